Source: an optimization exercise on an open RTL-to-GDS flow (aim: small area). Production flows keep margins and buffers that such runs may drop.
Where RTL was checked, it was by simulation tests only, not by an equivalence proof against the original.
Runs are listed by start time; runs that overlapped did not see each other's results, and the first one shown may already differ from the original design.
The series may have gaps, and a smaller design here may also do less where the tests do not look.
No functional check of the RTL was part of runs 1, 5, 6 and 9.
Power figures rest on the tool's default switching activity, not on a simulated workload.

==> design.v <==
`timescale 1ns / 1ps
module complete_alu(input clock,reset,enable_arith,enable_shift,input signed [15:0] aluin1,aluin2,input [2:0] operation,opselect,input [4:0] shift_number,output  reg [15:0] aluoutfinal);
reg [15:0] aluoutarith,aluoutshift;
parameter MEM_READ = 3'b101;
parameter MEM_WRITE=3'b100;
parameter ARITH_LOGIC = 3'b001;
parameter SHIFT_REG=3'b000;
parameter ADD=3'b000;
parameter HADD=3'b001;
parameter SUB=3'b010;
parameter NOT=3'b011;
parameter AND=3'b100;
parameter OR=3'b101;
parameter XOR=3'b110;
parameter LHG=3'b111;
parameter SHLEFTLOG = 3'b000;
parameter SHLEFTART = 3'b001;
parameter SHRGHTLOG = 3'b010;
parameter SHRGHTART = 3'b011;
parameter LOADBYTE = 3'b000;
parameter LOADBYTEU =3'b100;
parameter LOADHALF = 3'b001;
parameter LOADHALFU = 3'b101;
parameter LOADWORD=3'b011;
always@(posedge clock)
begin
if(!reset)
begin
aluoutfinal <= 0;
aluoutarith<=0;
aluoutshift<=0;
end
else
begin
if(enable_arith)
     begin
     aluoutfinal<=aluoutarith;
      if(opselect == ARITH_LOGIC)
       begin
            if(operation == ADD)
            aluoutarith<=aluin1+aluin2;
            else if(operation == HADD)
            {aluoutarith[15],aluoutarith[6:0]}<=aluin1[6:0]+aluin2[6:0];
            else if(operation == SUB)
            aluoutarith<=aluin1-aluin2;
            else if(operation == NOT)
            aluoutarith<={1'b0,~aluin2[14:0]};
            else if(operation == AND)
            aluoutarith<=aluin1 & aluin2;
            else if(operation == OR)
            aluoutarith<=aluin1 | aluin2;
            else if(operation == XOR)
            aluoutarith<=aluin1 ^ aluin2;
            else if(operation == LHG)
            begin
            aluoutarith[14:6]<= aluin2[6:0];
            aluoutarith[6:0]<= 0;
            end
      end
else
if(opselect == MEM_READ)
    begin
            if (operation == LOADBYTE)
            aluoutarith<={{7{aluin2[7]}},{aluin2[7:0]}};
            else if (operation == LOADBYTEU)
            aluoutarith<={{7{aluoutarith[15]}},{aluin2[7:0]}};
            else if (operation == LOADHALF)
            aluoutarith<={{8{aluin2[6]}},{aluin2[6:0]}};
            else if (operation == LOADHALFU)
            aluoutarith<={{8{aluoutarith[15]}},{aluin2[6:0]}};
            else if (operation == LOADWORD)
            aluoutarith<={{1{aluoutarith[15]}},{aluin2}};
    end
    end
 else
  if(enable_shift)
      begin
      aluoutshift[15]<=0;
      if(operation==SHLEFTLOG)
      aluoutshift[14:0] <= aluin1<<shift_number;
      else if(operation==SHLEFTART)
      begin
      aluoutshift[15]<=aluin1[14];
      aluoutshift[14:0] <= aluin1<<<shift_number;
      end
      else if(operation==SHRGHTLOG)
      aluoutshift[14:0] <= aluin1>>shift_number;
      else if(operation==SHRGHTART)
      aluoutshift[14:0]<=aluin1>>>shift_number;
      aluoutfinal<=aluoutshift;
      end
end
end
endmodule
`timescale 1ns / 1ps
module new_process(input clock,reset,enable_ex,input [15:0]imm,mem_data_read_in1,mem_data_read_in2,input [6:0]control_in,output  reg enable_arith,enable_shift,output reg [4:0]  shift_number,output reg [2:0] operation,opselect,output reg [15:0]aluin1,aluin2,output  [15:0] aluoutfinal);
complete_alu b3(.clock(clock),.reset(reset),.enable_arith(enable_arith),.enable_shift(enable_shift),.aluin1(aluin1),.aluin2(aluin2),.operation(operation),.opselect(opselect),.shift_number(shift_number),.aluoutfinal(aluoutfinal));
parameter MEM_READ = 3'b101;
parameter ARITH_LOGIC = 3'b001;
parameter SHIFT_REG=3'b000;
always@(posedge clock)
begin
if(!reset)
    begin
    enable_arith<=0;
    enable_shift<=0;
    shift_number<=0;
    aluin1<=0;
    aluin2<=0;
    opselect<=0;
    operation<=0;
    end
else
    begin
    opselect<={control_in[2:0]};
    operation<={control_in[6:4]};
    if(enable_ex) 
        begin
        aluin1<=mem_data_read_in1;
        if(opselect== ARITH_LOGIC && control_in[3]==1)
            begin
            aluin2<=imm;
            enable_arith<=1;
            enable_shift<=0;
            end
        else if(opselect== ARITH_LOGIC && control_in[3]==0)
            begin
            aluin2<=mem_data_read_in2;
            enable_arith<=1;
            enable_shift<=0;
            end
        else if(opselect== MEM_READ && control_in[3]==0)
            begin
            aluin2<=aluin2;
            enable_arith<=0;
            enable_shift<=0;
            end
        else if(opselect== MEM_READ && control_in[3]==1)
            begin
            aluin2<=mem_data_read_in2;
            enable_arith<=1;
            enable_shift<=0;
            end
        else if(opselect== SHIFT_REG  && imm[2]==0)
            begin
            shift_number<=imm[10:6];
            enable_shift<=1;
            enable_arith<=0;
            end
        else if(opselect== SHIFT_REG  && imm[2]==1)
            begin
            shift_number<=mem_data_read_in2[4:0];
            enable_shift<=1;
            enable_arith<=0;
            end
       end
    end
end
endmodule
`timescale 1ns / 1ps
module fetch_controller(foutput,operation,opselect,enable_arith,enable_shift,shift_number,aluin1,aluin2,wr_a, mem_data_read_in1,mem_data_read_in2,reset,control_in,datain_a,addr_a,dataout_a, clock, src1, src2,imm);
parameter n = 16;
input  [n-1:0] dataout_a; 
output reg [12:0] addr_a; 
input  wr_a,reset;
output reg [n-1:0]datain_a,mem_data_read_in1,mem_data_read_in2;
output  [n-1:0] aluin1,aluin2;
output  [4:0] shift_number;
input clock;
output reg [6:0]control_in;
output reg [n-1:0]src1;
output reg [n-1:0]src2;
output reg [n-1:0]imm;
reg enable_ex;
reg [n-1:0] control_in2; 
reg [n-1:0] src12;
reg [n-1:0] src22;
reg [n-1:0] imm2;
reg [n-1:0] mem_data_read_in12;
output  [n-1:0] foutput;
integer i;
integer j;
output   enable_arith,enable_shift;
output [2:0] operation,opselect;
new_process np(.enable_arith(enable_arith),.enable_shift(enable_shift),.operation(operation),.opselect(opselect),.shift_number(shift_number),.aluin1(aluin1),.aluin2(aluin2),.clock(clock),.reset(reset),.enable_ex(enable_ex),.imm(imm),.mem_data_read_in1(mem_data_read_in1),.mem_data_read_in2(mem_data_read_in2),.control_in(control_in),.aluoutfinal(foutput));
always@(posedge clock)
    begin
    if(!reset)
        begin
        i<=-1;
        datain_a<=0;
        end
    else
        begin
        datain_a <= 0;
        if(!wr_a)
            begin
            if(i<8195)
                i<=i+1;
            else
                i<=0;
            end
        end
    end
always@(posedge clock)
begin
    if(!reset)
        j<=0;
    else if(!wr_a&i>2)
        begin
            if(j<5)
                j<=j+1;
            else
                j<=0;
        end
end
always@(posedge clock)
begin
if(!reset)
    begin
    addr_a<=0;
    enable_ex<=0;
    control_in2<=0;
    src12<=0;
    src22<=0;
    imm2<=0;
    mem_data_read_in12<=0;
    mem_data_read_in1<=0;
    mem_data_read_in2<=0;
    control_in<=0;
    src1<=0;
    src2<=0;
    imm<=0;
    end
else if(!wr_a)
    begin
case(j)
2: begin     addr_a<=i;  src12<=dataout_a;  end
3: begin     addr_a<=i;  src22<= dataout_a;end
4: begin addr_a<= src12; imm2<=dataout_a;end
5: begin   addr_a<= src22;mem_data_read_in12<=dataout_a; end
0: begin    addr_a<=i;   enable_ex<=1; mem_data_read_in2<=dataout_a;mem_data_read_in1<=mem_data_read_in12;  control_in<=control_in2[6:0]; src1 <= src12; src2 <= src22; imm<=imm2; end
1: begin     addr_a<=i;   control_in2<=dataout_a;end
default:begin addr_a <= 89; end
endcase
    end
end
endmodule
==> run.sh <==
#!/bin/bash
# synth_recipe.tcl (not shown) runs the flow's synth.tcl, then flattens the netlist and writes it again
# the make line also repeats each setting of config.mk as NAME=value (left out here)
make -C /OpenROAD-flow-scripts/flow DESIGN_CONFIG=/design/flow/config.mk WORK_HOME=/design/flow/orfs CLKGATE_MAP_FILE= SYNTH_SCRIPT=/design/flow/synth_recipe.tcl finish
==> config.mk <==
export PLATFORM = sky130hd
export DESIGN_NAME = fetch_controller
export DESIGN_NICKNAME = fetch_controller
export VERILOG_FILES = /design/flow/design.v
export SDC_FILE = /design/flow/constraint.sdc
export NUM_CORES = 4
export LEC_CHECK = 0
export CAP_MARGIN = 20
export CORE_MARGIN = 2
export CORE_UTILIZATION = 40
export SLEW_MARGIN = 20
==> constraint.sdc <==
create_clock -name core_clock -period 5.0 [get_ports {clock}]
set_input_delay 1.0000 -clock core_clock [delete_from_list [all_inputs] [get_ports {clock}]]
set_output_delay 1.0000 -clock core_clock [all_outputs]
set_load 0.01 [all_outputs]
==> out/summary.txt, run 1 <==
Outcome - timing/DRC/antenna clean
Routed len/inst - 20.7 um
FMAX - 0.289 GHz
Clock sinks - 329
Final WL - 59.4 mm
FP Rows - 75
Core area - 42,100 sq um
Synth async-reset ratio - 0%
FF/Latch Area - 6590 sq um
Final setup viols - 0
CP arrival - 3.84 ns
First-pass GRT wire length - 91.5 mm
RSZ-0062 raised after global routing - false
Flop and latch count out of synthesis - 329
Post-CTS Resized - 0
Mapped Area - 17,100 sq um
Worst-margin pin slew - 1.12 ns
RD Place Congestion - 0.932
Initial antenna violation count - 0
CP Class - register to register
Vias - 16.2k
Clock skew - 0.0384 ns
CTS tree - built
Worst R2R Setup Slack - 1.54 ns
Vias in the first global route - 15.3k
VDD IR-drop max - 263 uV
Ys flop type - dfxtp_1
Final slew viol count - 0
Clock transition at path regs - 0.06 ns
Dpl ws - 1.15 ns
TNS Setup - 0 ns
First-pass DRT Iterations - 7
Die X - 211 um
Post-Syn Instances - 2,198
Capture point of the worst reg-to-reg path - np.b3.aluoutarith[6]$_SDFFE_PN0P_
Ant diodes - 0
Residual DRC count - 0
Leakage - 7.29 nW
Num ports - 196
Area of the multi-input gates - 9600 sq um
Seq/Total Area, Yosys - 38.5%
GR Util All Layers - 26.4%
Mapped Avg Cell Area - 7.79 sq um
Critical Path Source Type - register
YS warnings - 3
Slew margin rel. - 25.1%
RR Startpoint - np.aluin1[2]$_SDFFE_PN0P_
Antenna-violating nets left - 0
Hpwl dp - 42.9 mm
Cts hold-fix bufs - 0
Nets - 2,374
Initial Util - 40.6%
H-Tree Depth - 2
Layout Cells excl Fill - 2,870
Critical Path Sink Type - register
Synth top area cells - dfxtp_1 (38%), nand2_1 (9.5%), a21oi_1 (8.6%)
Util after Layout - 48.8%
Pwr Total - 6.95 mW
Max clock buf depth - 3
Max_cap viols - 0
P&R area growth vs syn - 20.2%
Cell taking the most area after synthesis - dfxtp_1
Final setup margin - 1.54 ns
Fill cells - 4,160
Pwr Density - 338 nW/um^2
Post-synth EDFFs - 0
Library cells used by synthesis - 77
CP Max Fanout - 8
R2R depth - 10
Setup Buffers After CTS - 0
Placed insts - 2,797
Critical Path RT - 5.38 ns
Crit path from - np.aluin1[2]$_SDFFE_PN0P_
Largest net degree at the start of global routing - 127
Clk Latency, worst-skew pair - 0.58 ns
End of the critical path - np.b3.aluoutarith[6]$_SDFFE_PN0P_
First DRT Iteration DRCs - 1,405
Grt ovf - 0
Most frequent cell after synthesis - nand2_1
Num CTS Buffers - 39
Hold Path Class - register to register
Crit share post-route - 69.2%
Root Buffer - clkbuf_16
Crit path time final - 3.46 ns
Yosys top cell area share - 38.5%
Die ar. - 44,500 sq um
IO buf count - 179
Share of cells above drive strength 1 - 6.35%
Die H - 211 um
Vias per cell - 5.66
Synth cell count leaders - nand2_1 (433), dfxtp_1 (329), a21oi_1 (294), nor2_1 (175), o21ai_0 (124)
Final hold vios - 0
==> per-layer routing <==
metal | part of all wire (%) | vias up | track usage (%) | routed length [um]
met5 | 0 | - | 0 | 0
met4 | 3.9 | 0 | 11.1 | 2290
met3 | 5.9 | 107 | 3.57 | 3530
met2 | 48 | 546 | 44.4 | 28300
met1 | 42 | 7762 | 34.1 | 25200
li1 | - | 7821 | - | -
==> area by class of cell <==
class | instances | share of cell area [%]
Clock inverter | 20 | 1.35
Multi-Input combinational cell | 1649 | 46.7
Clock buffer | 52 | 5.42
Tap cell | 539 | 3.28
Sequential cell | 329 | 32.0
Timing Repair Buffer | 213 | 10.0
Inverter | 68 | 1.26
==> power by group <==
group          internal [mW]  leakage, nW  switching, mW
Sequential              2.79         2.66          0.180
Clock                   1.84        0.689           1.20
Combinational          0.389         3.94          0.544
Total                   5.02         7.29           1.93
==> logic make-up (layout without fill, tap and decap cells) <==
| kind of cell | Yosys count | count (layout) | synth area share (%) |
|---|---|---|---|
| fa+ha+maj | 55 | 55 | 4.11 |
| compound gates | 595 | 595 | 20.8 |
| flops | 329 | 329 | 38.5 |
| other cells | 1 | 16 | 0.0219 |
| simple gates | 823 | 823 | 21.3 |
| buf+inv | 235 | 353 | 5.93 |
| mux | 100 | 100 | 6.34 |
| xor+xnor | 60 | 60 | 3.07 |
==> layout by cell type, fill, tap and decap left out, types with 16 or more instances in the layout <==
master	count
inv_1	65
or3_1	25
clkdlybuf4s50_1	178
xor2_1	31
nor2_1	175
clkbuf_16	39
dfxtp_1	327
nor4_1	18
buf_4	32
and2_1	19
a21oi_1	293
nand2_1	432
nand3_1	42
a211oi_1	32
and3_1	19
xnor2_1	29
o21ai_0	124
mux2i_1	86
conb_1	16
ha_1	53
nor3_1	20
==> per-stage QoR <==
stage	area (sq um)	hold WS (ns)
2_1_floorplan	17200	0.432
3_3_place_gp	19200	0.436
3_5_place_dp	19200	0.443
4_1_cts	20600	0.443
5_1_grt	20600	0.466
6_report	20600	0.437
==> registers in the layout (all words and copies together) (netlist names), 13 cells and up <==
register / cells
i: 32
j: 32
imm2: 16
imm: 16
mem_data_read_in12: 16
mem_data_read_in1: 16
mem_data_read_in2: 16
np.aluin1: 16
np.aluin2: 16
np.b3.aluoutarith: 16
np.b3.aluoutfinal: 16
np.b3.aluoutshift: 16
src12: 16
src1: 16
src22: 16
src2: 16
addr_a: 13
==> critical path: stages, from the launching register on <==
cell and delay (ns):
dfxtp_1 0.59, inv_1 0.16, ha_1 0.43, nand2b_1 0.23, a221o_1 0.38, a21oi_1 0.19, nor2_1 0.08, a221o_1 0.35
a222oi_1 0.33, a2bb2oi_1 0.41, a21oi_1 0.12
==> worst min path at each step <==
stage                                                    from                                 end  slack [ns]  depth (start not counted)
after global placement                  imm2[15]$_SDFFE_PN0P_                imm[15]$_SDFFE_PN0P_        0.44                          2
after floorplan            np.b3.aluoutshift[15]$_SDFFE_PN0P_  np.b3.aluoutshift[15]$_SDFFE_PN0P_        0.43                          2
final                                  src22[14]$_SDFFE_PN0P_               src2[14]$_SDFFE_PN0P_        0.44                          2
after global routing      mem_data_read_in12[13]$_SDFFE_PN0P_  mem_data_read_in1[13]$_SDFFE_PN0P_        0.47                          2
after CTS                              src22[14]$_SDFFE_PN0P_               src2[14]$_SDFFE_PN0P_        0.44                          2
after detailed placement                imm2[15]$_SDFFE_PN0P_                imm[15]$_SDFFE_PN0P_        0.44                          2
==> run 2: changes to the inputs <==
==> design.v (replaced) <==
`timescale 1ns / 1ps
module complete_alu(input clock,reset,enable_arith,enable_shift,input [15:0] aluin1,aluin2,input [2:0] operation,opselect,input [4:0] shift_number,output reg [15:0] aluoutfinal);
reg [15:0] aluoutarith, aluoutshift;
wire [15:0] a = aluin1, b = aluin2;
wire [15:0] ar = aluoutarith;
wire os_al = (opselect == 3'b001);
wire os_mr = (opselect == 3'b101);
wire op0 = (operation == 3'b000), op1 = (operation == 3'b001), op2 = (operation == 3'b010);
wire op3 = (operation == 3'b011), op4 = (operation == 3'b100), op5 = (operation == 3'b101);
wire op6 = (operation == 3'b110), op7 = (operation == 3'b111);
wire addop = os_al & (op0 | op1 | op2);
wire t0 = os_al & (op2 | op3);                          
wire t1 = os_al & (op0 | op1 | op5 | op6) | os_mr;      
wire t2 = os_al & (op0 | op1 | op3 | op5 | op6);        
wire t3 = os_al & (op2 | op4 | op5) | os_mr;            
wire sub = operation[1];
wire [16:0] c;
assign c[0] = sub;
wire [15:0] lin;
genvar k;
generate for (k = 0; k < 16; k = k + 1) begin : g_bit
    wire bb = b[k] ^ sub;
    assign c[k+1] = (a[k] & bb) | (c[k] & (a[k] ^ bb));
    wire f = a[k] ? (b[k] ? t3 : t2) : (b[k] ? t1 : t0);
    assign lin[k] = f ^ (addop & c[k]);
end endgenerate
wire ld_b = os_mr & (op0 | op4);           
wire ld_h = os_mr & (op1 | op5);           
wire extv = operation[2] ? ar[15] : (operation[0] ? b[6] : b[7]);
wire lhg = os_al & op7;
reg [15:0] an;
integer m;
always @* begin
    an[6:0] = lin[6:0];
    an[7] = lhg ? b[1] : ld_h ? extv : lin[7];
    for (m = 8; m < 13; m = m + 1)
        an[m] = lhg ? b[m-6] : (ld_b | ld_h) ? extv : lin[m];
    for (m = 13; m < 15; m = m + 1)
        an[m] = (ld_b | ld_h) ? extv : lin[m];
    an[15] = (os_al & op1) ? c[7] : ((os_al & op3) | (os_mr & ~op3)) ? 1'b0 : lin[15];
end
wire en_all = enable_arith & (os_al | (os_mr & (op0 | op4 | op1 | op5 | op3)));
wire en_mid = en_all & ~(os_al & op1);
wire en_15  = en_all & ~lhg;
wire left = ~operation[1];
wire fill = operation[1] & operation[0] & aluin1[15];
wire [15:0] x;
generate for (k = 0; k < 16; k = k + 1) begin : g_x
    assign x[k] = left ? aluin1[15-k] : aluin1[k];
end endgenerate
wire [31:0] xe = {{16{fill}}, x};
wire [31:0] xs = xe >> shift_number[3:0];
wire [15:0] t = shift_number[4] ? {16{fill}} : xs[15:0];
wire [14:0] sh;
generate for (k = 0; k < 15; k = k + 1) begin : g_sh
    assign sh[k] = left ? t[15-k] : t[k];
end endgenerate
wire es_only = enable_shift & ~enable_arith;
wire s_lo = reset & es_only & ~operation[2];
wire s_15 = reset & es_only;
wire a_lo = reset & en_all, a_mid = reset & en_mid, a_15 = reset & en_15;
wire f_a = reset & enable_arith, f_s = reset & es_only;
wire f_h = reset & ~enable_arith & ~enable_shift;
always @(posedge clock) begin
    aluoutfinal <= ({16{f_a}} & ar) | ({16{f_s}} & aluoutshift) | ({16{f_h}} & aluoutfinal);
    aluoutarith[6:0]  <= ({7{a_lo}} & an[6:0]) | ({7{reset & ~a_lo}} & ar[6:0]);
    aluoutarith[14:7] <= ({8{a_mid}} & an[14:7]) | ({8{reset & ~a_mid}} & ar[14:7]);
    aluoutarith[15]   <= (a_15 & an[15]) | (reset & ~a_15 & ar[15]);
    aluoutshift[14:0] <= ({15{s_lo}} & sh) | ({15{reset & ~s_lo}} & aluoutshift[14:0]);
    aluoutshift[15]   <= (s_15 & (operation == 3'b001) & aluin1[14]) | (reset & ~s_15 & aluoutshift[15]);
end
endmodule
`timescale 1ns / 1ps
`timescale 1ns / 1ps
module fetch_controller(foutput,operation,opselect,enable_arith,enable_shift,shift_number,aluin1,aluin2,wr_a, mem_data_read_in1,mem_data_read_in2,reset,control_in,datain_a,addr_a,dataout_a, clock, src1, src2,imm);
parameter n = 16;
input  [n-1:0] dataout_a;
output [12:0] addr_a;
input  wr_a,reset;
output [n-1:0] datain_a;
output reg [n-1:0] mem_data_read_in2;
output [n-1:0] mem_data_read_in1;
output [n-1:0] aluin1;
output reg [n-1:0] aluin2;
output reg [4:0] shift_number;
input clock;
output [6:0] control_in;
output reg [n-1:0] src1;
output reg [n-1:0] src2;
output reg [n-1:0] imm;
output [n-1:0] foutput;
output reg enable_arith,enable_shift;
output [2:0] operation,opselect;
assign datain_a = 16'd0;
reg [13:0] pi;       
reg        first;    
reg [2:0]  j;        
reg [15:0] src12, src22, imm2;
reg [6:0]  c0, c1;   
reg [15:0] r0, r1;   
reg        p;        
reg        q;        
wire exec = !wr_a;
wire pi_3fff = pi[13] & pi[12];
wire pi_8195 = pi[13] & ~pi[12] & pi[1] & pi[0];
wire pi_hi   = |pi[12:2] | pi[13];
wire pi_gt2  = (pi_hi | (pi[1] & pi[0])) & ~pi_3fff;              
wire i_gt2   = ~first & (pi_hi | pi[1]) & ~pi_3fff & ~pi_8195;    
wire [13:0] i_now = first ? 14'h3fff : (pi_8195 ? 14'd0 : pi + 14'd1);
wire j0 = (j == 3'd0), j1 = (j == 3'd1), j2 = (j == 3'd2);
wire j3 = (j == 3'd3), j4 = (j == 3'd4), j5 = (j == 3'd5);
wire last4 = pi_gt2 ? j5 : j4;
wire last5 = pi_gt2 ? j0 : j5;
wire copy  = exec & j0 & last5;
assign addr_a = last4 ? src12[12:0] : last5 ? src22[12:0] : pi[12:0];
assign control_in = p ? c1 : c0;
assign mem_data_read_in1 = p ? r1 : r0;
wire [6:0] cq = q ? c1 : c0;
assign opselect  = cq[2:0];
assign operation = cq[6:4];
assign aluin1 = q ? r1 : r0;
wire ld_pi = reset & exec;             
wire hd_pi = reset & ~exec;
wire ld_j  = reset & exec & i_gt2;
wire hd_j  = reset & ~(exec & i_gt2);
wire ld_c0 = reset & exec & j1 & p,  hd_c0 = reset & ~(exec & j1 & p);
wire ld_r0 = reset & exec & j5 & p,  hd_r0 = reset & ~(exec & j5 & p);
wire ld_m2 = reset & exec & j0,      hd_m2 = reset & ~(exec & j0);
wire ld_cp = reset & copy,           hd_cp = reset & ~copy;
wire ld_c1 = exec & j1 & ~p, ld_r1 = exec & j5 & ~p;
wire ld_s1 = exec & j2, ld_s2 = exec & j3, ld_im = exec & j4;
always @(posedge clock) begin
    pi    <= ({14{ld_pi}} & i_now) | ({14{hd_pi}} & pi);
    first <= ~reset | (hd_pi & first);
    j     <= ({3{ld_j}} & (j5 ? 3'd0 : j + 3'd1)) | ({3{hd_j}} & j);
    p     <= (ld_cp & ~p) | (hd_cp & p);
    q     <= reset & p;
    c0    <= ({7{ld_c0}} & dataout_a[6:0]) | ({7{hd_c0}} & c0);
    r0    <= ({16{ld_r0}} & dataout_a) | ({16{hd_r0}} & r0);
    mem_data_read_in2 <= ({16{ld_m2}} & dataout_a) | ({16{hd_m2}} & mem_data_read_in2);
    src1  <= ({16{ld_cp}} & src12) | ({16{hd_cp}} & src1);
    src2  <= ({16{ld_cp}} & src22) | ({16{hd_cp}} & src2);
    imm   <= ({16{ld_cp}} & imm2)  | ({16{hd_cp}} & imm);
    c1    <= ({7{ld_c1}} & dataout_a[6:0]) | ({7{~ld_c1}} & c1);
    r1    <= ({16{ld_r1}} & dataout_a) | ({16{~ld_r1}} & r1);
    src12 <= ({16{ld_s1}} & dataout_a) | ({16{~ld_s1}} & src12);
    src22 <= ({16{ld_s2}} & dataout_a) | ({16{~ld_s2}} & src22);
    imm2  <= ({16{ld_im}} & dataout_a) | ({16{~ld_im}} & imm2);
end
wire act   = reset & ~first;
wire os_al = (opselect == 3'b001);
wire os_mr = (opselect == 3'b101);
wire os_sh = (opselect == 3'b000);
wire a2_imm = act & os_al & control_in[3];
wire a2_m2  = act & (os_al & ~control_in[3] | os_mr & control_in[3]);
wire a2_hd  = reset & ~(a2_imm | a2_m2);
wire ld_e   = act & (os_al | os_mr | os_sh), hd_e = reset & ~ld_e;
wire sn_m2  = act & os_sh & imm[2];
wire sn_im  = act & os_sh & ~imm[2];
wire sn_hd  = reset & ~(act & os_sh);
always @(posedge clock) begin
    aluin2 <= ({16{a2_imm}} & imm) | ({16{a2_m2}} & mem_data_read_in2) | ({16{a2_hd}} & aluin2);
    shift_number <= ({5{sn_m2}} & mem_data_read_in2[4:0]) | ({5{sn_im}} & imm[10:6]) | ({5{sn_hd}} & shift_number);
    enable_arith <= (ld_e & (os_al | os_mr & control_in[3])) | (hd_e & enable_arith);
    enable_shift <= (ld_e & os_sh) | (hd_e & enable_shift);
end
complete_alu b3(.clock(clock),.reset(reset),.enable_arith(enable_arith),.enable_shift(enable_shift),.aluin1(aluin1),.aluin2(aluin2),.operation(operation),.opselect(opselect),.shift_number(shift_number),.aluoutfinal(foutput));
endmodule
--- a/config.mk
+++ b/config.mk
@@ -5,7 +5,9 @@
 export SDC_FILE = /design/flow/constraint.sdc
 export NUM_CORES = 4
 export LEC_CHECK = 0
+export ABC_AREA = 1
 export CAP_MARGIN = 20
 export CORE_MARGIN = 2
 export CORE_UTILIZATION = 40
+export CTS_BUF_LIST = sky130_fd_sc_hd__clkbuf_4
 export SLEW_MARGIN = 20
==> out/summary.txt, run 2 <==
Flop and latch count out of synthesis - 249 (-24%)
Slew margin rel. - 26.0% (+0.95 points)
Critical Path Most Common Cell - nand2_1
Post-synth EDFFs - 71 (+71)
Cell taking the most area after synthesis - dfxtp_1
Crit share post-route - 89.8% (+21 points)
Leading cell types in the layout, fill and taps excluded - nand2_1 (267), inv_1 (222), o21ai_0 (219)
Hpwl dp - 31.8 mm (-26%)
Clock skew - 0.0497 ns (+0.0113 ns)
Clock transition at path regs - 0.06 ns (about the same)
Xor-xnor portion of the synthesized cell area - 1.83% (-1.2 points)
FP Rows - 63 (-16%)
Post-Syn Instances - 1,499 (-32%)
RD Place Congestion - 0.969 (+4.0%)
CP arrival - 3.49 ns (-0.35 ns)
Final setup margin - 0.508 ns (-1.03 ns)
Final setup viols - 0 (unchanged)
Max clock buf depth - 3 (unchanged)
Largest family of logic cells by synthesized area - compound AO/OA/AOI/OAI gates
CP Max Fanout - 42 (+34)
Mapped Area - 12,000 sq um (-30%)
Num ports - 196 (unchanged)
Most frequent cell after synthesis - nand2_1
Initial Util - 40.5% (-0.13 points)
Compound-Gate Fraction of Synth Area - 21.0% (+0.19 points)
CP Class - register to primary output
FMAX - 0.223 GHz (-23%)
Critical Path Sink Type - primary output
Mux contribution to synthesized area - 0.0836% (-6.3 points)
Nets - 1,736 (-27%)
P&R area growth vs syn - 25.5%
Grt ovf - 0 (unchanged)
Dpl ws - 1.18 ns (+0.0275 ns)
Synth cell count leaders - nand2_1 (267), inv_1 (222), o21ai_0 (219), dfxtp_1 (178), nor2_1 (87)
Share of cells above drive strength 1 - 11.3% (+4.9 points)
Post-synthesis simple-gate area fraction - 17.3% (-4.0 points)
Hold Worst Slack - 0.450 ns (+0.0131 ns)
Post-CTS Resized - 0 (unchanged)
Vias in the first global route - 10.8k (-30%)
Die H - 177 um (-16%)
First-pass DRT Iterations - 5 (-2)
YS warnings - 2 (-1)
CTS tree - built
H-Tree Depth - 3 (+1)
GR Util All Layers - 26.5% (+0.081 points)
IO buf count - 179 (unchanged)
Pwr Density - 343 nW/um^2 (+1.4%)
Largest net degree at the start of global routing - 56 (-56%)
CP max-delay cell - clkdlybuf4s50_1
Synth top area cells - dfxtp_1 (30%), edfxtp_1 (18%), o21ai_0 (9.2%)
Post-Synth Adder-Cell Area - 1.67% (-2.4 points)
CP bufs+invs - 3 (+2)
Vias - 11.5k (-29%)
First-pass GRT wire length - 63.0 mm (-31%)
Final slew viol count - 0 (unchanged)
Die ar. - 31,300 sq um (-30%)
Final WL - 42.2 mm (-29%)
Initial antenna violation count - 1 (+1)
Worst-margin pin slew - 1.11 ns (-0.00906 ns)
First DRT Iteration DRCs - 1,079 (-23%)
RSZ-0062 raised after global routing - false
Critical Path Source Type - register
Library cells used by synthesis - 47 (-39%)
Root Buffer - clkbuf_4
Crit path time final - 4.49 ns (+1.03 ns)
Clk Latency, worst-skew pair - 0.69 ns (+0.11 ns)
Synth async-reset ratio - 0% (unchanged)
Critical Path RT - 4.00 ns (-1.38 ns)
Max_cap viols - 0 (unchanged)
Worst path cell trace - inv_1, nand4_1, nor3_1, nand2_1, nand2_1, nand2_1, o21ai_4, buf_4, nor2_1, o22ai_1, clkdlybuf4s50_1
Final hold vios - 0 (unchanged)
Top Family by Delay on Critical Path - buffers and inverters
Routed len/inst - 19.7 um (-5.0%)
Vias per cell - 5.38 (-4.9%)
Yosys top cell area share - 29.8% (-8.7 points)
Setup Buffers After CTS - 0 (unchanged)
VDD IR-drop max - 185 uV (-30%)
Seq/Total Area, Yosys - 47.6% (+9.1 points)
Clock sinks - 249 (-24%)
Ys flop type - dfxtp_1
Leakage - 5.82 nW (-20%)
Outcome - timing/DRC/antenna clean
Residual DRC count - 0 (unchanged)
Pwr Total - 5.15 mW (-26%)
Commonest non-fill, non-tap cell in the layout - nand2_1
Antenna-violating nets left - 0 (unchanged)
Mapped Avg Cell Area - 7.99 sq um (+2.5%)
Num CTS Buffers - 68 (+74%)
Core area - 29,600 sq um (-30%)
TNS Setup - 0 ns (unchanged)
Largest stage delay on the critical path - 0.58 ns (about the same)
Hold Path Class - register to register
Die X - 177 um (-16%)
Cts hold-fix bufs - 0 (unchanged)
==> run 2: changes by cell type after synthesis, sizes merged, moves of 108 or more <==
cell / delta
dfxtp: -151
a21oi: -279
nand2: -147
o21ai: +108
inv: +163
==> run 2: kinds of logic (layout without fill, tap and decap cells) <==
group / Yosys count / count (layout)
AOI/OAI and AO/OA: 417 / 417
xor gates and xnor gates: 25 / 25
adders and majority gates: 16 / 16
buffers and inverters: 314 / 554
DFF: 249 / 249
muxes: 1 / 1
other: 1 / 17
and+or+nand+nor: 476 / 476
==> run 2: where the power goes <==
group | internal (mW) | total [mW] | switching (mW)
sequential | 2.16 | 2.23 | 0.0712
clock | 1.00 | 1.88 | 0.881
combinational | 0.397 | 1.03 | 0.636
==> run 2: layout make-up <==
cell class                 count  area [sq um]
inverter                     230           863
tap                          390           488
sequential                   249          5700
clock buffer                 109           818
fill                        2935         14500
clock inverter                14          86.3
antenna                        1          2.50
multi-input combinational    951          5100
timing repair buffer         201          1960
==> run 2: through the flow <==
| stage | cells | cell area [sq um] | util, % |
|---|---|---|---|
| after CTS | 2144 | 15000 | 50.8 |
| final | 2145 | 15000 | 50.8 |
| after floorplan | 1514 | 12000 | - |
| after detailed placement | 2021 | 14100 | 47.8 |
| after global placement | 2020 | 14100 | 47.7 |
| after global routing | 2145 | 15000 | 50.8 |
==> run 2: worst paths after layout <==
kind / from / to / slack (ns) / cells after the start
max: pi[9]$_DFF_P_ / addr_a[12] / 0.51 / 11
min: b3.aluoutfinal[15]$_DFF_P_ / b3.aluoutfinal[15]$_DFF_P_ / 0.45 / 2
max reg2reg: q$_DFF_P_ / b3.aluoutarith[14]$_DFF_P_ / 1.22 / 32
min reg2reg: b3.aluoutfinal[15]$_DFF_P_ / b3.aluoutfinal[15]$_DFF_P_ / 0.45 / 2
==> run 2: per-layer routing <==
metal,part of all wire [%],GRT usage [%],vias to the layer above
met3,7.8,4.49,91
met4,3.6,10.9,0
met5,0,0,-
met1,46,38.4,5403
li1,-,-,5502
met2,43,39.0,546
==> run 2: worst reg2reg max path, delay by kind of cell, from the launching register on <==
kind | cells | cell delay (ns)
xor+xnor | 1 | 0.18
simple gates | 27 | 2.25
fa+ha+maj | 1 | 0.25
compound gates | 1 | 0.06
flops | 1 | 0.37
buf+inv | 2 | 0.60
==> run 3: changes to the inputs <==
--- a/config.mk
+++ b/config.mk
@@ -9,5 +9,4 @@
 export CAP_MARGIN = 20
 export CORE_MARGIN = 2
 export CORE_UTILIZATION = 40
-export CTS_BUF_LIST = sky130_fd_sc_hd__clkbuf_4
 export SLEW_MARGIN = 20
==> out/summary.txt, run 3 <==
Hpwl dp - 31.8 mm (unchanged)
Clock skew - 0.00746 ns (-0.0422 ns)
Clock sinks - 249 (unchanged)
Pwr Density - 350 nW/um^2 (+2.2%)
Library cells used by synthesis - 47 (unchanged)
Leakage - 5.72 nW (-1.8%)
First-pass DRT Iterations - 6 (+1)
Leading cell types in the layout, fill and taps excluded - nand2_1 (267), inv_1 (222), o21ai_0 (219)
Crit share post-route - 87.5% (-2.3 points)
Ant diodes - 0 (-1)
Final slew viol count - 0 (unchanged)
Max_cap viols - 0 (unchanged)
Num ports - 196 (unchanged)
Clock transition at path regs - 0.06 ns (about the same)
Critical Path Sink Type - primary output
Cell taking the most area after synthesis - dfxtp_1
Commonest non-fill, non-tap cell in the layout - nand2_1
Worst-margin pin slew - 1.12 ns (+0.00956 ns)
Hold Path Class - register to register
Post-CTS Resized - 0 (unchanged)
Grt ovf - 0 (unchanged)
H-Tree Depth - 1 (-2)
Core area - 29,600 sq um (unchanged)
Antenna-violating nets left - 0 (unchanged)
Outcome - timing/DRC/antenna clean
Residual DRC count - 0 (unchanged)
Vias per cell - 5.45 (+1.2%)
RSZ-0062 raised after global routing - false
Pwr Total - 5.25 mW (+2.0%)
Post-Syn Instances - 1,499 (unchanged)
Root Buffer - clkbuf_16
Crit path from - pi[9]$_DFF_P_
YS warnings - 2 (unchanged)
IO buf count - 179 (unchanged)
Final setup viols - 0 (unchanged)
Cts hold-fix bufs - 0 (unchanged)
Dpl ws - 1.18 ns (unchanged)
Post-synth EDFFs - 71 (unchanged)
CP Max Fanout - 42 (unchanged)
Final setup margin - 0.623 ns (+0.115 ns)
Clk Latency, worst-skew pair - 0.54 ns (-0.15 ns)
Layout Cells excl Fill - 2,071 (-3.4%)
Crit path time final - 4.38 ns (-0.115 ns)
Setup Buffers After CTS - 0 (unchanged)
Vias - 11.3k (-2.2%)
Seq/Total Area, Yosys - 47.6% (unchanged)
First-pass GRT wire length - 62.5 mm (-0.88%)
Largest net degree at the start of global routing - 56 (unchanged)
CTS tree - built
Flop and latch count out of synthesis - 249 (unchanged)
Hold Worst Slack - 0.453 ns (+0.00249 ns)
GR Util All Layers - 26.2% (-0.35 points)
Routed len/inst - 20.2 um (+2.9%)
Nets - 1,695 (-2.4%)
Die ar. - 31,300 sq um (unchanged)
FMAX - 0.228 GHz (+2.6%)
Die X - 177 um (unchanged)
Synth async-reset ratio - 0% (unchanged)
Critical Path Source Type - register
Final hold vios - 0 (unchanged)
Yosys top cell area share - 29.8% (unchanged)
Die H - 177 um (unchanged)
RR Startpoint - q$_DFF_P_
First DRT Iteration DRCs - 1,103 (+2.2%)
Mapped Area - 12,000 sq um (unchanged)
Initial antenna violation count - 0 (-1)
Most frequent cell after synthesis - nand2_1
CP Class - register to primary output
Max clock buf depth - 3 (unchanged)
Synth top area cells - dfxtp_1 (30%), edfxtp_1 (18%), o21ai_0 (9.2%)
Placed insts - 2,021 (unchanged)
CP arrival - 3.38 ns (-0.11 ns)
P&R area growth vs syn - 25.2%
Share of cells above drive strength 1 - 7.32% (-4.0 points)
Hold_sp - b3.aluoutfinal[15]$_DFF_P_
Num CTS Buffers - 27 (-60%)
Synth cell count leaders - nand2_1 (267), inv_1 (222), o21ai_0 (219), dfxtp_1 (178), nor2_1 (87)
Critical Path RT - 4.00 ns (about the same)
VDD IR-drop max - 237 uV (+28%)
RD Place Congestion - 0.969 (unchanged)
Ys flop type - dfxtp_1
Mapped Avg Cell Area - 7.99 sq um (unchanged)
Vias in the first global route - 10.4k (-3.3%)
TNS Setup - 0 ns (unchanged)
Slew margin rel. - 25.4% (-0.64 points)
Initial Util - 40.5% (unchanged)
FP Rows - 63 (unchanged)
Final WL - 41.9 mm (-0.69%)
-- run 3: changes by cell type in the layout (fill, tap and decap cells not counted) --
cell | before | now
clkinvlp_4 | 1 | 0
clkbuf_1 | 0 | 8
bufinv_16 | 0 | 2
inv_6 | 3 | 1
clkinv_4 | 3 | 1
clkinv_2 | 0 | 7
clkinv_1 | 9 | 3
clkbuf_16 | 0 | 28
clkbuf_4 | 109 | 0
clkbuf_8 | 0 | 2
diode_2 | 1 | 0
-- run 3: metrics by stage --
stage / area [sq um] / utilization [%]
2_1_floorplan: 12000 / -
3_3_place_gp: 14100 / 47.7
3_5_place_dp: 14100 / 47.8
4_1_cts: 15000 / 50.7
5_1_grt: 15000 / 50.7
6_report: 15000 / 50.7
-- run 3: cell type report --
type                       instances  area (sq um)
clock buffer                      38           758
clock inverter                    12           116
fill                            2881         14600
inverter                         230           863
multi-input combinational        951          5100
sequential                       249          5700
tap                              390           488
timing repair buffer             201          1960
-- run 3: kinds of logic (layout without fill, tap and decap cells) --
kind of cell / count (synthesis) / in the layout / share of synthesized area [%]
multiplexers: 1 / 1 / 0.0836
flip-flops: 249 / 249 / 47.6
AO/OA/AOI/OAI: 417 / 417 / 21.0
AND/OR/NAND/NOR: 476 / 476 / 17.3
XOR/XNOR: 25 / 25 / 1.83
other: 1 / 16 / 0.0313
buffers and inverters: 314 / 481 / 10.6
adder cells (fa/ha/maj): 16 / 16 / 1.67
-- run 3: metal layers --
metal / global-route usage (%) / vias to the layer above / part of all wire [%]
li1: - / 5368 / -
met1: 38.6 / 5298 / 46
met4: 10.1 / 0 / 4.2
met2: 38.7 / 516 / 43
met5: 0 / - / 0
met3: 3.46 / 101 / 6.9
-- run 3: critical path, stage by stage, from the launching register on --
cell	delay (ns)
dfxtp_1	0.33
inv_1	0.15
nand4_1	0.13
nor3_1	0.30
nand2_1	0.08
nand2_1	0.17
nand2_1	0.12
o21ai_4	0.16
buf_4	0.48
nor2_1	0.12
o22ai_1	0.22
clkdlybuf4s50_1	0.58
-- run 3: power breakdown --
group          total, mW  internal [mW]  switching [mW]
Sequential          2.23           2.16          0.0718
Clock               1.98           1.16           0.821
Combinational       1.03          0.397           0.636
Total               5.25           3.72            1.53
-- run 3: final timing paths --
check | cells past startpoint | slack [ns] | end
hold / removal | 2 | 0.45 | b3.aluoutfinal[15]$_DFF_P_
setup / recovery | 11 | 0.62 | addr_a[12]
hold reg to reg | 2 | 0.45 | b3.aluoutfinal[15]$_DFF_P_
setup reg to reg | 35 | 1.21 | b3.aluoutarith[14]$_DFF_P_
==> run 4: changes to the inputs <==
==> flow/run.sh (new file) <==
#!/bin/bash
# The standard layout (standard.sh) with three changes:
#  * synthesis uses synth_recipe.tcl unchanged, but ABC maps with the
#    area-oriented script flow/abc_area.script (registers are untouched);
#  * the port buffers are the smallest buffer cell (buf_1);
#  * clock tree: clkbuf_8 cells, smaller sink clusters, no dummy loads.
# Each tool's output goes to the ORFS logs under orfs/logs; the make output
# goes to standard.log.
set -euo pipefail
HERE=$(pwd)
rm -rf "$HERE/myscripts"
cp -r "$FLOW_HOME/scripts" "$HERE/myscripts"
cp "$HERE/flow/abc_area.script" "$HERE/myscripts/abc_area.script"
{ echo "set ::env(SCRIPTS_DIR) $HERE/myscripts"; cat "$HERE/synth_recipe.tcl"; } > "$HERE/my_synth.tcl"
sed "s|SYNTH_SCRIPT=[^ ]*|SYNTH_SCRIPT=$HERE/my_synth.tcl|" "$HERE/standard.sh" > "$HERE/my_standard.sh"
grep -q "SYNTH_SCRIPT=$HERE/my_synth.tcl" "$HERE/my_standard.sh"
export BUFFER_PORTS_ARGS="-buffer_cell sky130_fd_sc_hd__buf_1"
CTS_OPTS=""
if [[ -f "$HERE/flow/cts_args.txt" ]]; then CTS_OPTS=$(cat "$HERE/flow/cts_args.txt"); fi
if [[ -n "$CTS_OPTS" ]]; then export CTS_ARGS="$CTS_OPTS"; fi
bash "$HERE/my_standard.sh" > "$HERE/standard.log" 2>&1
==> flow/abc_area.script (new file) <==
strash
dc2
balance
rewrite
refactor
balance
rewrite
rewrite -z
balance
refactor -z
rewrite -z
balance
dc2
balance
rewrite
refactor
balance
rewrite
rewrite -z
balance
refactor -z
rewrite -z
balance
dc2
&get -n
&st
&dch -f
&nf -a -R 2000
&put
topo
==> flow/cts_args.txt (new file) <==
-sink_clustering_enable -repair_clock_nets -dont_use_dummy_load -buf_list sky130_fd_sc_hd__clkbuf_8 -sink_clustering_size 20 -sink_clustering_max_diameter 60
==> standard.sh (new file) <==
#!/bin/bash
# synth_recipe.tcl (not shown) runs the flow's synth.tcl, then flattens the netlist and writes it again
# the make line also repeats each setting of config.mk as NAME=value (left out here)
make -C /OpenROAD-flow-scripts/flow DESIGN_CONFIG=/design/flow/config.mk WORK_HOME=/design/flow/orfs CLKGATE_MAP_FILE= SYNTH_SCRIPT=/design/flow/synth_recipe.tcl "${@:-finish}"
removed: run.sh
==> out/summary.txt, run 4 <==
RD Place Congestion - 0.933 (-3.7%)
Ant diodes - 0 (unchanged)
RSZ-0062 raised after global routing - false
Comb power frac - 16.4% (-3.3 points)
Post-synth EDFFs - 71 (unchanged)
Yosys top cell area share - 32.3% (+2.5 points)
Commonest non-fill, non-tap cell in the layout - nand2_1
Post-DP Area - 12,300 sq um (-13%)
Fin area - 12,600 sq um (-16%)
Clock power share - 25.7% (-12 points)
GR Util met2 - 36.4% (-2.3 points)
Largest net degree at the start of global routing - 50 (-11%)
Final setup viols - 0 (unchanged)
Core area - 27,000 sq um (-8.6%)
Util after Layout - 46.7% (-4.0 points)
Max_cap viols - 0 (unchanged)
Ys flop type - dfxtp_1
Crit path time final - 4.52 ns (+0.142 ns)
Pwr Total - 3.86 mW (-26%)
Clock transition at path regs - 0.11 ns (+0.05 ns)
Switching part of the total - 29.4% (+0.23 points)
CP arrival - 5.00 ns (+1.62 ns)
Xor-xnor portion of the synthesized cell area - 2.46% (+0.63 points)
YS warnings - 2 (unchanged)
Synth top area cells - dfxtp_1 (32%), edfxtp_1 (19%), a22o_1 (6.9%)
First DRT Iteration DRCs - 890 (-19%)
Largest stage delay on the critical path - 0.51 ns (-0.07 ns)
Final slew viol count - 0 (unchanged)
Leading cell types in the layout, fill and taps excluded - nand2_1 (183), buf_1 (179), dfxtp_1 (177)
Clock sinks - 249 (unchanged)
Post-synthesis simple-gate area fraction - 12.1% (-5.2 points)
Post-Syn Instances - 1,071 (-29%)
GR Util All Layers - 23.6% (-2.6 points)
Seq/Total Area, Yosys - 51.6% (+4.0 points)
Outcome - timing/DRC/antenna clean
Flop and latch count out of synthesis - 249 (unchanged)
Leakage - 4.75 nW (-17%)
Post-Synth Adder-Cell Area - 1.81% (+0.14 points)
Final WL - 34.9 mm (-17%)
P&R area growth vs syn - 14.3%
Vias - 9,397 (-17%)
Largest family of logic cells by synthesized area - compound AO/OA/AOI/OAI gates
Mapped Area - 11,000 sq um (-7.8%)
IO buf count - 179 (unchanged)
Critical Path RT - 5.48 ns (+1.48 ns)
Initial antenna violation count - 0 (unchanged)
Synth async-reset ratio - 0% (unchanged)
Synth cell count leaders - nand2_1 (183), dfxtp_1 (178), a22o_1 (87), nor2_1 (78), edfxtp_1 (71)
Vias per cell - 5.74 (+5.3%)
Switching power - 1.13 mW (-26%)
Mux contribution to synthesized area - 8.47% (+8.4 points)
Cell taking the most area after synthesis - dfxtp_1
Final setup margin - 0.482 ns (-0.142 ns)
Die ar. - 28,900 sq um (-7.6%)
CP Max Fanout - 14 (-67%)
Initial Util - 40.8% (+0.35 points)
Hpwl dp - 25.6 mm (-19%)
Num ports - 196 (unchanged)
TNS Setup - 0 ns (unchanged)
Crit share post-route - 90.4% (+2.8 points)
FP Rows - 60 (-4.8%)
VDD IR-drop max - 245 uV (+3.4%)
Clock skew - 0.0459 ns (+0.0384 ns)
GRT met1 Usage - 34.5% (-4.0 points)
Num CTS Buffers - 20 (-26%)
Hold Worst Slack - 0.430 ns (-0.0232 ns)
Critical Path Source Type - register
Share of power burned in registers - 57.9% (+15 points)
Grt ovf - 0 (unchanged)
CP max-delay cell - dfxtp_2
Placed insts - 1,618 (-20%)
Compound-Gate Fraction of Synth Area - 21.0% (+0.048 points)
Antenna-violating nets left - 0 (unchanged)
Final hold vios - 0 (unchanged)
Cts hold-fix bufs - 0 (unchanged)
Mapped Avg Cell Area - 10.3 sq um (+29%)
Nets - 1,334 (-21%)
H-Tree Depth - 1 (unchanged)
Residual DRC count - 0 (unchanged)
Critical Path Most Common Cell - a21o_1
FMAX - 0.221 GHz (-3.1%)
Dpl ws - 0.447 ns (-0.730 ns)
CP Class - register to register
Most frequent cell after synthesis - nand2_1
Worst path cell trace - buf_4, mux2_1, ha_1, a21o_1, a21o_1, a21oi_1, o21bai_1, a21o_1, a21o_1, a21o_1, a21o_1, a21o_1, a21o_1, a21o_1, a21oi_1, nor2_1, a22oi_1, xor2_1, nand3_1, a31oi_1
Top Usage Layer GRT - met2
Share of cells above drive strength 1 - 5.63% (-1.7 points)
Worst-margin pin slew - 1.16 ns (+0.0396 ns)
Die H - 170 um (-3.9%)
First-pass DRT Iterations - 6 (unchanged)
Slew margin rel. - 22.7% (-2.7 points)
Die X - 170 um (-3.9%)
GRT met3 Usage - 4.12% (+0.66 points)
Clk Latency, worst-skew pair - 0.55 ns (about the same)
Hold Path Class - register to register
Layout Cells excl Fill - 1,638 (-21%)
Max clock buf depth - 3 (unchanged)
Routed len/inst - 21.3 um (+5.5%)
CTS tree - built
First-pass GRT wire length - 52.3 mm (-16%)
Post-CTS Resized - 0 (unchanged)
Root Buffer - clkbuf_8
Critical Path Sink Type - register
Vias in the first global route - 8,605 (-17%)
Pwr Density - 306 nW/um^2 (-13%)
Library cells used by synthesis - 46 (-2.1%)
Setup Buffers After CTS - 0 (unchanged)
Int Power - 2.73 mW (-27%)
run 4: changes by cell type after synthesis, sizes merged, moves of 18 or more:
cell    previous run  this run
a21oi             15        55
a22o               0        87
a22oi              1        21
clkbuf            54         0
clkinv             2        41
inv              228         0
mux2               0        37
nand2            286       183
nand3             58        12
o211ai            22         4
o21ai            233        63
o221ai            30         0
o22ai             84         3
xnor2              9        27
run 4: layout make-up:
class / instances / area [sq um]
Fill cell: 2606 / 14400
Sequential cell: 249 / 5700
Clock buffer: 20 / 275
Timing Repair Buffer: 208 / 890
Inverter: 41 / 154
Tap cell: 341 / 427
Multi-Input combinational cell: 779 / 5180
run 4: power groups by stage:
stage | Combinational (mW) | Sequential [mW] | Clock [mW]
2_1_floorplan | 0.354 | 2.30 | 0
3_3_place_gp | 0.625 | 2.28 | 0
3_5_place_dp | 0.627 | 2.28 | 0
4_1_cts | 0.630 | 2.23 | 1.02
5_1_grt | 0.692 | 2.25 | 1.07
6_report | 0.633 | 2.24 | 0.990
run 4: critical path, delay by kind of cell, from the launching register on:
kind	cells	cell delay [ns]
adder cells (fa/ha/maj)	1	0.32
multiplexers	1	0.45
buffers and inverters	1	0.32
flip-flops	1	0.51
AND/OR/NAND/NOR	2	0.18
AO/OA/AOI/OAI	14	2.53
XOR/XNOR	1	0.16
run 4: final timing paths:
check,from,end,slack (ns),cells past startpoint
max,q$_DFF_P_,b3.aluoutarith[15]$_DFF_P_,0.48,20
min,b3.aluoutarith[11]$_DFF_P_,b3.aluoutfinal[11]$_DFF_P_,0.43,2
max reg2reg,q$_DFF_P_,b3.aluoutarith[15]$_DFF_P_,0.48,20
min reg2reg,b3.aluoutarith[11]$_DFF_P_,b3.aluoutfinal[11]$_DFF_P_,0.43,2
run 4: cells by family after synthesis:
| logic type | after synthesis |
|---|---|
| compound gates | 324 |
| other cells | 1 |
| mux | 70 |
| fa+ha+maj | 16 |
| simple gates | 322 |
| flops | 249 |
| xor+xnor | 31 |
| buf+inv | 58 |
run 4: routing by layer:
metal	share of wire [%]	vias to the layer above	wire [um]
met5	0	-	0
met1	47	4537	16500
met3	7.0	37	2440
li1	-	4452	-
met2	43	371	15200
met4	2.2	0	780
==> run 5: changes to the inputs <==
--- a/design.v
+++ b/design.v
@@ -95,11 +95,11 @@
 reg [13:0] pi;       
 reg        first;    
 reg [2:0]  j;        
-reg [15:0] src12, src22, imm2;
-reg [6:0]  c0, c1;   
-reg [15:0] r0, r1;   
-reg        p;        
-reg        q;        
+reg [15:0] src12, src22, imm2, mdr12;
+reg [6:0]  ctl2;
+reg [6:0]  ctl;
+reg [15:0] mdr1, a1;
+reg [5:0]  opr;      
 wire exec = !wr_a;
 wire pi_3fff = pi[13] & pi[12];
 wire pi_8195 = pi[13] & ~pi[12] & pi[1] & pi[0];
@@ -113,36 +113,33 @@
 wire last5 = pi_gt2 ? j0 : j5;
 wire copy  = exec & j0 & last5;
 assign addr_a = last4 ? src12[12:0] : last5 ? src22[12:0] : pi[12:0];
-assign control_in = p ? c1 : c0;
-assign mem_data_read_in1 = p ? r1 : r0;
-wire [6:0] cq = q ? c1 : c0;
-assign opselect  = cq[2:0];
-assign operation = cq[6:4];
-assign aluin1 = q ? r1 : r0;
+assign control_in = ctl;
+assign mem_data_read_in1 = mdr1;
+assign opselect  = opr[2:0];
+assign operation = opr[5:3];
+assign aluin1 = a1;
 wire ld_pi = reset & exec;             
 wire hd_pi = reset & ~exec;
 wire ld_j  = reset & exec & i_gt2;
 wire hd_j  = reset & ~(exec & i_gt2);
-wire ld_c0 = reset & exec & j1 & p,  hd_c0 = reset & ~(exec & j1 & p);
-wire ld_r0 = reset & exec & j5 & p,  hd_r0 = reset & ~(exec & j5 & p);
 wire ld_m2 = reset & exec & j0,      hd_m2 = reset & ~(exec & j0);
 wire ld_cp = reset & copy,           hd_cp = reset & ~copy;
-wire ld_c1 = exec & j1 & ~p, ld_r1 = exec & j5 & ~p;
+wire ld_c2 = exec & j1, ld_m12 = exec & j5;
 wire ld_s1 = exec & j2, ld_s2 = exec & j3, ld_im = exec & j4;
 always @(posedge clock) begin
     pi    <= ({14{ld_pi}} & i_now) | ({14{hd_pi}} & pi);
     first <= ~reset | (hd_pi & first);
     j     <= ({3{ld_j}} & (j5 ? 3'd0 : j + 3'd1)) | ({3{hd_j}} & j);
-    p     <= (ld_cp & ~p) | (hd_cp & p);
-    q     <= reset & p;
-    c0    <= ({7{ld_c0}} & dataout_a[6:0]) | ({7{hd_c0}} & c0);
-    r0    <= ({16{ld_r0}} & dataout_a) | ({16{hd_r0}} & r0);
     mem_data_read_in2 <= ({16{ld_m2}} & dataout_a) | ({16{hd_m2}} & mem_data_read_in2);
     src1  <= ({16{ld_cp}} & src12) | ({16{hd_cp}} & src1);
     src2  <= ({16{ld_cp}} & src22) | ({16{hd_cp}} & src2);
     imm   <= ({16{ld_cp}} & imm2)  | ({16{hd_cp}} & imm);
-    c1    <= ({7{ld_c1}} & dataout_a[6:0]) | ({7{~ld_c1}} & c1);
-    r1    <= ({16{ld_r1}} & dataout_a) | ({16{~ld_r1}} & r1);
+    ctl   <= ({7{ld_cp}} & ctl2)   | ({7{hd_cp}} & ctl);
+    mdr1  <= ({16{ld_cp}} & mdr12) | ({16{hd_cp}} & mdr1);
+    opr   <= {6{reset}} & {ctl[6:4], ctl[2:0]};
+    a1    <= {16{reset}} & mdr1;
+    ctl2  <= ({7{ld_c2}} & dataout_a[6:0]) | ({7{~ld_c2}} & ctl2);
+    mdr12 <= ({16{ld_m12}} & dataout_a) | ({16{~ld_m12}} & mdr12);
     src12 <= ({16{ld_s1}} & dataout_a) | ({16{~ld_s1}} & src12);
     src22 <= ({16{ld_s2}} & dataout_a) | ({16{~ld_s2}} & src22);
     imm2  <= ({16{ld_im}} & dataout_a) | ({16{~ld_im}} & imm2);
==> flow/cts_args.txt (replaced) <==
-sink_clustering_enable -repair_clock_nets -dont_use_dummy_load -buf_list sky130_fd_sc_hd__clkbuf_8 -sink_clustering_size 15 -sink_clustering_max_diameter 50
==> out/summary.txt, run 5 <==
GR Util All Layers - 22.4% (-1.1 points)
RSZ-0062 raised after global routing - false
YS warnings - 2 (unchanged)
Die X - 170 um (+0.16%)
H-Tree Depth - 1 (unchanged)
Initial antenna violation count - 0 (unchanged)
Synth cell count leaders - dfxtp_1 (198), nand2_1 (112), a22o_1 (88), nor2_1 (74), edfxtp_1 (71)
Mapped Avg Cell Area - 10.9 sq um (+5.9%)
Vias per cell - 5.49 (-4.3%)
Setup Buffers After CTS - 0 (unchanged)
CP arrival - 4.70 ns (-0.30 ns)
CP Class - register to register
Root Buffer - clkbuf_8
Flop and latch count out of synthesis - 269 (+8.0%)
Vias - 8,872 (-5.6%)
Final hold vios - 0 (unchanged)
Largest net degree at the start of global routing - 45 (-10%)
FMAX - 0.234 GHz (+5.9%)
Fill cells - 2,600 (-0.23%)
Ant diodes - 0 (unchanged)
Vias in the first global route - 8,594 (-0.13%)
P&R area growth vs syn - 15.3%
Core area - 27,100 sq um (+0.28%)
Hpwl dp - 24.0 mm (-6.1%)
Ys flop type - dfxtp_1
Cell taking the most area after synthesis - dfxtp_1
Critical Path RT - 5.43 ns (-0.05 ns)
Worst R2R Setup Slack - 0.73 ns (+0.25 ns)
Mapped Area - 11,100 sq um (+0.33%)
Synth async-reset ratio - 0% (unchanged)
Commonest non-fill, non-tap cell in the layout - dfxtp_1
Outcome - timing/DRC/antenna clean
Crit path time final - 4.27 ns (-0.251 ns)
Critical Path Source Type - register
Antenna-violating nets left - 0 (unchanged)
Hold Path Class - register to register
TNS Setup - 0 ns (unchanged)
Most frequent cell after synthesis - dfxtp_1
Critical Path Sink Type - register
VDD IR-drop max - 214 uV (-13%)
Yosys top cell area share - 35.8% (+3.5 points)
R2R depth - 19 (-5.0%)
Max_cap viols - 0 (unchanged)
RD Place Congestion - 0.855 (-8.3%)
First-pass DRT Iterations - 6 (unchanged)
First-pass GRT wire length - 50.7 mm (-3.1%)
First DRT Iteration DRCs - 725 (-19%)
IO buf count - 179 (unchanged)
Slew margin rel. - 26.7% (+4.0 points)
Max clock buf depth - 3 (unchanged)
FP Rows - 60 (unchanged)
Residual DRC count - 0 (unchanged)
Leakage - 4.80 nW (+1.2%)
Final slew viol count - 0 (unchanged)
Num ports - 196 (unchanged)
Die ar. - 29,000 sq um (+0.32%)
Final WL - 33.1 mm (-5.4%)
End of the critical path - b3.aluoutarith[15]$_DFF_P_
Crit path from - opr[4]$_DFF_P_
Die H - 170 um (+0.16%)
Grt ovf - 0 (unchanged)
Leading cell types in the layout, fill and taps excluded - dfxtp_1 (196), buf_1 (179), nand2_1 (112)
Capture point of the worst reg-to-reg path - b3.aluoutarith[15]$_DFF_P_
Num CTS Buffers - 28 (+40%)
Crit share post-route - 85.4% (-5.0 points)
Util after Layout - 47.1% (+0.43 points)
Clock transition at path regs - 0.09 ns (-0.02 ns)
Library cells used by synthesis - 52 (+13%)
Post-synth EDFFs - 71 (unchanged)
Initial Util - 40.9% (about the same)
Pwr Density - 337 nW/um^2 (+10%)
Clock sinks - 269 (+8.0%)
Nets - 1,281 (-4.0%)
Final setup viols - 0 (unchanged)
CTS tree - built
Synth top area cells - dfxtp_1 (36%), edfxtp_1 (19%), a22o_1 (7.0%)
Post-CTS Resized - 0 (unchanged)
Share of cells above drive strength 1 - 6.35% (+0.72 points)
Cts hold-fix bufs - 0 (unchanged)
Clock skew - 0.140 ns (+0.0944 ns)
Seq/Total Area, Yosys - 55.0% (+3.4 points)
Post-Syn Instances - 1,015 (-5.2%)
CP Max Fanout - 27 (+13)
Worst-margin pin slew - 1.10 ns (-0.0637 ns)
RR Startpoint - opr[4]$_DFF_P_
Clk Latency, worst-skew pair - 0.63 ns (+0.08 ns)
Routed len/inst - 20.5 um (-4.1%)
[run 5: cell count changes after synthesis, moves of 16 or more]
cell,before,now
mux2_1,37,10
dfxtp_1,178,198
xor2_1,4,20
xnor2_1,27,8
nand2_1,183,112
and2_0,6,28
[run 5: cells by family after synthesis]
logic type	share of synthesized area, %
muxes	5.72
xor gates and xnor gates	2.21
other	0.0339
DFF	55.0
adders and majority gates	1.81
AOI/OAI and AO/OA	21.2
buffers and inverters	2.34
and+or+nand+nor	11.6
[run 5: cell type report]
cell class	count	area (sq um)	share of cell area, %
sequential	269	6100	47.8
inverter	35	131	1.03
multi-input combinational	709	4820	37.8
timing repair buffer	203	865	6.77
clock buffer	28	385	3.02
tap	372	465	3.64
[run 5: worst min-delay path by stage]
stage	startpoint	to	slack (ns)	cells after the start
after floorplan	b3.aluoutarith[8]$_DFF_P_	b3.aluoutarith[8]$_DFF_P_	0.41	2
after global placement	b3.aluoutshift[15]$_DFF_P_	b3.aluoutfinal[15]$_DFF_P_	0.44	2
after detailed placement	b3.aluoutarith[8]$_DFF_P_	b3.aluoutarith[8]$_DFF_P_	0.44	2
after CTS	b3.aluoutshift[15]$_DFF_P_	b3.aluoutfinal[15]$_DFF_P_	0.40	2
after global routing	b3.aluoutshift[3]$_DFF_P_	b3.aluoutfinal[3]$_DFF_P_	0.45	2
final	b3.aluoutshift[15]$_DFF_P_	b3.aluoutfinal[15]$_DFF_P_	0.40	2
[run 5: through the flow]
stage                     cells  setup slack (ns)  instance area [sq um]  total power [mW]  hold slack [ns]
final                      1616             0.732                  12800              4.30            0.404
after global routing       1616             0.405                  12800              4.49            0.449
after CTS                  1616             0.723                  12800              4.34            0.404
after detailed placement   1588             0.810                  12400              3.15            0.438
after global placement     1588             0.899                  12400              3.15            0.436
after floorplan            1030             0.545                  11100              2.88            0.414
[run 5: worst max-delay path, stage by stage (launching register included)]
cell and delay [ns]:
dfxtp_2 0.51, buf_4 0.44, xor2_1 0.19, ha_1 0.24
a21o_1 0.16, a21o_1 0.19, a21o_1 0.18, a21o_1 0.20
a21o_1 0.20, a21o_1 0.19, a21o_1 0.19, a21o_1 0.20
a21o_1 0.19, a21o_1 0.21, a21oi_1 0.16, nor3_1 0.08
a22oi_1 0.19, xor2_1 0.17, o211ai_1 0.11, a31oi_1 0.13
[run 5: power by group]
part           switching [mW]  internal (mW)
sequential              0.136           2.35
clock                   0.703          0.494
combinational           0.397          0.227
total                    1.24           3.07
[run 5: layer usage]
layer,vias to the layer above,wire length [um],GRT usage (%)
met5,-,0,0
met4,0,889,5.98
met3,53,1980,4.47
met2,257,15500,37.2
met1,4268,14700,30.0
li1,4294,-,-
==> run 6: changes to the inputs <==
--- a/design.v
+++ b/design.v
@@ -15,14 +15,15 @@
 wire t3 = os_al & (op2 | op4 | op5) | os_mr;            
 wire sub = operation[1];
 wire [16:0] c;
-assign c[0] = sub;
+assign c[0] = sub & addop;
+wire x1 = addop & ~sub, x0 = addop & sub;
 wire [15:0] lin;
 genvar k;
 generate for (k = 0; k < 16; k = k + 1) begin : g_bit
-    wire bb = b[k] ^ sub;
-    assign c[k+1] = (a[k] & bb) | (c[k] & (a[k] ^ bb));
+    wire bb = b[k] ? x1 : x0;
+    assign c[k+1] = (a[k] & bb) | (c[k] & (a[k] | bb));
     wire f = a[k] ? (b[k] ? t3 : t2) : (b[k] ? t1 : t0);
-    assign lin[k] = f ^ (addop & c[k]);
+    assign lin[k] = f ^ c[k];
 end endgenerate
 wire ld_b = os_mr & (op0 | op4);           
 wire ld_h = os_mr & (op1 | op5);           
@@ -95,11 +96,11 @@
 reg [13:0] pi;       
 reg        first;    
 reg [2:0]  j;        
-reg [15:0] src12, src22, imm2, mdr12;
-reg [6:0]  ctl2;
-reg [6:0]  ctl;
-reg [15:0] mdr1, a1;
-reg [5:0]  opr;      
+reg [15:0] src12, src22, imm2;
+reg [6:0]  c0, c1;   
+reg [15:0] r0, r1;   
+reg        p;        
+reg        q;        
 wire exec = !wr_a;
 wire pi_3fff = pi[13] & pi[12];
 wire pi_8195 = pi[13] & ~pi[12] & pi[1] & pi[0];
@@ -113,33 +114,36 @@
 wire last5 = pi_gt2 ? j0 : j5;
 wire copy  = exec & j0 & last5;
 assign addr_a = last4 ? src12[12:0] : last5 ? src22[12:0] : pi[12:0];
-assign control_in = ctl;
-assign mem_data_read_in1 = mdr1;
-assign opselect  = opr[2:0];
-assign operation = opr[5:3];
-assign aluin1 = a1;
+assign control_in = p ? c1 : c0;
+assign mem_data_read_in1 = p ? r1 : r0;
+wire [6:0] cq = q ? c1 : c0;
+assign opselect  = cq[2:0];
+assign operation = cq[6:4];
+assign aluin1 = q ? r1 : r0;
 wire ld_pi = reset & exec;             
 wire hd_pi = reset & ~exec;
 wire ld_j  = reset & exec & i_gt2;
 wire hd_j  = reset & ~(exec & i_gt2);
+wire ld_c0 = reset & exec & j1 & p,  hd_c0 = reset & ~(exec & j1 & p);
+wire ld_r0 = reset & exec & j5 & p,  hd_r0 = reset & ~(exec & j5 & p);
 wire ld_m2 = reset & exec & j0,      hd_m2 = reset & ~(exec & j0);
 wire ld_cp = reset & copy,           hd_cp = reset & ~copy;
-wire ld_c2 = exec & j1, ld_m12 = exec & j5;
+wire ld_c1 = exec & j1 & ~p, ld_r1 = exec & j5 & ~p;
 wire ld_s1 = exec & j2, ld_s2 = exec & j3, ld_im = exec & j4;
 always @(posedge clock) begin
     pi    <= ({14{ld_pi}} & i_now) | ({14{hd_pi}} & pi);
     first <= ~reset | (hd_pi & first);
     j     <= ({3{ld_j}} & (j5 ? 3'd0 : j + 3'd1)) | ({3{hd_j}} & j);
+    p     <= (ld_cp & ~p) | (hd_cp & p);
+    q     <= reset & p;
+    c0    <= ({7{ld_c0}} & dataout_a[6:0]) | ({7{hd_c0}} & c0);
+    r0    <= ({16{ld_r0}} & dataout_a) | ({16{hd_r0}} & r0);
     mem_data_read_in2 <= ({16{ld_m2}} & dataout_a) | ({16{hd_m2}} & mem_data_read_in2);
     src1  <= ({16{ld_cp}} & src12) | ({16{hd_cp}} & src1);
     src2  <= ({16{ld_cp}} & src22) | ({16{hd_cp}} & src2);
     imm   <= ({16{ld_cp}} & imm2)  | ({16{hd_cp}} & imm);
-    ctl   <= ({7{ld_cp}} & ctl2)   | ({7{hd_cp}} & ctl);
-    mdr1  <= ({16{ld_cp}} & mdr12) | ({16{hd_cp}} & mdr1);
-    opr   <= {6{reset}} & {ctl[6:4], ctl[2:0]};
-    a1    <= {16{reset}} & mdr1;
-    ctl2  <= ({7{ld_c2}} & dataout_a[6:0]) | ({7{~ld_c2}} & ctl2);
-    mdr12 <= ({16{ld_m12}} & dataout_a) | ({16{~ld_m12}} & mdr12);
+    c1    <= ({7{ld_c1}} & dataout_a[6:0]) | ({7{~ld_c1}} & c1);
+    r1    <= ({16{ld_r1}} & dataout_a) | ({16{~ld_r1}} & r1);
     src12 <= ({16{ld_s1}} & dataout_a) | ({16{~ld_s1}} & src12);
     src22 <= ({16{ld_s2}} & dataout_a) | ({16{~ld_s2}} & src22);
     imm2  <= ({16{ld_im}} & dataout_a) | ({16{~ld_im}} & imm2);
==> flow/run.sh (replaced) <==
#!/bin/bash
# The standard layout (standard.sh) with these changes:
#  * synthesis uses synth_recipe.tcl unchanged, but ABC maps with the
#    area-oriented script flow/abc_area.script (registers are untouched);
#  * the port buffers are the smallest buffer cell (buf_1);
#  * one tie cell drives all constant outputs (no tie fanout repair);
#  * clock tree: options from flow/cts_args.txt (clkbuf_8, smaller sink
#    clusters, no dummy loads).
# Each tool's output goes to its ORFS log under orfs/logs; the make output
# goes to standard.log.
set -euo pipefail
HERE=$(pwd)
rm -rf "$HERE/myscripts"
cp -r "$FLOW_HOME/scripts" "$HERE/myscripts"
cp "$HERE/flow/abc_area.script" "$HERE/myscripts/abc_area.script"
{ echo "set ::env(SCRIPTS_DIR) $HERE/myscripts"; cat "$HERE/synth_recipe.tcl"; } > "$HERE/my_synth.tcl"
sed "s|SYNTH_SCRIPT=[^ ]*|SYNTH_SCRIPT=$HERE/my_synth.tcl|" "$HERE/standard.sh" > "$HERE/my_standard.sh"
grep -q "SYNTH_SCRIPT=$HERE/my_synth.tcl" "$HERE/my_standard.sh"
export BUFFER_PORTS_ARGS="-buffer_cell sky130_fd_sc_hd__buf_1"
export SKIP_REPAIR_TIE_FANOUT=1
export CTS_ARGS="$(cat "$HERE/flow/cts_args.txt")"
bash "$HERE/my_standard.sh" > "$HERE/standard.log" 2>&1
--- a/config.mk
+++ b/config.mk
@@ -9,4 +9,5 @@
 export CAP_MARGIN = 20
 export CORE_MARGIN = 2
 export CORE_UTILIZATION = 40
+export GPL_TIMING_DRIVEN = 0
 export SLEW_MARGIN = 20
==> out/summary.txt, run 6 <==
Seq/Total Area, Yosys - 52.2% (-2.9 points)
Critical Path Source Type - register
CP max-delay cell - dfxtp_4
Vias - 9,958 (+12%)
Max clock buf depth - 3 (unchanged)
Slew margin rel. - 26.7% (about the same)
Critical Path RT - 5.41 ns (-0.02 ns)
Flop and latch count out of synthesis - 249 (-7.4%)
Fin area - 13,400 sq um (+4.8%)
Residual DRC count - 0 (unchanged)
FP Rows - 60 (unchanged)
Final setup margin - -0.977 ns (-1.71 ns)
Largest stage delay on the critical path - 0.43 ns (-0.08 ns)
Synth top area cells - dfxtp_1 (33%), edfxtp_1 (20%), a22o_1 (7.1%)
Crit share post-route - 120% (+34 points)
Pwr Total - 4.04 mW (-6.0%)
Dpl ws - -2.05 ns (-2.86 ns)
VDD IR-drop max - 183 uV (-15%)
Synth async-reset ratio - 0% (unchanged)
Critical Path Sink Type - register
Die ar. - 28,600 sq um (-1.4%)
CTS tree - built
Post-synth EDFFs - 71 (unchanged)
Final setup viols - 4 (+4)
Fill cells - 2,577 (-0.88%)
Grt ovf - 0 (unchanged)
Final WL - 36.2 mm (+9.4%)
Ant diodes - 0 (unchanged)
Final hold vios - 0 (unchanged)
Clock sinks - 249 (-7.4%)
Worst R2R Setup Slack - -0.98 ns (-1.71 ns)
Capture point of the worst reg-to-reg path - b3.aluoutarith[15]$_DFF_P_
RR Startpoint - q$_DFF_P_
Clock skew - 0.118 ns (-0.0223 ns)
Leading cell types in the layout, fill and taps excluded - buf_1 (179), dfxtp_1 (176), nand2_1 (164)
YS warnings - 2 (unchanged)
Post-Syn Instances - 1,094 (+7.8%)
Clk Latency, worst-skew pair - 0.60 ns (-0.03 ns)
Crit path time final - 5.98 ns (+1.71 ns)
Nets - 1,384 (+8.0%)
Num CTS Buffers - 26 (-7.1%)
Initial antenna violation count - 0 (unchanged)
Die H - 169 um (-0.70%)
Synth cell count leaders - dfxtp_1 (178), nand2_1 (168), nor2_1 (106), a22o_1 (88), o21ai_0 (76)
Critical Path Most Common Cell - maj3_2
Hold Path Class - register to register
Share of cells above drive strength 1 - 12.9% (+6.6 points)
Commonest non-fill, non-tap cell in the layout - buf_1
First DRT Iteration DRCs - 1,070 (+48%)
Yosys top cell area share - 32.6% (-3.2 points)
Cell taking the most area after synthesis - dfxtp_1
Post-DP Area - 12,400 sq um (about the same)
Routed len/inst - 21.3 um (+3.9%)
RSZ-0062 raised after global routing - true
Leakage - 4.94 nW (+2.9%)
Crit path from - q$_DFF_P_
Die X - 169 um (-0.70%)
Pwr Density - 302 nW/um^2 (-10%)
CP Max Fanout - 6 (-78%)
FMAX - 0.167 GHz (-29%)
Fail Reasons - setup timing
FF/Latch Area - 5700 sq um (-6.5%)
Hpwl dp - 25.7 mm (+6.7%)
GR Util All Layers - 24.4% (+2.0 points)
Mapped Avg Cell Area - 9.98 sq um (-8.5%)
Library cells used by synthesis - 46 (-12%)
Max_cap viols - 0 (unchanged)
First-pass DRT Iterations - 6 (unchanged)
Vias in the first global route - 9,120 (+6.1%)
R2R depth - 29 (+10)
Outcome - finished with violations
CP arrival - 6.39 ns (+1.69 ns)
IO buf count - 179 (unchanged)
Final slew viol count - 0 (unchanged)
Num ports - 196 (unchanged)
Area of the multi-input gates - 5210 sq um (+8.0%)
Util after Layout - 49.8% (+2.7 points)
H-Tree Depth - 1 (unchanged)
First-pass GRT wire length - 54.2 mm (+6.9%)
Initial Util - 40.6% (-0.24 points)
RD Place Congestion - 0.918 (+7.3%)
Antenna-violating nets left - 0 (unchanged)
Core area - 26,900 sq um (-0.83%)
Clock transition at path regs - 0.07 ns (-0.02 ns)
Most frequent cell after synthesis - dfxtp_1
End of the critical path - b3.aluoutarith[15]$_DFF_P_
Ys flop type - dfxtp_1
P&R area growth vs syn - 22.6%
Worst-margin pin slew - 1.09 ns (-0.000853 ns)
Largest net degree at the start of global routing - 31 (-31%)
Mapped Area - 10,900 sq um (-1.4%)
Vias per cell - 5.85 (+6.6%)
CP Class - register to register
Root Buffer - clkbuf_8
[run 6: how the worst min path moves through the flow]
stage                               startpoint                    endpoint  slack (ns)  depth (start not counted)
finish              b3.aluoutfinal[15]$_DFF_P_  b3.aluoutfinal[15]$_DFF_P_        0.44                          2
CTS                 b3.aluoutfinal[15]$_DFF_P_  b3.aluoutfinal[15]$_DFF_P_        0.44                          2
global route        b3.aluoutfinal[15]$_DFF_P_  b3.aluoutfinal[15]$_DFF_P_        0.46                          2
floorplan           b3.aluoutarith[10]$_DFF_P_  b3.aluoutarith[10]$_DFF_P_        0.42                          2
detailed placement  b3.aluoutfinal[15]$_DFF_P_  b3.aluoutfinal[15]$_DFF_P_        0.43                          2
global placement    b3.aluoutfinal[15]$_DFF_P_  b3.aluoutfinal[15]$_DFF_P_        0.43                          2
[run 6: repair_timing]
action / CTS / global route
setup buffers: 26 / 17
pin swaps: 21 / 23
hold buffers: 0 / 0
cloned: 3 / 0
gates resized for setup: 36 / 15
setup endpoints to repair: 8 / 5
[run 6: final cells by class]
type	count	area share, %
Multi-Input combinational cell	779	38.9
Inverter	49	1.61
Buffer	17	0.953
Clock buffer	26	2.67
Sequential cell	249	42.6
Timing Repair inverter	1	0.122
Tap cell	341	3.19
Timing Repair Buffer	240	9.94
[run 6: stage by stage]
step	cells	hold slack, ns	TNS, ns
2_1_floorplan	1094	0.424	-2.85
3_3_place_gp	1614	0.431	-57.29
3_5_place_dp	1629	0.432	-8.31
4_1_cts	1684	0.442	-2.16
5_1_grt	1702	0.459	-3.22
6_report	1702	0.443	-2.36
[run 6: logic make-up (layout without fill, tap and decap cells)]
family | Yosys count | after routing | synth area share (%)
xor gates and xnor gates | 10 | 10 | 0.802
DFF | 249 | 249 | 52.2
buffers and inverters | 66 | 333 | 2.85
AOI/OAI and AO/OA | 354 | 354 | 22.5
and+or+nand+nor | 335 | 335 | 12.7
muxes | 67 | 67 | 7.82
adders and majority gates | 12 | 12 | 1.15
other | 1 | 1 | 0.0343
[run 6: layer usage]
layer	track usage, %	wire length [um]
met2	37.2	15800
met5	0	0
met3	6.27	3390
met4	6.39	792
met1	34.6	16200
[run 6: power by group]
part	total, mW	switching, mW	internal (mW)	leakage, nW
Sequential	2.26	0.105	2.15	2.09
Clock	1.12	0.655	0.461	0.187
Combinational	0.673	0.418	0.255	2.67
[run 6: worst max-delay path: cells and delay by family (launching register included)]
family	cells	cell delay (ns)
adder cells (fa/ha/maj)	10	3.09
AO/OA/AOI/OAI	9	1.09
buffers and inverters	5	0.55
flip-flops	1	0.43
multiplexers	2	0.32
AND/OR/NAND/NOR	3	0.32
==> run 7: changes to the inputs <==
--- a/design.v
+++ b/design.v
@@ -128,8 +128,11 @@
 wire ld_r0 = reset & exec & j5 & p,  hd_r0 = reset & ~(exec & j5 & p);
 wire ld_m2 = reset & exec & j0,      hd_m2 = reset & ~(exec & j0);
 wire ld_cp = reset & copy,           hd_cp = reset & ~copy;
-wire ld_c1 = exec & j1 & ~p, ld_r1 = exec & j5 & ~p;
-wire ld_s1 = exec & j2, ld_s2 = exec & j3, ld_im = exec & j4;
+wire ld_c1 = reset & exec & j1 & ~p, hd_c1 = reset & ~(exec & j1 & ~p);
+wire ld_r1 = reset & exec & j5 & ~p, hd_r1 = reset & ~(exec & j5 & ~p);
+wire ld_s1 = reset & exec & j2,      hd_s1 = reset & ~(exec & j2);
+wire ld_s2 = reset & exec & j3,      hd_s2 = reset & ~(exec & j3);
+wire ld_im = reset & exec & j4,      hd_im = reset & ~(exec & j4);
 always @(posedge clock) begin
     pi    <= ({14{ld_pi}} & i_now) | ({14{hd_pi}} & pi);
     first <= ~reset | (hd_pi & first);
@@ -142,11 +145,11 @@
     src1  <= ({16{ld_cp}} & src12) | ({16{hd_cp}} & src1);
     src2  <= ({16{ld_cp}} & src22) | ({16{hd_cp}} & src2);
     imm   <= ({16{ld_cp}} & imm2)  | ({16{hd_cp}} & imm);
-    c1    <= ({7{ld_c1}} & dataout_a[6:0]) | ({7{~ld_c1}} & c1);
-    r1    <= ({16{ld_r1}} & dataout_a) | ({16{~ld_r1}} & r1);
-    src12 <= ({16{ld_s1}} & dataout_a) | ({16{~ld_s1}} & src12);
-    src22 <= ({16{ld_s2}} & dataout_a) | ({16{~ld_s2}} & src22);
-    imm2  <= ({16{ld_im}} & dataout_a) | ({16{~ld_im}} & imm2);
+    c1    <= ({7{ld_c1}} & dataout_a[6:0]) | ({7{hd_c1}} & c1);
+    r1    <= ({16{ld_r1}} & dataout_a) | ({16{hd_r1}} & r1);
+    src12 <= ({16{ld_s1}} & dataout_a) | ({16{hd_s1}} & src12);
+    src22 <= ({16{ld_s2}} & dataout_a) | ({16{hd_s2}} & src22);
+    imm2  <= ({16{ld_im}} & dataout_a) | ({16{hd_im}} & imm2);
 end
 wire act   = reset & ~first;
 wire os_al = (opselect == 3'b001);
--- a/config.mk
+++ b/config.mk
@@ -9,5 +9,4 @@
 export CAP_MARGIN = 20
 export CORE_MARGIN = 2
 export CORE_UTILIZATION = 40
-export GPL_TIMING_DRIVEN = 0
 export SLEW_MARGIN = 20
==> out/summary.txt, run 7 <==
Outcome - finished with violations
Fail Reasons - setup timing
VDD IR-drop max - 189 uV (+3.6%)
Dpl ws - -0.438 ns (+1.62 ns)
Post-synth EDFFs - 0 (-100%)
Clk Latency, worst-skew pair - 0.61 ns (about the same)
Slew margin rel. - 29.1% (+2.4 points)
Vias - 10.3k (+3.0%)
Most frequent cell after synthesis - dfxtp_1
Antenna-violating nets left - 0 (unchanged)
Mapped Avg Cell Area - 9.44 sq um (-5.4%)
Max clock buf depth - 3 (unchanged)
Cts hold-fix bufs - 0 (unchanged)
Clock skew - 0.122 ns (+0.00390 ns)
Crit path from - q$_DFF_P_
Clock transition at path regs - 0.10 ns (+0.03 ns)
Max_cap viols - 0 (unchanged)
Top Family by Delay on Critical Path - adder cells
Seq/Total Area, Yosys - 46.0% (-6.2 points)
Num CTS Buffers - 26 (unchanged)
Leading cell types in the layout, fill and taps excluded - dfxtp_1 (248), buf_1 (179), a22o_1 (161)
FMAX - 0.182 GHz (+8.9%)
Mapped Area - 10,800 sq um (-0.72%)
Initial antenna violation count - 0 (unchanged)
Ys flop type - dfxtp_1
Library cells used by synthesis - 46 (unchanged)
Die X - 169 um (-0.35%)
Initial Util - 40.4% (-0.18 points)
Synth async-reset ratio - 0% (unchanged)
Final hold vios - 0 (unchanged)
Synth cell count leaders - dfxtp_1 (249), a22o_1 (161), nand2_1 (161), nor2_1 (94), o21ai_0 (81)
Post-Syn Instances - 1,148 (+4.9%)
Clock sinks - 249 (unchanged)
CP arrival - 5.95 ns (-0.44 ns)
First DRT Iteration DRCs - 826 (-23%)
Critical Path Source Type - register
Final slew viol count - 0 (unchanged)
FP Rows - 60 (unchanged)
Yosys top cell area share - 46.0% (+13 points)
YS warnings - 2 (unchanged)
Num ports - 196 (unchanged)
First-pass DRT Iterations - 9 (+3)
Vias in the first global route - 9,589 (+5.1%)
P&R area growth vs syn - 21.4%
Hpwl dp - 26.8 mm (+4.5%)
Hold Worst Slack - 0.431 ns (-0.0122 ns)
IO buf count - 179 (unchanged)
Area of the multi-input gates - 5710 sq um (+9.5%)
Crit path time final - 5.49 ns (-0.488 ns)
Worst path cell trace - buf_6, mux2i_4, nor2_1, o211a_1, maj3_2, maj3_2, maj3_2, maj3_2, maj3_2, maj3_2, maj3_2, maj3_2, clkinv_2, maj3_2, maj3_2, maj3_2, a21o_1, o21ai_2, inv_2, maj3_2, maj3_2, xnor2_2, nand2_1, a31oi_1
Root Buffer - clkbuf_8
First-pass GRT wire length - 56.2 mm (+3.8%)
Nets - 1,461 (+5.6%)
Die ar. - 28,400 sq um (-0.70%)
Largest net degree at the start of global routing - 44 (+42%)
Synth top area cells - dfxtp_1 (46%), a22o_1 (13%), nand2_1 (5.6%)
Worst-margin pin slew - 1.06 ns (-0.0355 ns)
Commonest non-fill, non-tap cell in the layout - dfxtp_1
Final setup viols - 5 (+1)
Final WL - 36.7 mm (+1.4%)
Cell taking the most area after synthesis - dfxtp_1
CP bufs+invs - 3 (-2)
Pwr Total - 3.63 mW (-10%)
Share of cells above drive strength 1 - 12.7% (-0.28 points)
Routed len/inst - 20.6 um (-3.0%)
H-Tree Depth - 1 (unchanged)
RD Place Congestion - 0.915 (-0.30%)
Flop and latch count out of synthesis - 249 (unchanged)
Residual DRC count - 0 (unchanged)
Hold Path Class - register to register
Critical Path Sink Type - register
CTS tree - built
GR Util All Layers - 25.0% (+0.64 points)
CP Class - register to register
RSZ-0062 raised after global routing - true
Core area - 26,800 sq um (-0.28%)
RR Startpoint - q$_DFF_P_
Crit share post-route - 110% (-9.8 points)
FF/Latch Area - 4990 sq um (-12%)
CP Max Fanout - 5 (-1)
Final setup margin - -0.489 ns (+0.488 ns)
Ant diodes - 0 (unchanged)
Util after Layout - 49.1% (-0.70 points)
Largest stage delay on the critical path - 0.42 ns (about the same)
Vias per cell - 5.76 (-1.5%)
CP max-delay cell - dfxtp_4
Die H - 169 um (-0.35%)
Grt ovf - 0 (unchanged)
Critical Path RT - 5.46 ns (+0.05 ns)
Pwr Density - 276 nW/um^2 (-8.7%)
Hold_sp - b3.aluoutshift[7]$_DFF_P_
Critical Path Most Common Cell - maj3_2
Fill cells - 2,660 (+3.2%)
Leakage - 5.11 nW (+3.4%)
[run 7: cell types whose count changed in the layout (fill, tap and decap cells not counted), moves of 5 or more]
cell / change
a22o_1: +73
buf_4: +37
clkinv_1: +7
dfxtp_1: +72
edfxtp_1: -71
nand2_1: -5
nor2_1: -5
nor3_1: -5
or2_0: +6
[run 7: what timing repair did]
action	CTS	global route
buffers inserted	12	10
pin swaps	12	12
cloned	0	0
endpoints found under the setup margin	4	6
gates resized for setup	11	4
[run 7: where the power goes]
part	internal [mW]	switching (mW)
clock network	0.459	0.665
registers	2.02	0.0476
logic	0.135	0.303
[run 7: tightest hold or removal path, cell delays in order, from the launching register on]
cell	delay (ns)
dfxtp_1	0.31
nand2_1	0.06
nand2_1	0.04
[run 7: final timing paths]
| check | end | slack, ns | cells after the start |
|---|---|---|---|
| setup / recovery | b3.aluoutarith[15]$_DFF_P_ | -0.49 | 24 |
| hold / removal | b3.aluoutfinal[7]$_DFF_P_ | 0.43 | 2 |
| setup reg to reg | b3.aluoutarith[15]$_DFF_P_ | -0.49 | 24 |
| hold reg to reg | b3.aluoutfinal[7]$_DFF_P_ | 0.43 | 2 |
[run 7: metal layers]
layer  global-route usage [%]  share of wire [%]
met1                     32.8                 43
met2                     42.8                 48
met3                     4.35                6.0
met4                     6.67                2.6
met5                        0                  0
[run 7: layout make-up]
| type | instances | share of cell area [%] |
|---|---|---|
| multi-input cells | 827 | 43.4 |
| inverters | 55 | 1.63 |
| flip-flops and latches | 249 | 37.9 |
| well taps | 341 | 3.24 |
| repair buffers | 281 | 11.2 |
| clock buffers | 26 | 2.72 |
[run 7: kinds of logic (layout without fill, tap and decap cells)]
group           count (synthesis)  in the layout  synth area share (%)
flops                         249            249                  46.0
other cells                     1              1                0.0346
compound gates                416            416                  28.0
buf+inv                        72            362                  3.08
simple gates                  314            314                  12.0
mux                            69             69                  8.53
fa+ha+maj                      15             15                  1.43
xor+xnor                       12             12                 0.970
[run 7: stage by stage]
stage / area (sq um) / std cells / TNS (ns)
5_1_grt: 13200 / 1779 / -2.63
2_1_floorplan: 10900 / 1148 / -3.00
3_5_place_dp: 12600 / 1731 / -0.727
3_3_place_gp: 12600 / 1731 / -0.363
6_report: 13200 / 1779 / -1.36
4_1_cts: 13100 / 1769 / -1.09
==> run 8: changes to the inputs <==
--- a/design.v
+++ b/design.v
@@ -15,15 +15,14 @@
 wire t3 = os_al & (op2 | op4 | op5) | os_mr;            
 wire sub = operation[1];
 wire [16:0] c;
-assign c[0] = sub & addop;
-wire x1 = addop & ~sub, x0 = addop & sub;
+assign c[0] = sub;
 wire [15:0] lin;
 genvar k;
 generate for (k = 0; k < 16; k = k + 1) begin : g_bit
-    wire bb = b[k] ? x1 : x0;
-    assign c[k+1] = (a[k] & bb) | (c[k] & (a[k] | bb));
+    wire bb = b[k] ^ sub;
+    assign c[k+1] = (a[k] & bb) | (c[k] & (a[k] ^ bb));
     wire f = a[k] ? (b[k] ? t3 : t2) : (b[k] ? t1 : t0);
-    assign lin[k] = f ^ c[k];
+    assign lin[k] = f ^ (addop & c[k]);
 end endgenerate
 wire ld_b = os_mr & (op0 | op4);           
 wire ld_h = os_mr & (op1 | op5);           
==> flow/abc_area.script (replaced) <==
strash
dc2
balance
rewrite
refactor
balance
rewrite
rewrite -z
balance
refactor -z
rewrite -z
balance
dc2
&get -n
&st
&deepsyn -T 60
&dch -f
&nf -a -R 2000
&put
topo
==> out/summary.txt, run 8 <==
Final setup margin - 0.476 ns (+0.965 ns)
First-pass DRT Iterations - 7 (-2)
Crit share post-route - 90.5% (-19 points)
Critical Path Source Type - register
Die H - 169 um (+0.31%)
Residual DRC count - 0 (unchanged)
Hold Worst Slack - 0.418 ns (-0.0134 ns)
Leakage - 5.00 nW (-2.1%)
Clock sinks - 249 (unchanged)
Post-DP Area - 12,300 sq um (-2.6%)
Post-CTS Resized - 0 (-11)
Final setup viols - 0 (-5)
Share of cells above drive strength 1 - 5.90% (-6.8 points)
CP Depth - 22 (-8.3%)
Mapped Area - 10,900 sq um (+0.65%)
VDD IR-drop max - 201 uV (+6.3%)
P&R area growth vs syn - 15.8%
Met2 wire length - 17.6 mm (-0.96%)
Metal1 wirelength - 16.6 mm (+5.4%)
Critical Path Most Common Cell - a21o_1
Seq/Total Area, Yosys - 45.7% (-0.30 points)
Critical Path Sink Type - register
YS warnings - 2 (unchanged)
R2R depth - 22 (-8.3%)
Leading cell types in the layout, fill and taps excluded - dfxtp_1 (248), buf_1 (179), a22o_1 (165)
Top sig layer - met4
Core area - 26,900 sq um (+0.28%)
Num CTS Buffers - 28 (+7.7%)
Pwr Total - 3.60 mW (-0.75%)
Cts hold-fix bufs - 0 (unchanged)
RD Place Congestion - 0.992 (+8.4%)
Ys flop type - dfxtp_1
Dpl ws - 0.534 ns (+0.972 ns)
Post-Syn Instances - 1,159 (+0.96%)
H-Tree Depth - 1 (unchanged)
Clock skew - 0.130 ns (+0.00850 ns)
Initial antenna violation count - 0 (unchanged)
First DRT Iteration DRCs - 839 (+1.6%)
Post-synthesis simple-gate area fraction - 13.0% (+1.0 points)
CP arrival - 4.95 ns (-1.00 ns)
End of the critical path - b3.aluoutarith[15]$_DFF_P_
Flop and latch count out of synthesis - 249 (unchanged)
Hpwl dp - 28.6 mm (+6.6%)
Largest net degree at the start of global routing - 51 (+16%)
CP bufs+invs - 1 (-2)
First-pass GRT wire length - 59.3 mm (+5.4%)
Crit path time final - 4.52 ns (-0.965 ns)
Xor-xnor portion of the synthesized cell area - 1.85% (+0.88 points)
GR Util All Layers - 26.3% (+1.2 points)
Root Buffer - clkbuf_8
Ant diodes - 0 (unchanged)
Mapped Avg Cell Area - 9.41 sq um (-0.31%)
Hold Path Class - register to register
IO buf count - 179 (unchanged)
Crit path from - q$_DFF_P_
Worst path cell trace - mux2i_1, clkinv_1, nand2_1, o21ai_0, a21o_1, a21o_1, a21o_1, a21o_1, a21o_1, a21o_1, a21o_1, a21o_1, a21oi_1, o21bai_1, a21o_1, a21oi_1, nor2_1, a22o_1, a22oi_1, xnor2_1, o221ai_1, a31oi_1
Mux contribution to synthesized area - 5.08% (-3.4 points)
Max clock buf depth - 3 (unchanged)
Area of the multi-input gates - 5700 sq um (-0.11%)
Largest family of logic cells by synthesized area - compound AO/OA/AOI/OAI gates
CP Max Fanout - 7 (+2)
Num ports - 196 (unchanged)
Worst-margin pin slew - 1.04 ns (-0.0167 ns)
Capture point of the worst reg-to-reg path - b3.aluoutarith[15]$_DFF_P_
Clock transition at path regs - 0.08 ns (-0.02 ns)
Most frequent cell after synthesis - dfxtp_1
Vias per cell - 5.93 (+2.9%)
FMAX - 0.221 GHz (+21%)
FP Rows - 60 (unchanged)
CP Class - register to register
CP max-delay cell - dfxtp_2
Vias - 10.3k (+0.20%)
Routed wl met3 - 3.04 mm (+39%)
Pwr Density - 285 nW/um^2 (+3.4%)
RR Startpoint - q$_DFF_P_
Initial Util - 40.6% (+0.15 points)
Die X - 169 um (+0.31%)
RSZ-0062 raised after global routing - false
FF/Latch Area - 4990 sq um (about the same)
Slew margin rel. - 30.5% (+1.3 points)
Fill cells - 2,667 (+0.26%)
Outcome - timing/DRC/antenna clean
Max_cap viols - 0 (unchanged)
Compound-Gate Fraction of Synth Area - 29.9% (+2.0 points)
Yosys top cell area share - 45.7% (-0.30 points)
Library cells used by synthesis - 51 (+11%)
Synth cell count leaders - dfxtp_1 (249), a22o_1 (165), nand2_1 (156), nor2_1 (68), o21ai_0 (56)
Synth top area cells - dfxtp_1 (46%), a22o_1 (13%), nand2_1 (5.4%)
Largest stage delay on the critical path - 0.47 ns (+0.05 ns)
Synth async-reset ratio - 0% (unchanged)
Post-Synth Adder-Cell Area - 1.84% (+0.40 points)
Top Family by Delay on Critical Path - compound AO/OA/AOI/OAI gates
Nets - 1,428 (-2.3%)
Routed len/inst - 22.2 um (+7.7%)
Setup Buffers After CTS - 0 (-12)
CTS tree - built
Worst R2R Setup Slack - 0.48 ns (+0.97 ns)
Critical Path RT - 5.42 ns (-0.04 ns)
Grt ovf - 0 (unchanged)
Final WL - 38.5 mm (+4.9%)
Vias in the first global route - 9,954 (+3.8%)
Die ar. - 28,600 sq um (+0.63%)
Clk Latency, worst-skew pair - 0.61 ns (about the same)
Post-synth EDFFs - 0 (unchanged)
Antenna-violating nets left - 0 (unchanged)
Final slew viol count - 0 (unchanged)
Commonest non-fill, non-tap cell in the layout - dfxtp_1
TNS Setup - 0 ns (+1.36 ns)
Cell taking the most area after synthesis - dfxtp_1
Final hold vios - 0 (unchanged)
Fin area - 12,600 sq um (-4.0%)
==> run 8: changes by cell type in the layout (fill, tap and decap cells not counted), sizes merged, moves of 15 or more <==
cell | before | now
nor2 | 94 | 68
o22ai | 2 | 20
a22oi | 10 | 45
a21oi | 70 | 55
o21ai | 81 | 56
nor3 | 10 | 25
buf | 281 | 221
==> run 8: worst min-delay path by stage <==
| stage | start | endpoint | cells past startpoint |
|---|---|---|---|
| after floorplan | b3.aluoutarith[10]$_DFF_P_ | b3.aluoutarith[10]$_DFF_P_ | 2 |
| after global placement | b3.aluoutarith[8]$_DFF_P_ | b3.aluoutfinal[8]$_DFF_P_ | 2 |
| after detailed placement | b3.aluoutarith[10]$_DFF_P_ | b3.aluoutarith[10]$_DFF_P_ | 2 |
| after CTS | b3.aluoutarith[11]$_DFF_P_ | b3.aluoutfinal[11]$_DFF_P_ | 2 |
| after global routing | b3.aluoutarith[11]$_DFF_P_ | b3.aluoutfinal[11]$_DFF_P_ | 2 |
| final | b3.aluoutarith[11]$_DFF_P_ | b3.aluoutfinal[11]$_DFF_P_ | 2 |
==> run 8: where the power goes <==
| group | switching, mW | internal [mW] |
|---|---|---|
| registers | 0.0509 | 2.03 |
| logic | 0.257 | 0.111 |
| clock network | 0.665 | 0.494 |
| total | 0.973 | 2.63 |
==> run 8: per-layer routing <==
metal | global-route usage (%) | vias up
met2 | 42.5 | 428
li1 | - | 4884
met4 | 7.92 | 0
met3 | 5.76 | 69
met1 | 35.2 | 4892
met5 | 0 | -
==> run 8: stage by stage <==
step           std cells  util (%)
3_3_place_gp        1704      45.6
2_1_floorplan       1159         -
5_1_grt             1732      47.0
3_5_place_dp        1704      45.6
4_1_cts             1732      47.0
6_report            1732      47.0
==> run 8: logic make-up after synthesis <==
logic type / Yosys count
AND/OR/NAND/NOR: 324
other: 1
AO/OA/AOI/OAI: 440
XOR/XNOR: 23
multiplexers: 49
flip-flops: 249
adder cells (fa/ha/maj): 16
buffers and inverters: 57
==> run 8: cell type report <==
type,instances,share of cell area [%]
Clock buffer,28,3.05
Inverter,40,1.19
Multi-Input combinational cell,853,45.1
Sequential cell,249,39.5
Tap cell,341,3.38
Timing Repair Buffer,221,7.81
==> run 8: worst register-to-register path, delay by kind of cell (launching register included) <==
family          cells  cell delay [ns]
simple gates        2             0.16
compound gates     17             3.15
buf+inv             1             0.15
xor+xnor            1             0.15
mux                 1             0.37
flops               1             0.47
==> run 9: changes to the inputs <==
--- a/design.v
+++ b/design.v
@@ -1,5 +1,5 @@
 `timescale 1ns / 1ps
-module complete_alu(input clock,reset,enable_arith,enable_shift,input [15:0] aluin1,aluin2,input [2:0] operation,opselect,input [4:0] shift_number,output reg [15:0] aluoutfinal);
+module complete_alu(input clock,reset,enable_arith,enable_shift,input [15:0] aluin1,aluin2,input [2:0] operation,opselect,input [4:0] shift_number,input [6:0] next_ctl,output reg [15:0] aluoutfinal);
 reg [15:0] aluoutarith, aluoutshift;
 wire [15:0] a = aluin1, b = aluin2;
 wire [15:0] ar = aluoutarith;
@@ -15,14 +15,20 @@
 wire t3 = os_al & (op2 | op4 | op5) | os_mr;            
 wire sub = operation[1];
 wire [16:0] c;
-assign c[0] = sub;
+wire n_add = (next_ctl[2:0] == 3'b001) & ~next_ctl[6] & ~(next_ctl[5] & next_ctl[4]);
+reg x1, x0;
+always @(posedge clock) begin
+    x1 <= reset & n_add & ~next_ctl[5];
+    x0 <= reset & n_add & next_ctl[5];
+end
+assign c[0] = x0;
 wire [15:0] lin;
 genvar k;
 generate for (k = 0; k < 16; k = k + 1) begin : g_bit
-    wire bb = b[k] ^ sub;
-    assign c[k+1] = (a[k] & bb) | (c[k] & (a[k] ^ bb));
+    wire bb = b[k] ? x1 : x0;
+    assign c[k+1] = (a[k] & bb) | (c[k] & (a[k] | bb));
     wire f = a[k] ? (b[k] ? t3 : t2) : (b[k] ? t1 : t0);
-    assign lin[k] = f ^ (addop & c[k]);
+    assign lin[k] = f ^ c[k];
 end endgenerate
 wire ld_b = os_mr & (op0 | op4);           
 wire ld_h = os_mr & (op1 | op5);           
@@ -167,5 +173,5 @@
     enable_arith <= (ld_e & (os_al | os_mr & control_in[3])) | (hd_e & enable_arith);
     enable_shift <= (ld_e & os_sh) | (hd_e & enable_shift);
 end
-complete_alu b3(.clock(clock),.reset(reset),.enable_arith(enable_arith),.enable_shift(enable_shift),.aluin1(aluin1),.aluin2(aluin2),.operation(operation),.opselect(opselect),.shift_number(shift_number),.aluoutfinal(foutput));
+complete_alu b3(.clock(clock),.reset(reset),.enable_arith(enable_arith),.enable_shift(enable_shift),.aluin1(aluin1),.aluin2(aluin2),.operation(operation),.opselect(opselect),.shift_number(shift_number),.next_ctl(control_in),.aluoutfinal(foutput));
 endmodule
==> out/summary.txt, run 9 <==
Pwr Density - 288 nW/um^2 (+0.82%)
First-pass GRT wire length - 57.6 mm (-2.8%)
First DRT Iteration DRCs - 1,042 (+24%)
Flop and latch count out of synthesis - 251 (+0.80%)
Fill cells - 2,608 (-2.2%)
Critical Path Source Type - register
FP Rows - 60 (unchanged)
Xor-xnor portion of the synthesized cell area - 0.732% (-1.1 points)
P&R area growth vs syn - 17.4%
CTS tree - built
GR Util All Layers - 25.8% (-0.43 points)
YS warnings - 2 (unchanged)
Num CTS Buffers - 28 (unchanged)
First-pass DRT Iterations - 10 (+3)
Slew margin rel. - 31.2% (+0.75 points)
Initial antenna violation count - 0 (unchanged)
Leading cell types in the layout, fill and taps excluded - dfxtp_1 (250), buf_1 (179), a22o_1 (160)
Die ar. - 28,300 sq um (-1.2%)
Die H - 168 um (-0.62%)
Final WL - 37.8 mm (-1.9%)
Cts hold-fix bufs - 0 (unchanged)
Root Buffer - clkbuf_8
Ant diodes - 0 (unchanged)
Synth cell count leaders - dfxtp_1 (251), a22o_1 (160), nor2_1 (108), nand2_1 (73), o21ai_0 (67)
Mapped Area - 10,800 sq um (-1.3%)
Yosys top cell area share - 46.7% (+0.96 points)
Critical Path Sink Type - register
Core area - 26,700 sq um (-0.56%)
Residual DRC count - 0 (unchanged)
Ys flop type - dfxtp_1
Share of cells above drive strength 1 - 9.06% (+3.2 points)
Post-DP Area - 12,200 sq um (-0.48%)
CP Class - register to register
Final hold vios - 0 (unchanged)
Hpwl dp - 27.1 mm (-5.1%)
Largest family of logic cells by synthesized area - compound AO/OA/AOI/OAI gates
Post-synth EDFFs - 0 (unchanged)
CP Max Fanout - 4 (-3)
RD Place Congestion - 0.911 (-8.2%)
Cell taking the most area after synthesis - dfxtp_1
Die X - 168 um (-0.62%)
Synth async-reset ratio - 0% (unchanged)
Max clock buf depth - 3 (unchanged)
IO buf count - 179 (unchanged)
Vias per cell - 6.13 (+3.4%)
Crit share post-route - 95.9% (+5.4 points)
Mapped Avg Cell Area - 9.84 sq um (+4.5%)
Library cells used by synthesis - 48 (-5.9%)
Routed len/inst - 22.5 um (+1.4%)
Worst-margin pin slew - 1.02 ns (-0.0201 ns)
Clock skew - 0.119 ns (-0.0116 ns)
Mux contribution to synthesized area - 8.60% (+3.5 points)
Seq/Total Area, Yosys - 46.7% (+0.96 points)
Crit path time final - 4.79 ns (+0.269 ns)
VDD IR-drop max - 182 uV (-9.4%)
Clock transition at path regs - 0.10 ns (+0.02 ns)
Num ports - 196 (unchanged)
Final slew viol count - 0 (unchanged)
Nets - 1,358 (-4.9%)
Antenna-violating nets left - 0 (unchanged)
Fin area - 12,600 sq um (about the same)
Leakage - 4.76 nW (-4.9%)
Largest net degree at the start of global routing - 51 (unchanged)
FMAX - 0.209 GHz (-5.6%)
Critical Path RT - 5.39 ns (-0.03 ns)
Vias in the first global route - 9,596 (-3.6%)
Clock sinks - 251 (+0.80%)
Max_cap viols - 0 (unchanged)
Hold Path Class - register to register
Post-Synth Adder-Cell Area - 0.976% (-0.86 points)
Most frequent cell after synthesis - dfxtp_1
Synth top area cells - dfxtp_1 (47%), a22o_1 (13%), nor2_1 (3.8%)
Hold Worst Slack - 0.447 ns (+0.0290 ns)
Vias - 10.3k (+0.068%)
Commonest non-fill, non-tap cell in the layout - dfxtp_1
Compound-Gate Fraction of Synth Area - 28.8% (-1.1 points)
Initial Util - 40.3% (-0.29 points)
Post-Syn Instances - 1,095 (-5.5%)
Outcome - timing/DRC/antenna clean
H-Tree Depth - 1 (unchanged)
Grt ovf - 0 (unchanged)
Final setup viols - 0 (unchanged)
Clk Latency, worst-skew pair - 0.62 ns (about the same)
CP arrival - 5.19 ns (+0.24 ns)
Post-synthesis simple-gate area fraction - 10.9% (-2.1 points)
==> run 9: cell count changes after synthesis, moves of 10 or more <==
| cell | delta |
|---|---|
| nand2_1 | -83 |
| nor2_1 | +40 |
| a222oi_1 | +20 |
| a22oi_1 | -20 |
| clkinv_1 | +20 |
| ha_1 | -14 |
| nor3_1 | -13 |
| a21oi_1 | -12 |
| xnor2_1 | -12 |
| mux4_2 | +11 |
| o21ai_0 | +11 |
| nor2b_1 | -10 |
| o31ai_1 | -10 |
==> run 9: layer usage <==
| metal | wire length [um] | vias up | GRT usage (%) | share of wire (%) |
|---|---|---|---|---|
| met5 | 0 | - | 0 | 0 |
| met4 | 1560 | 0 | 9.97 | 4.1 |
| met3 | 2880 | 83 | 4.89 | 7.6 |
| met2 | 17000 | 486 | 41.1 | 45 |
| met1 | 16300 | 4989 | 34.9 | 43 |
| li1 | - | 4722 | - | - |
==> run 9: critical path: stages (launching register included) <==
cell,delay [ns]
dfxtp_4,0.39
mux2i_4,0.26
clkinv_2,0.10
nand2_2,0.09
nor2_1,0.04
o21ai_1,0.17
a22oi_2,0.12
maj3_2,0.34
maj3_2,0.32
maj3_2,0.31
maj3_2,0.35
o21ai_2,0.18
maj3_2,0.23
a21o_1,0.15
maj3_2,0.20
maj3_2,0.19
a21oi_1,0.04
o21bai_4,0.19
o21ai_2,0.17
a21oi_2,0.08
maj3_2,0.31
o21ai_2,0.11
a21oi_1,0.05
o221a_1,0.19
==> run 9: final timing paths <==
kind / from / slack [ns] / endpoint / depth (start not counted)
setup / recovery: q$_DFF_P_ / 0.21 / b3.aluoutarith[15]$_DFF_P_ / 23
hold / removal: imm2[15]$_DFF_P_ / 0.45 / imm[15]$_DFF_P_ / 1
setup reg to reg: q$_DFF_P_ / 0.21 / b3.aluoutarith[15]$_DFF_P_ / 23
hold reg to reg: imm2[15]$_DFF_P_ / 0.45 / imm[15]$_DFF_P_ / 1
==> run 9: repair_timing <==
action / in CTS / in global routing
gates resized for setup: 3 / 4
setup buffers: 0 / 6
hold endpoints to repair: 0 / 0
endpoints found under the setup margin: 1 / 1
pin swaps: 1 / 13
==> run 9: layout make-up <==
type                    count  area [sq um]  share of cell area (%)
inverters                  60           226                    1.79
clock buffers              28           385                    3.05
well taps                 341           427                    3.37
multi-input cells         767          5520                    43.6
repair buffers            229          1060                    8.38
flip-flops and latches    251          5030                    39.8
==> run 9: power by group <==
group | total, mW | switching [mW] | internal [mW]
Sequential | 2.10 | 0.0608 | 2.04
Clock | 1.17 | 0.677 | 0.494
Combinational | 0.367 | 0.252 | 0.115
==> run 9: cells by family after synthesis <==
logic type                 Yosys count
and+or+nand+nor                    267
DFF                                251
xor gates and xnor gates             9
other                                1
buffers and inverters               77
AOI/OAI and AO/OA                  408
muxes                               72
adders and majority gates           10
==> run 9: through the flow <==
step                total power, mW  worst slack (ns)  instances  TNS (ns)  utilization (%)
finish                         3.63             0.207       1676         0             47.3
global route                   3.78           -0.0698       1676   -0.0698             47.3
CTS                            3.66           0.00163       1670         0             47.1
detailed placement             2.50            0.0893       1642         0             45.6
global placement               2.50             0.163       1641         0             45.5
floorplan                      2.34           -0.0555       1095   -0.0555                -
==> run 10: changes to the inputs <==
--- a/design.v
+++ b/design.v
@@ -1,5 +1,5 @@
 `timescale 1ns / 1ps
-module complete_alu(input clock,reset,enable_arith,enable_shift,input [15:0] aluin1,aluin2,input [2:0] operation,opselect,input [4:0] shift_number,input [6:0] next_ctl,output reg [15:0] aluoutfinal);
+module complete_alu(input clock,reset,enable_arith,enable_shift,input [15:0] aluin1,aluin2,input [2:0] operation,opselect,input [4:0] shift_number,output reg [15:0] aluoutfinal);
 reg [15:0] aluoutarith, aluoutshift;
 wire [15:0] a = aluin1, b = aluin2;
 wire [15:0] ar = aluoutarith;
@@ -15,20 +15,14 @@
 wire t3 = os_al & (op2 | op4 | op5) | os_mr;            
 wire sub = operation[1];
 wire [16:0] c;
-wire n_add = (next_ctl[2:0] == 3'b001) & ~next_ctl[6] & ~(next_ctl[5] & next_ctl[4]);
-reg x1, x0;
-always @(posedge clock) begin
-    x1 <= reset & n_add & ~next_ctl[5];
-    x0 <= reset & n_add & next_ctl[5];
-end
-assign c[0] = x0;
+assign c[0] = sub;
 wire [15:0] lin;
 genvar k;
 generate for (k = 0; k < 16; k = k + 1) begin : g_bit
-    wire bb = b[k] ? x1 : x0;
-    assign c[k+1] = (a[k] & bb) | (c[k] & (a[k] | bb));
+    wire bb = b[k] ^ sub;
+    assign c[k+1] = (a[k] & bb) | (c[k] & (a[k] ^ bb));
     wire f = a[k] ? (b[k] ? t3 : t2) : (b[k] ? t1 : t0);
-    assign lin[k] = f ^ c[k];
+    assign lin[k] = f ^ (addop & c[k]);
 end endgenerate
 wire ld_b = os_mr & (op0 | op4);           
 wire ld_h = os_mr & (op1 | op5);           
@@ -173,5 +167,5 @@
     enable_arith <= (ld_e & (os_al | os_mr & control_in[3])) | (hd_e & enable_arith);
     enable_shift <= (ld_e & os_sh) | (hd_e & enable_shift);
 end
-complete_alu b3(.clock(clock),.reset(reset),.enable_arith(enable_arith),.enable_shift(enable_shift),.aluin1(aluin1),.aluin2(aluin2),.operation(operation),.opselect(opselect),.shift_number(shift_number),.next_ctl(control_in),.aluoutfinal(foutput));
+complete_alu b3(.clock(clock),.reset(reset),.enable_arith(enable_arith),.enable_shift(enable_shift),.aluin1(aluin1),.aluin2(aluin2),.operation(operation),.opselect(opselect),.shift_number(shift_number),.aluoutfinal(foutput));
 endmodule
--- a/config.mk
+++ b/config.mk
@@ -8,5 +8,5 @@
 export ABC_AREA = 1
 export CAP_MARGIN = 20
 export CORE_MARGIN = 2
-export CORE_UTILIZATION = 40
+export CORE_UTILIZATION = 50
 export SLEW_MARGIN = 20
==> out/summary.txt, run 10 <==
Synth cell count leaders - dfxtp_1 (249), a22o_1 (165), nand2_1 (156), nor2_1 (68), o21ai_0 (56)
Synth async-reset ratio - 0% (unchanged)
Fill cells - 2,034 (-22%)
Worst R2R Setup Slack - 0.48 ns (+0.27 ns)
First-pass GRT wire length - 55.7 mm (-3.4%)
Placed insts - 1,636 (-0.37%)
Max clock buf depth - 3 (unchanged)
Hold Path Class - register to register
Comb power frac - 10.2% (about the same)
Cell taking the most area after synthesis - dfxtp_1
Ys flop type - dfxtp_1
Hold_sp - b3.aluoutarith[7]$_DFF_P_
IO buf count - 179 (unchanged)
Mapped Avg Cell Area - 9.41 sq um (-4.3%)
Seq/Total Area, Yosys - 45.7% (-0.96 points)
Max_cap viols - 0 (unchanged)
TNS Setup - 0 ns (unchanged)
Capture point of the worst reg-to-reg path - b3.aluoutarith[15]$_DFF_P_
H-Tree Depth - 1 (unchanged)
Leakage - 4.96 nW (+4.3%)
Int Power - 2.60 mW (-1.8%)
Critical Path Source Type - register
Clock power share - 31.4% (-0.8 points)
Clock skew - 0.0631 ns (-0.0557 ns)
Ant diodes - 0 (unchanged)
Grt ovf - 0 (unchanged)
FP Rows - 54 (-10%)
Most frequent cell after synthesis - dfxtp_1
Hpwl dp - 27.5 mm (+1.6%)
Slew margin rel. - 30.6% (-0.63 points)
Share of cells above drive strength 1 - 5.42% (-3.6 points)
Commonest non-fill, non-tap cell in the layout - dfxtp_1
Initial Util - 50.5% (+10 points)
CP Class - register to register
Final WL - 37.1 mm (-1.8%)
Area of the multi-input gates - 5700 sq um (+3.4%)
Vias per cell - 6.23 (+1.6%)
P&R area growth vs syn - 14.7%
First DRT Iteration DRCs - 784 (-25%)
Routed len/inst - 22.3 um (-1.1%)
Final setup viols - 0 (unchanged)
RD Place Congestion - 1.02 (+12%)
Final hold vios - 0 (unchanged)
Post-synth EDFFs - 0 (unchanged)
Clock transition at path regs - 0.09 ns (about the same)
Largest net degree at the start of global routing - 51 (unchanged)
Library cells used by synthesis - 51 (+6.3%)
Crit share post-route - 90.5% (-5.4 points)
RSZ-0062 raised after global routing - false
Post-Syn Instances - 1,159 (+5.8%)
CP arrival - 4.98 ns (-0.21 ns)
Crit path time final - 4.52 ns (-0.270 ns)
Share of power burned in registers - 58.4% (+0.7 points)
VDD IR-drop max - 225 uV (+23%)
Switching power - 0.959 mW (-3.1%)
Vias - 10.4k (+0.84%)
Clk Latency, worst-skew pair - 0.59 ns (-0.03 ns)
Antenna-violating nets left - 0 (unchanged)
Leading cell types in the layout, fill and taps excluded - dfxtp_1 (248), buf_1 (179), a22o_1 (165)
Switching part of the total - 27.0% (-0.26 points)
Outcome - timing/DRC/antenna clean
Num CTS Buffers - 26 (-7.1%)
FF/Latch Area - 4990 sq um (-0.80%)
CP Max Fanout - 11 (+7)
Critical Path Sink Type - register
CTS tree - built
Layout Cells excl Fill - 1,663 (-0.78%)
Initial antenna violation count - 0 (unchanged)
Die H - 152 um (-9.7%)
Root Buffer - clkbuf_8
GR Util All Layers - 31.3% (+5.5 points)
YS warnings - 2 (unchanged)
Flop and latch count out of synthesis - 249 (-0.80%)
Nets - 1,420 (+4.6%)
WHS Path Cells - 2 (+1)
Die X - 152 um (-9.7%)
Clock sinks - 249 (-0.80%)
Final slew viol count - 0 (unchanged)
Num ports - 196 (unchanged)
Critical Path RT - 5.45 ns (+0.06 ns)
Yosys top cell area share - 45.7% (-0.96 points)
RR Startpoint - q$_DFF_P_
FMAX - 0.221 GHz (+6.0%)
R2R depth - 22 (-4.3%)
Worst-margin pin slew - 1.04 ns (+0.0182 ns)
Die ar. - 23,000 sq um (-19%)
Vias in the first global route - 9,576 (-0.21%)
Mapped Area - 10,900 sq um (+1.3%)
Hold worst-path end - b3.aluoutfinal[7]$_DFF_P_
Synth top area cells - dfxtp_1 (46%), a22o_1 (13%), nand2_1 (5.4%)
Core area - 21,600 sq um (-19%)
First-pass DRT Iterations - 7 (-3)
Cts hold-fix bufs - 0 (unchanged)
Residual DRC count - 0 (unchanged)
Pwr Density - 284 nW/um^2 (-1.1%)
## run 10: changes by cell type after synthesis, sizes merged, moves of 12 or more
cell / previous run / this run
a222oi: 36 / 16
nand2: 73 / 156
a21oi: 43 / 55
nor2: 108 / 68
clkinv: 60 / 40
nor3: 12 / 25
xnor2: 7 / 19
ha: 2 / 16
a22oi: 25 / 45
## run 10: timing repair
| action | 4_1_cts | 5_1_grt |
|---|---|---|
| gates resized for setup | 0 | 1 |
| setup buffers | 0 | 0 |
| endpoints found under the setup margin | 0 | 1 |
## run 10: through the flow
stage	power [mW]	cell area, sq um	setup slack, ns	hold WS [ns]	utilization (%)
3_5_place_dp	2.48	12100	0.481	0.432	56.0
2_1_floorplan	2.33	10900	0.149	0.415	-
4_1_cts	3.57	12500	0.355	0.438	57.7
6_report	3.56	12500	0.477	0.431	57.9
3_3_place_gp	2.48	12100	0.552	0.427	56.0
5_1_grt	3.68	12500	0.102	0.458	57.9
## run 10: worst max-delay path, stage by stage, from the launching register on
cell	delay, ns
dfxtp_4	0.48
mux2i_1	0.34
clkinv_1	0.13
nand2_1	0.08
o21ai_0	0.10
a21o_1	0.22
a21o_1	0.19
a21o_1	0.21
a21o_1	0.20
a21o_1	0.20
a21o_1	0.21
a21o_1	0.20
a21o_1	0.20
a21oi_1	0.22
o21bai_1	0.13
a21o_1	0.21
a21oi_1	0.14
nor2_1	0.07
a22o_1	0.20
a22oi_1	0.17
xnor2_1	0.16
o221ai_1	0.14
a31oi_1	0.17
## run 10: final cells by class
| type | count | share of cell area, % |
|---|---|---|
| inverter | 40 | 1.20 |
| multi-input combinational | 853 | 45.6 |
| sequential | 249 | 39.9 |
| tap | 280 | 2.80 |
| timing repair buffer | 215 | 7.69 |
| clock buffer | 26 | 2.86 |
## run 10: how the worst max path moves through the flow
stage	from	endpoint	slack (ns)	depth (start not counted)
after global routing	q$_DFF_P_	b3.aluoutarith[15]$_DFF_P_	0.10	22
after floorplan	q$_DFF_P_	b3.aluoutarith[15]$_DFF_P_	0.15	21
final	q$_DFF_P_	b3.aluoutarith[15]$_DFF_P_	0.48	22
after global placement	q$_DFF_P_	b3.aluoutarith[15]$_DFF_P_	0.55	21
after detailed placement	q$_DFF_P_	b3.aluoutarith[15]$_DFF_P_	0.48	22
after CTS	q$_DFF_P_	b3.aluoutarith[15]$_DFF_P_	0.36	22
## run 10: power groups by stage
stage	clock [mW]	combinational [mW]	sequential, mW
5_1_grt	1.21	0.394	2.08
3_5_place_dp	0	0.355	2.12
6_report	1.12	0.364	2.08
4_1_cts	1.14	0.356	2.08
2_1_floorplan	0	0.201	2.13
3_3_place_gp	0	0.355	2.12
## run 10: logic make-up after synthesis
group / synth area share (%)
AOI/OAI and AO/OA: 29.9
xor gates and xnor gates: 1.85
adders and majority gates: 1.84
buffers and inverters: 2.55
DFF: 45.7
muxes: 5.08
other: 0.0344
and+or+nand+nor: 13.0
## run 10: layer usage
layer / vias to the layer above / routed length [um] / global-route usage [%]
li1: 4875 / - / -
met1: 4935 / 15200 / 39.7
met2: 453 / 16800 / 49.5
met3: 103 / 2870 / 6.77
met4: 0 / 2200 / 17.6
met5: - / 0 / 0
==> run 11: changes to the inputs <==
--- a/config.mk
+++ b/config.mk
@@ -8,5 +8,5 @@
 export ABC_AREA = 1
 export CAP_MARGIN = 20
 export CORE_MARGIN = 2
-export CORE_UTILIZATION = 50
+export CORE_UTILIZATION = 58
 export SLEW_MARGIN = 20
==> out/summary.txt, run 11 <==
YS warnings - 2 (unchanged)
CP max-delay cell - dfxtp_4
Clock sinks - 249 (unchanged)
GR Util All Layers - 35.4% (+4.0 points)
Residual DRC count - 0 (unchanged)
Clock skew - 0.0561 ns (-0.00699 ns)
Core area - 18,600 sq um (-14%)
Layout Cells excl Fill - 1,611 (-3.1%)
Max_cap viols - 0 (unchanged)
VDD IR-drop max - 256 uV (+14%)
Ys flop type - dfxtp_1
IO buf count - 179 (unchanged)
Final slew viol count - 0 (unchanged)
Top Family by Delay on Critical Path - compound AO/OA/AOI/OAI gates
Critical Path Source Type - register
RR Startpoint - q$_DFF_P_
Grt ovf - 0 (unchanged)
CP bufs+invs - 2 (+1)
Largest stage delay on the critical path - 0.44 ns (-0.04 ns)
Post-DP Area - 12,000 sq um (-0.67%)
WHS Path Cells - 2 (unchanged)
Seq/Total Area, Yosys - 45.7% (unchanged)
Setup Buffers After CTS - 0 (unchanged)
Antenna-violating nets left - 0 (unchanged)
Flop and latch count out of synthesis - 249 (unchanged)
First-pass GRT wire length - 55.8 mm (about the same)
Hold Path Class - register to register
FMAX - 0.218 GHz (-1.5%)
Num CTS Buffers - 25 (-3.8%)
H-Tree Depth - 1 (unchanged)
Mapped Avg Cell Area - 9.41 sq um (unchanged)
Final setup margin - 0.406 ns (-0.0708 ns)
Routed len/inst - 22.6 um (+1.6%)
Die ar. - 19,900 sq um (-13%)
Max clock buf depth - 3 (unchanged)
Hold_sp - b3.aluoutarith[5]$_DFF_P_
CP Max Fanout - 12 (+1)
Largest net degree at the start of global routing - 51 (unchanged)
Placed insts - 1,585 (-3.1%)
Slew margin rel. - 28.7% (-1.9 points)
Critical Path Sink Type - register
Initial Util - 58.7% (+8.3 points)
CP Class - register to register
Pwr Density - 283 nW/um^2 (-0.37%)
Final hold vios - 0 (unchanged)
Cts hold-fix bufs - 0 (unchanged)
Final setup viols - 0 (unchanged)
Leakage - 4.94 nW (-0.48%)
CTS tree - built
Hold worst-path end - b3.aluoutfinal[5]$_DFF_P_
TNS Setup - 0 ns (unchanged)
Nets - 1,414 (-0.42%)
Worst-margin pin slew - 1.07 ns (+0.0279 ns)
First DRT Iteration DRCs - 1,018 (+30%)
Fin area - 12,400 sq um (-0.60%)
Outcome - timing/DRC/antenna clean
Vias per cell - 6.55 (+5.1%)
Worst path cell trace - buf_4, mux2i_2, clkinv_1, ha_1, a21o_1, a21o_1, a21o_1, a21o_1, a21o_1, a21o_1, a21oi_1, o21bai_1, a21o_1, a21oi_1, nor2_1, a22o_1, a22oi_1, xnor2_1, o221ai_1, a31oi_1
Worst R2R Setup Slack - 0.41 ns (-0.07 ns)
Most frequent cell after synthesis - dfxtp_1
Vias in the first global route - 9,838 (+2.7%)
Commonest non-fill, non-tap cell in the layout - dfxtp_1
Critical Path RT - 5.46 ns (about the same)
Yosys top cell area share - 45.7% (unchanged)
Util after Layout - 66.9% (+9.1 points)
Die H - 141 um (-7.0%)
Critical Path Most Common Cell - a21o_1
Synth top area cells - dfxtp_1 (46%), a22o_1 (13%), nand2_1 (5.4%)
Vias - 10.6k (+1.8%)
Root Buffer - clkbuf_8
CP arrival - 5.05 ns (+0.07 ns)
Post-Syn Instances - 1,159 (unchanged)
Die X - 141 um (-7.0%)
Final WL - 36.5 mm (-1.6%)
Synth cell count leaders - dfxtp_1 (249), a22o_1 (165), nand2_1 (156), nor2_1 (68), o21ai_0 (56)
Hpwl dp - 26.7 mm (-3.0%)
Capture point of the worst reg-to-reg path - b3.aluoutarith[15]$_DFF_P_
Initial antenna violation count - 0 (unchanged)
Leading cell types in the layout, fill and taps excluded - dfxtp_1 (248), buf_1 (179), a22o_1 (165)
Clock transition at path regs - 0.09 ns (about the same)
Mapped Area - 10,900 sq um (unchanged)
Post-synth EDFFs - 0 (unchanged)
RSZ-0062 raised after global routing - false
R2R depth - 20 (-9.1%)
Crit share post-route - 91.9% (+1.4 points)
P&R area growth vs syn - 14.0%
Clk Latency, worst-skew pair - 0.55 ns (-0.04 ns)
Dpl ws - 0.296 ns (-0.185 ns)
Library cells used by synthesis - 51 (unchanged)
Crit path time final - 4.59 ns (+0.0708 ns)
Synth async-reset ratio - 0% (unchanged)
First-pass DRT Iterations - 6 (-1)
FP Rows - 50 (-7.4%)
Share of cells above drive strength 1 - 5.23% (-0.19 points)
Ant diodes - 0 (unchanged)
Num ports - 196 (unchanged)
Cell taking the most area after synthesis - dfxtp_1
RD Place Congestion - 0.990 (-2.6%)
[run 11: changes by cell type in the layout (fill, tap and decap cells not counted), sizes merged]
cell	before	now
buf	215	210
clkbuf	26	25
[run 11: layout make-up]
class / instances / area [sq um]
clock buffers: 25 / 344
fillers: 1595 / 6140
inverters: 40 / 150
multi-input cells: 853 / 5740
flip-flops and latches: 249 / 4990
well taps: 234 / 293
repair buffers: 210 / 925
[run 11: cell families (layout without fill, tap and decap cells)]
logic type / after synthesis / in the layout / synth area share [%]
fa+ha+maj: 16 / 16 / 1.84
other cells: 1 / 1 / 0.0344
xor+xnor: 23 / 23 / 1.85
flops: 249 / 249 / 45.7
mux: 49 / 49 / 5.08
buf+inv: 57 / 275 / 2.55
compound gates: 440 / 440 / 29.9
simple gates: 324 / 324 / 13.0
[run 11: worst max path at each step]
stage / startpoint / slack (ns) / to / cells past startpoint
6_report: q$_DFF_P_ / 0.41 / b3.aluoutarith[15]$_DFF_P_ / 20
5_1_grt: q$_DFF_P_ / 0.009 / b3.aluoutarith[15]$_DFF_P_ / 23
4_1_cts: q$_DFF_P_ / 0.25 / b3.aluoutarith[15]$_DFF_P_ / 20
3_5_place_dp: q$_DFF_P_ / 0.30 / b3.aluoutarith[15]$_DFF_P_ / 20
3_3_place_gp: q$_DFF_P_ / 0.50 / b3.aluoutarith[15]$_DFF_P_ / 20
2_1_floorplan: q$_DFF_P_ / 0.15 / b3.aluoutarith[15]$_DFF_P_ / 21
[run 11: timing repair]
| item | in CTS | in global routing |
|---|---|---|
| setup endpoints to repair | 0 | 1 |
| gates resized for setup | 0 | 4 |
| endpoints found under the hold margin | 0 | 0 |
[run 11: stage by stage]
step / power, mW / hold slack [ns]
2_1_floorplan: 2.33 / 0.415
3_3_place_gp: 2.47 / 0.424
3_5_place_dp: 2.47 / 0.432
4_1_cts: 3.52 / 0.432
5_1_grt: 3.64 / 0.437
6_report: 3.52 / 0.425
[run 11: power breakdown]
| part | total [mW] | internal [mW] | switching [mW] |
|---|---|---|---|
| clock network | 1.08 | 0.443 | 0.636 |
| registers | 2.08 | 2.03 | 0.0512 |
| logic | 0.366 | 0.112 | 0.254 |
[run 11: worst reg2reg max path: stages, from the launching register on]
cell      delay, ns
dfxtp_4        0.44
buf_4          0.27
mux2i_2        0.38
clkinv_1       0.24
ha_1           0.34
a21o_1         0.18
a21o_1         0.20
a21o_1         0.21
a21o_1         0.22
a21o_1         0.20
a21o_1         0.20
a21oi_1        0.22
o21bai_1       0.13
a21o_1         0.22
a21oi_1        0.15
nor2_1         0.08
a22o_1         0.21
a22oi_1        0.17
xnor2_1        0.16
o221ai_1       0.13
a31oi_1        0.17
[run 11: routing by layer]
metal | part of all wire [%] | track usage, % | vias to the layer above
li1 | - | - | 4862
met1 | 39 | 44.1 | 4993
met2 | 47 | 57.6 | 568
met3 | 8.8 | 7.51 | 128
met4 | 5.8 | 18.6 | 0
met5 | 0 | 0 | -
==> run 12: changes to the inputs <==
--- a/design.v
+++ b/design.v
@@ -44,17 +44,19 @@
 wire en_15  = en_all & ~lhg;
 wire left = ~operation[1];
 wire fill = operation[1] & operation[0] & aluin1[15];
-wire [15:0] x;
-generate for (k = 0; k < 16; k = k + 1) begin : g_x
-    assign x[k] = left ? aluin1[15-k] : aluin1[k];
+wire [15:0] st0 = aluin1;
+wire [15:0] st1, st2, st3, st4;
+generate for (k = 0; k < 16; k = k + 1) begin : g_shs
+    wire l0 = shift_number[0] & left, r0 = shift_number[0] & ~left, k0 = ~shift_number[0];
+    wire l1 = shift_number[1] & left, r1 = shift_number[1] & ~left, k1 = ~shift_number[1];
+    wire l2 = shift_number[2] & left, r2 = shift_number[2] & ~left, k2 = ~shift_number[2];
+    wire l3 = shift_number[3] & left, r3 = shift_number[3] & ~left, k3 = ~shift_number[3];
+    assign st1[k] = (k0 & st0[k]) | (l0 & (k >= 1 ? st0[(k+15)%16] : 1'b0)) | (r0 & (k <= 14 ? st0[(k+1)%16] : fill));
+    assign st2[k] = (k1 & st1[k]) | (l1 & (k >= 2 ? st1[(k+14)%16] : 1'b0)) | (r1 & (k <= 13 ? st1[(k+2)%16] : fill));
+    assign st3[k] = (k2 & st2[k]) | (l2 & (k >= 4 ? st2[(k+12)%16] : 1'b0)) | (r2 & (k <= 11 ? st2[(k+4)%16] : fill));
+    assign st4[k] = (k3 & st3[k]) | (l3 & (k >= 8 ? st3[(k+8)%16] : 1'b0)) | (r3 & (k <= 7 ? st3[(k+8)%16] : fill));
 end endgenerate
-wire [31:0] xe = {{16{fill}}, x};
-wire [31:0] xs = xe >> shift_number[3:0];
-wire [15:0] t = shift_number[4] ? {16{fill}} : xs[15:0];
-wire [14:0] sh;
-generate for (k = 0; k < 15; k = k + 1) begin : g_sh
-    assign sh[k] = left ? t[15-k] : t[k];
-end endgenerate
+wire [14:0] sh = shift_number[4] ? {15{fill}} : st4[14:0];
 wire es_only = enable_shift & ~enable_arith;
 wire s_lo = reset & es_only & ~operation[2];
 wire s_15 = reset & es_only;
==> out/summary.txt, run 12 <==
IO buf count - 179 (unchanged)
Ant diodes - 0 (unchanged)
Synth top area cells - dfxtp_1 (46%), a22o_1 (13%), nand2_1 (3.3%)
First-pass DRT Iterations - 6 (unchanged)
Mapped Area - 10,900 sq um (-0.38%)
Setup Buffers After CTS - 0 (unchanged)
P&R area growth vs syn - 14.0% (about the same)
Fill cells - 1,614 (+1.2%)
GR Util All Layers - 34.9% (-0.42 points)
RD Place Congestion - 0.946 (-4.4%)
Final WL - 35.6 mm (-2.3%)
Post-DP Area - 12,000 sq um (-0.47%)
Synth async-reset ratio - 0% (unchanged)
Int Power - 2.63 mW (+1.7%)
Max clock buf depth - 3 (unchanged)
Share of cells above drive strength 1 - 5.55% (+0.32 points)
H-Tree Depth - 1 (unchanged)
RSZ-0062 raised after global routing - false
Die X - 141 um (-0.18%)
Library cells used by synthesis - 53 (+3.9%)
GRT met3 Usage - 6.35% (-1.2 points)
Die H - 141 um (-0.18%)
Clock sinks - 249 (unchanged)
Final slew viol count - 0 (unchanged)
Nets - 1,371 (-3.0%)
Crit share post-route - 93.6% (+1.7 points)
Max_cap viols - 0 (unchanged)
Initial Util - 58.7% (about the same)
Share of power burned in registers - 57.9% (-1.1 points)
VDD IR-drop max - 219 uV (-15%)
Cts hold-fix bufs - 0 (unchanged)
TNS Setup - 0 ns (unchanged)
Worst-margin pin slew - 1.09 ns (+0.0170 ns)
Cell taking the most area after synthesis - dfxtp_1
Seq/Total Area, Yosys - 45.9% (+0.17 points)
YS warnings - 2 (unchanged)
Flop and latch count out of synthesis - 249 (unchanged)
Leakage - 4.84 nW (-2.0%)
Outcome - timing/DRC/antenna clean
CP Class - register to register
Ys flop type - dfxtp_1
Largest stage delay on the critical path - 0.40 ns (-0.04 ns)
Leading cell types in the layout, fill and taps excluded - dfxtp_1 (248), buf_1 (179), a22o_1 (162)
Comb power frac - 11.3% (+0.9 points)
Area of the multi-input gates - 5600 sq um (-2.4%)
FF/Latch Area - 4990 sq um (about the same)
Vias - 10.3k (-2.3%)
Commonest non-fill, non-tap cell in the layout - dfxtp_1
CTS tree - built
FMAX - 0.214 GHz (-1.8%)
Switching power - 0.991 mW (+5.3%)
Post-Syn Instances - 1,112 (-4.1%)
Yosys top cell area share - 45.9% (+0.17 points)
Critical Path Source Type - register
Clock skew - 0.100 ns (+0.0443 ns)
Clock transition at path regs - 0.06 ns (-0.03 ns)
Hold Path Class - register to register
Critical Path RT - 5.43 ns (-0.03 ns)
Vias in the first global route - 9,583 (-2.6%)
Root Buffer - clkbuf_8
FP Rows - 50 (unchanged)
Vias per cell - 6.57 (+0.38%)
Hpwl dp - 25.7 mm (-3.6%)
Fin area - 12,400 sq um (-0.37%)
GR Util met2 - 57.4% (-0.28 points)
First DRT Iteration DRCs - 967 (-5.0%)
Residual DRC count - 0 (unchanged)
CP max-delay cell - dfxtp_2
Grt ovf - 0 (unchanged)
Clock power share - 30.7% (about the same)
Routed len/inst - 22.7 um (+0.33%)
Critical Path Most Common Cell - a21o_1
Slew margin rel. - 27.6% (-1.1 points)
Core area - 18,500 sq um (-0.34%)
Post-CTS Resized - 0 (unchanged)
Clk Latency, worst-skew pair - 0.59 ns (+0.04 ns)
Pwr Density - 292 nW/um^2 (+3.1%)
Antenna-violating nets left - 0 (unchanged)
GRT met1 Usage - 46.3% (+2.2 points)
CP arrival - 5.11 ns (+0.06 ns)
Crit path time final - 4.68 ns (+0.0848 ns)
Initial antenna violation count - 0 (unchanged)
Num ports - 196 (unchanged)
Final setup viols - 0 (unchanged)
Largest net degree at the start of global routing - 51 (unchanged)
Top Usage Layer GRT - met2
Worst path cell trace - mux2i_4, buf_8, xnor2_1, ha_1, a21o_1, a21o_1, a21o_1, a21o_1, a21o_1, a21o_1, a21o_1, a21o_1, a21o_1, a21o_1, a21oi_1, nor2_1, a22o_1, a22o_1, xor2_1, o211ai_1, a41oi_1
Final hold vios - 0 (unchanged)
Critical Path Sink Type - register
Switching part of the total - 27.4% (+0.68 points)
CP Max Fanout - 19 (+7)
Most frequent cell after synthesis - dfxtp_1
Post-synth EDFFs - 0 (unchanged)
Mapped Avg Cell Area - 9.77 sq um (+3.8%)
Die ar. - 19,800 sq um (-0.37%)
First-pass GRT wire length - 54.8 mm (-1.7%)
Synth cell count leaders - dfxtp_1 (249), a22o_1 (162), nand2_1 (96), nor2_1 (83), o21ai_0 (56)
Num CTS Buffers - 26 (+4.0%)
==> run 12: routing by layer <==
metal / wire length, um / vias to the layer above
met5: 0 / -
met3: 2990 / 85
li1: - / 4738
met4: 1380 / 0
met1: 14700 / 4988
met2: 16500 / 497
==> run 12: kinds of logic (layout without fill, tap and decap cells) <==
group | after synthesis | count (layout) | share of synthesized area, %
other | 1 | 1 | 0.0345
adder cells (fa/ha/maj) | 16 | 16 | 1.84
AND/OR/NAND/NOR | 268 | 268 | 11.0
buffers and inverters | 71 | 293 | 3.04
AO/OA/AOI/OAI | 423 | 423 | 29.7
XOR/XNOR | 25 | 25 | 2.01
multiplexers | 59 | 59 | 6.48
flip-flops | 249 | 249 | 45.9
==> run 12: power groups by stage <==
stage / logic, mW / clock network, mW / registers [mW]
floorplan: 0.235 / 0 / 2.13
global placement: 0.398 / 0 / 2.14
detailed placement: 0.400 / 0 / 2.14
CTS: 0.401 / 1.11 / 2.09
global route: 0.443 / 1.19 / 2.10
finish: 0.410 / 1.11 / 2.10
==> run 12: metrics by stage <==
stage               power (mW)  hold slack, ns  worst slack [ns]  util [%]  std cells
floorplan                 2.37           0.414            -0.349         -       1112
global placement          2.54           0.422             0.396      64.7       1540
detailed placement        2.54           0.447             0.302      64.7       1540
CTS                       3.61           0.454             0.210      66.6       1566
global route              3.74           0.479            0.0267      66.9       1568
finish                    3.62           0.450             0.321      66.9       1568
==> run 12: worst paths after layout <==
check	from	endpoint	slack (ns)	cells past startpoint
setup / recovery	q$_DFF_P_	b3.aluoutarith[15]$_DFF_P_	0.32	21
hold / removal	b3.aluoutfinal[15]$_DFF_P_	b3.aluoutfinal[15]$_DFF_P_	0.45	2
setup reg to reg	q$_DFF_P_	b3.aluoutarith[15]$_DFF_P_	0.32	21
hold reg to reg	b3.aluoutfinal[15]$_DFF_P_	b3.aluoutfinal[15]$_DFF_P_	0.45	2
==> run 12: cell type report <==
type | count | share of cell area (%)
multi-input combinational | 792 | 45.2
timing repair buffer | 213 | 7.70
tap | 234 | 2.36
clock buffer | 26 | 2.89
sequential | 249 | 40.2
inverter | 54 | 1.64
==> run 12: critical path: cells and delay by family, from the launching register on <==
| family | cells | cell delay, ns |
|---|---|---|
| muxes | 1 | 0.33 |
| AOI/OAI and AO/OA | 15 | 2.89 |
| xor gates and xnor gates | 2 | 0.32 |
| and+or+nand+nor | 1 | 0.08 |
| DFF | 1 | 0.40 |
| buffers and inverters | 1 | 0.24 |
| adders and majority gates | 1 | 0.26 |
==> run 13: changes to the inputs <==
--- a/design.v
+++ b/design.v
@@ -1,5 +1,5 @@
 `timescale 1ns / 1ps
-module complete_alu(input clock,reset,enable_arith,enable_shift,input [15:0] aluin1,aluin2,input [2:0] operation,opselect,input [4:0] shift_number,output reg [15:0] aluoutfinal);
+module complete_alu(input clock,reset,enable_arith,enable_shift,input [15:0] aluin1,aluin2,input [2:0] operation,opselect,input [4:0] shift_number,input [6:0] next_ctl,output reg [15:0] aluoutfinal);
 reg [15:0] aluoutarith, aluoutshift;
 wire [15:0] a = aluin1, b = aluin2;
 wire [15:0] ar = aluoutarith;
@@ -15,14 +15,20 @@
 wire t3 = os_al & (op2 | op4 | op5) | os_mr;            
 wire sub = operation[1];
 wire [16:0] c;
-assign c[0] = sub;
+wire n_add = (next_ctl[2:0] == 3'b001) & ~next_ctl[6] & ~(next_ctl[5] & next_ctl[4]);
+reg x1, x0;
+always @(posedge clock) begin
+    x1 <= reset & n_add & ~next_ctl[5];
+    x0 <= reset & n_add & next_ctl[5];
+end
+assign c[0] = x0;
 wire [15:0] lin;
 genvar k;
 generate for (k = 0; k < 16; k = k + 1) begin : g_bit
-    wire bb = b[k] ^ sub;
-    assign c[k+1] = (a[k] & bb) | (c[k] & (a[k] ^ bb));
+    wire bb = b[k] ? x1 : x0;
+    assign c[k+1] = (a[k] & bb) | (c[k] & (a[k] | bb));
     wire f = a[k] ? (b[k] ? t3 : t2) : (b[k] ? t1 : t0);
-    assign lin[k] = f ^ (addop & c[k]);
+    assign lin[k] = f ^ c[k];
 end endgenerate
 wire ld_b = os_mr & (op0 | op4);           
 wire ld_h = os_mr & (op1 | op5);           
@@ -169,5 +175,5 @@
     enable_arith <= (ld_e & (os_al | os_mr & control_in[3])) | (hd_e & enable_arith);
     enable_shift <= (ld_e & os_sh) | (hd_e & enable_shift);
 end
-complete_alu b3(.clock(clock),.reset(reset),.enable_arith(enable_arith),.enable_shift(enable_shift),.aluin1(aluin1),.aluin2(aluin2),.operation(operation),.opselect(opselect),.shift_number(shift_number),.aluoutfinal(foutput));
+complete_alu b3(.clock(clock),.reset(reset),.enable_arith(enable_arith),.enable_shift(enable_shift),.aluin1(aluin1),.aluin2(aluin2),.operation(operation),.opselect(opselect),.shift_number(shift_number),.next_ctl(control_in),.aluoutfinal(foutput));
 endmodule
==> out/summary.txt, run 13 <==
Outcome - timing/DRC/antenna clean
Synth top area cells - dfxtp_1 (47%), a22o_1 (13%), nor2_1 (3.5%)
Metal1 wirelength - 14.5 mm (-1.9%)
Clock skew - 0.0651 ns (-0.0353 ns)
Dpl ws - -0.0708 ns (-0.373 ns)
Post-DP Area - 11,900 sq um (-0.66%)
P&R area growth vs syn - 14.9%
Worst R2R Setup Slack - 0.40 ns (+0.08 ns)
Antenna-violating nets left - 0 (unchanged)
Initial Util - 59.3% (+0.65 points)
IO buf count - 179 (unchanged)
CP Class - register to register
Top sig layer - met4
Capture point of the worst reg-to-reg path - b3.aluoutarith[15]$_DFF_P_
Leakage - 4.53 nW (-6.3%)
Met2 wire length - 15.8 mm (-4.2%)
Fill cells - 1,558 (-3.5%)
Critical Path Sink Type - register
Vias in the first global route - 9,355 (-2.4%)
Crit path time final - 4.60 ns (-0.0781 ns)
Synth async-reset ratio - 0% (unchanged)
Crit path from - q$_DFF_P_
Die ar. - 19,600 sq um (-1.2%)
TNS Setup - 0 ns (unchanged)
Share of cells above drive strength 1 - 7.42% (+1.9 points)
Vias - 10.2k (-0.75%)
GR Util All Layers - 34.1% (-0.86 points)
Num CTS Buffers - 27 (+3.8%)
Critical Path RT - 5.47 ns (+0.04 ns)
Vias per cell - 6.54 (-0.49%)
Clock sinks - 251 (+0.80%)
Die X - 140 um (-0.61%)
RR Startpoint - q$_DFF_P_
Mapped Avg Cell Area - 9.71 sq um (-0.63%)
H-Tree Depth - 1 (unchanged)
End of the critical path - b3.aluoutarith[15]$_DFF_P_
FP Rows - 49 (-2.0%)
First DRT Iteration DRCs - 1,169 (+21%)
Final hold vios - 0 (unchanged)
Commonest non-fill, non-tap cell in the layout - dfxtp_1
Synth cell count leaders - dfxtp_1 (251), a22o_1 (160), nor2_1 (99), nand2_1 (98), o21ai_0 (73)
VDD IR-drop max - 251 uV (+15%)
Worst-margin pin slew - 1.01 ns (-0.0704 ns)
YS warnings - 2 (unchanged)
Die H - 140 um (-0.61%)
Hold Worst Slack - 0.444 ns (-0.00579 ns)
Final setup margin - 0.399 ns (+0.0781 ns)
Nets - 1,358 (-0.95%)
Library cells used by synthesis - 50 (-5.7%)
Ys flop type - dfxtp_1
R2R depth - 24 (+14%)
Slew margin rel. - 31.8% (+4.2 points)
Grt ovf - 0 (unchanged)
Hpwl dp - 25.0 mm (-2.8%)
Clk Latency, worst-skew pair - 0.59 ns (about the same)
FMAX - 0.217 GHz (+1.7%)
Layout Cells excl Fill - 1,564 (-0.26%)
Flop and latch count out of synthesis - 251 (+0.80%)
FF/Latch Area - 5030 sq um (+0.85%)
Placed insts - 1,532 (-0.52%)
Final setup viols - 0 (unchanged)
RD Place Congestion - 1.02 (+7.5%)
Post-synth EDFFs - 0 (unchanged)
Max clock buf depth - 3 (unchanged)
Fin area - 12,300 sq um (-0.44%)
Num ports - 196 (unchanged)
Root Buffer - clkbuf_8
Max_cap viols - 0 (unchanged)
Area of the multi-input gates - 5440 sq um (-2.9%)
Hold Path Class - register to register
Residual DRC count - 0 (unchanged)
Final WL - 34.7 mm (-2.7%)
Final slew viol count - 0 (unchanged)
Core area - 18,100 sq um (-2.3%)
CTS tree - built
Ant diodes - 0 (unchanged)
Initial antenna violation count - 0 (unchanged)
Largest net degree at the start of global routing - 50 (-2.0%)
Mapped Area - 10,700 sq um (-1.3%)
CP Max Fanout - 6 (-13)
Yosys top cell area share - 46.8% (+0.96 points)
Seq/Total Area, Yosys - 46.8% (+0.96 points)
Routed wl met3 - 2.62 mm (-13%)
RSZ-0062 raised after global routing - false
Leading cell types in the layout, fill and taps excluded - dfxtp_1 (250), buf_1 (179), a22o_1 (160)
Clock transition at path regs - 0.10 ns (+0.04 ns)
Pwr Density - 291 nW/um^2 (-0.25%)
First-pass GRT wire length - 53.3 mm (-2.8%)
Routed len/inst - 22.2 um (-2.5%)
First-pass DRT Iterations - 24 (+18)
Critical Path Source Type - register
Cell taking the most area after synthesis - dfxtp_1
Post-Syn Instances - 1,105 (-0.63%)
CP arrival - 5.07 ns (-0.04 ns)
Most frequent cell after synthesis - dfxtp_1
Crit share post-route - 92.0% (-1.6 points)
Hold_sp - b3.aluoutarith[4]$_DFF_P_
[run 13: report_power, final]
part | total, mW | switching (mW) | internal [mW]
sequential | 2.10 | 0.0577 | 2.04
combinational | 0.357 | 0.246 | 0.112
clock | 1.14 | 0.661 | 0.477
[run 13: cell type report]
cell class / instances / share of cell area (%)
repair buffers: 220 / 8.04
flip-flops and latches: 251 / 40.8
multi-input cells: 778 / 44.1
clock buffers: 27 / 3.01
inverters: 59 / 1.80
well taps: 229 / 2.32
[run 13: kinds of logic (layout without fill, tap and decap cells)]
logic type	count (synthesis)	in the layout	synth area share [%]
DFF	251	251	46.8
other	1	1	0.0349
buffers and inverters	76	306	3.25
and+or+nand+nor	264	264	10.5
muxes	68	68	7.96
adders and majority gates	9	9	0.886
AOI/OAI and AO/OA	426	426	29.7
xor gates and xnor gates	10	10	0.816
[run 13: worst max-delay path, stage by stage (launching register included)]
cell	delay [ns]
dfxtp_4	0.39
mux2i_4	0.20
clkinv_1	0.06
nand2_1	0.08
nor2_1	0.09
o21ai_0	0.07
o21ai_0	0.08
o21ai_1	0.11
maj3_2	0.35
a21oi_2	0.17
maj3_2	0.24
o21ai_1	0.10
maj3_2	0.32
a21oi_2	0.17
clkinv_1	0.09
maj3_2	0.33
maj3_2	0.34
a21oi_2	0.16
maj3_2	0.23
o21ai_1	0.10
maj3_2	0.36
a21oi_2	0.14
xnor2_1	0.13
a21oi_1	0.08
nor3_1	0.13
[run 13: what timing repair did]
action / CTS / global route
resized for setup: 3 / 7
hold buffers: 0 / 0
setup endpoints to repair: 1 / 2
gates cloned: 0 / 0
pin swaps: 0 / 7
setup buffers: 0 / 4
[run 13: worst min path at each step]
stage	depth (start not counted)	end
detailed placement	2	b3.aluoutfinal[15]$_DFF_P_
global route	2	b3.aluoutarith[4]$_DFF_P_
CTS	2	b3.aluoutarith[4]$_DFF_P_
floorplan	2	b3.aluoutarith[4]$_DFF_P_
finish	2	b3.aluoutarith[4]$_DFF_P_
global placement	2	b3.aluoutarith[4]$_DFF_P_
[run 13: per-layer routing]
metal	GRT usage [%]	vias up
met2	54.6	507
met1	45.4	4876
li1	-	4745
met3	5.68	103
met5	0	-
met4	15.7	0
[run 13: through the flow]
step	utilization, %	total power, mW
6_report	68.2	3.59
5_1_grt	68.2	3.70
4_1_cts	67.9	3.59
3_5_place_dp	65.8	2.49
3_3_place_gp	65.8	2.48
2_1_floorplan	-	2.34
==> run 14: changes to the inputs <==
--- a/config.mk
+++ b/config.mk
@@ -8,5 +8,5 @@
 export ABC_AREA = 1
 export CAP_MARGIN = 20
 export CORE_MARGIN = 2
-export CORE_UTILIZATION = 58
+export CORE_UTILIZATION = 50
 export SLEW_MARGIN = 20
==> out/summary.txt, run 14 <==
Core area - 21,000 sq um (+16%)
Cts hold-fix bufs - 0 (unchanged)
Leakage - 4.60 nW (+1.4%)
Worst-margin pin slew - 1.05 ns (+0.0339 ns)
Fill cells - 1,942 (+25%)
Hold Worst Slack - 0.410 ns (-0.0347 ns)
Grt ovf - 0 (unchanged)
Mapped Area - 10,700 sq um (unchanged)
Util after Layout - 59.4% (-8.8 points)
TNS Setup - 0 ns (unchanged)
IO buf count - 179 (unchanged)
RD Place Congestion - 1.01 (-0.93%)
Top Usage Layer GRT - met2
First-pass GRT wire length - 55.4 mm (+4.1%)
Routed len/inst - 22.5 um (+1.8%)
Hold Path Class - register to register
Final setup viols - 0 (unchanged)
Synth async-reset ratio - 0% (unchanged)
Vias - 10.1k (-0.94%)
GR Util met2 - 50.8% (-3.8 points)
GRT met3 Usage - 7.03% (+1.4 points)
Largest net degree at the start of global routing - 50 (unchanged)
Initial antenna violation count - 0 (unchanged)
Cell taking the most area after synthesis - dfxtp_1
Ys flop type - dfxtp_1
Most frequent cell after synthesis - dfxtp_1
Initial Util - 51.1% (-8.3 points)
Fin area - 12,500 sq um (+1.3%)
Num CTS Buffers - 29 (+7.4%)
Vias in the first global route - 9,561 (+2.2%)
Ant diodes - 0 (unchanged)
R2R depth - 24 (unchanged)
Leading cell types in the layout, fill and taps excluded - dfxtp_1 (250), buf_1 (179), a22o_1 (160)
Commonest non-fill, non-tap cell in the layout - dfxtp_1
Post-Syn Instances - 1,105 (unchanged)
Library cells used by synthesis - 50 (unchanged)
Clock skew - 0.0791 ns (+0.0140 ns)
Die H - 151 um (+7.5%)
Antenna-violating nets left - 0 (unchanged)
Post-synthesis simple-gate area fraction - 10.5% (unchanged)
FF/Latch Area - 5030 sq um (unchanged)
Final WL - 36.6 mm (+5.5%)
YS warnings - 2 (unchanged)
Pwr Total - 3.65 mW (+1.6%)
Hold worst-path end - b3.aluoutfinal[1]$_DFF_P_
Post-DP Area - 12,000 sq um (+0.93%)
Post-Synth Adder-Cell Area - 0.886% (unchanged)
Num ports - 196 (unchanged)
Critical Path RT - 5.46 ns (about the same)
H-Tree Depth - 1 (unchanged)
CP Class - register to register
Seq/Total Area, Yosys - 46.8% (unchanged)
Hpwl dp - 26.8 mm (+7.2%)
Root Buffer - clkbuf_8
Critical Path Source Type - register
Yosys top cell area share - 46.8% (unchanged)
FP Rows - 53 (+8.2%)
Max_cap viols - 0 (unchanged)
Clock sinks - 251 (unchanged)
First DRT Iteration DRCs - 854 (-27%)
Synth cell count leaders - dfxtp_1 (251), a22o_1 (160), nor2_1 (99), nand2_1 (98), o21ai_0 (73)
Layout Cells excl Fill - 1,621 (+3.6%)
Flop and latch count out of synthesis - 251 (unchanged)
Compound-Gate Fraction of Synth Area - 29.7% (unchanged)
GR Util All Layers - 31.6% (-2.5 points)
Hold_sp - b3.aluoutshift[1]$_DFF_P_
Xor-xnor portion of the synthesized cell area - 0.816% (unchanged)
CTS tree - built
Largest family of logic cells by synthesized area - compound AO/OA/AOI/OAI gates
First-pass DRT Iterations - 8 (-67%)
Max clock buf depth - 3 (unchanged)
WHS Path Cells - 2 (unchanged)
Dpl ws - -0.0881 ns (-0.0173 ns)
Critical Path Sink Type - register
FMAX - 0.215 GHz (-1.2%)
P&R area growth vs syn - 16.4%
Clk Latency, worst-skew pair - 0.60 ns (about the same)
Final setup margin - 0.343 ns (-0.0568 ns)
Outcome - timing/DRC/antenna clean
Final slew viol count - 0 (unchanged)
CP Max Fanout - 6 (unchanged)
Pwr Density - 292 nW/um^2 (+0.32%)
Placed insts - 1,585 (+3.5%)
Die X - 151 um (+7.5%)
Mapped Avg Cell Area - 9.71 sq um (unchanged)
RSZ-0062 raised after global routing - false
Area of the multi-input gates - 5430 sq um (about the same)
GRT met1 Usage - 40.5% (-4.9 points)
Clock transition at path regs - 0.09 ns (about the same)
Slew margin rel. - 29.8% (-2.0 points)
Mux contribution to synthesized area - 7.96% (unchanged)
Nets - 1,369 (+0.81%)
RR Startpoint - q$_DFF_P_
Share of cells above drive strength 1 - 8.02% (+0.61 points)
Synth top area cells - dfxtp_1 (47%), a22o_1 (13%), nor2_1 (3.5%)
Post-synth EDFFs - 0 (unchanged)
Vias per cell - 6.25 (-4.4%)
Final hold vios - 0 (unchanged)
VDD IR-drop max - 194 uV (-23%)
Capture point of the worst reg-to-reg path - b3.aluoutarith[15]$_DFF_P_
Crit share post-route - 93.1% (+1.1 points)
Worst R2R Setup Slack - 0.34 ns (-0.06 ns)
Crit path time final - 4.66 ns (+0.0568 ns)
Residual DRC count - 0 (unchanged)
CP arrival - 5.12 ns (+0.05 ns)
Die ar. - 22,700 sq um (+16%)
run 14: worst max-delay path: stages, from the launching register on:
cell and delay (ns):
dfxtp_4 0.39, mux2i_4 0.20, clkinv_1 0.06, nand2_1 0.08, nor2_1 0.10, o21ai_0 0.08
o21ai_0 0.08, o21ai_1 0.12, maj3_2 0.34, a21oi_2 0.15, maj3_2 0.21, o21ai_1 0.10
maj3_2 0.32, a21oi_2 0.17, clkinv_1 0.09, maj3_1 0.39, maj3_2 0.35, a21oi_2 0.17
maj3_2 0.22, o21ai_1 0.09, maj3_2 0.34, a21oi_2 0.14, xnor2_1 0.12, a21oi_1 0.08
nor3_1 0.17
run 14: routing by layer:
| layer | vias to the layer above | share of wire, % |
|---|---|---|
| met3 | 112 | 8.3 |
| met4 | 0 | 4.8 |
| met5 | - | 0 |
| met1 | 4790 | 41 |
| li1 | 4762 | - |
| met2 | 471 | 46 |
run 14: logic make-up (layout without fill, tap and decap cells):
family / Yosys count / after routing
fa+ha+maj: 9 / 9
xor+xnor: 10 / 10
compound gates: 426 / 426
flops: 251 / 251
mux: 68 / 68
other cells: 1 / 1
buf+inv: 76 / 317
simple gates: 264 / 264
run 14: final cells by class:
| cell class | instances | area share [%] |
|---|---|---|
| Sequential cell | 251 | 40.3 |
| Clock buffer | 29 | 3.20 |
| Multi-Input combinational cell | 778 | 43.5 |
| Tap cell | 275 | 2.75 |
| Timing Repair Buffer | 229 | 8.54 |
| Inverter | 59 | 1.77 |
run 14: report_power, final:
part           internal (mW)  leakage [nW]  total [mW]  switching (mW)
clock network          0.509         0.209        1.19           0.679
registers               2.04          2.03        2.10          0.0581
logic                  0.113          2.36       0.364           0.250
total                   2.66          4.60        3.65           0.988
run 14: worst max path at each step:
stage | start | endpoint | cells after the start
detailed placement | q$_DFF_P_ | b3.aluoutarith[15]$_DFF_P_ | 24
global route | q$_DFF_P_ | b3.aluoutarith[15]$_DFF_P_ | 24
finish | q$_DFF_P_ | b3.aluoutarith[15]$_DFF_P_ | 24
floorplan | q$_DFF_P_ | b3.aluoutarith[15]$_DFF_P_ | 24
CTS | q$_DFF_P_ | b3.aluoutarith[15]$_DFF_P_ | 24
global placement | q$_DFF_P_ | b3.aluoutarith[15]$_DFF_P_ | 24
run 14: repair_timing:
item	in CTS	in global routing
gates resized for setup	5	4
endpoints found under the hold margin	0	0
setup buffers	1	5
endpoints found under the setup margin	1	2
pin swaps	1	7

[static timing again, ports no longer ideal]
The results above use ideal ports. As a check the final layouts listed here were re-extracted and re-timed, cells and wires unchanged. Step 1 (the two cells are an assumption about what drives the block):
set clk [get_ports {clock}]
set_driving_cell -lib_cell sky130_fd_sc_hd__clkbuf_16 $clk
set_driving_cell -lib_cell sky130_fd_sc_hd__buf_2 [delete_from_list [all_inputs] $clk]
Step 2 also shifts input and output timing later by t, the mid clock arrival at the registers, as if the neighbouring blocks saw the same clock. a / b / c = ideal ports / drivers / drivers and shift; a / b = the first two.
| run | t (ns) | slack for setup (ns) | clock arrival spread, ns | worst register clock-pin slew, ns |
|---|---|---|---|---|
| run 1 | 0.615 | 1.542 / 1.542 / 1.132 | 0.039 / 0.039 | 0.07 / 0.07 |
| run 2 | 0.713 | 0.508 / 0.461 / 1.173 | 0.050 / 0.051 | 0.07 / 0.07 |
| run 3 | 0.585 | 0.623 / 0.573 / 1.158 | 0.008 / 0.008 | 0.07 / 0.07 |
| run 4 | 0.572 | 0.482 / 0.482 / 0.482 | 0.045 / 0.046 | 0.12 / 0.12 |
| run 5 | 0.611 | 0.732 / 0.729 / 0.732 | 0.141 / 0.142 | 0.10 / 0.10 |
| run 6 | 0.586 | -0.977 / -0.977 / -0.977 | 0.119 / 0.119 | 0.10 / 0.10 |
| run 7 | 0.602 | -0.489 / -0.489 / -0.489 | 0.122 / 0.122 | 0.10 / 0.10 |
| run 8 | 0.590 | 0.476 / 0.476 / 0.476 | 0.131 / 0.131 | 0.10 / 0.10 |
| run 9 | 0.608 | 0.207 / 0.207 / 0.207 | 0.135 / 0.135 | 0.10 / 0.10 |
| run 10 | 0.598 | 0.477 / 0.477 / 0.477 | 0.065 / 0.064 | 0.10 / 0.10 |
| run 11 | 0.566 | 0.406 / 0.406 / 0.406 | 0.063 / 0.063 | 0.10 / 0.10 |
| run 12 | 0.585 | 0.321 / 0.321 / 0.321 | 0.103 / 0.103 | 0.10 / 0.10 |
| run 13 | 0.597 | 0.399 / 0.399 / 0.399 | 0.067 / 0.066 | 0.10 / 0.10 |
| run 14 | 0.603 | 0.343 / 0.343 / 0.343 | 0.081 / 0.081 | 0.09 / 0.09 |
The setup slack of run 1, which loses most, moves by 0.000 ns with the drivers and by -0.410 ns with both steps.
